What follows belongs to an exercise in optimizing a design on an open flow for small area, a short achievable clock period and few clock cycles; a production flow would make more cautious choices. In this exercise RTL edits were held to simulation tests only and were not proved equivalent to the original. Runs are listed by start time; runs that overlapped did not see each other's results, and the first one shown may already differ from the original design. The series may have gaps, and a smaller design here may also do less where the tests do not look. No activity file was given, so power comes from the tool's default toggle rates.

[design/flow/design.v]
typedef struct packed {
    logic        valid;
    logic [31:0] pc;
    logic [31:0] pc_plus_four;
} if_id_reg_t;
typedef struct packed {
    logic          valid;
    logic [31:0]   pc_plus_four;
    logic [2:0]    func3;
    logic          ex_ma_intlk;
    logic [31:0] alu_op1;
    logic [31:0] alu_op2;
    logic [10:0] alu_fun;
    logic        dmem_rd_en;
    logic        dmem_wr_en;
    logic [31:0] dmem_data;
    logic        instr_branch;
    logic        instr_jalr;
    logic [31:0] branch_addr;
    logic        rs1_used;
    logic        rs2_used;
    logic [4:0]  rs1_addr;
    logic [4:0]  rs2_addr;
    logic       reg_wr_en;
    logic [1:0] reg_wr_sel;
    logic [4:0] reg_wr_addr;
} id_ex_reg_t;                 
typedef struct packed {
    logic valid;
    logic [31:0] pc_plus_four;
    logic        ex_ma_intlk;
    logic [31:0] alu_result;
    logic        dmem_rd_en;
    logic        dmem_wr_en;
    logic [31:0] dmem_data;
    logic [1:0]  dmem_size;
    logic        dmem_sign;
    logic        reg_wr_en;
    logic [1:0]  reg_wr_sel;
    logic [4:0]  reg_wr_addr;
} ex_ma_reg_t;                 
typedef struct packed {
    logic        valid;
    logic [31:0] pc_plus_four;
    logic [31:0] alu_result;
    logic        reg_wr_en;
    logic [1:0]  reg_wr_sel;
    logic [4:0]  reg_wr_addr;
} ma_wb_reg_t;
module instr_decoder (
        input [6:0] opcode_i,  
        input [2:0] func3_i,   
        input [0:0] func7_i,   
        output logic [10:0] alu_fun_o,        
        output logic [0:0]  alu_op1_sel_o,  
        output logic [1:0]  alu_op2_sel_o,  
        output logic       reg_wr_en_o,   
        output logic [1:0] reg_wr_sel_o,  
        output logic dmem_rd_en_o,       
        output logic dmem_wr_en_o,       
        output logic instr_jalr_o,
        output logic instr_jal_o,
        output logic instr_branch_o,
        output logic rs1_used_o,
        output logic rs2_used_o
    );
    always_comb begin : decode_instr
        alu_fun_o      = '0;
        alu_op1_sel_o  = '0;
        alu_op2_sel_o  = '0;
        reg_wr_en_o    = 1'b0;
        reg_wr_sel_o   = '0;
        dmem_rd_en_o   = 1'b0;
        dmem_wr_en_o   = 1'b0;
        instr_jalr_o   = 1'b0;
        instr_jal_o    = 1'b0;
        instr_branch_o = 1'b0;
        rs1_used_o     = 1'b0;
        rs2_used_o     = 1'b0;
        unique case (opcode_i)
            7'b0110111: begin                
                reg_wr_en_o   = 1'b1;
                reg_wr_sel_o  = 2'b00;
                alu_fun_o     = 11'b10000000000;
                alu_op1_sel_o = 1'b1;   
                alu_op2_sel_o = 2'b00;  
            end
            7'b0010111: begin                
                reg_wr_en_o   = 1'b1;
                reg_wr_sel_o  = 2'b00;
                alu_fun_o     = 11'b00000000001;
                alu_op1_sel_o = 1'b1;   
                alu_op2_sel_o = 2'b11;  
            end
            7'b1101111: begin
                instr_jal_o  = 1'b1;                
                reg_wr_en_o  = 1'b1;
                reg_wr_sel_o = 2'b10;  
            end
            7'b1100111: begin
                instr_jalr_o  = 1'b1;                
                reg_wr_en_o   = 1'b1;
                reg_wr_sel_o  = 2'b10;  
                alu_op1_sel_o = 1'b0;   
                alu_op2_sel_o = 2'b01;  
                alu_fun_o     = 11'b10000000000;  
                rs1_used_o    = 1'b1;
            end
            7'b1100011: begin
                instr_branch_o = 1'b1;
                alu_op1_sel_o  = 1'b0;
                alu_op2_sel_o  = 2'b00;
                rs1_used_o     = 1'b1;
                rs2_used_o     = 1'b1;
            end
            7'b0000011: begin                
                dmem_rd_en_o = 1'b1;  
                reg_wr_en_o  = 1'b1;
                reg_wr_sel_o = 2'b01;  
                alu_fun_o     = 11'b00000000001;
                alu_op1_sel_o = 1'b0;  
                alu_op2_sel_o = 2'b01;  
                rs1_used_o    = 1'b1;      
            end
            7'b0100011:  begin                
                dmem_wr_en_o = 1'b1;
                reg_wr_en_o  = 1'b0;
                alu_fun_o     = 11'b00000000001;
                alu_op1_sel_o = 1'b0;   
                alu_op2_sel_o = 2'b10;  
                rs1_used_o    = 1'b1;
                rs2_used_o    = 1'b1;
            end
            7'b0010011: begin
                reg_wr_en_o   =  1'b1;
                reg_wr_sel_o  = 2'b00;  
                alu_op1_sel_o = 1'b0;   
                alu_op2_sel_o = 2'b01;  
                rs1_used_o    = 1'b1;
                unique case (func3_i)
                    3'b000:  alu_fun_o = 11'b00000000001;  
                    3'b001:  alu_fun_o = 11'b00000000010;  
                    3'b010:  alu_fun_o = 11'b00000000100;  
                    3'b011: alu_fun_o = 11'b00000001000;  
                    3'b100:  alu_fun_o = 11'b00000010000;  
                    3'b110:   alu_fun_o = 11'b00001000000;  
                    3'b111:  alu_fun_o = 11'b00010000000;  
                    3'b101: begin  
                        if (func7_i) alu_fun_o = 11'b01000000000;  
                        else         alu_fun_o = 11'b00000100000;  
                    end 
                    default:
                        alu_fun_o = '0;
                endcase
            end
            7'b0110011: begin                
                reg_wr_en_o   =  1'b1;
                reg_wr_sel_o  = 2'b00;  
                alu_op1_sel_o = 1'b0;   
                alu_op2_sel_o = 2'b00;  
                rs1_used_o    = 1'b1;
                rs2_used_o    = 1'b1;
                unique case (func3_i)
                    3'b001:  alu_fun_o = 11'b00000000010;  
                    3'b010:  alu_fun_o = 11'b00000000100;  
                    3'b011: alu_fun_o = 11'b00000001000;  
                    3'b100:  alu_fun_o = 11'b00000010000;  
                    3'b110:   alu_fun_o = 11'b00001000000;  
                    3'b111:  alu_fun_o = 11'b00010000000;  
                    3'b000: begin  
                        if (func7_i) alu_fun_o = 11'b00100000000;  
                        else         alu_fun_o = 11'b00000000001;  
                    end
                    3'b101: begin  
                        if (func7_i) alu_fun_o = 11'b01000000000;  
                        else         alu_fun_o = 11'b00000100000;  
                    end 
                    default: alu_fun_o = '0;
                endcase
            end
            7'b1110011: begin
            end
            default: begin
            end
        endcase      
    end
endmodule
module alu_onehot (
        input [31:0] op1_i,
        input [31:0] op2_i,
        input [10:0] alu_fun_i,
        output logic [31:0] result_o
    );
    always @(*) begin
        case (alu_fun_i)
            11'b00000000001  : result_o = op1_i + op2_i;  
            11'b00100000000  : result_o = op1_i - op2_i;  
            11'b00001000000   : result_o = op1_i | op2_i;  
            11'b00010000000  : result_o = op1_i & op2_i;  
            11'b00000010000  : result_o = op1_i ^ op2_i;  
            11'b00000100000  : result_o = op1_i >> op2_i[4:0];  
            11'b00000000010  : result_o = op1_i << op2_i[4:0];  
            11'b01000000000  : result_o = $signed(op1_i) >>> op2_i[4:0];  
            11'b00000000100  : result_o = {31'b0, $signed(op1_i) < $signed(op2_i)};  
            11'b00000001000 : result_o = {31'b0, op1_i < op2_i};  
            11'b10000000000  : result_o = op1_i;  
            default  : result_o = 32'hdead_beef;
        endcase
    end
endmodule
module branch_cond_gen (
    input logic [31:0] data_rs1_i,
    input logic [31:0] data_rs2_i,
    input logic [2:0]  func3_i,
    input logic        instr_branch_i,
    output logic       branch_taken_o
    );
    logic br_eq;
    logic br_lt;
    logic br_ltu;
    logic branch_cond_true;
    assign br_eq  = (data_rs1_i == data_rs2_i);
    assign br_lt  = ($signed(data_rs1_i) < $signed(data_rs2_i));
    assign br_ltu = (data_rs1_i < data_rs2_i);
    always_comb begin
        case (func3_i)   
            3'b000:  branch_cond_true = br_eq;
            3'b001:  branch_cond_true = ~br_eq;
            3'b100:  branch_cond_true = br_lt;
            3'b101:  branch_cond_true = ~br_lt;
            3'b110: branch_cond_true = br_ltu;
            3'b111: branch_cond_true = ~br_ltu;
            default: branch_cond_true = 1'b0;  
        endcase
        branch_taken_o = (instr_branch_i && branch_cond_true) ? 1'b1 : 1'b0;
    end
endmodule
module reg_file (
        input               clk,
        input [4:0]         rd_addr1_i,
        input [4:0]         rd_addr2_i,
        input [4:0]         wr_addr_i,
        input [31:0]        wr_data_i,
        input               wr_en_i,
        output logic [31:0] rd_rs1_o,
        output logic [31:0] rd_rs2_o
    );
    logic [31:0] regs [31:0];
    always_ff @(negedge clk) begin
        if (wr_en_i && wr_addr_i != '0) begin
            regs[wr_addr_i] <= wr_data_i;
        end
    end
    assign rd_rs1_o = (rd_addr1_i == '0) ? 32'b0 : regs[rd_addr1_i];
    assign rd_rs2_o = (rd_addr2_i == '0) ? 32'b0 : regs[rd_addr2_i];
endmodule
`timescale 1ns / 1ps
module stage_fetch(
    input clk,
    input rst_i,
    input stall_i,
    input squash_i,
    input instr_jal_i,
    input instr_jalr_i,
    input branch_taken_i,
    input [31:0] jal_addr_i,
    input [31:0] branch_addr_i,
    input [31:0] jalr_addr_i,
    output logic [31:0] imem_addr_o,
    output logic        imem_rd_en_o,    
    output if_id_reg_t  if_id_reg_o  
    );
    if_id_reg_t if_id_r;  
    if_id_reg_t if_id_n;  
    logic [31:0] pc_r;  
    logic [31:0] pc_n;  
    logic [31:0] pc_plus_four;
    assign pc_plus_four = pc_r + 4;
    always_comb begin : next_pc_mux 
        if (instr_jalr_i)        pc_n = jalr_addr_i;
        else if (branch_taken_i) pc_n = branch_addr_i;
        else if (instr_jal_i)    pc_n = jal_addr_i;
        else                     pc_n = pc_plus_four;
    end
    always_ff @(posedge clk) begin : pc_reg
        if (rst_i) 
            pc_r <= '0;  
        else if (!stall_i) 
            pc_r <= pc_n;  
    end
    assign imem_addr_o = pc_r;
    assign imem_rd_en_o = !stall_i;  
    always_comb begin
        if_id_n.valid = (squash_i) ? 1'b0 : 1'b1;
        if_id_n.pc = pc_r;
        if_id_n.pc_plus_four = pc_plus_four;
    end
    always_ff @(posedge clk) begin
        if (rst_i) if_id_r.valid <= 1'b0;  
        else if (!stall_i) begin
            if_id_r <= if_id_n;
        end
    end
    assign if_id_reg_o = if_id_r; 
endmodule
`timescale 1ns / 1ps
module stage_decode (
        input             clk,
        input             rst_i,
        input             stall_i,
        input             squash_i, 
        input [31:0]      instr_i,
        input if_id_reg_t if_id_i,
        input [31:0]      data_rs1_i,
        input [31:0]      data_rs2_i,
        input id_ex_reg_t id_ex_fwd_i,
        output id_ex_reg_t  id_ex_reg_o,
        output logic        instr_jal_o,  
        output logic [31:0] jal_addr_o
    );
    id_ex_reg_t id_ex_r;  
    id_ex_reg_t id_ex_n;  
    logic [10:0] alu_fun;
    logic        alu_op1_sel;
    logic [1:0]  alu_op2_sel; 
    logic        dmem_rd_en;
    logic        dmem_wr_en;
    logic        reg_wr_en;
    logic [1:0]  reg_wr_sel;
    logic        rs1_used;
    logic        rs2_used;
    logic [31:0] u_type_imm;
    logic [31:0] i_type_imm;
    logic [31:0] s_type_imm;
    logic [31:0] j_type_imm;
    logic [31:0] b_type_imm;
    logic        instr_branch;
    logic        instr_jalr;
    logic        instr_jal;
    logic [31:0] branch_addr;
    instr_decoder riscv_decoder (
        .opcode_i       (instr_i[6:0]),
        .func3_i        (instr_i[14:12]),
        .func7_i        (instr_i[30]), 
        .alu_fun_o      (alu_fun),  
        .alu_op1_sel_o  (alu_op1_sel),
        .alu_op2_sel_o  (alu_op2_sel),
        .reg_wr_en_o    (reg_wr_en),
        .reg_wr_sel_o   (reg_wr_sel),
        .dmem_rd_en_o   (dmem_rd_en),
        .dmem_wr_en_o   (dmem_wr_en),
        .instr_jalr_o   (instr_jalr),
        .instr_jal_o    (instr_jal),
        .instr_branch_o (instr_branch),
        .rs1_used_o     (rs1_used),
        .rs2_used_o     (rs2_used)
    );
    assign u_type_imm = {instr_i[31:12], 12'b0};
    assign i_type_imm = {{21{instr_i[31]}}, instr_i[30:25], instr_i[24:20]};
    assign s_type_imm = {{21{instr_i[31]}}, instr_i[30:25], instr_i[11:7]};
    assign j_type_imm = {{12{instr_i[31]}}, instr_i[19:12], instr_i[20], instr_i[30:21], 1'b0};
    assign b_type_imm = {{20{instr_i[31]}}, instr_i[7], instr_i[30:25], instr_i[11:8], 1'b0};
    assign branch_addr   = if_id_i.pc + b_type_imm;
    assign jal_addr_o    = if_id_i.pc + j_type_imm;
    always_comb begin
        unique case (alu_op1_sel)
            1'b0: id_ex_n.alu_op1 = data_rs1_i;  
            1'b1: id_ex_n.alu_op1 = u_type_imm;  
        endcase
    end
    always_comb begin
        unique case (alu_op2_sel)
            2'b00: id_ex_n.alu_op2 = data_rs2_i;  
            2'b01: id_ex_n.alu_op2 = i_type_imm;  
            2'b10: id_ex_n.alu_op2 = s_type_imm;  
            2'b11: id_ex_n.alu_op2 = if_id_i.pc;  
        endcase
    end
    always_comb begin
        if (squash_i) begin
            id_ex_n.valid = 1'b0;
            id_ex_n.dmem_wr_en  = 1'b0;
        end
        else begin
            id_ex_n.valid = if_id_i.valid;
            id_ex_n.dmem_wr_en  = dmem_wr_en;
        end
        id_ex_n.pc_plus_four = if_id_i.pc_plus_four;
        id_ex_n.func3        = instr_i[14:12];  
        id_ex_n.ex_ma_intlk  = (instr_jal_o || dmem_rd_en);
        id_ex_n.alu_fun      = alu_fun;
        id_ex_n.dmem_data    = data_rs2_i;
        id_ex_n.dmem_rd_en   = dmem_rd_en;
        id_ex_n.instr_branch = instr_branch;
        id_ex_n.instr_jalr   = instr_jalr;
        id_ex_n.branch_addr  = branch_addr;
        id_ex_n.rs1_used     = rs1_used;
        id_ex_n.rs2_used     = rs2_used;
        id_ex_n.rs1_addr     = instr_i[19:15];
        id_ex_n.rs2_addr     = instr_i[24:20];
        id_ex_n.reg_wr_en    = (instr_i[11:7] == '0) ? '0 :reg_wr_en;
        id_ex_n.reg_wr_sel   = reg_wr_sel;
        id_ex_n.reg_wr_addr  = instr_i[11:7];    
    end
    always_ff @(posedge clk) begin
        if (rst_i) id_ex_r.valid <= '0;  
        else if (!stall_i) begin
            id_ex_r <= id_ex_n;
        end
        else begin
            id_ex_r.alu_op1   <= id_ex_fwd_i.alu_op1;
            id_ex_r.alu_op2   <= id_ex_fwd_i.alu_op2;
            id_ex_r.dmem_data <= id_ex_fwd_i.dmem_data;
        end
    end 
    assign instr_jal_o = (instr_jal && if_id_i.valid && !squash_i);
    assign id_ex_reg_o = id_ex_r;
endmodule
module stage_ex (
    input clk,
    input rst_i,
    input squash_i,
    input stall_i,
    input id_ex_reg_t id_ex_i,
    output ex_ma_reg_t  ex_ma_reg_o,
    output logic        instr_jalr_o,
    output logic        branch_taken_o,
    output logic [31:0] jalr_addr_o,
    output logic [31:0] branch_addr_o
    );
    ex_ma_reg_t ex_ma_r, ex_ma_n;
    logic [31:0] alu_result;
    logic [31:0] rs1_i_imm_sum;  
    logic        branch_taken;
    alu_onehot ALU (
        .op1_i        (id_ex_i.alu_op1),
        .op2_i        (id_ex_i.alu_op2),
        .alu_fun_i    (id_ex_i.alu_fun),
        .result_o (alu_result)
    );
    branch_cond_gen bcg (
        .data_rs1_i     (id_ex_i.alu_op1),
        .data_rs2_i     (id_ex_i.alu_op2),
        .func3_i        (id_ex_i.func3),
        .instr_branch_i (id_ex_i.instr_branch),
        .branch_taken_o (branch_taken)
    );
    assign branch_addr_o  = id_ex_i.branch_addr;
    assign rs1_i_imm_sum  = id_ex_i.alu_op1 + id_ex_i.alu_op2;
    assign jalr_addr_o    = {rs1_i_imm_sum[31:1], 1'b0};
    assign instr_jalr_o   = (id_ex_i.instr_jalr && id_ex_i.valid && !squash_i);
    assign branch_taken_o = (branch_taken && id_ex_i.valid && !squash_i);
    always_comb begin
        if (squash_i) begin
            ex_ma_n.valid = 1'b0;
            ex_ma_n.dmem_wr_en  = 1'b0;
        end
        else begin
            ex_ma_n.valid = id_ex_i.valid;
            ex_ma_n.dmem_wr_en  = (id_ex_i.dmem_wr_en && id_ex_i.valid);
        end
        ex_ma_n.pc_plus_four = id_ex_i.pc_plus_four;
        ex_ma_n.alu_result   = alu_result;
        ex_ma_n.ex_ma_intlk  = id_ex_i.ex_ma_intlk;
        ex_ma_n.dmem_data  = id_ex_i.dmem_data;
        ex_ma_n.dmem_rd_en = (id_ex_i.dmem_rd_en && id_ex_i.valid);
        ex_ma_n.dmem_size  = id_ex_i.func3[1:0];
        ex_ma_n.dmem_sign  = id_ex_i.func3[2];
        ex_ma_n.reg_wr_en   = id_ex_i.reg_wr_en;
        ex_ma_n.reg_wr_sel  = id_ex_i.reg_wr_sel;
        ex_ma_n.reg_wr_addr = id_ex_i.reg_wr_addr;
    end
    always_ff @(posedge clk) begin
        if (rst_i) begin
            ex_ma_r.valid      <= 1'b0;
            ex_ma_r.dmem_rd_en <= 1'b0;
            ex_ma_r.dmem_wr_en <= 1'b0;
        end
        else if (!stall_i) begin
            ex_ma_r <= ex_ma_n;
        end
    end
    assign ex_ma_reg_o = ex_ma_r;
    wire _unused = &{1'b0, rs1_i_imm_sum[0], id_ex_i.rs1_used, id_ex_i.rs2_used,
        id_ex_i.rs1_addr, id_ex_i.rs2_addr, id_ex_i.ex_ma_intlk};
endmodule
module stage_ma (
    input logic        clk,
    input logic        rst_i,
    input logic        stall_i,
    input logic        squash_i,
    input ex_ma_reg_t  ex_ma_i,  
    output ma_wb_reg_t ma_wb_reg_o
);
    ma_wb_reg_t ma_wb_r;  
    ma_wb_reg_t ma_wb_n;  
    always_comb begin
        if (squash_i) ma_wb_n.valid = 1'b0;
        else          ma_wb_n.valid = ex_ma_i.valid;
        ma_wb_n.pc_plus_four = ex_ma_i.pc_plus_four;
        ma_wb_n.alu_result   = ex_ma_i.alu_result;
        ma_wb_n.reg_wr_en    = ex_ma_i.reg_wr_en;
        ma_wb_n.reg_wr_sel   = ex_ma_i.reg_wr_sel;
        ma_wb_n.reg_wr_addr  = ex_ma_i.reg_wr_addr;
    end
    always_ff @(posedge clk) begin
        if (rst_i) ma_wb_r.valid <= 1'b0;
        else if (!stall_i) begin
            ma_wb_r <= ma_wb_n;
        end
    end
    assign ma_wb_reg_o = ma_wb_r;
    wire _unused = &{
        1'b0, 
        ex_ma_i.dmem_data, 
        ex_ma_i.dmem_rd_en,
        ex_ma_i.dmem_wr_en,
        ex_ma_i.dmem_size,
        ex_ma_i.dmem_sign,
        ex_ma_i.ex_ma_intlk};
endmodule
module core_riscv (
    input logic         clk,
    input logic         rst_i,
    input  logic [31:0] imem_data_i,
    output logic [31:0] imem_addr_o,
    output logic        imem_rd_en_o,
    input  logic [31:0] dmem_data_i,
    output logic [31:0] dmem_data_o,
    output logic [31:0] dmem_addr_o,
    output logic        dmem_rd_en_o,
    output logic        dmem_wr_en_o,
    output logic [1:0]  dmem_size_o,
    output logic        dmem_sign_o
);
    logic instr_jal;
    logic instr_jalr;
    logic branch_taken;
    logic [31:0] jal_addr;
    logic [31:0] jalr_addr;
    logic [31:0] branch_addr;
    if_id_reg_t if_id_reg;
    id_ex_reg_t id_ex_reg, id_ex_forwarded;
    ex_ma_reg_t ex_ma_reg;
    ma_wb_reg_t ma_wb_reg;
    logic        wb_reg_wr_en;
    logic [31:0] wb_data;
    logic [4:0]  wb_reg_wr_addr;
    logic [31:0] data_rs1;
    logic [31:0] data_rs2;
    logic forward_ex_ma_valid;
    logic forward_ma_wb_valid;
    logic squash_if;
    logic squash_id;
    logic squash_ex;
    logic squash_ma;
    logic squash_wb;
    logic stall_if;
    logic stall_id;
    logic stall_ex;
    logic stall_ma;
    stage_fetch fetch (
        .clk            (clk),
        .rst_i          (rst_i),
        .stall_i        (stall_if),
        .squash_i       (squash_if),
        .instr_jal_i    (instr_jal),
        .instr_jalr_i   (instr_jalr),
        .branch_taken_i (branch_taken),
        .jal_addr_i     (jal_addr),
        .jalr_addr_i    (jalr_addr),
        .branch_addr_i  (branch_addr),
        .imem_addr_o    (imem_addr_o),   
        .imem_rd_en_o   (imem_rd_en_o),  
        .if_id_reg_o    (if_id_reg)     
    );
    stage_decode decode (
        .clk            (clk),
        .rst_i          (rst_i),
        .stall_i        (stall_id),
        .squash_i       (squash_id),
        .instr_i        (imem_data_i),  
        .if_id_i        (if_id_reg),    
        .data_rs1_i     (data_rs1),
        .data_rs2_i     (data_rs2),
        .id_ex_fwd_i    (id_ex_forwarded),
        .id_ex_reg_o    (id_ex_reg),   
        .instr_jal_o    (instr_jal),
        .jal_addr_o     (jal_addr)
    );
    stage_ex ex (
        .clk            (clk),
        .rst_i          (rst_i),
        .stall_i        (stall_ex),
        .squash_i       (squash_ex),
        .id_ex_i        (id_ex_forwarded),  
        .ex_ma_reg_o    (ex_ma_reg),   
        .instr_jalr_o   (instr_jalr),
        .branch_taken_o (branch_taken),
        .jalr_addr_o    (jalr_addr),
        .branch_addr_o  (branch_addr)
    );
    stage_ma ma (
        .clk         (clk),
        .rst_i       (rst_i),
        .stall_i     (stall_ma),
        .squash_i    (squash_ma),
        .ex_ma_i     (ex_ma_reg),  
        .ma_wb_reg_o (ma_wb_reg)  
    );
    assign dmem_rd_en_o = ex_ma_reg.dmem_rd_en;  
    assign dmem_wr_en_o = ex_ma_reg.dmem_wr_en;  
    assign dmem_addr_o  = ex_ma_reg.alu_result;  
    assign dmem_data_o  = ex_ma_reg.dmem_data;   
    assign dmem_size_o  = ex_ma_reg.dmem_size;   
    assign dmem_sign_o  = ex_ma_reg.dmem_sign;   
    assign wb_reg_wr_en = (ma_wb_reg.valid && ma_wb_reg.reg_wr_en && !squash_wb) ? 1'b1 : 1'b0;
    assign wb_reg_wr_addr = ma_wb_reg.reg_wr_addr;  
    always_comb begin
        unique case (ma_wb_reg.reg_wr_sel)
        2'b00: wb_data = ma_wb_reg.alu_result;  
        2'b01: wb_data = dmem_data_i;           
        2'b10: wb_data = ma_wb_reg.pc_plus_four;  
        2'b11: wb_data = '0;  
        default: wb_data = '0;  
        endcase
    end
    reg_file core_reg_file (
        .clk        (clk),
        .rd_addr1_i (imem_data_i[19:15]),  
        .rd_addr2_i (imem_data_i[24:20]),  
        .wr_addr_i  (wb_reg_wr_addr),  
        .wr_data_i  (wb_data),
        .wr_en_i    (wb_reg_wr_en),
        .rd_rs1_o   (data_rs1),
        .rd_rs2_o   (data_rs2)
    );
    always_comb begin
        squash_if = 1'b0;
        squash_id = 1'b0;
        squash_ex = 1'b0;
        squash_ma = 1'b0;
        squash_wb = 1'b0;
        stall_if = 1'b0;
        stall_id = 1'b0;
        stall_ex = 1'b0;
        stall_ma = 1'b0;
        if (instr_jalr || branch_taken) begin
            squash_if = 1'b1;
            squash_id = 1'b1;
        end
        if (instr_jal) begin
            squash_if = 1'b1;
        end
        if (((id_ex_reg.rs1_used && ex_ma_reg.reg_wr_addr == id_ex_reg.rs1_addr)
            || (id_ex_reg.rs2_used && ex_ma_reg.reg_wr_addr == id_ex_reg.rs2_addr))
            && ex_ma_reg.valid && ex_ma_reg.reg_wr_en
            && ex_ma_reg.dmem_rd_en) begin
            stall_if  = 1'b1;
            stall_id  = 1'b1;
            squash_ex = 1'b1;
        end
    end
    logic [31:0] ex_ma_fwd_data;
    assign ex_ma_fwd_data = (ex_ma_reg.reg_wr_sel == 2'b10) ? ex_ma_reg.pc_plus_four
                                                            : ex_ma_reg.alu_result;
    always_comb begin
        id_ex_forwarded     = id_ex_reg;
        forward_ex_ma_valid = (ex_ma_reg.valid && ex_ma_reg.reg_wr_en);
        forward_ma_wb_valid = (ma_wb_reg.valid && ma_wb_reg.reg_wr_en);
        if (id_ex_reg.rs1_used && forward_ex_ma_valid 
                && (id_ex_reg.rs1_addr == ex_ma_reg.reg_wr_addr)) begin
            id_ex_forwarded.alu_op1 = ex_ma_fwd_data;
        end
        else if (id_ex_reg.rs1_used && forward_ma_wb_valid 
                && (id_ex_reg.rs1_addr == ma_wb_reg.reg_wr_addr)) begin
            id_ex_forwarded.alu_op1 = wb_data;  
        end
        else begin
            id_ex_forwarded.alu_op1 = id_ex_reg.alu_op1;
        end
        if (id_ex_reg.rs2_used && forward_ex_ma_valid
                && (id_ex_reg.rs2_addr == ex_ma_reg.reg_wr_addr)) begin
            if (id_ex_reg.dmem_wr_en) id_ex_forwarded.dmem_data = ex_ma_fwd_data;
            else                      id_ex_forwarded.alu_op2   = ex_ma_fwd_data;
        end
        else if (id_ex_reg.rs2_used && forward_ma_wb_valid 
                && (id_ex_reg.rs2_addr == ma_wb_reg.reg_wr_addr)) begin
            if (id_ex_reg.dmem_wr_en) id_ex_forwarded.dmem_data = wb_data;
            else                      id_ex_forwarded.alu_op2   = wb_data;
        end
        else begin
            id_ex_forwarded.dmem_data = id_ex_reg.dmem_data;
            id_ex_forwarded.alu_op2   = id_ex_reg.alu_op2;
        end
    end
endmodule
[design/flow/run.sh]
#!/bin/bash
# synth_recipe.tcl (not shown) runs the flow's synth.tcl, then flattens the netlist and writes it again
# the make line also repeats each setting of config.mk as NAME=value (left out here)
make -C /OpenROAD-flow-scripts/flow DESIGN_CONFIG=/design/flow/config.mk WORK_HOME=/design/flow/orfs CLKGATE_MAP_FILE= SYNTH_SCRIPT=/design/flow/synth_recipe.tcl finish
[design/flow/config.mk]
export PLATFORM = sky130hd
export DESIGN_NAME = core_riscv
export DESIGN_NICKNAME = core_riscv
export VERILOG_FILES = /design/flow/design.v
export SDC_FILE = /design/flow/constraint.sdc
export NUM_CORES = 4
export LEC_CHECK = 0
export CAP_MARGIN = 20
export CORE_MARGIN = 2
export CORE_UTILIZATION = 40
export PLACE_DENSITY = 0.6
export SLEW_MARGIN = 20
[design/flow/constraint.sdc]
create_clock -name core_clock -period 10.0 [get_ports {clk}]
set_input_delay 2.0000 -clock core_clock [delete_from_list [all_inputs] [get_ports {clk}]]
set_output_delay 2.0000 -clock core_clock [all_outputs]
set_load 0.01 [all_outputs]
==> results.txt, run 1 <==
In this run the power density over the cells is 190.0 mW/mm^2. After detailed routing, the number of vias per cell comes to 6.224. Biggest area consumer among synthesized cells: sky130_fd_sc_hd__edfxtp_1. In this run, placement finished with an instance count of 8312. For this run, the leading register cell type out of synthesis is sky130_fd_sc_hd__edfxtp_1. Remaining design rule violation count: 0. The logs give 0 ns for the setup TNS and 0.09408 mm^2 for the final instance area. Global routing used 29.51% of the available tracks.

The unique cell type count in the Yosys netlist was 101. The tools report the tightest hold margin as 0.4179 ns. The critical path launch point type was an input port. The final core utilization came out at 47.22%. The tools report the post-synth design cell area as 0.07998 mm^2.

Number of gates resized after cts: 0. The mux cell area share after synthesis works out to 19.53%. The count of standard-cell rows was 164.

Data on the critical path is required at its endpoint by 5.44 ns. The path with the worst hold slack has its endpoint at decode.id_ex_r[170]$_DFFE_PP_. Setup repair after global routing left no endpoint under its margin. The maximum number of pins on one net before global-route repair is 140, and the reported leakage power is 36.67 nW. After clock tree synthesis, the flow added hold-fix buffers numbering 0. For the worst setup path, the data arrival time is 3.81 ns. The area taken by flip-flops and latches is 0.04463 mm^2. The number of global-route vias before repair came out at 60188.

The design draws 17.87 mW. In this run the tightest slew margin relative to its limit is 16.63%. Once detail routing completed, the nets flagged for antenna violations numbered 0. STA classifies the critical path endpoint as a register. At the pin with the least slew margin, the transition time is 1.242 ns.

After the first detailed-routing iteration, the DRC count stood at 7953. Clock-pin slew was measured on the worst setup and hold paths at 0.07 ns. For the worst flop-to-flop path, the logic depth is 7. Sorting the synthesized cells by area gives the leading types as sky130_fd_sc_hd__edfxtp_1 55%, sky130_fd_sc_hd__mux4_2 13%, sky130_fd_sc_hd__mux2i_1 6.2%, sky130_fd_sc_hd__ha_1 2.2%, sky130_fd_sc_hd__a21oi_1 2.1%. Across all register-to-register paths, the minimum setup slack is 1.74 ns. Total count of hold-check failures in the final report: 0. The total area inside the core boundary comes to 0.1992 mm^2. Summing over every cut layer, the via total after detailed routing is 60069. The total of max-cap violations was 0; the sequential area share after synthesis was 55.81%.

Of the total synthesized cell area, the portion taken by AND, OR, NAND and NOR gates is 6.070%. The run finished with no timing, DRC or antenna violations. The class of the tightest hold or removal check is reg2reg.

In this run the horizontal extent of the chip is 451.2 um. The adder-cell share of the synthesized area came out at 2.306%. The depth of the CTS H-tree was 4. The clock net in this run drives a total of 1499 sinks.

The logs give 3 for the buffer depth of the longest clock path and 168 for the number of ports placed on the die boundary. The layout has 17607 filler cells. For the post-synthesis cell count, the log shows 5795.

The startpoint identified for the worst hold timing path is fetch.if_id_r[3]$_DFFE_PP_. The mean area per synthesized cell works out to 13.80 um^2. Summing the areas of all compound-gate instances in the mapped netlist gives 10.83% of the synthesized area.

The synthesized design contains 1499 register bits. The initial antenna violation count is 13. The most repeated cell in the gate-level netlist after synthesis is sky130_fd_sc_hd__edfxtp_1. For this run, the number of Yosys warnings is 9. TritonCTS built the clock tree.

For the die area, the log shows 0.2035 mm^2. The run gives 197400 um as the sum of net half-perimeters after detailed placement. By area, the combinational part of the netlist is dominated by multiplexers. The post-synthesis xor/xnor area fraction is 1.621%, and the average wire per standard cell is 31.69 um. The commonest cells after synthesis are 1461 x sky130_fd_sc_hd__edfxtp_1, 499 x sky130_fd_sc_hd__mux2i_1, 451 x sky130_fd_sc_hd__mux4_2, 403 x sky130_fd_sc_hd__nor2_1, 343 x sky130_fd_sc_hd__a21oi_1. The number of stages on the worst hold path was 0. The portion of synthesized cell area occupied by the leading cell type was 54.86%; the combined area of the multi-input logic cells was 0.03285 mm^2. The count of buffers added on input and output ports is 167. The first TritonRoute pass finished after 6 iterations.

On the final layout, the worst clock skew is 0.07628 ns. Setup violations remaining at the end of the flow were counted as 0. After global routing the overflow that remains totals 0. The tools report the startpoint of the lowest-slack register-to-register path as core_reg_file.regs[28][17]$_DFFE_NP_. At the end of routability-driven placement, the weighted congestion stood at 1.053.

Of all flip-flops after synthesis, the portion carrying an async set or reset was 0%. The finished layout holds 9651 standard cells, fillers aside. The first global-routing pass estimated 428900 um of wire. The endpoint of the worst-slack reg-to-reg timing path is decode.id_ex_r[116]$_DFFE_PN_. The final layout contains 7062 nets. The maximum fanout along the worst path is 33, and the worst slack after detailed placement is 0.8206 ns. Count of flip-flops with a built-in enable after synthesis: 1461. Cells with a size suffix above 1 make up 15.27% of the layout. The number of clock buffers added by TritonCTS is 166. In this run the vertical extent of the chip is 451.2 um.

The clock network latency to the later pin of the worst-skew pair is 0.84 ns. The relative area change from synthesis to final layout came out at 17.64%. After layout, the worst setup slack is 1.633 ns.

The root buffer cell is sky130_fd_sc_hd__clkbuf_16. The logs give 305800 um for the final routed wirelength across all metal layers and 0 for the number of pins exceeding their max-slew limit in the final report. The tools report the initial standard-cell utilization of the core as 40.14%. The peak ir drop on the vdd network was 166.6 uV. The worst setup path is of the in2reg kind.

The number of setup buffers added after CTS is 0. After detailed placement, the total cell area comes to 0.08445 mm^2.
## worst max-delay path, cell delays in order
cell and delay (ns):
sky130_fd_sc_hd__clkdlybuf4s50_1 0.79, sky130_fd_sc_hd__a21oi_1 0.20, sky130_fd_sc_hd__inv_1 0.78
## sequential cells by signal (all words and copies together) (netlist names)
register,count
fetch.if_id_r,63
ex.ex_ma_r,110
ma.ma_wb_r,73
decode.id_ex_r,197
core_reg_file.regs,1024
fetch.pc_r,32
## cells by family (layout without fill, tap and decap cells)
kind of cell | Yosys count | after routing
muxes | 989 | 989
DFF | 1499 | 1499
and+or+nand+nor | 1065 | 1065
adders and majority gates | 145 | 145
buffers and inverters | 655 | 1817
other | 1 | 39
xor gates and xnor gates | 148 | 148
AOI/OAI and AO/OA | 1293 | 1293
## per-layer routing
| metal | up-vias | global-route usage (%) | wire [um] |
|---|---|---|---|
| met5 | - | 0 | 23 |
| met4 | 4 | 21.11 | 22890 |
| met1 | 30316 | 36.06 | 111800 |
| met3 | 771 | 7.118 | 29210 |
| li1 | 25171 | - | - |
| met2 | 3807 | 45.86 | 142000 |
## layout by cell type, fill, tap and decap left out, drive strengths merged, types with 141 or more instances in the layout
master,count
mux2i,499
o221ai,149
inv,1207
clkbuf,180
mux4,453
ha,141
a21oi,350
o21ai,269
edfxtp,1461
nor2,407
nand2,299
clkdlybuf4s50,157
buf,197
## power breakdown
part	switching (mW)	internal [mW]	leakage, nW
sequential	0.146	7.20	13.9
clock	3.75	4.23	8.29
combinational	1.70	0.858	14.5
## area by class of cell
cell class / instances / share of cell area [%]
inverter: 134 / 0.5479
antenna: 7 / 0.01862
sequential: 1499 / 47.44
clock buffer: 180 / 4.536
clock inverter: 1149 / 5.559
multi-input combinational: 3672 / 34.91
tap: 2656 / 3.532
timing repair buffer: 354 / 3.452
## worst max path at each step
stage,startpoint,slack (ns),cells past startpoint,endpoint
final,dmem_data_i[26],1.63,3,core_reg_file.regs[4][26]$_DFFE_NP_
after global routing,dmem_data_i[26],1.42,3,core_reg_file.regs[4][26]$_DFFE_NP_
after CTS,dmem_data_i[25],1.65,3,core_reg_file.regs[0][25]$_DFFE_NP_
after detailed placement,dmem_data_i[25],0.82,3,core_reg_file.regs[0][25]$_DFFE_NP_
after global placement,dmem_data_i[25],0.91,3,core_reg_file.regs[1][25]$_DFFE_NP_
after floorplan,rst_i,1.44,3,fetch.pc_r[8]$_SDFFE_PP0N_
Testbench counts, summed over its fixed seeds: cycles 58,968.
==> inputs of run 2 (changes only) <==
==> design/flow/design.v (replaced) <==
module core_riscv (
    input  logic        clk,
    input  logic        rst_i,
    input  logic [31:0] imem_data_i,
    output logic [31:0] imem_addr_o,
    output logic        imem_rd_en_o,
    input  logic [31:0] dmem_data_i,
    output logic [31:0] dmem_data_o,
    output logic [31:0] dmem_addr_o,
    output logic        dmem_rd_en_o,
    output logic        dmem_wr_en_o,
    output logic [1:0]  dmem_size_o,
    output logic        dmem_sign_o
);
    logic [31:0] pc_f;       
    logic [31:0] pc_i;       
    logic        i_valid;
    logic        stall_r;    
    logic [31:0] ir;
    logic [31:0] pc_r;
    logic        r_valid;
    logic [31:0] e_op1, e_op2, e_x;    
    logic [4:0]  e_rd;
    logic [2:0]  e_f3;
    logic        e_sub, e_s_add, e_s_slt, e_s_sltu, e_s_xor, e_s_or, e_s_and, e_s_sh, e_s_link;
    logic        e_shl, e_sra;
    logic        e_br, e_pred, e_jalr, e_ld, e_st, e_wr;
    logic        e_fwd1, e_fwd2, e_fwds;
    logic [31:0] m_res, m_sd;
    logic [4:0]  m_rd;
    logic [1:0]  m_size;
    logic        m_sign, m_ld, m_st, m_wr;
    logic [31:0] w_res;
    logic [4:0]  w_rd;
    logic        w_ld, w_wr;
    logic [31:0] rf [1:31];
    logic [31:0] wb_data;
    assign wb_data = w_ld ? dmem_data_i : w_res;
    genvar gi;
    generate
        for (gi = 1; gi < 32; gi++) begin : g_rf
            always_ff @(posedge clk) begin
                if (w_wr && w_rd == gi) rf[gi] <= wb_data;
            end
        end
    endgenerate
    logic [4:0] rs1, rs2, rd;
    assign rs1 = ir[19:15];
    assign rs2 = ir[24:20];
    assign rd  = ir[11:7];
    logic [31:0] rf1, rf2;
    always_comb begin
        rf1 = '0;
        rf2 = '0;
        for (int i = 1; i < 32; i++) begin
            rf1 = rf1 | (rf[i] & {32{rs1 == 5'(i)}});
            rf2 = rf2 | (rf[i] & {32{rs2 == 5'(i)}});
        end
    end
    logic [4:0] opc;
    assign opc = ir[6:2];
    logic is_lui, is_auipc, is_jal, is_jalr, is_br, is_ld, is_st, is_opi, is_op;
    assign is_lui   = (opc == 5'b01101);
    assign is_auipc = (opc == 5'b00101);
    assign is_jal   = (opc == 5'b11011);
    assign is_jalr  = (opc == 5'b11001);
    assign is_br    = (opc == 5'b11000);
    assign is_ld    = (opc == 5'b00000);
    assign is_st    = (opc == 5'b01000);
    assign is_opi   = (opc == 5'b00100);
    assign is_op    = (opc == 5'b01100);
    logic [2:0] f3;
    assign f3 = ir[14:12];
    logic r_wr, use1, use2, r_ldw;
    assign r_wr  = (is_lui | is_auipc | is_jal | is_jalr | is_ld | is_opi | is_op) && (rd != 5'd0);
    assign use1  = is_jalr | is_br | is_ld | is_st | is_opi | is_op;    
    assign use2  = is_br | is_op;                                       
    assign r_ldw = r_valid & is_ld & (rd != 5'd0);
    logic [31:0] imm_i, imm_s, imm_b, imm_u, imm_j;
    assign imm_i = {{21{ir[31]}}, ir[30:20]};
    assign imm_s = {{21{ir[31]}}, ir[30:25], ir[11:7]};
    assign imm_b = {{20{ir[31]}}, ir[7], ir[30:25], ir[11:8], 1'b0};
    assign imm_u = {ir[31:12], 12'b0};
    assign imm_j = {{12{ir[31]}}, ir[19:12], ir[20], ir[30:21], 1'b0};
    logic [31:0] r_tgt, r_pc4;
    assign r_tgt = pc_r + (is_jal ? imm_j : imm_b);
    assign r_pc4 = pc_r + 32'd4;
    logic r_pred;    
    assign r_pred = is_br & ir[31];
    logic r_redir;
    assign r_redir = r_valid & ~stall_r & (is_jal | r_pred);
    logic hm1, hm2, hw1, hw2, lw1, lw2;
    assign hm1 = m_wr && (m_rd == rs1);
    assign hm2 = m_wr && (m_rd == rs2);
    assign hw1 = w_wr && (w_rd == rs1);
    assign hw2 = w_wr && (w_rd == rs2);
    assign lw1 = hw1 & w_ld & ~hm1;    
    assign lw2 = hw2 & w_ld & ~hm2;
    logic [31:0] v1, v2;    
    assign v1 = hm1 ? m_res : (hw1 ? w_res : rf1);
    assign v2 = hm2 ? m_res : (hw2 ? w_res : rf2);
    logic [31:0] op1_n, op2_n, x_n;
    always_comb begin
        if (use1 & lw1)      op1_n = dmem_data_i;
        else if (is_lui)     op1_n = '0;
        else if (is_auipc)   op1_n = pc_r;
        else                 op1_n = v1;
        if (use2 & lw2)      op2_n = dmem_data_i;
        else if (use2)       op2_n = v2;
        else if (is_st)      op2_n = imm_s;
        else if (is_lui | is_auipc) op2_n = imm_u;
        else                 op2_n = imm_i;
        if (is_st & lw2)     x_n = dmem_data_i;
        else if (is_st)      x_n = v2;
        else if (is_br & ~r_pred) x_n = r_tgt;
        else                 x_n = r_pc4;
    end
    logic a_sub, a_add, a_slt, a_sltu, a_xor, a_or, a_and, a_sh, a_shl, a_sra;
    logic alu_rr;    
    assign alu_rr = is_op | is_opi;
    always_comb begin
        a_add  = is_lui | is_auipc | is_ld | is_st | (alu_rr & f3 == 3'b000);
        a_sub  = (is_op & f3 == 3'b000 & ir[30]) | (alu_rr & f3[2:1] == 2'b01) | is_br;
        a_slt  = alu_rr & f3 == 3'b010;
        a_sltu = alu_rr & f3 == 3'b011;
        a_xor  = alu_rr & f3 == 3'b100;
        a_or   = alu_rr & f3 == 3'b110;
        a_and  = alu_rr & f3 == 3'b111;
        a_sh   = alu_rr & f3[1:0] == 2'b01;
        a_shl  = ~f3[2];
        a_sra  = ir[30];
    end
    logic [4:0] q_op;
    logic q_use1, q_use2;
    assign q_op   = imem_data_i[6:2];
    assign q_use1 = ~(q_op[0] & (q_op[2] | q_op[1]));    
    assign q_use2 = q_op[3] & ~q_op[0];                   
    logic q_hit_r, q_hit_e, h_hit_e;
    assign q_hit_r = r_ldw & ((q_use1 & imem_data_i[19:15] == rd) |
                              (q_use2 & imem_data_i[24:20] == rd));
    assign q_hit_e = e_ld & e_wr & ((q_use1 & imem_data_i[19:15] == e_rd) |
                                    (q_use2 & imem_data_i[24:20] == e_rd));
    assign h_hit_e = e_ld & e_wr & ((use1 & rs1 == e_rd) |
                                    ((use2 | is_st) & rs2 == e_rd));
    logic [31:0] a, b, sd;
    assign a  = e_fwd1 ? m_res : e_op1;
    assign b  = e_fwd2 ? m_res : e_op2;
    assign sd = e_fwds ? m_res : e_x;
    logic [31:0] b_in, sum;
    logic        cout;
    assign b_in = b ^ {32{e_sub}};
    assign {cout, sum} = {1'b0, a} + {1'b0, b_in} + {32'd0, e_sub};
    logic ltu, lt, eq;
    assign ltu = ~cout;
    assign lt  = (a[31] ^ b[31]) ? a[31] : sum[31];
    assign eq  = (a == b);
    logic [31:0] sh_in, sh_r, sh_out;
    logic [32:0] sh_w;
    always_comb begin
        for (int i = 0; i < 32; i++) sh_in[i] = e_shl ? a[31-i] : a[i];
    end
    assign sh_w = $signed({e_sra & a[31], sh_in}) >>> b[4:0];
    assign sh_r = sh_w[31:0];
    always_comb begin
        for (int i = 0; i < 32; i++) sh_out[i] = e_shl ? sh_r[31-i] : sh_r[i];
    end
    logic [31:0] res;
    assign res = ({32{e_s_add}}  & sum)
               | ({32{e_s_slt}}  & {31'd0, lt})
               | ({32{e_s_sltu}} & {31'd0, ltu})
               | ({32{e_s_xor}}  & (a ^ b))
               | ({32{e_s_or}}   & (a | b))
               | ({32{e_s_and}}  & (a & b))
               | ({32{e_s_sh}}   & sh_out)
               | ({32{e_s_link}} & e_x);
    logic taken, redir_e;
    logic [31:0] e_tgt;
    assign taken   = (e_f3[2] ? (e_f3[1] ? ltu : lt) : eq) ^ e_f3[0];
    assign redir_e = e_jalr | (e_br & (taken ^ e_pred));
    assign e_tgt   = e_jalr ? {sum[31:1], 1'b0} : e_x;
    logic e_go;
    assign e_go = r_valid & ~stall_r & ~redir_e;
    always_ff @(posedge clk) begin
        if (rst_i)            pc_f <= '0;
        else if (redir_e)     pc_f <= e_tgt;
        else if (stall_r)     pc_f <= pc_f;
        else if (r_redir)     pc_f <= r_tgt;
        else                  pc_f <= pc_f + 32'd4;
        if (!stall_r) pc_i <= pc_f;
        if (rst_i || redir_e || r_redir) i_valid <= 1'b0;
        else if (!stall_r)               i_valid <= 1'b1;
        if (rst_i || redir_e || r_redir) stall_r <= 1'b0;
        else if (stall_r)                stall_r <= r_valid & h_hit_e;
        else                             stall_r <= i_valid & (q_hit_r | q_hit_e);
        if (!stall_r) begin
            ir   <= imem_data_i;
            pc_r <= pc_i;
        end
        if (rst_i || redir_e)  r_valid <= 1'b0;
        else if (!stall_r)     r_valid <= i_valid & ~r_redir;
        e_op1 <= op1_n;
        e_op2 <= op2_n;
        e_x   <= x_n;
        e_rd  <= rd;
        e_f3  <= f3;
        e_sub <= a_sub;
        e_s_add  <= a_add;
        e_s_slt  <= a_slt;
        e_s_sltu <= a_sltu;
        e_s_xor  <= a_xor;
        e_s_or   <= a_or;
        e_s_and  <= a_and;
        e_s_sh   <= a_sh;
        e_s_link <= is_jal | is_jalr;
        e_shl    <= a_shl;
        e_sra    <= a_sra;
        e_pred   <= r_pred;
        e_fwd1   <= use1 & e_wr & (e_rd == rs1);
        e_fwd2   <= use2 & e_wr & (e_rd == rs2);
        e_fwds   <= is_st & e_wr & (e_rd == rs2);
        if (rst_i || !e_go) begin
            e_br   <= 1'b0;
            e_jalr <= 1'b0;
            e_ld   <= 1'b0;
            e_st   <= 1'b0;
            e_wr   <= 1'b0;
        end else begin
            e_br   <= is_br;
            e_jalr <= is_jalr;
            e_ld   <= is_ld;
            e_st   <= is_st;
            e_wr   <= r_wr;
        end
        m_res  <= res;
        m_sd   <= sd;
        m_rd   <= e_rd;
        m_size <= e_f3[1:0];
        m_sign <= e_f3[2];
        if (rst_i) begin
            m_ld <= 1'b0;
            m_st <= 1'b0;
            m_wr <= 1'b0;
        end else begin
            m_ld <= e_ld;
            m_st <= e_st;
            m_wr <= e_wr;
        end
        w_res <= m_res;
        w_rd  <= m_rd;
        w_ld  <= m_ld;
        if (rst_i) w_wr <= 1'b0;
        else       w_wr <= m_wr;
    end
    assign imem_addr_o  = pc_f;
    assign imem_rd_en_o = ~stall_r;
    assign dmem_addr_o  = m_res;
    assign dmem_data_o  = m_sd;
    assign dmem_rd_en_o = m_ld;
    assign dmem_wr_en_o = m_st;
    assign dmem_size_o  = m_size;
    assign dmem_sign_o  = m_sign;
endmodule
==> results.txt, run 2 <==
Yosys attributes the largest share of cell area to sky130_fd_sc_hd__edfxtp_1 48%, sky130_fd_sc_hd__dfxtp_1 8.1%, sky130_fd_sc_hd__a22oi_1 7.8%, sky130_fd_sc_hd__and3_1 3.0%, sky130_fd_sc_hd__nand2_1 2.4%. The most repeated cell in the gate-level netlist after synthesis was sky130_fd_sc_hd__edfxtp_1. After the last flow step, the layout net total stands at 6133. For the number of ports placed on the die boundary, the log shows 168.

The kind of end point of the critical path was a register. The root buffer cell is sky130_fd_sc_hd__clkbuf_16. The H-tree was split into 4 levels.

At the end of routability-driven placement, the weighted congestion stood at 1.021. In this run the worst setup path begins at e_fwd1$_DFF_P_. The hold buffer count at cts is 0, and the count of fill cells added during filler insertion is 15102. The worst register-to-register path ends at pc_f[6]$_SDFFE_PP0P_. The count of nets left with antenna violations once routing finished came out at 0. The tools report the peak ir drop on the vdd network as 237.5 uV. The worst pin sits at a relative slew slack of 15.83%. The Yosys step of the flow raised 2 warnings. The number of I/O port buffers was 165. The relative area change from synthesis to final layout came out at 14.34%.

Sequential cells were found to cover 56.40% of the synthesized design area. Of the available clock period, the critical path in the final layout requires 56.27%. The total routing usage reported by global routing came out at 39.43%.

The logs give 0.02781 mm^2 for the combined area of the multi-input logic cells and 61206 for the number of vias after detailed routing. The post-synthesis register bit count was 1359; the final setup skew was 0.07045 ns. The tools report the first-pass GRT wire length as 470200 um. The clock period minus final worst setup slack is 5.627 ns. The commonest cells after synthesis are 1086 x sky130_fd_sc_hd__edfxtp_1, 705 x sky130_fd_sc_hd__a22oi_1, 437 x sky130_fd_sc_hd__nand2_1, 353 x sky130_fd_sc_hd__nor2_1, 328 x sky130_fd_sc_hd__and3_1.

The power per unit of standard cell area works out to 184.0 mW/mm^2. The final layout contains routed wiring with a total length of 353600 um. The tools report the maximum number of pins on one net before global-route repair as 70. The path depth of the worst reg2reg path is 14. The logs give 0 ns for the setup TNS and 40.32% for the initial standard-cell utilization of the core.

The initial antenna violation count was 29. The region available for standard cell placement spans 0.1674 mm^2. The startpoint of the lowest-slack register-to-register path was e_fwd1$_DFF_P_. The tools report the post-synthesis cell count as 5868.

At the worst endpoint, the required time is 10.69 ns. The total of max-cap violations came out at 0. Cells with a size suffix above 1 make up 11.79% of the layout.

The flow ran to the end and the layout has no timing, DRC or antenna violations. Average wire per standard cell: 42.68 um. The setup path with the least slack is of type reg2reg. The floorplan step defined a die boundary enclosing 0.1721 mm^2.

The number of global-route vias before repair was 56293; the number of sinks on the clock net was 1359. Yosys mapped the design onto 95 distinct sky130hd cell types. The portion of synthesized cell area occupied by the leading cell type is 48.31%, and the transition time of the tightest slew-check pin is 1.251 ns. The count of standard-cell rows came out at 150. The sum of overflow across all layers after global routing is 0, and the clock edge transition at the registers on the reported setup and hold paths is 0.06 ns.

TritonCTS built the clock tree. For the number of gates resized after cts, the log shows 0. In this run the worst setup path terminates at pc_f[6]$_SDFFE_PP0P_.

Leaving out fill and tap cells, the most frequent cells in the layout are 1086 x sky130_fd_sc_hd__edfxtp_1, 705 x sky130_fd_sc_hd__a22oi_1, 437 x sky130_fd_sc_hd__nand2_1, 326 x sky130_fd_sc_hd__and3_1, 307 x sky130_fd_sc_hd__nor2_1. The mapped netlist covers 0.06751 mm^2. STA classifies the critical path startpoint as a register.

The number of post-CTS setup repair buffers was 0. The most instantiated flip-flop cell in the synthesis netlist is sky130_fd_sc_hd__edfxtp_1. The class of the tightest hold or removal check is reg2reg. The vertical die dimension is 414.8 um. After detailed routing, the number of remaining DRC violations is 0. Clock network latency to the later pin of the worst-skew pair: 0.85 ns. The number of pins exceeding their max-slew limit in the final report was 0; the minimum setup slack among reg-to-reg paths was 4.37 ns.

Setup repair after global routing left no endpoint under its margin. The count of flip-flops with a built-in enable after synthesis is 1086, and the area taken by flip-flops and latches is 0.03809 mm^2. Excluding fillers, the count of instances in the completed layout stands at 8285. The final setup violation count was 0.

Detailed placement ended at an HPWL of 210200 um. The synthesized design spends more area on one cell type than any other, namely sky130_fd_sc_hd__edfxtp_1. For this design the static power due to leakage is 28.60 nW. No sink is reached through more buffers than the 3 on the longest clock path. The mean area per synthesized cell came out at 11.50 um^2. Based on the critical path, the design can be clocked at up to 0.1777 GHz. In the routed layout, each cell is associated on average with a via count of 7.388. Of all nets on the critical path, the largest fanout is 34. The logs give 6.32 ns for the data arrival time of the worst path and 14782 for the DRC violation total after the first TritonRoute iteration. For this run, asynchronously set or reset flops after synthesis account for 0%. Once placement completed, the tool counted placed cells totaling 7995. Commonest non-fill, non-tap cell in the layout: sky130_fd_sc_hd__edfxtp_1.

The register bank with the most flops was rf. The register with the most flip-flops in the layout has 992 of them. From left edge to right edge, the die measures 414.8 um. The total CTS buffers was 145. The logs give 17 for the detailed-router iteration count before antenna repair and 0 for the total count of hold-check failures in the final report.
run 2: cell types whose count changed after synthesis, moves of 141 or more:
cell and change:
sky130_fd_sc_hd__edfxtp_1 -375, sky130_fd_sc_hd__nand3_1 +158, sky130_fd_sc_hd__mux4_2 -415, sky130_fd_sc_hd__dfxtp_1 +235, sky130_fd_sc_hd__a22oi_1 +691, sky130_fd_sc_hd__and3_1 +299
sky130_fd_sc_hd__o221ai_1 -141, sky130_fd_sc_hd__mux2i_1 -338
run 2: report_power, final:
group,leakage (nW),switching (mW),total [mW],internal (mW)
clock,2.38,2.47,5.64,3.18
combinational,13.7,1.43,2.07,0.643
sequential,12.5,0.192,6.49,6.30
total,28.6,4.09,14.2,10.1
run 2: worst min-delay path by stage:
stage / cells after the start / startpoint / endpoint
2_1_floorplan: 0 / ir[14]$_DFFE_PN_ / e_f3[2]$_DFF_P_
5_1_grt: 0 / m_ld$_SDFF_PP0_ / w_ld$_DFF_P_
4_1_cts: 0 / m_ld$_SDFF_PP0_ / w_ld$_DFF_P_
3_5_place_dp: 0 / m_ld$_SDFF_PP0_ / w_ld$_DFF_P_
3_3_place_gp: 0 / m_ld$_SDFF_PP0_ / w_ld$_DFF_P_
6_report: 0 / m_ld$_SDFF_PP0_ / w_ld$_DFF_P_
run 2: worst max-delay path: stages (launching register included):
cell,delay [ns]
sky130_fd_sc_hd__dfxtp_2,0.76
sky130_fd_sc_hd__buf_4,0.61
sky130_fd_sc_hd__mux2i_1,0.47
sky130_fd_sc_hd__inv_1,0.12
sky130_fd_sc_hd__ha_1,0.35
sky130_fd_sc_hd__o21a_1,0.16
sky130_fd_sc_hd__o31a_1,0.15
sky130_fd_sc_hd__o41ai_2,0.63
sky130_fd_sc_hd__o211a_1,0.33
sky130_fd_sc_hd__o21a_1,0.23
sky130_fd_sc_hd__o311ai_1,0.16
sky130_fd_sc_hd__a211oi_2,0.36
sky130_fd_sc_hd__buf_4,0.41
sky130_fd_sc_hd__o221ai_1,0.33
sky130_fd_sc_hd__a311oi_1,0.34
run 2: kinds of logic (layout without fill, tap and decap cells):
group,count (synthesis),after routing,share of synthesized area [%]
buffers and inverters,543,730,3.275
other,0,26,0
adders and majority gates,129,129,2.413
and+or+nand+nor,1688,1688,12.35
DFF,1359,1359,56.40
xor gates and xnor gates,166,166,2.154
muxes,278,278,5.036
AOI/OAI and AO/OA,1705,1705,18.36
run 2: routing by layer:
layer	vias up	track usage (%)	share of wire, %
met3	1931	18.44	17
met4	22	30.00	9.9
met1	29153	46.49	33
met2	6846	55.39	40
met5	-	1.334	0.18
li1	23254	-	-
run 2: stage by stage:
stage	instance area [um^2]	power, mW	setup WS [ns]	hold slack, ns	util, %
2_1_floorplan	67510	7.586	4.717	0.3462	-
3_3_place_gp	72210	8.528	4.546	0.3892	43.13
3_5_place_dp	72220	8.536	4.519	0.3874	43.14
4_1_cts	77090	14.04	4.466	0.3963	46.05
5_1_grt	77130	14.43	4.196	0.3975	46.07
6_report	77190	14.20	4.374	0.3823	46.11
run 2: cell type report:
cell class,count,share of cell area (%)
antenna,26,0.08429
clock buffer,178,5.119
clock inverter,86,1.200
inverter,95,0.4685
multi-input combinational,3966,36.02
sequential,1359,49.34
tap,2204,3.573
timing repair buffer,371,4.192
Testbench counts for the RTL of run 2, summed over its fixed seeds: cycles 67,539.
==> inputs of run 3 (changes only) <==
--- a/design/flow/design.v
+++ b/design/flow/design.v
@@ -14,4 +14,4 @@
 );
-    logic [31:0] pc_f;       
-    logic [31:0] pc_i;       
+    logic [9:0]  pc_f;       
+    logic [9:0]  pc_i;       
     logic        i_valid;
@@ -19,4 +19,8 @@
     logic [31:0] ir;
-    logic [31:0] pc_r;
+    logic [31:0] pc_r;       
+    logic [31:0] npc;        
+    logic        use_npc;
     logic        r_valid;
+    logic        is_lui, is_auipc, is_jal, is_jalr, is_br, is_ld, is_st, is_opi, is_op;
+    logic        r_wr, use1, use2, r_pred;
     logic [31:0] e_op1, e_op2, e_x;    
@@ -51,29 +55,38 @@
     logic [31:0] rf1, rf2;
-    always_comb begin
-        rf1 = '0;
-        rf2 = '0;
-        for (int i = 1; i < 32; i++) begin
-            rf1 = rf1 | (rf[i] & {32{rs1 == 5'(i)}});
-            rf2 = rf2 | (rf[i] & {32{rs2 == 5'(i)}});
-        end
-    end
-    logic [4:0] opc;
-    assign opc = ir[6:2];
-    logic is_lui, is_auipc, is_jal, is_jalr, is_br, is_ld, is_st, is_opi, is_op;
-    assign is_lui   = (opc == 5'b01101);
-    assign is_auipc = (opc == 5'b00101);
-    assign is_jal   = (opc == 5'b11011);
-    assign is_jalr  = (opc == 5'b11001);
-    assign is_br    = (opc == 5'b11000);
-    assign is_ld    = (opc == 5'b00000);
-    assign is_st    = (opc == 5'b01000);
-    assign is_opi   = (opc == 5'b00100);
-    assign is_op    = (opc == 5'b01100);
+    logic [31:0] rfa [0:31];
+    always_comb begin
+        rfa[0] = '0;
+        for (int i = 1; i < 32; i++) rfa[i] = rf[i];
+    end
+    assign rf1 = rfa[rs1];
+    assign rf2 = rfa[rs2];
+    logic [4:0] q_op;
+    assign q_op = imem_data_i[6:2];
+    logic q_lui, q_auipc, q_jal, q_jalr, q_br, q_ld, q_st, q_opi, q_op_r;
+    assign q_lui   = (q_op == 5'b01101);
+    assign q_auipc = (q_op == 5'b00101);
+    assign q_jal   = (q_op == 5'b11011);
+    assign q_jalr  = (q_op == 5'b11001);
+    assign q_br    = (q_op == 5'b11000);
+    assign q_ld    = (q_op == 5'b00000);
+    assign q_st    = (q_op == 5'b01000);
+    assign q_opi   = (q_op == 5'b00100);
+    assign q_op_r  = (q_op == 5'b01100);
+    logic q_use1, q_use2, q_use2s, q_wr, q_pred;
+    assign q_use1  = q_jalr | q_br | q_ld | q_st | q_opi | q_op_r;    
+    assign q_use2  = q_br | q_op_r;                                   
+    assign q_use2s = q_br | q_op_r | q_st;                            
+    assign q_wr    = (q_lui | q_auipc | q_jal | q_jalr | q_ld | q_opi | q_op_r)
+                     && (imem_data_i[11:7] != 5'd0);
+    assign q_pred  = q_br & imem_data_i[31];
+    logic [9:0] q_off, q_tgt;
+    assign q_off = q_jal ? {imem_data_i[20], imem_data_i[30:22]}
+                         : {imem_data_i[7], imem_data_i[30:25], imem_data_i[11:9]};
+    assign q_tgt = pc_i + q_off;
+    logic i_redir;
+    assign i_redir = i_valid & ~stall_r & (q_jal | q_pred);
     logic [2:0] f3;
     assign f3 = ir[14:12];
-    logic r_wr, use1, use2, r_ldw;
-    assign r_wr  = (is_lui | is_auipc | is_jal | is_jalr | is_ld | is_opi | is_op) && (rd != 5'd0);
-    assign use1  = is_jalr | is_br | is_ld | is_st | is_opi | is_op;    
-    assign use2  = is_br | is_op;                                       
-    assign r_ldw = r_valid & is_ld & (rd != 5'd0);
+    logic r_ldw;
+    assign r_ldw = r_valid & is_ld & r_wr;
     logic [31:0] imm_i, imm_s, imm_b, imm_u, imm_j;
@@ -87,6 +100,4 @@
     assign r_pc4 = pc_r + 32'd4;
-    logic r_pred;    
-    assign r_pred = is_br & ir[31];
-    logic r_redir;
-    assign r_redir = r_valid & ~stall_r & (is_jal | r_pred);
+    logic r_fix;    
+    assign r_fix = r_valid & (is_jal | r_pred);
     logic hm1, hm2, hw1, hw2, lw1, lw2;
@@ -132,12 +143,7 @@
     end
-    logic [4:0] q_op;
-    logic q_use1, q_use2;
-    assign q_op   = imem_data_i[6:2];
-    assign q_use1 = ~(q_op[0] & (q_op[2] | q_op[1]));    
-    assign q_use2 = q_op[3] & ~q_op[0];                   
     logic q_hit_r, q_hit_e, h_hit_e;
     assign q_hit_r = r_ldw & ((q_use1 & imem_data_i[19:15] == rd) |
-                              (q_use2 & imem_data_i[24:20] == rd));
+                              (q_use2s & imem_data_i[24:20] == rd));
     assign q_hit_e = e_ld & e_wr & ((q_use1 & imem_data_i[19:15] == e_rd) |
-                                    (q_use2 & imem_data_i[24:20] == e_rd));
+                                    (q_use2s & imem_data_i[24:20] == e_rd));
     assign h_hit_e = e_ld & e_wr & ((use1 & rs1 == e_rd) |
@@ -180,14 +186,15 @@
     assign e_tgt   = e_jalr ? {sum[31:1], 1'b0} : e_x;
-    logic e_go;
+    logic e_go, r_in;
     assign e_go = r_valid & ~stall_r & ~redir_e;
+    assign r_in = i_valid & ~stall_r & ~redir_e;    
     always_ff @(posedge clk) begin
         if (rst_i)            pc_f <= '0;
-        else if (redir_e)     pc_f <= e_tgt;
+        else if (redir_e)     pc_f <= e_tgt[11:2];
         else if (stall_r)     pc_f <= pc_f;
-        else if (r_redir)     pc_f <= r_tgt;
-        else                  pc_f <= pc_f + 32'd4;
+        else if (i_redir)     pc_f <= q_tgt;
+        else                  pc_f <= pc_f + 10'd1;
         if (!stall_r) pc_i <= pc_f;
-        if (rst_i || redir_e || r_redir) i_valid <= 1'b0;
+        if (rst_i || redir_e || i_redir) i_valid <= 1'b0;
         else if (!stall_r)               i_valid <= 1'b1;
-        if (rst_i || redir_e || r_redir) stall_r <= 1'b0;
+        if (rst_i || redir_e)            stall_r <= 1'b0;
         else if (stall_r)                stall_r <= r_valid & h_hit_e;
@@ -195,7 +202,32 @@
         if (!stall_r) begin
-            ir   <= imem_data_i;
-            pc_r <= pc_i;
+            ir       <= imem_data_i;
+            is_lui   <= q_lui;
+            is_auipc <= q_auipc;
+            is_jal   <= q_jal;
+            is_jalr  <= q_jalr;
+            is_br    <= q_br;
+            is_ld    <= q_ld;
+            is_st    <= q_st;
+            is_opi   <= q_opi;
+            is_op    <= q_op_r;
+            r_wr     <= q_wr;
+            use1     <= q_use1;
+            use2     <= q_use2;
+            r_pred   <= q_pred;
         end
         if (rst_i || redir_e)  r_valid <= 1'b0;
-        else if (!stall_r)     r_valid <= i_valid & ~r_redir;
+        else if (!stall_r)     r_valid <= i_valid;
+        if (r_in) pc_r <= use_npc ? npc : r_pc4;
+        if (rst_i) begin
+            npc     <= '0;
+            use_npc <= 1'b1;
+        end else if (redir_e) begin
+            npc     <= e_tgt;
+            use_npc <= 1'b1;
+        end else if (r_fix) begin
+            npc     <= r_tgt;
+            use_npc <= 1'b1;
+        end else if (r_in) begin
+            use_npc <= 1'b0;
+        end
         e_op1 <= op1_n;
@@ -253,3 +285,3 @@
     end
-    assign imem_addr_o  = pc_f;
+    assign imem_addr_o  = {20'd0, pc_f, 2'b00};
     assign imem_rd_en_o = ~stall_r;
--- a/design/flow/config.mk
+++ b/design/flow/config.mk
@@ -11,2 +11,3 @@
 export PLACE_DENSITY = 0.6
+export SETUP_SLACK_MARGIN = 5
 export SLEW_MARGIN = 20
==> results.txt, run 3 <==
Net switching is 29.34% of the power. The most common cell in the synthesized netlist is sky130_fd_sc_hd__edfxtp_1. Commonest non-fill, non-tap cell in the layout: sky130_fd_sc_hd__edfxtp_1. The tools report the worst-case headroom to the max-slew limit as 17.41%. The setup TNS was 0 ns; the transition time of the tightest slew-check pin was 1.229 ns. After clock tree synthesis, the clock-pin slew on the worst setup and hold paths is 0.06 ns. Buffers inserted during clock tree synthesis total 145. The remaining design rule violation count is 0, and the clock period minus final worst setup slack is 5.185 ns.

The finished cells cover 0.07697 mm^2. Count of flip-flops with a built-in enable after synthesis: 1072. Max-cap violations in this run came to 0. The mean area per synthesized cell is 11.39 um^2. The share of synthesized flip-flops with an asynchronous set or reset was 0%; the initial standard-cell utilization of the core was 40.26%.

The die is 414.0 um tall. The number of cells on the worst reg-to-reg path is 13. Sorting the synthesized cells by how often they occur yields 1072 x sky130_fd_sc_hd__edfxtp_1, 735 x sky130_fd_sc_hd__a22oi_1, 594 x sky130_fd_sc_hd__nand2_1, 400 x sky130_fd_sc_hd__clkbuf_1, 284 x sky130_fd_sc_hd__dfxtp_1.

Counting the fill cells in the layout gives 15035. The highest achievable clock rate was 0.1929 GHz. The final critical path takes up 51.85% of the cycle.

The tools report the total routing usage reported by global routing as 37.09%. In the post-synthesis netlist, the biggest area contributors are sky130_fd_sc_hd__edfxtp_1 48%, sky130_fd_sc_hd__dfxtp_1 8.5%, sky130_fd_sc_hd__a22oi_1 8.2%, sky130_fd_sc_hd__nand2_1 3.3%, sky130_fd_sc_hd__and3_1 2.5%. The run gives 54651 as the number of global-route vias before repair.

The worst-case IR drop observed on VDD is 167.9 uV. The register with the most flip-flops in the layout has 992 of them. The relative area change from synthesis to final layout is 14.46%. The clock network is responsible for 39.3% of the overall power. On the final layout, the worst clock skew is 0.06796 ns. The worst setup path is launched from a register. The portion of synthesized cell area occupied by the leading cell type is 47.87%. Entering global routing, the biggest net connects 66 pins. The tools report the worst slack after detailed placement as 3.964 ns.

The tools report the die area as 0.1714 mm^2. Number of nets with antenna violations after detailed routing: 0. The kind of end point of the critical path was a register.

The reported leakage power is 28.00 nW, and the post-synthesis register bit count is 1356. After floorplanning, the core was divided into 150 placement rows. Final routed wirelength across all metal layers: 332500 um.

The net count of the finished layout is 6147. The routed layout has 59373 vias. The detailed-route vias per instance is 7.170, and the DRC violation total after the first TritonRoute iteration is 13180. The relative contribution of combinational cells to total power was 15.0%; the number of stages on the worst hold path was 0. Total count of hold-check failures in the final report: 0. The logs give 85 for the unique cell type count in the Yosys netlist and 0.06725 mm^2 for the post-synth design cell area.

The run gives 5.91 ns as the data arrival time of the worst path. In this run the tool buffered the top-level ports with 143 buffer cells. Counting every instance in the synthesized netlist gives 5905.

The register bank with the most flops was rf. The tree is rooted in a sky130_fd_sc_hd__clkbuf_16. The width of the die was 414.0 um; the hold buffer count at cts was 0.

The design draws 14.37 mW. The worst setup margin is 4.815 ns, and the initial antenna violation count is 24. The power per unit of standard cell area works out to 186.6 mW/mm^2.

Global routing finished with a remaining overflow of 0. The net switching power came out at 4.215 mW. TritonCTS built the clock tree. The logs give 3 for the warning count from the yosys run and 15 for the detailed-router iteration count before antenna repair. The longest clock path from root to sink contains 3 buffers. At the end of routability-driven placement, the weighted congestion stood at 0.9903.

The flow ran to the end and the layout has no timing, DRC or antenna violations. Cells with a size suffix above 1 make up 12.10% of the layout. Number of sinks on the clock net: 1356. The most used flip-flop cell after synthesis is sky130_fd_sc_hd__edfxtp_1. Summed over all nets, the half-perimeter wirelength after detailed placement is 192200 um.

Of all nets on the critical path, the largest fanout is 34. Placeable core region: 0.1670 mm^2. In the layout the commonest cells are 1072 x sky130_fd_sc_hd__edfxtp_1, 735 x sky130_fd_sc_hd__a22oi_1, 594 x sky130_fd_sc_hd__nand2_1, 269 x sky130_fd_sc_hd__dfxtp_1, 267 x sky130_fd_sc_hd__and3_1.

Setup repair after global routing left no endpoint under its margin. After detailed routing, the average wire length per cell comes to 40.15 um. The share of total power dissipated in sequential elements is 45.7%. The class of the tightest hold or removal check is reg2reg. For the worst setup path, the data required time is 10.73 ns.

Biggest area consumer among synthesized cells: sky130_fd_sc_hd__edfxtp_1. The depth of the CTS H-tree is 4. The placed instances occupy a cell area of 0.07171 mm^2. The number of ports placed on the die boundary is 168. The later pin in the worst-skew pair is clocked with a latency of 0.83 ns. The run gives 0 as the number of pins exceeding their max-slew limit in the final report. Summing the sequential cell areas from Yosys gives 56.33% of the chip area.

The path type of the worst setup path was reg2reg. The first-pass GRT wire length is 446000 um. Setup violations remaining at the end of the flow were counted as 0. The internal portion of the total power is 10.15 mW.
==> run 3: cell types whose count changed after synthesis, sizes merged, moves of 57 or more <==
| cell | delta |
|---|---|
| nor2 | -73 |
| buf | -69 |
| clkbuf | +86 |
| o21ai | +57 |
| a31oi | -62 |
| nand2 | +157 |
==> run 3: per-stage QoR <==
| stage | util, % | hold WS [ns] | instances |
|---|---|---|---|
| after detailed placement | 42.93 | 0.3805 | 7987 |
| final | 46.08 | 0.3981 | 8281 |
| after global placement | 42.92 | 0.3864 | 7985 |
| after floorplan | - | 0.3290 | 5926 |
| after global routing | 46.06 | 0.4063 | 8265 |
| after CTS | 45.97 | 0.3991 | 8260 |
==> run 3: metal layers <==
layer  up-vias  global-route usage (%)  wire length [um]
li1      23135                       -                 -
met1     28649                   44.35            111600
met2      5881                   53.75            137800
met3      1694                   15.31             52660
met4        14                   26.78             30270
met5         -                       0               148
==> run 3: worst paths after layout <==
check	from	endpoint	slack, ns
worst max-delay path	ir[20]$_DFFE_PN_	e_x[12]$_DFF_P_	4.82
worst min-delay path	m_rd[4]$_DFF_P_	w_rd[4]$_DFF_P_	0.40
worst max register to register	ir[20]$_DFFE_PN_	e_x[12]$_DFF_P_	4.82
worst min register to register	m_rd[4]$_DFF_P_	w_rd[4]$_DFF_P_	0.40
==> run 3: logic make-up after synthesis <==
family | share of synthesized area (%)
DFF | 56.33
adders and majority gates | 2.620
xor gates and xnor gates | 2.357
and+or+nand+nor | 11.98
other | 0.005577
AOI/OAI and AO/OA | 18.04
muxes | 5.308
buffers and inverters | 3.358
==> run 3: worst max-delay path, stage by stage (launching register included) <==
cell and delay [ns]:
sky130_fd_sc_hd__edfxtp_1 0.32, sky130_fd_sc_hd__buf_4 0.35, sky130_fd_sc_hd__nor2b_4 0.71, sky130_fd_sc_hd__buf_4 0.61
sky130_fd_sc_hd__and2_2 0.80, sky130_fd_sc_hd__buf_4 0.55, sky130_fd_sc_hd__a222oi_1 0.20, sky130_fd_sc_hd__nand3_1 0.13
sky130_fd_sc_hd__nor4_1 0.09, sky130_fd_sc_hd__o211ai_1 0.16, sky130_fd_sc_hd__o21ai_0 0.09, sky130_fd_sc_hd__o21ai_0 0.75
sky130_fd_sc_hd__nor2_1 0.08, sky130_fd_sc_hd__a31oi_1 0.16
==> run 3: power groups by stage <==
stage / logic, mW / clock network [mW] / registers [mW]
3_3_place_gp: 2.01 / 0 / 6.67
2_1_floorplan: 1.19 / 0 / 6.53
4_1_cts: 2.05 / 5.63 / 6.55
5_1_grt: 2.23 / 5.84 / 6.56
3_5_place_dp: 2.03 / 0 / 6.67
6_report: 2.16 / 5.64 / 6.56
==> run 3: timing repair <==
| action | 4_1_cts | 5_1_grt |
|---|---|---|
| gates cloned | 1 | 0 |
| endpoints found under the setup margin | 93 | 76 |
| setup buffers | 7 | 4 |
| resized for setup | 27 | 23 |
| pin swaps | 0 | 1 |
| endpoints found under the hold margin | 0 | 0 |
==> run 3: layout make-up <==
type,count,area (um^2),share of cell area (%)
Clock inverter,83,974.7,1.266
Inverter,104,390.4,0.5072
Multi-Input combinational cell,4002,28060,36.45
Timing Repair Buffer,333,2925,3.801
Antenna cell,17,42.54,0.05527
Sequential cell,1356,37900,49.24
Clock buffer,182,3923,5.096
Tap cell,2204,2758,3.583
Testbench counts for the RTL of run 3, summed over its fixed seeds: cycles 63,663.
==> inputs of run 4 (changes only) <==
--- a/design/flow/design.v
+++ b/design/flow/design.v
@@ -24,3 +24,3 @@
     logic        is_lui, is_auipc, is_jal, is_jalr, is_br, is_ld, is_st, is_opi, is_op;
-    logic        r_wr, use1, use2, r_pred;
+    logic        r_wr, use1, use2, r_pred, r_redi;
     logic [31:0] e_op1, e_op2, e_x;    
@@ -30,3 +30,3 @@
     logic        e_shl, e_sra;
-    logic        e_br, e_pred, e_jalr, e_ld, e_st, e_wr;
+    logic        e_br, e_pred, e_jalr, e_ld, e_st, e_wr, e_k2, e_k3;
     logic        e_fwd1, e_fwd2, e_fwds;
@@ -81,2 +81,5 @@
     assign q_pred  = q_br & imem_data_i[31];
+    logic q_jal4, q_redi;
+    assign q_jal4 = q_jal & (imem_data_i[31:12] == 20'h00400);
+    assign q_redi = (q_jal & ~q_jal4) | q_pred;
     logic [9:0] q_off, q_tgt;
@@ -86,3 +89,3 @@
     logic i_redir;
-    assign i_redir = i_valid & ~stall_r & (q_jal | q_pred);
+    assign i_redir = i_valid & ~stall_r & q_redi;
     logic [2:0] f3;
@@ -101,3 +104,7 @@
     logic r_fix;    
-    assign r_fix = r_valid & (is_jal | r_pred);
+    assign r_fix = r_valid & r_redi;
+    logic r_k1, r_k2, r_k3;
+    assign r_k1 = (imm_b == 32'd4);
+    assign r_k2 = (imm_b == 32'd8);
+    assign r_k3 = (imm_b == 32'd12);
     logic hm1, hm2, hw1, hw2, lw1, lw2;
@@ -184,6 +191,11 @@
     assign taken   = (e_f3[2] ? (e_f3[1] ? ltu : lt) : eq) ^ e_f3[0];
-    assign redir_e = e_jalr | (e_br & (taken ^ e_pred));
+    logic ok2, ok3, skip2, skip3;
+    assign ok2     = e_k2 & r_valid & ~r_fix & ~stall_r & i_valid;
+    assign ok3     = e_k3 & r_valid & ~r_fix & ~stall_r & i_valid & ~i_redir;
+    assign skip2   = e_br & taken & ok2;
+    assign skip3   = e_br & taken & ok3;
+    assign redir_e = e_jalr | (e_br & (taken ^ e_pred) & ~(ok2 | ok3));
     assign e_tgt   = e_jalr ? {sum[31:1], 1'b0} : e_x;
     logic e_go, r_in;
-    assign e_go = r_valid & ~stall_r & ~redir_e;
+    assign e_go = r_valid & ~stall_r & ~redir_e & ~skip2 & ~skip3;
     assign r_in = i_valid & ~stall_r & ~redir_e;    
@@ -216,5 +228,6 @@
             r_pred   <= q_pred;
+            r_redi   <= q_redi;
         end
         if (rst_i || redir_e)  r_valid <= 1'b0;
-        else if (!stall_r)     r_valid <= i_valid;
+        else if (!stall_r)     r_valid <= i_valid & ~skip3;
         if (r_in) pc_r <= use_npc ? npc : r_pc4;
@@ -249,2 +262,4 @@
         e_pred   <= r_pred;
+        e_k2     <= r_k2;
+        e_k3     <= r_k3;
         e_fwd1   <= use1 & e_wr & (e_rd == rs1);
@@ -259,3 +274,3 @@
         end else begin
-            e_br   <= is_br;
+            e_br   <= is_br & ~r_k1;
             e_jalr <= is_jalr;
--- a/design/flow/config.mk
+++ b/design/flow/config.mk
@@ -10,2 +10,5 @@
 export CORE_UTILIZATION = 40
+export CTS_BUF_LIST = sky130_fd_sc_hd__clkbuf_16
+export CTS_CLUSTER_DIAMETER = 80
+export CTS_CLUSTER_SIZE = 24
 export PLACE_DENSITY = 0.6
==> results.txt, run 4 <==
Counting flops with a built-in enable in the synthesized netlist gives 1073. The largest single stage delay on the critical path is 0.52 ns. Measured on the finished design, the core utilization comes to 44.83%. Net switching is 30.83% of the power. The path type of the worst setup path was reg2reg.

The worst-case headroom to the max-slew limit is 17.46%, and the transition time of the tightest slew-check pin is 1.227 ns. In the routed layout, each cell is associated on average with a via count of 7.276. The remaining design rule violation count came out at 0.

Counting flops and latches in the post-synthesis netlist gives 1359. The tools report the maximum number of pins on one net before global-route repair as 69. In the final timing run, aggregate negative setup slack is 0 ns.

Wire segments on met2 add up to 134000 um in the final route. Data arrives at the worst endpoint at 5.58 ns. After routing the design area is 0.07371 mm^2. By instance count, the leading cell after synthesis is sky130_fd_sc_hd__edfxtp_1. The relative area change from synthesis to final layout was 11.71%; the clock network latency to the later pin of the worst-skew pair was 0.76 ns. The logs give 52350 for the number of global-route vias before repair and 149 for the count of standard-cell rows. The register bank with the most flops is rf. The H-tree was split into 3 levels. For the post-synthesis cell count, the log shows 5540.

The combinational family with the most area after synthesis was compound AO/OA/AOI/OAI gates. The first global-routing pass estimated 429200 um of wire. The number of sinks on the clock net was 1359. The register with the most flip-flops in the layout has 992 of them. After Yosys synthesis, and, or, nand and nor cells account for 8.717% of the synthesized area. Summed over all layers, the routed wires come to 320200 um. The slowest cell on the critical path is sky130_fd_sc_hd__a2111oi_2. In this run, the number of DRC markers left after iteration 0 of detailed routing was 12141.

The critical path required time was 10.62 ns. The share of total power dissipated in the clock network is 30.3%. The longest clock path from root to sink contains 3 buffers.

The initial antenna violation count was 19; the vertical die dimension was 410.2 um. Measured against the total synthesized area, the mux share comes to 4.549%. Timing would allow up to 0.2017 GHz. The detail route stage leaves a number of antenna-violating nets equal to 0. Per report_power, the sequential group accounts for 52.3% of the total. For the post-synth design cell area, the log shows 0.06598 mm^2. Peak ir drop on the vdd network: 142.4 uV. Of the post-synthesis cell area, the dominant cell type holds 48.83%. Once the floorplan was initialized, standard cells occupied 40.13% of the core. The synthesized netlist devotes 20.86% of its cell area to compound gates. After layout, the minimum clock period comes to 4.959 ns. The mean area per synthesized cell was 11.91 um^2.

Setup repair after global routing left no endpoint under its margin. Placeable core region: 0.1644 mm^2. The filler cells instantiated in the layout total 15013.

The post-synthesis xor/xnor area fraction came out at 2.414%. Before antenna repair, the detailed router went through 11 iterations. The power per unit of standard cell area is 170.2 mW/mm^2, and the total of max-cap violations is 0. Number of ports placed on the die boundary: 168. The tree is rooted in a sky130_fd_sc_hd__clkbuf_16.

The internal power of the cells totals 8.675 mW. Clock-pin slew was measured on the worst setup and hold paths at 0.09 ns. The tools report the critical path launch point type as a register. The run gives 0.04200 ns as the final setup skew. After legalization and detailed placement, the total HPWL measured 189800 um.

Walking the worst path, the cells encountered are buf_12 -> buf_4 -> mux2i_1 -> xnor2_1 -> ha_1 -> nand3_1 -> a21oi_1 -> a2111oi_2 -> o311ai_2 -> or3_1 -> a31o_1 -> o22a_2 -> xor3_2 -> and2_4 -> o21ai_1 -> a221o_1. The tools report the reported leakage power as 25.08 nW. The share of synthesized flip-flops with an asynchronous set or reset is 0%.

The detailed router placed 56704 vias in this run. Leaving out fill and tap cells, the most frequent cell in the layout is sky130_fd_sc_hd__edfxtp_1. The tools report the number of pins exceeding their max-slew limit in the final report as 0. Sorting the synthesized cells by area gives the leading types as sky130_fd_sc_hd__edfxtp_1 49%, sky130_fd_sc_hd__dfxtp_1 8.7%, sky130_fd_sc_hd__a22oi_1 4.6%, sky130_fd_sc_hd__a221oi_1 3.9%, sky130_fd_sc_hd__a22o_1 3.8%.

The top cell types in the final layout, fill and taps aside, are 1073 x sky130_fd_sc_hd__edfxtp_1, 412 x sky130_fd_sc_hd__nand2_1, 403 x sky130_fd_sc_hd__a22oi_1, 293 x sky130_fd_sc_hd__a221oi_1, 285 x sky130_fd_sc_hd__a22o_1. For the unique cell type count in the Yosys netlist, the log shows 87. Of all cell types, the one taking the most synthesized area is sky130_fd_sc_hd__edfxtp_1. The number of I/O port buffers was 143. After detailed routing, the met3 layer carries 48430 um of wire.

The run gives 108000 um as the detailed-routing wirelength on met1. The run gives 17.4% as the relative contribution of combinational cells to total power. Total CTS buffers: 80. Setup violations remaining at the end of the flow were counted as 0. The width of the die works out to 410.2 um. The total routing usage reported by global routing is 36.49%.

In the final layout, the share of cells above drive strength 1 is 11.26%. Layout net count: 5743. The run gives 3.867 mW as the net switching power.

Of the total synthesized cell area, the portion taken by full adders, half adders and majority gates is 2.670%. The average wire per standard cell came out at 41.09 um. The run finished with no timing, DRC or antenna violations.

The run gives 0 as the total count of hold-check failures in the final report. The kind of end point of the critical path is a register. Sorting the synthesized cells by how often they occur yields 1073 x sky130_fd_sc_hd__edfxtp_1, 414 x sky130_fd_sc_hd__nand2_1, 403 x sky130_fd_sc_hd__a22oi_1, 364 x sky130_fd_sc_hd__clkbuf_1, 294 x sky130_fd_sc_hd__a221oi_1.

The highest layer touched by signal routing is met5. Among all flip-flop cells after synthesis, the most frequent one is sky130_fd_sc_hd__edfxtp_1. The placed instances occupy a cell area of 0.07042 mm^2. Summing the sequential cell areas from Yosys gives 57.51% of the chip area. Die area: 0.1682 mm^2.

The warning count from the yosys run is 3. Maximum fanout along the worst path: 12. In this run the worst hold path is classified as reg2reg. TritonCTS built the clock tree. The total overflow left after global routing is 0. The share of the cycle needed by the critical path after routing was 49.59%. The congestion estimate from routability-driven global placement came to 1.016.
## run 4: cell types whose count changed in the layout (fill, tap and decap cells not counted), sizes merged, moves of 61 or more
cell,delta
a2111oi,-77
nand2,-180
a22oi,-332
nand4,+61
a22o,+272
clkbuf,-98
a221oi,+275
and3,-235
## run 4: cells by family after synthesis
kind of cell | Yosys count
AOI/OAI and AO/OA | 1848
DFF | 1359
and+or+nand+nor | 1219
buffers and inverters | 543
muxes | 251
xor gates and xnor gates | 180
adders and majority gates | 139
other | 1
## run 4: power by group through the flow
| stage | logic [mW] | registers, mW | clock network (mW) |
|---|---|---|---|
| final | 2.19 | 6.56 | 3.80 |
| after detailed placement | 2.03 | 6.67 | 0 |
| after floorplan | 1.18 | 6.55 | 0 |
| after CTS | 2.05 | 6.54 | 3.78 |
| after global placement | 2.02 | 6.67 | 0 |
| after global routing | 2.25 | 6.56 | 3.97 |
## run 4: path summary, 6_finish.rpt
path / from / end / slack (ns) / cells after the start
hold reg to reg: m_ld$_SDFF_PP0_ / w_ld$_DFF_P_ / 0.35 / 0
setup / recovery: e_fwd2$_DFF_P_ / npc[30]$_SDFFE_PP0P_ / 5.04 / 16
setup reg to reg: e_fwd2$_DFF_P_ / npc[30]$_SDFFE_PP0P_ / 5.04 / 16
hold / removal: m_ld$_SDFF_PP0_ / w_ld$_DFF_P_ / 0.35 / 0
## run 4: area by class of cell
class	instances	area [um^2]	area share [%]
clock buffers	80	2002	2.716
inverters	101	379.1	0.5143
well taps	2189	2739	3.716
diodes	19	47.55	0.06450
flip-flops and latches	1359	37970	51.51
clock inverters	49	643.1	0.8725
repair buffers	336	3042	4.126
multi-input cells	3660	26890	36.48
## run 4: repair_timing
| item | CTS | global route |
|---|---|---|
| hold buffers | 0 | 0 |
| pin swaps | 4 | 3 |
| endpoints found under the setup margin | 88 | 82 |
| setup buffers | 13 | 10 |
| gates resized for setup | 27 | 35 |
| cloned | 1 | 4 |
## run 4: metal layers
metal	vias to the layer above	track usage (%)
met4	20	26.26
met5	-	0
li1	21998	-
met2	5571	53.84
met3	1536	13.21
met1	27579	43.99
## run 4: through the flow
stage | instances | power (mW) | hold slack (ns) | setup WS, ns
2_1_floorplan | 5561 | 7.722 | 0.3290 | 4.956
3_3_place_gp | 7613 | 8.687 | 0.3450 | 3.405
3_5_place_dp | 7614 | 8.698 | 0.3400 | 3.444
4_1_cts | 7757 | 12.37 | 0.3489 | 5.003
5_1_grt | 7783 | 12.78 | 0.3667 | 4.972
6_report | 7793 | 12.54 | 0.3480 | 5.041
## run 4: worst max-delay path, delay by kind of cell, from the launching register on
kind,cells,cell delay [ns]
AO/OA/AOI/OAI,7,1.97
AND/OR/NAND/NOR,3,0.89
XOR/XNOR,2,0.44
flip-flops,1,0.42
adder cells (fa/ha/maj),1,0.39
multiplexers,1,0.38
buffers and inverters,2,0.31
Testbench counts for the RTL of run 4, summed over its fixed seeds: cycles 59,197.
==> inputs of run 5 (changes only) <==
==> design/flow/flow/run.sh (new file) <==
#!/bin/bash
set -euo pipefail
echo 'export SETUP_SLACK_MARGIN = 6.5' >> config.mk
bash standard.sh > standard.log 2>&1
==> design/flow/standard.sh (new file) <==
#!/bin/bash
# synth_recipe.tcl (not shown) runs the flow's synth.tcl, then flattens the netlist and writes it again
# the make line also repeats each setting of config.mk as NAME=value (left out here)
make -C /OpenROAD-flow-scripts/flow DESIGN_CONFIG=/design/flow/config.mk WORK_HOME=/design/flow/orfs CLKGATE_MAP_FILE= SYNTH_SCRIPT=/design/flow/synth_recipe.tcl "${@:-finish}"
--- a/design/flow/config.mk
+++ b/design/flow/config.mk
@@ -14,3 +14,3 @@
 export PLACE_DENSITY = 0.6
-export SETUP_SLACK_MARGIN = 5
 export SLEW_MARGIN = 20
+export SETUP_SLACK_MARGIN = 6.5
removed: design/flow/run.sh
==> results.txt, run 5 <==
The flow ran to the end and the layout has no timing, DRC or antenna violations. During I/O placement, the number of pins put on the boundary was 168. TritonCTS built the clock tree. Counting flops and latches in the post-synthesis netlist gives 1359.

Clock-pin slew was measured on the worst setup and hold paths at 0.10 ns. The run gives 53513 as the number of global-route vias before repair. Yosys printed 3 warnings. CTS built an H-tree with a depth of 3. The worst setup path is of the reg2reg kind. Ranked by flip-flop count, first place goes to rf.

Total routing usage reported by global routing: 37.52%. The total count of hold-check failures in the final report was 0; the data arrival time of the worst path was 5.07 ns. The vertical die dimension came out at 410.2 um. The logs give 0.08050 mm^2 for the final instance area and 1359 for the number of sinks on the clock net. Using the TritonRoute via totals, the vias-per-cell ratio works out to 7.262. The width of the die was 410.2 um; the critical path required time was 10.45 ns. The tools report the DRC violation total after the first TritonRoute iteration as 12634.

The proportion of layout cells with a drive suffix above 1 is 23.72%. The setup TNS came out at 0 ns. Leaving out fill and tap cells, the most frequent cells in the layout are 1073 x sky130_fd_sc_hd__edfxtp_1, 387 x sky130_fd_sc_hd__nand2_1, 384 x sky130_fd_sc_hd__a22oi_1, 353 x sky130_fd_sc_hd__buf_4, 286 x sky130_fd_sc_hd__a22o_1. The worst path needs 4.618 ns of the cycle, external delays included.

The post-synth design cell area is 0.06598 mm^2, and the detailed-router iteration count before antenna repair is 10. Combinational logic burns 21.0% of the power. The worst setup path is captured at a register. The simple-gate portion of the synthesized area is 8.717%. sky130_fd_sc_hd__edfxtp_1 takes more of the synthesized area than any other cell. In this run the tightest slew margin relative to its limit is 17.07%. The first global-routing pass estimated 440200 um of wire. Based on the critical path, the design can be clocked at up to 0.2166 GHz. After synthesis, the cell types taking the most area are sky130_fd_sc_hd__edfxtp_1 49%, sky130_fd_sc_hd__dfxtp_1 8.7%, sky130_fd_sc_hd__a22oi_1 4.6%, sky130_fd_sc_hd__a221oi_1 3.9%, sky130_fd_sc_hd__a22o_1 3.8%.

For the worst-skew pair, the clock arrives at the later sink with an insertion delay of 0.77 ns. The logs give 0 for the number of pins exceeding their max-slew limit in the final report and 0 for the remaining design rule violation count. The total area inside the core boundary comes to 0.1644 mm^2. The most repeated cell in the gate-level netlist after synthesis is sky130_fd_sc_hd__edfxtp_1. The count of flip-flops with a built-in enable after synthesis was 1073; the met2 wirelength from detailed routing was 137000 um. The power per unit of standard cell area was 161.2 mW/mm^2; the adder-cell share of the synthesized area was 2.670%. The share of the synthesized area in compound gates (AO/OA/AOI/OAI) was 20.86%; the power share of the clock group was 28.7%. The min-delay analysis places its worst path in the category reg2reg. The final routed wirelength across all metal layers came out at 335100 um. The clock passes through at most 3 buffers. In this run the core area contains 149 standard-cell rows. Counting instances in the post-synthesis netlist gives the leading cell types as 1073 x sky130_fd_sc_hd__edfxtp_1, 414 x sky130_fd_sc_hd__nand2_1, 403 x sky130_fd_sc_hd__a22oi_1, 364 x sky130_fd_sc_hd__clkbuf_1, 294 x sky130_fd_sc_hd__a221oi_1.

The average wire per standard cell came out at 41.27 um. Entering global routing, the biggest net connects 67 pins. The detailed route wirelength on metal3 is 55190 um, and the number of nets with antenna violations after detailed routing is 0.

The detailed router used layers up to and including met5. The worst setup path is launched from a register. Setup violations remaining at the end of the flow were counted as 0. Setup repair after global routing could not meet its margin everywhere. Sequential elements use 57.51% of the synthesized area. Counting the buffers created by CTS gives 80. Sequential cells burn 50.3% of the power. The post-synthesis cell count is 5540. The portion of synthesized cell area occupied by the leading cell type is 48.83%. After synthesis, the largest family of logic cells by area is compound AO/OA/AOI/OAI gates.

Along the worst path, the maximum fanout reaches 8. Post-synthesis xor/xnor area fraction: 2.414%. Share of synthesized flip-flops with an asynchronous set or reset: 0%.

The relative area change from synthesis to final layout works out to 22.01%. The mean area per synthesized cell is 11.91 um^2. The commonest non-fill, non-tap cell in the layout was sky130_fd_sc_hd__edfxtp_1. After detailed placement, the total cell area comes to 0.07052 mm^2. The internal power of the cells totals 8.951 mW. The netlist uses 87 different library cells. After legalization and detailed placement, the total HPWL measured 191900 um. The net switching power was 4.029 mW; the transition time of the tightest slew-check pin was 1.239 ns. The layout net count came out at 6076.

The die covers 0.1682 mm^2. In the synthesized netlist the dominant register cell turns out to be sky130_fd_sc_hd__edfxtp_1. Global routing finished with a remaining overflow of 0. The number of I/O port buffers was 143. The total of max-cap violations is 0, and the final setup skew is 0.05892 ns.

The register with the most flip-flops in the layout has 992 of them. In this run switching power makes up 31.04% of total power. The run gives 162.0 uV as the peak ir drop on the vdd network. Once the floorplan was initialized, standard cells occupied 40.13% of the core. The share of the cycle needed by the critical path after routing is 46.18%. In this run the clock root is driven by a sky130_fd_sc_hd__clkbuf_16.

Summed over all cells, the static leakage comes to 27.97 nW. The detailed-routing wirelength on met1 was 110500 um; the initial antenna violation count was 13. The number of vias after detailed routing is 58955, and the last weighted congestion value of the routability-driven placer is 1.061. The mux cell area share after synthesis came out at 4.549%.
-- run 5: worst paths after layout --
kind	startpoint	to	slack [ns]	depth (start not counted)
min reg2reg	m_ld$_SDFF_PP0_	w_ld$_DFF_P_	0.36	0
max reg2reg	e_fwd2$_DFF_P_	pc_r[3]$_DFFE_PP_	5.38	18
min	m_ld$_SDFF_PP0_	w_ld$_DFF_P_	0.36	0
max	e_fwd2$_DFF_P_	pc_r[3]$_DFFE_PP_	5.38	18
-- run 5: cell families after synthesis --
logic type / after synthesis
compound gates: 1848
flops: 1359
simple gates: 1219
buf+inv: 543
mux: 251
xor+xnor: 180
fa+ha+maj: 139
other cells: 1
-- run 5: repair_timing --
item | CTS | global route
setup endpoints to repair | 293 | 221
hold buffers | 0 | 0
pin swaps | 106 | 131
gates cloned | 16 | 12
setup buffers | 209 | 132
gates resized for setup | 636 | 447
-- run 5: cell type report --
| type | count | area, um^2 |
|---|---|---|
| clock buffer | 80 | 2002 |
| antenna | 10 | 25.02 |
| clock inverter | 50 | 556.8 |
| tap | 2189 | 2739 |
| timing repair buffer | 664 | 7005 |
| inverter | 101 | 384.1 |
| sequential | 1359 | 38110 |
| multi-input combinational | 3665 | 29690 |
| fill | 14425 | 83930 |
-- run 5: worst max-delay path, stage by stage, from the launching register on --
cell,delay (ns)
sky130_fd_sc_hd__dfxtp_4,0.44
sky130_fd_sc_hd__buf_6,0.13
sky130_fd_sc_hd__buf_16,0.16
sky130_fd_sc_hd__mux2i_4,0.27
sky130_fd_sc_hd__xnor2_1,0.15
sky130_fd_sc_hd__ha_2,0.35
sky130_fd_sc_hd__buf_4,0.16
sky130_fd_sc_hd__a21oi_2,0.37
sky130_fd_sc_hd__o211ai_1,0.15
sky130_fd_sc_hd__nand3_1,0.16
sky130_fd_sc_hd__o311ai_2,0.12
sky130_fd_sc_hd__or3_1,0.34
sky130_fd_sc_hd__a31o_1,0.19
sky130_fd_sc_hd__o22a_4,0.27
sky130_fd_sc_hd__xor3_2,0.30
sky130_fd_sc_hd__and2_4,0.19
sky130_fd_sc_hd__nor3_4,0.16
sky130_fd_sc_hd__buf_12,0.18
sky130_fd_sc_hd__clkbuf_16,0.20
-- run 5: stage by stage --
stage               power (mW)  utilization [%]  hold WS [ns]  cells  worst slack [ns]
finish                   12.98            48.96        0.3631   8118             5.382
global route             13.23            48.95        0.3786   8110             5.338
detailed placement       8.677            42.89        0.3956   7608             3.797
floorplan                7.735                -        0.3290   5561             4.961
global placement         8.666            42.88        0.3898   7607             3.883
CTS                      12.52            46.90        0.3839   7963             5.565
-- run 5: power groups by stage --
| stage | combinational (mW) | clock [mW] | sequential (mW) |
|---|---|---|---|
| floorplan | 1.19 | 0 | 6.55 |
| global placement | 1.99 | 0 | 6.67 |
| detailed placement | 2.00 | 0 | 6.67 |
| CTS | 2.30 | 3.70 | 6.52 |
| global route | 2.79 | 3.90 | 6.54 |
| finish | 2.73 | 3.72 | 6.53 |
-- run 5: metal layers --
metal | global-route usage, % | up-vias
met5 | 0.2299 | -
met4 | 25.26 | 28
met3 | 15.50 | 1656
met2 | 54.45 | 6062
met1 | 45.44 | 28488
li1 | - | 22721
==> inputs of run 6 (changes only) <==
--- a/design/flow/design.v
+++ b/design/flow/design.v
@@ -22,2 +22,4 @@
     logic        use_npc;
+    logic [31:0] et_r;       
+    logic        use_et;     
     logic        r_valid;
@@ -30,4 +32,9 @@
     logic        e_shl, e_sra;
-    logic        e_br, e_pred, e_jalr, e_ld, e_st, e_wr, e_k2, e_k3;
-    logic        e_fwd1, e_fwd2, e_fwds;
+    logic        e_brq, e_jalrq, e_ldq, e_stq, e_wrq, e_kill;    
+    logic        e_br, e_jalr, e_ld, e_st, e_wr, e_pred, e_k2, e_k3;
+    assign e_br   = e_brq   & ~e_kill;
+    assign e_jalr = e_jalrq & ~e_kill;
+    assign e_ld   = e_ldq   & ~e_kill;
+    assign e_st   = e_stq   & ~e_kill;
+    assign e_wr   = e_wrq   & ~e_kill;
     logic [31:0] m_res, m_sd;
@@ -84,6 +91,8 @@
     assign q_redi = (q_jal & ~q_jal4) | q_pred;
-    logic [9:0] q_off, q_tgt;
-    assign q_off = q_jal ? {imem_data_i[20], imem_data_i[30:22]}
-                         : {imem_data_i[7], imem_data_i[30:25], imem_data_i[11:9]};
-    assign q_tgt = pc_i + q_off;
+    logic [9:0] q_tgt_j, q_tgt_b, q_tgt;
+    pfx_add #(.W(10)) u_qj (.a(pc_i), .b({imem_data_i[20], imem_data_i[30:22]}),
+                            .ci(1'b0), .s(q_tgt_j), .co());
+    pfx_add #(.W(10)) u_qb (.a(pc_i), .b({imem_data_i[7], imem_data_i[30:25], imem_data_i[11:9]}),
+                            .ci(1'b0), .s(q_tgt_b), .co());
+    assign q_tgt = q_jal ? q_tgt_j : q_tgt_b;
     logic i_redir;
@@ -101,3 +110,3 @@
     logic [31:0] r_tgt, r_pc4;
-    assign r_tgt = pc_r + (is_jal ? imm_j : imm_b);
+    pfx_add #(.W(32)) u_rt (.a(pc_r), .b(is_jal ? imm_j : imm_b), .ci(1'b0), .s(r_tgt), .co());
     assign r_pc4 = pc_r + 32'd4;
@@ -119,17 +128,25 @@
     assign v2 = hm2 ? m_res : (hw2 ? w_res : rf2);
-    logic [31:0] op1_n, op2_n, x_n;
+    logic fe1, fe2, fes;
+    assign fe1 = use1  & e_wr & (e_rd == rs1);
+    assign fe2 = use2  & e_wr & (e_rd == rs2);
+    assign fes = is_st & e_wr & (e_rd == rs2);
+    logic [31:0] res;
+    logic [31:0] op1_p, op2_p, x_p, op1_n, op2_n, x_n;
+    assign op1_n = fe1 ? res : op1_p;
+    assign op2_n = fe2 ? res : op2_p;
+    assign x_n   = fes ? res : x_p;
     always_comb begin
-        if (use1 & lw1)      op1_n = dmem_data_i;
-        else if (is_lui)     op1_n = '0;
-        else if (is_auipc)   op1_n = pc_r;
-        else                 op1_n = v1;
-        if (use2 & lw2)      op2_n = dmem_data_i;
-        else if (use2)       op2_n = v2;
-        else if (is_st)      op2_n = imm_s;
-        else if (is_lui | is_auipc) op2_n = imm_u;
-        else                 op2_n = imm_i;
-        if (is_st & lw2)     x_n = dmem_data_i;
-        else if (is_st)      x_n = v2;
-        else if (is_br & ~r_pred) x_n = r_tgt;
-        else                 x_n = r_pc4;
+        if (use1 & lw1)      op1_p = dmem_data_i;
+        else if (is_lui)     op1_p = '0;
+        else if (is_auipc)   op1_p = pc_r;
+        else                 op1_p = v1;
+        if (use2 & lw2)      op2_p = dmem_data_i;
+        else if (use2)       op2_p = v2;
+        else if (is_st)      op2_p = imm_s;
+        else if (is_lui | is_auipc) op2_p = imm_u;
+        else                 op2_p = imm_i;
+        if (is_st & lw2)     x_p = dmem_data_i;
+        else if (is_st)      x_p = v2;
+        else if (is_br & ~r_pred) x_p = r_tgt;
+        else                 x_p = r_pc4;
     end
@@ -158,5 +175,5 @@
     logic [31:0] a, b, sd;
-    assign a  = e_fwd1 ? m_res : e_op1;
-    assign b  = e_fwd2 ? m_res : e_op2;
-    assign sd = e_fwds ? m_res : e_x;
+    assign a  = e_op1;
+    assign b  = e_op2;
+    assign sd = e_x;
     logic [31:0] b_in, sum;
@@ -164,3 +181,3 @@
     assign b_in = b ^ {32{e_sub}};
-    assign {cout, sum} = {1'b0, a} + {1'b0, b_in} + {32'd0, e_sub};
+    pfx_add #(.W(32)) u_alu (.a(a), .b(b_in), .ci(e_sub), .s(sum), .co(cout));
     logic ltu, lt, eq;
@@ -179,3 +196,2 @@
     end
-    logic [31:0] res;
     assign res = ({32{e_s_add}}  & sum)
@@ -199,4 +215,4 @@
     logic e_go, r_in;
-    assign e_go = r_valid & ~stall_r & ~redir_e & ~skip2 & ~skip3;
-    assign r_in = i_valid & ~stall_r & ~redir_e;    
+    assign e_go = r_valid & ~stall_r;
+    assign r_in = i_valid & ~stall_r;    
     always_ff @(posedge clk) begin
@@ -232,14 +248,16 @@
         else if (!stall_r)     r_valid <= i_valid & ~skip3;
-        if (r_in) pc_r <= use_npc ? npc : r_pc4;
+        if (r_in) pc_r <= use_et ? et_r : (use_npc ? npc : r_pc4);
+        if (e_br | e_jalr) et_r <= e_tgt;
+        if (rst_i)      npc <= '0;
+        else if (r_fix) npc <= r_tgt;
         if (rst_i) begin
-            npc     <= '0;
+            use_et  <= 1'b0;
             use_npc <= 1'b1;
         end else if (redir_e) begin
-            npc     <= e_tgt;
-            use_npc <= 1'b1;
-        end else if (r_fix) begin
-            npc     <= r_tgt;
-            use_npc <= 1'b1;
+            use_et  <= 1'b1;
         end else if (r_in) begin
+            use_et  <= 1'b0;
             use_npc <= 1'b0;
+        end else if (r_fix) begin
+            use_npc <= 1'b1;
         end
@@ -264,18 +282,16 @@
         e_k3     <= r_k3;
-        e_fwd1   <= use1 & e_wr & (e_rd == rs1);
-        e_fwd2   <= use2 & e_wr & (e_rd == rs2);
-        e_fwds   <= is_st & e_wr & (e_rd == rs2);
         if (rst_i || !e_go) begin
-            e_br   <= 1'b0;
-            e_jalr <= 1'b0;
-            e_ld   <= 1'b0;
-            e_st   <= 1'b0;
-            e_wr   <= 1'b0;
+            e_brq   <= 1'b0;
+            e_jalrq <= 1'b0;
+            e_ldq   <= 1'b0;
+            e_stq   <= 1'b0;
+            e_wrq   <= 1'b0;
         end else begin
-            e_br   <= is_br & ~r_k1;
-            e_jalr <= is_jalr;
-            e_ld   <= is_ld;
-            e_st   <= is_st;
-            e_wr   <= r_wr;
+            e_brq   <= is_br & ~r_k1;
+            e_jalrq <= is_jalr;
+            e_ldq   <= is_ld;
+            e_stq   <= is_st;
+            e_wrq   <= r_wr;
         end
+        e_kill <= redir_e | skip2 | skip3;
         m_res  <= res;
@@ -309 +325,39 @@
 endmodule
+module pfx_add #(
+    parameter int W = 32
+) (
+    input  logic [W-1:0] a,
+    input  logic [W-1:0] b,
+    input  logic         ci,
+    output logic [W-1:0] s,
+    output logic         co
+);
+    localparam int L = (W > 32) ? 6 : (W > 16) ? 5 : (W > 8) ? 4 : (W > 4) ? 3 : (W > 2) ? 2 : 1;
+    logic [(L+1)*W-1:0] gg, pp;
+    assign gg[W-1:0] = a & b;
+    assign pp[W-1:0] = a ^ b;
+    genvar l, i;
+    generate
+        for (l = 0; l < L; l++) begin : g_lv
+            for (i = 0; i < W; i++) begin : g_bt
+                if (((i >> l) & 1) == 1) begin : g_cmb
+                    localparam int J = ((i >> l) << l) - 1;
+                    assign gg[(l+1)*W + i] = gg[l*W + i] | (pp[l*W + i] & gg[l*W + J]);
+                    assign pp[(l+1)*W + i] = pp[l*W + i] & pp[l*W + J];
+                end else begin : g_pass
+                    assign gg[(l+1)*W + i] = gg[l*W + i];
+                    assign pp[(l+1)*W + i] = pp[l*W + i];
+                end
+            end
+        end
+    endgenerate
+    logic [W:0] c;
+    assign c[0] = ci;
+    generate
+        for (i = 0; i < W; i++) begin : g_c
+            assign c[i+1] = gg[L*W + i] | (pp[L*W + i] & ci);
+        end
+    endgenerate
+    assign s  = pp[W-1:0] ^ c[W-1:0];
+    assign co = c[W];
+endmodule
==> design/flow/run.sh (new file) <==
#!/bin/bash
# synth_recipe.tcl (not shown) runs the flow's synth.tcl, then flattens the netlist and writes it again
# the make line also repeats each setting of config.mk as NAME=value (left out here)
make -C /OpenROAD-flow-scripts/flow DESIGN_CONFIG=/design/flow/config.mk WORK_HOME=/design/flow/orfs CLKGATE_MAP_FILE= SYNTH_SCRIPT=/design/flow/synth_recipe.tcl finish
--- a/design/flow/config.mk
+++ b/design/flow/config.mk
@@ -9,3 +9,3 @@
 export CORE_MARGIN = 2
-export CORE_UTILIZATION = 40
+export CORE_UTILIZATION = 60
 export CTS_BUF_LIST = sky130_fd_sc_hd__clkbuf_16
@@ -13,4 +13,4 @@
 export CTS_CLUSTER_SIZE = 24
-export PLACE_DENSITY = 0.6
+export PLACE_DENSITY = 0.75
+export SETUP_SLACK_MARGIN = 5
 export SLEW_MARGIN = 20
-export SETUP_SLACK_MARGIN = 6.5
removed: design/flow/flow/run.sh
removed: design/flow/standard.sh
==> results.txt, run 6 <==
The tools report the startpoint of the lowest-slack register-to-register path as ir[23]$_DFFE_PN_. In this run the worst path has a maximum fanout of 23. The floorplan step set the die height to 338.5 um. Across the whole layout, storage elements account for 0.03890 mm^2. The run gives 0 as the total count of hold-check failures in the final report. Yosys instantiated no cell more often than sky130_fd_sc_hd__edfxtp_1. The average wire per standard cell works out to 42.65 um.

The tools report the peak ir drop on the vdd network as 204.2 uV. Measured against its own limit, the worst slew margin works out to 16.16%. The unique cell type count in the Yosys netlist came out at 87.

Setup violations remaining at the end of the flow were counted as 0. The worst setup path is of the reg2reg kind. For this run, the detailed router's first-pass iteration total came to 14. For this design the ratio of total power to cell area is 168.0 mW/mm^2. The detail route stage leaves a number of antenna-violating nets equal to 0. Measured in cells, the most critical reg-to-reg path has a length of 12. The library cells used most frequently in the layout, excluding fill and tap cells, are 1105 x sky130_fd_sc_hd__edfxtp_1, 752 x sky130_fd_sc_hd__a22oi_1, 451 x sky130_fd_sc_hd__nand2_1, 278 x sky130_fd_sc_hd__dfxtp_1, 212 x sky130_fd_sc_hd__a21oi_1.

The final route contains 58636 vias. The area growth from synthesis to layout is 8.406%. At the end of routability-driven placement, the weighted congestion stood at 1.064. In this run the cell area measured after placement is 0.07039 mm^2. After routing the design area is 0.07277 mm^2. After floorplanning, the core was divided into 122 placement rows. The total CTS buffers was 74; the layout net count was 5836. The first-pass GRT wire length is 414300 um, and the clock period minus final worst setup slack is 5.202 ns.

sky130_fd_sc_hd__edfxtp_1 takes more of the synthesized area than any other cell. STA classifies the critical path endpoint as a register. In this run the deepest clock path goes through 3 buffers. The commonest non-fill, non-tap cell in the layout was sky130_fd_sc_hd__edfxtp_1.

From left edge to right edge, the die measures 338.5 um. Once layout is complete, the cells apart from fillers number 7157. The detailed-route vias per instance came out at 8.193.

The power after layout was 12.23 mW. Setup repair after global routing could not meet its margin everywhere. Reported leakage power: 25.68 nW. The register bank with the most flops was rf. For the pin with the worst max-slew slack, the measured transition is 1.250 ns.

The run finished with no timing, DRC or antenna violations. For the combined area of the multi-input logic cells, the log shows 0.02647 mm^2. For the data arrival time of the worst path, the log shows 5.86 ns. The logs give 53455 for the number of global-route vias before repair and 0.1146 mm^2 for the die area.

Once routing completed, OpenROAD measured the worst setup slack at 4.798 ns. Timing would allow up to 0.1923 GHz. The commonest cells after synthesis are 1105 x sky130_fd_sc_hd__edfxtp_1, 752 x sky130_fd_sc_hd__a22oi_1, 454 x sky130_fd_sc_hd__nand2_1, 301 x sky130_fd_sc_hd__clkbuf_1, 285 x sky130_fd_sc_hd__dfxtp_1. The worst setup path is launched from a register.

Max-cap violations in this run came to 0. The initial antenna violation count was 19. For the number of sinks on the clock net, the log shows 1390. Of the available clock period, the critical path in the final layout requires 52.02%.

After clock tree synthesis, the clock-pin slew on the worst setup and hold paths is 0.09 ns. The total area inside the core boundary comes to 0.1108 mm^2. The mean area per synthesized cell was 11.88 um^2. The initial utilization of the core area, before any placement, comes to 60.57%.

The setup check on the worst reg-to-reg path leaves a slack of 4.80 ns. The synthesized design contains 1105 enable-type register cells. The worst slack after detailed placement is 4.695 ns, and the number of pins exceeding their max-slew limit in the final report is 0. The sum of overflow across all layers after global routing came out at 0. For this run, the total global-route usage over all layers was measured as 51.69%. The number of stages on the worst hold path works out to 0. The sequential area share after synthesis came out at 57.93%.

The worst hold path terminates at w_ld$_DFF_P_. The logs give 0 ns for the setup TNS and 7030 for the count of placed standard cells including taps. The tools report the launch point of the worst hold path as m_ld$_SDFF_PP0_. For this block, the initial DRC count from the detailed router was 14334.

The proportion of layout cells with a drive suffix above 1 came out at 9.648%. The worst register-to-register path ends at e_x[3]$_DFF_P_. The share of synthesized flip-flops with an asynchronous set or reset is 0%, and the maximum number of pins on one net before global-route repair is 67. Between clock sinks in the finished design, the worst skew comes to 0.05313 ns.

At the worst endpoint, the required time is 10.65 ns. The portion of synthesized cell area occupied by the leading cell type is 49.43%, and the count of fill cells added during filler insertion is 8426. Class of the tightest hold or removal check: reg2reg.

The clock network latency to the later pin of the worst-skew pair was 0.76 ns. In this run, synthesis produced a sequential element count of 1390. The number of ports placed on the die boundary was 168.

The number of I/O port buffers was 143. The run gives 3 as the warning count from the yosys run. The post-synthesis cell count is 5652. Number of flip-flops under the largest register name: 992.

Sorting the synthesized cells by area gives the leading types as sky130_fd_sc_hd__edfxtp_1 49%, sky130_fd_sc_hd__dfxtp_1 8.5%, sky130_fd_sc_hd__a22oi_1 8.4%, sky130_fd_sc_hd__ha_1 2.6%, sky130_fd_sc_hd__nand2_1 2.5%. TritonCTS built the clock tree. The most instantiated flip-flop cell in the synthesis netlist is sky130_fd_sc_hd__edfxtp_1.

CTS built an H-tree with a depth of 3. For this run, design rule violations remaining after detail routing come to 0. The logs give 305200 um for the final routed wirelength across all metal layers and 0.06713 mm^2 for the post-synth design cell area. The sum of net half-perimeters after detailed placement was 180200 um. In this run the clock root is driven by a sky130_fd_sc_hd__clkbuf_16.
[run 6: where the power goes]
| group | switching (mW) | internal (mW) | leakage, nW | total, mW |
|---|---|---|---|---|
| clock | 2.03 | 1.43 | 1.11 | 3.46 |
| sequential | 0.253 | 6.47 | 12.7 | 6.72 |
| combinational | 1.35 | 0.695 | 11.9 | 2.04 |
| total | 3.63 | 8.60 | 25.7 | 12.2 |
[run 6: worst max path at each step]
stage	from	to	slack, ns	depth (start not counted)
detailed placement	imem_data_i[30]	pc_f[7]$_SDFFE_PP0P_	4.69	12
global placement	imem_data_i[30]	pc_f[9]$_SDFFE_PP0P_	4.69	12
finish	ir[23]$_DFFE_PN_	e_x[3]$_DFF_P_	4.80	12
global route	is_jal$_DFFE_PN_	e_x[21]$_DFF_P_	4.90	13
CTS	stall_r$_SDFF_PP0_	imem_rd_en_o	5.23	3
floorplan	imem_data_i[6]	pc_f[8]$_SDFFE_PP0P_	5.81	13
[run 6: layer usage]
layer,wire [um],global-route usage [%],share of wire [%],vias up
li1,-,-,-,22102
met1,95230,61.17,31,27539
met2,120300,70.39,39,6800
met3,55150,25.70,18,2167
met4,34040,42.28,11,28
met5,506,1.542,0.17,-
[run 6: cell type report]
type / instances / share of cell area, %
timing repair buffer: 308 / 3.679
antenna: 20 / 0.06877
clock inverter: 28 / 0.4780
inverter: 150 / 0.7737
multi-input combinational: 3697 / 36.38
tap: 1488 / 2.558
clock buffer: 76 / 2.613
sequential: 1390 / 53.45
[run 6: what timing repair did]
action                     4_1_cts  5_1_grt
resized for setup                0        5
pin swaps                        1        0
hold buffers                     0        0
setup endpoints to repair        3       10
buffers inserted                 2        0
[run 6: logic make-up (layout without fill, tap and decap cells)]
| family | Yosys count | count (layout) | share of synthesized area (%) |
|---|---|---|---|
| AOI/OAI and AO/OA | 1811 | 1811 | 19.43 |
| xor gates and xnor gates | 169 | 169 | 2.205 |
| adders and majority gates | 149 | 149 | 2.911 |
| buffers and inverters | 586 | 562 | 3.504 |
| DFF | 1390 | 1390 | 57.93 |
| muxes | 231 | 231 | 4.546 |
| other | 1 | 42 | 0.005586 |
| and+or+nand+nor | 1315 | 1315 | 9.465 |
[run 6: critical path, stage by stage (launching register included)]
cell	delay [ns]
sky130_fd_sc_hd__edfxtp_1	0.33
sky130_fd_sc_hd__buf_4	0.38
sky130_fd_sc_hd__nor3b_2	0.75
sky130_fd_sc_hd__buf_4	0.32
sky130_fd_sc_hd__and2_2	0.61
sky130_fd_sc_hd__buf_4	0.61
sky130_fd_sc_hd__a22o_1	0.23
sky130_fd_sc_hd__nor3_1	0.05
sky130_fd_sc_hd__a31oi_1	0.88
sky130_fd_sc_hd__o22ai_1	0.23
sky130_fd_sc_hd__o211ai_1	0.23
sky130_fd_sc_hd__o21a_1	0.24
sky130_fd_sc_hd__mux2_2	0.17
[run 6: through the flow]
step	hold slack (ns)	utilization (%)
after floorplan	0.3290	-
after global placement	0.3649	63.52
after detailed placement	0.3778	63.52
after CTS	0.3947	65.56
after global routing	0.4002	65.63
final	0.3994	65.67
Testbench counts for the RTL of run 6, summed over its fixed seeds: cycles 59,197.
==> inputs of run 7 (changes only) <==
--- a/design/flow/design.v
+++ b/design/flow/design.v
@@ -16,2 +16,3 @@
     logic [9:0]  pc_i;       
+    logic        pc_f1, pc_i1;   
     logic        i_valid;
@@ -93,5 +94,7 @@
     pfx_add #(.W(10)) u_qj (.a(pc_i), .b({imem_data_i[20], imem_data_i[30:22]}),
-                            .ci(1'b0), .s(q_tgt_j), .co());
+                            .ci(pc_i1 & imem_data_i[21]), .s(q_tgt_j), .co());
     pfx_add #(.W(10)) u_qb (.a(pc_i), .b({imem_data_i[7], imem_data_i[30:25], imem_data_i[11:9]}),
-                            .ci(1'b0), .s(q_tgt_b), .co());
+                            .ci(pc_i1 & imem_data_i[8]), .s(q_tgt_b), .co());
+    logic q_tgt1;
+    assign q_tgt1 = pc_i1 ^ (q_jal ? imem_data_i[21] : imem_data_i[8]);
     assign q_tgt = q_jal ? q_tgt_j : q_tgt_b;
@@ -223,3 +226,9 @@
         else                  pc_f <= pc_f + 10'd1;
-        if (!stall_r) pc_i <= pc_f;
+        if (rst_i)            pc_f1 <= 1'b0;
+        else if (redir_e)     pc_f1 <= e_tgt[1];
+        else if (i_redir)     pc_f1 <= q_tgt1;
+        if (!stall_r) begin
+            pc_i  <= pc_f;
+            pc_i1 <= pc_f1;
+        end
         if (rst_i || redir_e || i_redir) i_valid <= 1'b0;
==> design/flow/flow/run.sh (new file) <==
#!/bin/bash
set -euo pipefail
echo 'export SETUP_SLACK_MARGIN = 6' >> config.mk
bash standard.sh > standard.log 2>&1
==> design/flow/standard.sh (new file) <==
#!/bin/bash
# synth_recipe.tcl (not shown) runs the flow's synth.tcl, then flattens the netlist and writes it again
# the make line also repeats each setting of config.mk as NAME=value (left out here)
make -C /OpenROAD-flow-scripts/flow DESIGN_CONFIG=/design/flow/config.mk WORK_HOME=/design/flow/orfs CLKGATE_MAP_FILE= SYNTH_SCRIPT=/design/flow/synth_recipe.tcl "${@:-finish}"
--- a/design/flow/config.mk
+++ b/design/flow/config.mk
@@ -14,3 +14,3 @@
 export PLACE_DENSITY = 0.75
-export SETUP_SLACK_MARGIN = 5
 export SLEW_MARGIN = 20
+export SETUP_SLACK_MARGIN = 6
removed: design/flow/run.sh
==> results.txt, run 7 <==
The number of global-route vias before repair is 54102. The sequential area share after synthesis was 57.45%. Global routing consumed, over all layers together, 51.93% of the routing resources. The count of cells in the finished layout, fillers not included, comes to 7349. Measured along the y axis, the die boundary spans 340.1 um. The logs give 0 for the remaining design rule violation count and 0 for the final setup violation count. For this run, the top clock speed supported by timing is 0.2309 GHz. The post-synth design cell area came out at 0.06778 mm^2. The maximum number of pins on one net before global-route repair is 75, and the sum of overflow across all layers after global routing is 0. In this run the cell area measured after placement is 0.07099 mm^2. At the worst endpoint, the required time is 10.58 ns. In the routed layout, each cell is associated on average with a via count of 8.148.

For the worst flop-to-flop path, the logic depth is 13. The power after layout is 12.29 mW. After clock tree synthesis, the clock-pin slew on the worst setup and hold paths is 0.10 ns. The register with the most flip-flops in the layout has 992 of them. At the end of routability-driven placement, the weighted congestion stood at 1.034. The proportion of layout cells with a drive suffix above 1 works out to 11.59%. After routing, the total negative slack on setup checks comes to 0 ns. Traced cell by cell, the critical path runs through buf_4 -> nor3b_4 -> buf_4 -> and2_4 -> buf_8 -> a22oi_1 -> nand4_1 -> nor4_1 -> a21oi_2 -> o22ai_1 -> o211ai_1 -> o21ai_0 -> a21oi_1. The library cells used most frequently in the layout, excluding fill and tap cells, are 1106 x sky130_fd_sc_hd__edfxtp_1, 743 x sky130_fd_sc_hd__a22oi_1, 469 x sky130_fd_sc_hd__nand2_1, 275 x sky130_fd_sc_hd__dfxtp_1, 236 x sky130_fd_sc_hd__o21ai_0.

Following the worst setup path forward leads to its endpoint at e_op2[30]$_DFF_P_. Kind of end point of the critical path: a register. The run finished with no timing, DRC or antenna violations. The minimum setup slack among reg-to-reg paths was 5.67 ns. Between clock sinks in the finished design, the worst skew comes to 0.05260 ns. Counting along the longest clock path gives a buffer depth of 3. Detailed-router iteration count before antenna repair: 14. The reported leakage power is 26.86 nW, and the peak per-stage delay on the critical path is 0.45 ns. The power per unit of standard cell area came out at 164.5 mW/mm^2. The share of synthesized flip-flops with an asynchronous set or reset is 0%, and the number of ports placed on the die boundary is 168. Summing all multi-input logic gate instances after layout gives 0.02750 mm^2. The average wire per standard cell is 42.22 um, and the number of pins exceeding their max-slew limit in the final report is 0. The critical path runs through a total of 13 cells.

Port buffering added 143 buffers. The startpoint of the lowest-slack register-to-register path is ir[21]$_DFFE_PN_. The logs give 0.07471 mm^2 for the final instance area and 4.91 ns for the data arrival time of the worst path.

The tools report the total CTS buffers as 74. The biggest area consumer among synthesized cells is sky130_fd_sc_hd__edfxtp_1. Buffering stage count on the worst path with inverters included: 3.

Counting the fill cells in the layout gives 8294. The endpoint of the worst-slack reg-to-reg timing path was e_op2[30]$_DFF_P_. The tightest hold path in the finished design has a slack of 0.3762 ns. The tools report the initial antenna violation count as 14.

The die is 340.1 um wide. For the DRC violation total after the first TritonRoute iteration, the log shows 14053. Of the available clock period, the critical path in the final layout requires 43.32%. The worst slack after detailed placement was 4.370 ns; the post-synthesis register bit count was 1392. The run gives 177200 um as the sum of net half-perimeters after detailed placement. The first global-routing pass estimated 418700 um of wire.

Ranked by flip-flop count, first place goes to rf. For this configuration, the core starts out at a cell density of 60.41%. The startpoint identified for the worst hold timing path is e_x[24]$_DFF_P_.

The placeable core region is 0.1122 mm^2. The H-tree was split into 3 levels. Total of max-cap violations: 0. Of all nets on the critical path, the largest fanout is 21. In this run the worst hold path is classified as reg2reg. STA classifies the critical path startpoint as a register. The clock period could shrink to 4.332 ns. In this run, synthesis inferred 1106 flip-flops with an integrated enable. The run gives 208.1 uV as the peak ir drop on the vdd network. The worst setup margin came out at 5.668 ns. Slowest cell on the critical path: sky130_fd_sc_hd__o211ai_1. By instance count, the leading cell after synthesis is sky130_fd_sc_hd__edfxtp_1. In this design, the largest share of critical-path delay is due to compound AO/OA/AOI/OAI gates. Synthesis instantiated 91 different standard cells from the library. The number of vias after detailed routing was 59879. Yosys printed 3 warnings.

The count of standard-cell rows was 123; the final routed wirelength across all metal layers was 310300 um. The tools report the root buffer cell as sky130_fd_sc_hd__clkbuf_16. The commonest cells after synthesis are 1106 x sky130_fd_sc_hd__edfxtp_1, 743 x sky130_fd_sc_hd__a22oi_1, 473 x sky130_fd_sc_hd__nand2_1, 363 x sky130_fd_sc_hd__clkbuf_1, 286 x sky130_fd_sc_hd__dfxtp_1.

The most critical setup path has its startpoint at ir[21]$_DFFE_PN_. Commonest non-fill, non-tap cell in the layout: sky130_fd_sc_hd__edfxtp_1. TritonCTS built the clock tree.

The portion of synthesized cell area occupied by the leading cell type was 49.00%; the die area was 0.1157 mm^2. The relative area change from synthesis to final layout is 10.23%. Path type of the worst setup path: reg2reg. The count of nets left with antenna violations once routing finished came out at 0. Among all flip-flop cells after synthesis, the most frequent one is sky130_fd_sc_hd__edfxtp_1.

CTS saw 1392 sinks. The tools report the final core utilization as 66.59%. The total count of hold-check failures in the final report is 0. By area the synthesized netlist is led by sky130_fd_sc_hd__edfxtp_1 49%, sky130_fd_sc_hd__dfxtp_1 8.4%, sky130_fd_sc_hd__a22oi_1 8.2%, sky130_fd_sc_hd__nand2_1 2.6%, sky130_fd_sc_hd__ha_1 2.6%.

The dominant cell type by count on the critical path is sky130_fd_sc_hd__buf_4. The later pin in the worst-skew pair is clocked with a latency of 0.74 ns. The worst-case headroom to the max-slew limit is 19.89%. Across the whole layout, storage elements account for 0.03896 mm^2. A synthesized cell averages 11.69 um^2. The run gives 7168 as the count of placed standard cells including taps. Synthesis produced a netlist whose cell count is 5800. The transition time of the tightest slew-check pin was 1.194 ns. Setup repair after global routing could not meet its margin everywhere. After the last flow step, the layout net total stands at 6027.
run 7: area by class of cell:
type                    count  area share (%)
flip-flops and latches   1392           52.14
well taps                1500           2.512
multi-input cells        3819           36.81
repair buffers            380           4.800
clock buffers              78           2.613
diodes                      7         0.02345
inverters                 148          0.7486
clock inverters            25          0.3500
run 7: worst reg2reg max path: stages (launching register included):
cell and delay, ns:
sky130_fd_sc_hd__edfxtp_1 0.42, sky130_fd_sc_hd__buf_4 0.29, sky130_fd_sc_hd__nor3b_4 0.36, sky130_fd_sc_hd__buf_4 0.34, sky130_fd_sc_hd__and2_4 0.39, sky130_fd_sc_hd__buf_8 0.41
sky130_fd_sc_hd__a22oi_1 0.18, sky130_fd_sc_hd__nand4_1 0.14, sky130_fd_sc_hd__nor4_1 0.07, sky130_fd_sc_hd__a21oi_2 0.35, sky130_fd_sc_hd__o22ai_1 0.15, sky130_fd_sc_hd__o211ai_1 0.45
sky130_fd_sc_hd__o21ai_0 0.23, sky130_fd_sc_hd__a21oi_1 0.41
run 7: kinds of logic after synthesis:
group,share of synthesized area [%]
AO/OA/AOI/OAI,19.13
XOR/XNOR,2.145
adder cells (fa/ha/maj),2.762
buffers and inverters,3.639
flip-flops,57.45
multiplexers,4.512
other,0.005533
AND/OR/NAND/NOR,10.35
run 7: report_power, final:
part | switching, mW | total [mW] | leakage, nW | internal, mW
clock network | 1.99 | 3.44 | 1.09 | 1.45
logic | 1.40 | 2.14 | 13.1 | 0.732
registers | 0.238 | 6.72 | 12.7 | 6.48
total | 3.63 | 12.3 | 26.9 | 8.66
run 7: per-layer routing:
layer  routed length, um  GRT usage, %  up-vias  share of wire [%]
li1                    -             -    22655                  -
met1               94870         62.12    27944                 31
met2              121000         70.94     6961                 39
met5                 737         2.369        -               0.24
met4               35660         40.39       38                 11
met3               58080         25.77     2281                 19
run 7: timing repair:
item,4_1_cts,5_1_grt
gates cloned,3,2
pin swaps,10,24
hold buffers,0,0
gates resized for setup,113,99
setup endpoints to repair,111,99
buffers inserted,28,37
run 7: worst min-delay path by stage:
stage / cells after the start / end
floorplan: 0 / m_sd[0]$_DFF_P_
global placement: 0 / m_sd[24]$_DFF_P_
detailed placement: 0 / m_sd[24]$_DFF_P_
CTS: 0 / m_sd[24]$_DFF_P_
global route: 0 / m_sd[24]$_DFF_P_
finish: 0 / m_sd[24]$_DFF_P_
Testbench counts for the RTL of run 7, summed over its fixed seeds: cycles 59,197.
==> inputs of run 8 (changes only) <==
--- a/design/flow/config.mk
+++ b/design/flow/config.mk
@@ -9,3 +9,3 @@
 export CORE_MARGIN = 2
-export CORE_UTILIZATION = 60
+export CORE_UTILIZATION = 40
 export CTS_BUF_LIST = sky130_fd_sc_hd__clkbuf_16
@@ -13,3 +13,3 @@
 export CTS_CLUSTER_SIZE = 24
-export PLACE_DENSITY = 0.75
+export PLACE_DENSITY = 0.6
 export SLEW_MARGIN = 20
==> results.txt, run 8 <==
Initial antenna violation count: 17. Critical path launch point type: a register. The post-synthesis xor/xnor area fraction is 2.145%.

For the pin with the worst max-slew slack, the measured transition is 1.271 ns. sky130_fd_sc_hd__edfxtp_1 is the most common cell in the netlist. The sum of net half-perimeters after detailed placement was 196500 um. The remaining design rule violation count was 0; the post-synthesis cell count was 5800.

The register with the most flip-flops in the layout has 992 of them. The die covers 0.1727 mm^2. Measured against its own limit, the worst slew margin works out to 15.25%. The share of synthesized flip-flops with an asynchronous set or reset is 0%, and the clock edge transition at the registers on the reported setup and hold paths is 0.09 ns. The tools report the detailed-router iteration count before antenna repair as 10. The clock period minus final worst setup slack works out to 4.173 ns.

Summing every instance area after synthesis gives 0.06778 mm^2. For this design, the sink count on the clock tree is 1392. In the final routed layout, each cell accounts on average for 40.84 um. The path type of the worst setup path is reg2reg.

In the final layout, the multi-input gates occupy 0.02763 mm^2. Detailed routing inserted a total of 58737 vias. TritonCTS built the clock tree. The post-route non-filler standard cell count is 8114. By area the synthesized netlist is led by sky130_fd_sc_hd__edfxtp_1 49%, sky130_fd_sc_hd__dfxtp_1 8.4%, sky130_fd_sc_hd__a22oi_1 8.2%, sky130_fd_sc_hd__nand2_1 2.6%, sky130_fd_sc_hd__ha_1 2.6%. The number of nets with antenna violations after detailed routing is 0. sky130_fd_sc_hd__edfxtp_1 takes more of the synthesized area than any other cell. Summed over all failing endpoints, the final setup total negative slack is 0 ns. The count of fill cells added during filler insertion was 15364. In the routed layout, each cell is associated on average with a via count of 7.239.

The peak ir drop on the vdd network is 146.2 uV, and the sum of overflow across all layers after global routing is 0. The clock tree synthesis step divided the H-tree into 3 levels. The sequential cells in the finished layout cover a total of 0.03896 mm^2. In this run, synthesis inferred 1106 flip-flops with an integrated enable.

The final setup skew is 0.06419 ns, and the data arrival time of the worst path is 4.83 ns. The mux cell area share after synthesis came out at 4.512%. Number of global-route vias before repair: 53656. The die is 415.6 um tall.

The width of the die is 415.6 um. In this run the worst hold path is classified as reg2reg. The number of pins exceeding their max-slew limit in the final report was 0; the sequential area share after synthesis was 57.45%.

The tools report the critical path startpoint as ir[22]$_DFFE_PN_. The detailed router finished its first iteration with 13138 violations. The adder-cell share of the synthesized area was 2.762%; the last weighted congestion value of the routability-driven placer was 0.9927. The run gives 331400 um as the final routed wirelength across all metal layers.

The flow ran to the end and the layout has no timing, DRC or antenna violations. The reported leakage power was 27.09 nW. In this run, synthesis produced a sequential element count of 1392. Setup violations remaining at the end of the flow were counted as 0.

The tools report the unique cell type count in the Yosys netlist as 91. The mean area per synthesized cell is 11.69 um^2, and the tightest hold margin is 0.3854 ns. The tools report the kind of end point of the critical path as a register. 168 I/O pins were placed. The commonest cells after synthesis are 1106 x sky130_fd_sc_hd__edfxtp_1, 743 x sky130_fd_sc_hd__a22oi_1, 473 x sky130_fd_sc_hd__nand2_1, 363 x sky130_fd_sc_hd__clkbuf_1, 286 x sky130_fd_sc_hd__dfxtp_1. Ranked by flip-flop count, first place goes to rf.

After the last flow step, the layout net total stands at 6046. The launch point of the worst hold path was e_x[25]$_DFF_P_. The run gives 0.1689 mm^2 as the placeable core region. The first global-routing pass estimated 443300 um of wire. Max-cap violations in this run came to 0.

Summing the areas of all and, or, nand and nor instances in the mapped netlist gives 10.35% of the synthesized area. Leaving out fill and tap cells, the most frequent cell in the layout is sky130_fd_sc_hd__edfxtp_1. The power per unit of standard cell area came out at 166.2 mW/mm^2. The instance area after placement came out at 0.07201 mm^2. The top cell types in the final layout, fill and taps aside, are 1106 x sky130_fd_sc_hd__edfxtp_1, 743 x sky130_fd_sc_hd__a22oi_1, 471 x sky130_fd_sc_hd__nand2_1, 273 x sky130_fd_sc_hd__dfxtp_1, 232 x sky130_fd_sc_hd__o21ai_0. In this run the worst path has a maximum fanout of 21.

The maximum number of pins on one net before global-route repair is 75, and the share of the cycle needed by the critical path after routing is 41.73%. The highest achievable clock rate came out at 0.2396 GHz. Critical path required time: 10.65 ns. The longest clock path from root to sink contains 3 buffers. The total count of hold-check failures in the final report was 0. The relative area change from synthesis to final layout is 12.44%, and the count of standard-cell rows is 151. In this run the critical register-to-register path is launched from ir[22]$_DFFE_PN_.

Global routing used 36.82% of the available tracks across all layers. After routing the design area is 0.07620 mm^2. The root buffer cell is sky130_fd_sc_hd__clkbuf_16. The share of synthesized area in the top cell type comes to 49.00%.

Yosys printed 3 warnings. The total CTS buffers came out at 79. The combinational family with the most area after synthesis is compound AO/OA/AOI/OAI gates. Share of the synthesized area in compound gates (AO/OA/AOI/OAI): 19.13%. Including well taps, the total number of placed cells is 7898. In this run, post-CTS hold repair placed 0 buffers. In the final layout, the share of cells above drive strength 1 is 12.52%. The number of I/O port buffers is 143. In the synthesized netlist the dominant register cell turns out to be sky130_fd_sc_hd__edfxtp_1. The logs give 0.80 ns for the clock network latency to the later pin of the worst-skew pair and 40.13% for the initial standard-cell utilization of the core.

Setup repair after global routing could not meet its margin everywhere.
## run 8: cell count changes in the layout (fill, tap and decap cells not counted), sizes merged
cell	delta
clkinv	+11
inv	+16
dlymetal6s2s	-6
dlygate4sd2	+3
buf	+14
diode	+3
nor2b	+1
clkbuf	+1
bufinv	+1
clkdlybuf4s50	+3
## run 8: final timing paths
path,cells after the start,end,slack (ns)
worst max-delay path,14,e_op2[28]$_DFF_P_,5.83
worst min-delay path,0,m_sd[25]$_DFF_P_,0.39
worst max register to register,14,e_op2[28]$_DFF_P_,5.83
worst min register to register,0,m_sd[25]$_DFF_P_,0.39
## run 8: per-layer routing
metal | wire (um) | up-vias | global-route usage (%) | share of wire (%)
met5 | 264 | - | 0.8891 | 0.080
met2 | 138000 | 5909 | 54.05 | 42
li1 | - | 22720 | - | -
met1 | 109300 | 28414 | 43.99 | 33
met3 | 51610 | 1676 | 13.95 | 16
met4 | 32220 | 18 | 27.00 | 9.7
## run 8: kinds of logic (layout without fill, tap and decap cells)
| family | Yosys count | in the layout |
|---|---|---|
| and+or+nand+nor | 1442 | 1444 |
| DFF | 1392 | 1392 |
| other | 1 | 32 |
| muxes | 224 | 224 |
| xor gates and xnor gates | 166 | 166 |
| adders and majority gates | 146 | 146 |
| buffers and inverters | 611 | 674 |
| AOI/OAI and AO/OA | 1818 | 1818 |
## run 8: cell type report
type | count | area share [%]
multi-input combinational | 3820 | 36.26
clock inverter | 53 | 0.7389
timing repair buffer | 393 | 4.837
tap | 2218 | 3.642
sequential | 1392 | 51.12
antenna | 10 | 0.03284
clock buffer | 80 | 2.627
inverter | 148 | 0.7405
## run 8: report_power, final
part	internal (mW)	switching [mW]
sequential	6.48	0.233
combinational	0.744	1.44
clock	1.57	2.19
total	8.79	3.87
## run 8: metrics by stage
step           total power [mW]  setup WS [ns]  utilization (%)
6_report                  12.66          5.827            45.12
5_1_grt                   12.89          5.920            45.11
4_1_cts                   12.44          5.910            44.72
3_5_place_dp              8.802          4.334            42.63
3_3_place_gp              8.788          4.252            42.61
2_1_floorplan             7.878          5.918                -
## run 8: repair_timing
item / in CTS / in global routing
gates cloned: 4 / 2
buffers inserted: 40 / 27
endpoints found under the hold margin: 0 / 0
endpoints found under the setup margin: 130 / 95
pin swaps: 9 / 19
gates resized for setup: 137 / 97
## run 8: critical path: stages (launching register included)
cell and delay [ns]:
sky130_fd_sc_hd__edfxtp_1 0.37, sky130_fd_sc_hd__buf_6 0.32, sky130_fd_sc_hd__nor3b_2 0.22, sky130_fd_sc_hd__buf_4 0.39, sky130_fd_sc_hd__and2_4 0.50, sky130_fd_sc_hd__buf_6 0.41
sky130_fd_sc_hd__a22oi_1 0.16, sky130_fd_sc_hd__nand2_1 0.13, sky130_fd_sc_hd__nor4_1 0.07, sky130_fd_sc_hd__a21oi_1 0.36, sky130_fd_sc_hd__o22ai_1 0.18, sky130_fd_sc_hd__o211ai_1 0.19
sky130_fd_sc_hd__o21ai_0 0.11, sky130_fd_sc_hd__buf_4 0.21, sky130_fd_sc_hd__a21oi_1 0.33
==> inputs of run 9 (changes only) <==
==> design/flow/flow/run.sh (replaced) <==
#!/bin/bash
set -euo pipefail
echo 'export SETUP_SLACK_MARGIN = 6.5' >> config.mk
bash standard.sh > standard.log 2>&1
--- a/design/flow/config.mk
+++ b/design/flow/config.mk
@@ -15,2 +15,2 @@
 export SLEW_MARGIN = 20
-export SETUP_SLACK_MARGIN = 6
+export SETUP_SLACK_MARGIN = 6.5
==> results.txt, run 9 <==
Leaving out fill and tap cells, the most frequent cell in the layout is sky130_fd_sc_hd__edfxtp_1. The total CTS buffers was 78. Power spread over the standard cell area amounts to 159.8 mW/mm^2.

In the layout the commonest cells are 1106 x sky130_fd_sc_hd__edfxtp_1, 734 x sky130_fd_sc_hd__a22oi_1, 463 x sky130_fd_sc_hd__nand2_1, 327 x sky130_fd_sc_hd__buf_4, 238 x sky130_fd_sc_hd__dfxtp_1. The endpoint of the worst-slack reg-to-reg timing path was pc_f[3]$_SDFFE_PP0P_. Width of the die: 415.6 um. The final routed wirelength across all metal layers was 343500 um; the number of I/O port buffers was 143.

The worst-case IR drop observed on VDD is 121.1 uV. The routed layout has 60482 vias. For the post-synth design cell area, the log shows 0.06778 mm^2. In the routed design, unresolved DRC markers number 0. Startpoint of the lowest-slack register-to-register path: e_sub$_DFF_P_. The number of stages on the worst hold path was 0; the clock edge transition at the registers on the reported setup and hold paths was 0.10 ns. For this design, the slowest cell found on the critical path is sky130_fd_sc_hd__dfxtp_4. The warning count from the yosys run is 3.

The total stage count of the critical path was 15. The critical path's top delay family is compound AO/OA/AOI/OAI gates. The total overflow left after global routing is 0. Setup repair after global routing could not meet its margin everywhere. The logs give 54985 for the number of global-route vias before repair and 57.45% for the sequential area share after synthesis. The run gives 4.51 ns as the data arrival time of the worst path. The floorplan has 151 rows.

In this run, synthesis inferred 1106 flip-flops with an integrated enable. Multiplexer cells account for 4.512% of the synthesized area. Averaged over all synthesized cells, the footprint is 11.69 um^2. Clock skew on the completed layout was measured at 0.04834 ns. The DRC violation total after the first TritonRoute iteration was 12922; the unique cell type count in the Yosys netlist was 91. Summing the areas of all and, or, nand and nor instances in the mapped netlist gives 10.35% of the synthesized area. The buffering stage count on the worst path with inverters included is 3, and the total count of hold-check failures in the final report is 0. Kind of end point of the critical path: a register. The maximum fanout along the worst path works out to 9.

The flow ran to the end and the layout has no timing, DRC or antenna violations. After synthesis, the largest family of logic cells by area is compound AO/OA/AOI/OAI gates. The relative area change from synthesis to final layout was 19.80%. Setup slack closes at 6.091 ns. The run gives 0 as the number of nets with antenna violations after detailed routing.

The critical path goes through buf_12 -> xor2_1 -> ha_1 -> o21a_1 -> a221o_1 -> a31oi_4 -> nor3b_4 -> a311o_1 -> o221ai_4 -> buf_12 -> o2111a_2 -> nor3_4 -> buf_12 -> mux2i_1 -> nor2_1. The vertical die dimension works out to 415.6 um. The register with the most flip-flops in the layout has 992 of them. The post-synthesis cell count is 5800. The critical path required time was 10.60 ns. For the setup TNS, the log shows 0 ns. The synthesized netlist devotes 2.762% of its cell area to adder and majority cells. The initial antenna violation count was 23. Of the available clock period, the critical path in the final layout requires 39.09%.

The post-synthesis xor/xnor area fraction came out at 2.145%. In the synthesized netlist, the cells that appear most often are 1106 x sky130_fd_sc_hd__edfxtp_1, 743 x sky130_fd_sc_hd__a22oi_1, 473 x sky130_fd_sc_hd__nand2_1, 363 x sky130_fd_sc_hd__clkbuf_1, 286 x sky130_fd_sc_hd__dfxtp_1. The tools report the layout net count as 6308. The register with the most flip-flops in the final layout is rf. Met2 track utilization from global routing: 54.76%. STA classifies the critical path startpoint as a register. Across the run, the number of max-cap violations was 0. met2 is the most crowded layer. The first detailed-routing pass ran for 11 iterations.

Counting flops with an async set or reset pin after synthesis yields a share of 0%. The sum of net half-perimeters after detailed placement is 199300 um, and the maximum number of pins on one net before global-route repair is 68. The root buffer cell was sky130_fd_sc_hd__clkbuf_16. The worst-case headroom to the max-slew limit was 11.81%. The logs give 0.1689 mm^2 for the placeable core region and 29.35 nW for the reported leakage power. The depth of the CTS H-tree is 3, and the buffer depth of the longest clock path is 3. Biggest area consumer among synthesized cells: sky130_fd_sc_hd__edfxtp_1. The tools report the endpoint with the worst hold slack as w_ld$_DFF_P_.

Setup violations remaining at the end of the flow were counted as 0. The layout has 15026 filler cells. The run gives 453400 um as the first-pass GRT wire length. The largest single stage delay on the critical path is 0.42 ns. TritonCTS built the clock tree. Initial standard-cell utilization of the core: 40.13%. The share of the synthesized area in compound gates (AO/OA/AOI/OAI) is 19.13%, and the area taken by flip-flops and latches is 0.03906 mm^2. The tools report the met3 demand-to-capacity share in global routing as 15.28%. In this run, synthesis produced a sequential element count of 1392.

The most repeated cell in the gate-level netlist after synthesis is sky130_fd_sc_hd__edfxtp_1. The worst register-to-register path has a setup slack of 6.09 ns. The transition time of the tightest slew-check pin works out to 1.320 ns. Among all flip-flop cells after synthesis, the most frequent one is sky130_fd_sc_hd__edfxtp_1. The path type of the worst setup path is reg2reg. The total routing usage reported by global routing was 37.69%; the hold buffer count at cts was 0. Sorting the synthesized cells by area gives the leading types as sky130_fd_sc_hd__edfxtp_1 49%, sky130_fd_sc_hd__dfxtp_1 8.4%, sky130_fd_sc_hd__a22oi_1 8.2%, sky130_fd_sc_hd__nand2_1 2.6%, sky130_fd_sc_hd__ha_1 2.6%.

The tightest min-delay check is of the reg2reg type. The path depth of the worst reg2reg path is 15, and the combined area of the multi-input logic cells is 0.02918 mm^2. The logs give 0.1727 mm^2 for the die area and 168 for the number of ports placed on the die boundary.

Clock tree synthesis found a total of 1392 sinks. Clock latency on the worst-skew pair, taken at its later pin, is 0.76 ns. The number of pins exceeding their max-slew limit in the final report was 0; the portion of synthesized cell area occupied by the leading cell type was 49.00%. The clock period minus final worst setup slack is 3.909 ns, and the average wire per standard cell is 40.95 um.

The logs give 4.506 ns for the worst slack after detailed placement and 44.66% for the met1 track utilization from global routing. The tools report the launch point of the worst hold path as m_ld$_SDFF_PP0_. Power comes to 12.97 mW.

In this design, the critical path's most frequently occurring cell is sky130_fd_sc_hd__buf_12. After detailed routing, the number of vias per cell comes to 7.211. Cells with a size suffix above 1 make up 20.65% of the layout.

Timing would allow up to 0.2558 GHz. The last weighted congestion value of the routability-driven placer was 0.9630.
run 9: cell counts after synthesis:
Identical to the previous run, type by type.
run 9: what timing repair did:
action                                  4_1_cts  5_1_grt
pin swaps                                   102      154
endpoints found under the setup margin      248      146
buffers inserted                            155      144
resized for setup                           684      301
gates cloned                                 14       13
run 9: logic make-up (layout without fill, tap and decap cells):
group / Yosys count / in the layout
AO/OA/AOI/OAI: 1818 / 1818
multiplexers: 224 / 224
flip-flops: 1392 / 1392
adder cells (fa/ha/maj): 146 / 146
other: 1 / 48
AND/OR/NAND/NOR: 1442 / 1443
buffers and inverters: 611 / 933
XOR/XNOR: 166 / 166
run 9: routing by layer:
layer	up-vias	part of all wire [%]
met4	14	10
met3	1746	16
met5	-	0.094
met1	29455	33
li1	23272	-
met2	5995	41
run 9: area by class of cell:
class / count / area share [%]
Tap cell: 2218 / 3.418
Multi-Input combinational cell: 3819 / 35.94
Antenna cell: 26 / 0.08013
Inverter: 148 / 0.7027
Clock inverter: 50 / 0.6888
Timing Repair Buffer: 657 / 8.668
Sequential cell: 1392 / 48.10
Clock buffer: 78 / 2.404
run 9: power breakdown:
part	switching, mW	total [mW]	internal [mW]
Combinational	1.59	2.54	0.950
Clock	2.16	3.70	1.54
Sequential	0.243	6.73	6.48
Total	3.99	13.0	8.98
run 9: worst register-to-register path, stage by stage (launching register included):
cell                       delay (ns)
sky130_fd_sc_hd__dfxtp_4         0.42
sky130_fd_sc_hd__buf_12          0.17
sky130_fd_sc_hd__xor2_1          0.17
sky130_fd_sc_hd__ha_1            0.38
sky130_fd_sc_hd__o21a_1          0.23
sky130_fd_sc_hd__a221o_1         0.35
sky130_fd_sc_hd__a31oi_4         0.27
sky130_fd_sc_hd__nor3b_4         0.30
sky130_fd_sc_hd__a311o_1         0.25
sky130_fd_sc_hd__o221ai_4        0.14
sky130_fd_sc_hd__buf_12          0.20
sky130_fd_sc_hd__o2111a_2        0.19
sky130_fd_sc_hd__nor3_4          0.25
sky130_fd_sc_hd__buf_12          0.17
sky130_fd_sc_hd__mux2i_1         0.20
sky130_fd_sc_hd__nor2_1          0.06
run 9: worst max-delay path by stage:
stage	startpoint	to
final	e_sub$_DFF_P_	pc_f[3]$_SDFFE_PP0P_
after global routing	e_sub$_DFF_P_	pc_f[7]$_SDFFE_PP0P_
after CTS	e_sub$_DFF_P_	pc_f[3]$_SDFFE_PP0P_
after detailed placement	imem_data_i[15]	pc_f[3]$_SDFFE_PP0P_
after global placement	imem_data_i[15]	pc_f[3]$_SDFFE_PP0P_
after floorplan	imem_data_i[21]	pc_f[3]$_SDFFE_PP0P_
run 9: per-stage QoR:
stage	utilization (%)	cell area [um^2]	cells	hold WS [ns]
2_1_floorplan	-	68070	5821	0.3442
3_3_place_gp	42.73	72170	7905	0.3389
3_5_place_dp	42.73	72170	7905	0.3401
4_1_cts	46.39	78360	8202	0.3519
5_1_grt	48.04	81140	8367	0.3629
6_report	48.07	81190	8388	0.3516
==> inputs of run 10 (changes only) <==
==> design/flow/flow/run.sh (replaced) <==
#!/bin/bash
set -euo pipefail
echo 'export SETUP_SLACK_MARGIN = 6.2' >> config.mk
bash standard.sh > standard.log 2>&1
--- a/design/flow/config.mk
+++ b/design/flow/config.mk
@@ -15,2 +15,2 @@
 export SLEW_MARGIN = 20
-export SETUP_SLACK_MARGIN = 6.5
+export SETUP_SLACK_MARGIN = 6.2
==> results.txt, run 10 <==
The count of buffers added on input and output ports is 143. In the routed design, unresolved DRC markers number 0. The logs give 0 for the sum of overflow across all layers after global routing and 3 for the depth of the CTS H-tree. Startpoint of the lowest-slack register-to-register path: ir[22]$_DFFE_PN_. The clock passes through at most 3 buffers. The critical path in this run is classified as reg2reg. For the warning count from the yosys run, the log shows 3. Yosys attributes the largest share of cell area to sky130_fd_sc_hd__edfxtp_1 49%, sky130_fd_sc_hd__dfxtp_1 8.4%, sky130_fd_sc_hd__a22oi_1 8.2%, sky130_fd_sc_hd__nand2_1 2.6%, sky130_fd_sc_hd__ha_1 2.6%.

TritonCTS built the clock tree. Initial standard-cell utilization of the core: 40.13%. Max-cap violations in this run came to 0.

The count of flip-flops with a built-in enable after synthesis is 1106, and the power per unit of standard cell area is 166.9 mW/mm^2. Critical path launch point type: a register. For the reported leakage power, the log shows 27.83 nW. Commonest non-fill, non-tap cell in the layout: sky130_fd_sc_hd__edfxtp_1. The final setup violation count was 0; the data arrival time of the worst path was 4.64 ns.

The final layout contains 6121 nets. Pin placement for this block handled 168 I/O pins. The transition time of the tightest slew-check pin was 1.208 ns.

Hold repair after CTS inserted 0 buffers. Measured along the y axis, the die boundary spans 415.6 um. The first-pass GRT wire length was 447900 um. The last weighted congestion value of the routability-driven placer was 0.9848.

The flow ran to the end and the layout has no timing, DRC or antenna violations. Setup slack on the worst reg-to-reg path comes out at 6.01 ns. Sequential cells were found to cover 57.45% of the synthesized design area.

Of all nets on the critical path, the largest fanout is 22. The detailed-route vias per instance is 7.251, and the initial antenna violation count is 22. The logs give 0.1689 mm^2 for the placeable core region and 0 for the total count of hold-check failures in the final report. The worst pin sits at a relative slew slack of 19.50%. The logs give 5800 for the post-synthesis cell count and 0.1727 mm^2 for the die area. Measured in cells, the most critical reg-to-reg path has a length of 14. Ranked by instance count, the synthesized netlist is headed by 1106 x sky130_fd_sc_hd__edfxtp_1, 743 x sky130_fd_sc_hd__a22oi_1, 473 x sky130_fd_sc_hd__nand2_1, 363 x sky130_fd_sc_hd__clkbuf_1, 286 x sky130_fd_sc_hd__dfxtp_1. Measured along the x axis, the die boundary spans 415.6 um. The total CTS buffers was 82. The register bank with the most flops was rf. The count of fill cells added during filler insertion was 15248. The synthesized design contains 1392 register bits. Of the available clock period, the critical path in the final layout requires 39.86%. The proportion of layout cells with a drive suffix above 1 came out at 15.43%.

Among all cell types in the netlist, the one instantiated most often is sky130_fd_sc_hd__edfxtp_1. Setup TNS: 0 ns. For this block, the via count after detailed routing is 59507. The tools report the launch point of the worst hold path as m_ld$_SDFF_PP0_. The DRC violation total after the first TritonRoute iteration came out at 12873. The number of stages on the worst hold path was 0.

The most instantiated flip-flop cell in the synthesis netlist is sky130_fd_sc_hd__edfxtp_1. The biggest area consumer among synthesized cells is sky130_fd_sc_hd__edfxtp_1. The number of flip-flops under the largest register name was 992. Across the whole layout, storage elements account for 0.03902 mm^2. The final setup skew was 0.07742 ns. The relative area change from synthesis to final layout works out to 14.99%. The min-delay analysis places its worst path in the category reg2reg.

In the layout the commonest cells are 1106 x sky130_fd_sc_hd__edfxtp_1, 740 x sky130_fd_sc_hd__a22oi_1, 469 x sky130_fd_sc_hd__nand2_1, 247 x sky130_fd_sc_hd__dfxtp_1, 236 x sky130_fd_sc_hd__buf_4. Across all hold checks on the routed design, the worst slack comes to 0.3521 ns. For the critical path required time, the log shows 10.66 ns. The kind of end point of the critical path is a register.

The detailed-router iteration count before antenna repair was 11; the highest achievable clock rate was 0.2509 GHz. Clock-pin slew was measured on the worst setup and hold paths at 0.10 ns. The clock period minus final worst setup slack works out to 3.986 ns. For this run, asynchronously set or reset flops after synthesis account for 0%. The path with the worst hold slack has its endpoint at w_ld$_DFF_P_.

The final layout contains routed wiring with a total length of 335400 um. The number of global-route vias before repair is 54066, and the average wire per standard cell is 40.86 um. At the later pin of the worst-skew pair, clock insertion delay measures 0.79 ns. CTS saw 1392 sinks.

The combined area of the multi-input logic cells is 0.02818 mm^2. The number of nets with antenna violations after detailed routing was 0; the sum of net half-perimeters after detailed placement was 200900 um. Across the VDD grid, the largest voltage drop is 121.5 uV. The worst register-to-register path ends at e_op2[24]$_DFF_P_. The run gives 0.06778 mm^2 as the post-synth design cell area. After synthesis, the largest area contributor takes up 49.00% of total cell area. The maximum number of pins on one net before global-route repair is 65. After floorplanning, the core was divided into 151 placement rows. Clock tree synthesis selected as its root buffer the cell sky130_fd_sc_hd__clkbuf_16.

Setup repair after global routing could not meet its margin everywhere. The mean area per synthesized cell was 11.69 um^2. Global routing used 37.20% of the available tracks across all layers. The unique cell type count in the Yosys netlist was 91. For the number of pins exceeding their max-slew limit in the final report, the log shows 0.
run 10: cell counts after synthesis:
Identical to the previous run, type by type.
run 10: per-stage QoR:
step                setup WS (ns)  util, %  std cells  cell area (um^2)  power (mW)
detailed placement          4.474    42.72       7904             72160       8.816
floorplan                   6.080        -       5821             68020       7.883
global route                5.970    46.12       8190             77890       13.25
global placement            4.514    42.72       7904             72160       8.800
finish                      6.015    46.14       8207             77940       13.01
CTS                         6.125    45.30       8116             76520       12.73
run 10: critical path, stage by stage (launching register included):
cell	delay, ns
sky130_fd_sc_hd__edfxtp_1	0.45
sky130_fd_sc_hd__buf_12	0.19
sky130_fd_sc_hd__buf_4	0.15
sky130_fd_sc_hd__nor3b_2	0.18
sky130_fd_sc_hd__buf_6	0.32
sky130_fd_sc_hd__and2_4	0.39
sky130_fd_sc_hd__buf_8	0.39
sky130_fd_sc_hd__a22oi_1	0.17
sky130_fd_sc_hd__nand2_1	0.10
sky130_fd_sc_hd__nor4_1	0.06
sky130_fd_sc_hd__a21oi_1	0.39
sky130_fd_sc_hd__o22ai_1	0.17
sky130_fd_sc_hd__o211ai_1	0.32
sky130_fd_sc_hd__o21ai_4	0.19
sky130_fd_sc_hd__a21oi_1	0.34
run 10: routing by layer:
layer  up-vias  track usage [%]  part of all wire [%]
li1      22890                -                     -
met1     28879            44.25                    33
met2      6009            54.04                    42
met3      1723            15.29                    16
met4         6            27.22                   9.3
met5         -                0                 0.012
run 10: final cells by class:
cell class | instances | area share (%)
Clock buffer | 84 | 2.697
Timing Repair Buffer | 465 | 5.812
Sequential cell | 1392 | 50.06
Multi-Input combinational cell | 3820 | 36.16
Clock inverter | 58 | 0.9135
Inverter | 148 | 0.7240
Antenna cell | 22 | 0.07064
Tap cell | 2218 | 3.561
run 10: kinds of logic after synthesis:
| group | synth area share [%] |
|---|---|
| and+or+nand+nor | 10.35 |
| muxes | 4.512 |
| other | 0.005533 |
| DFF | 57.45 |
| xor gates and xnor gates | 2.145 |
| AOI/OAI and AO/OA | 19.13 |
| adders and majority gates | 2.762 |
| buffers and inverters | 3.639 |
run 10: report_power, final:
group          internal, mW  switching, mW
sequential             6.48          0.232
clock                  1.73           2.22
combinational         0.826           1.51
total                  9.04           3.97
run 10: worst max path at each step:
| stage | to | depth (start not counted) | from |
|---|---|---|---|
| floorplan | pc_f[3]$_SDFFE_PP0P_ | 12 | imem_data_i[21] |
| global placement | pc_f[1]$_SDFFE_PP0P_ | 11 | imem_data_i[21] |
| detailed placement | pc_f[1]$_SDFFE_PP0P_ | 11 | imem_data_i[22] |
| CTS | use_npc$_SDFFE_PP1P_ | 17 | e_sub$_DFF_P_ |
| global route | pc_f[1]$_SDFFE_PP0P_ | 15 | e_sub$_DFF_P_ |
| finish | e_op2[24]$_DFF_P_ | 14 | ir[22]$_DFFE_PN_ |
run 10: timing repair:
| item | in CTS | in global routing |
|---|---|---|
| pin swaps | 41 | 70 |
| setup buffers | 63 | 60 |
| resized for setup | 268 | 190 |
| endpoints found under the setup margin | 190 | 109 |
| cloned | 7 | 7 |
| endpoints found under the hold margin | 0 | 0 |
==> inputs of run 11 (changes only) <==
==> design/flow/flow/run.sh (replaced) <==
#!/bin/bash
set -euo pipefail
echo 'export SETUP_SLACK_MARGIN = 6.8' >> config.mk
bash standard.sh > standard.log 2>&1
--- a/design/flow/config.mk
+++ b/design/flow/config.mk
@@ -15,2 +15,2 @@
 export SLEW_MARGIN = 20
-export SETUP_SLACK_MARGIN = 6.2
+export SETUP_SLACK_MARGIN = 6.8
==> results.txt, run 11 <==
The run gives 0.1689 mm^2 as the placeable core region. The run finished with no timing, DRC or antenna violations. After synthesis, flip-flops and latches occupy 57.45% of the total area. The share of total power dissipated in sequential elements is 50.9%. The DRC violation total after the first TritonRoute iteration came out at 14501.

The pre-antenna-repair detailed-routing pass consisted of 13 iterations. At the end of routability-driven placement, the weighted congestion stood at 1.031. The run gives 0.80 ns as the clock network latency to the later pin of the worst-skew pair. Averaged over all synthesized cells, the footprint is 11.69 um^2. Number of sinks on the clock net: 1392. Row generation in the floorplan step produced 151 rows. The first-pass GRT wire length is 468100 um. The tree is rooted in a sky130_fd_sc_hd__clkbuf_16. In this run, CTS created clock tree buffers numbering 76. The synthesized netlist contains 91 unique library cells.

The count of nets left with antenna violations once routing finished came out at 0. For the sum of net half-perimeters after detailed placement, the log shows 192800 um. The power per unit of standard cell area is 155.1 mW/mm^2. Traced cell by cell, the critical path runs through buf_12 -> buf_16 -> xor2_2 -> ha_1 -> nand4_1 -> a2111o_1 -> a31o_4 -> a311o_1 -> o221ai_4 -> buf_12 -> a211oi_4 -> nor3_4 -> buf_6 -> buf_16 -> nor2_4 -> a211oi_2. Max-cap violations in this run came to 0.

Wires add up to 356400 um. Counting flops per register, the top entry is rf. The share of total power dissipated in combinational logic is 21.8%. TritonCTS built the clock tree. The die is 415.6 um tall. The tools report the total count of hold-check failures in the final report as 0.

The proportion of layout cells with a drive suffix above 1 is 27.52%. Compared with the post-synthesis result, the final layout area differs by 25.80%. Derived from the worst setup path, the maximum achievable clock frequency is 0.2656 GHz. The cell-internal power is 9.142 mW, and the width of the die is 415.6 um. The biggest area consumer among synthesized cells is sky130_fd_sc_hd__edfxtp_1. During placement, the flow inserted port buffers numbering 143.

The share of the cycle needed by the critical path after routing works out to 37.65%. The class of the tightest hold or removal check was reg2reg. The fraction of power spent switching nets is 30.88%.

During I/O placement, the number of pins put on the boundary was 168. In the detailed route, the total length drawn on met3 is 58890 um. The kind of end point of the critical path is a register.

Headroom to the max-slew limit came out at 11.88%. Setup total negative slack on the finished layout was measured at 0 ns. Most instantiated flip-flop cell in the synthesis netlist: sky130_fd_sc_hd__edfxtp_1.

Data on the critical path is required at its endpoint by 10.68 ns. The mux cell area share after synthesis was 4.512%; the maximum fanout along the worst path was 8. The tools report the instance area after placement as 0.07226 mm^2. The detailed-route vias per instance is 7.363, and the post-synthesis register bit count is 1392. The combinational family with the most area after synthesis is compound AO/OA/AOI/OAI gates. For this design, the CTS-stage hold fixing added 0 buffers. The critical path starts at e_sub$_DFF_P_.

Count of flip-flops with a built-in enable after synthesis: 1106. In the routed design, unresolved DRC markers number 0. The library cells used most frequently in the layout, excluding fill and tap cells, are 1106 x sky130_fd_sc_hd__edfxtp_1, 721 x sky130_fd_sc_hd__a22oi_1, 456 x sky130_fd_sc_hd__nand2_1, 435 x sky130_fd_sc_hd__buf_4, 209 x sky130_fd_sc_hd__dfxtp_1. The share of total power dissipated in the clock network is 27.3%.

VDD sags by at most 148.9 uV. After layout, the design draws a total of 13.23 mW. The Yosys step of the flow raised 3 warnings. Signal routing reaches up to met5.

Summing the areas of all fa, ha and maj instances in the mapped netlist gives 2.762% of the synthesized area. The logs give 0 for the number of pins exceeding their max-slew limit in the final report and 4.084 mW for the net switching power. At the pin with the least slew margin, the transition time is 1.313 ns. The logs give 41 for the initial antenna violation count and 5800 for the post-synthesis cell count.

For the final setup skew, the log shows 0.07641 ns. The peak per-stage delay on the critical path was 0.47 ns; the average wire per standard cell was 41.45 um. Setup repair after global routing could not meet its margin everywhere.

For this run, asynchronously set or reset flops after synthesis account for 0%. The startpoint of the lowest-slack register-to-register path was e_sub$_DFF_P_. Global routing used 38.97% of the available tracks across all layers. For this configuration, the core starts out at a cell density of 40.13%. The final setup violation count is 0, and the portion of synthesized cell area occupied by the leading cell type is 49.00%. The detailed router placed 63303 vias in this run. On the final layout, the worst hold slack is 0.3651 ns. The tools report the layout net count as 6499.

The critical path in this run is classified as reg2reg. Sorting the synthesized cells by area gives the leading types as sky130_fd_sc_hd__edfxtp_1 49%, sky130_fd_sc_hd__dfxtp_1 8.4%, sky130_fd_sc_hd__a22oi_1 8.2%, sky130_fd_sc_hd__nand2_1 2.6%, sky130_fd_sc_hd__ha_1 2.6%. Among all stages on the critical path, the largest delay is contributed by sky130_fd_sc_hd__a2111o_1.

The simple-gate portion of the synthesized area is 10.35%. The library cell used most frequently in the layout, excluding fill and tap cells, is sky130_fd_sc_hd__edfxtp_1. STA classifies the critical path startpoint as a register. The longest clock path from root to sink contains 3 buffers. The number of global-route vias before repair is 57366, and the post-synth design cell area is 0.06778 mm^2. The post-synthesis xor/xnor area fraction is 2.145%.

Share of the synthesized area in compound gates (AO/OA/AOI/OAI): 19.13%. The most repeated cell in the gate-level netlist after synthesis was sky130_fd_sc_hd__edfxtp_1. The tools report the die area as 0.1727 mm^2.

The clock edge transition at the registers on the reported setup and hold paths works out to 0.09 ns. The worst hold path begins at e_x[27]$_DFF_P_. The reported leakage power was 30.99 nW. Summing all non-filler instances in the final layout gives an area of 0.08526 mm^2. The commonest cells after synthesis are 1106 x sky130_fd_sc_hd__edfxtp_1, 743 x sky130_fd_sc_hd__a22oi_1, 473 x sky130_fd_sc_hd__nand2_1, 363 x sky130_fd_sc_hd__clkbuf_1, 286 x sky130_fd_sc_hd__dfxtp_1.

STA puts the critical path data arrival time at 4.44 ns. Final core utilization: 50.48%. The routed design uses 142600 um of met2 wire. For the detailed-routing wirelength on met1, the log shows 112000 um. The depth of the CTS H-tree is 3, and the sum of overflow across all layers after global routing is 0. Entering global routing, the biggest net connects 68 pins. The clock period minus final worst setup slack works out to 3.765 ns. The register with the most flip-flops in the layout has 992 of them.
## run 11: cell counts after synthesis
Identical to the previous run, type by type.
## run 11: area by class of cell
class	count	area, um^2
Fill cell	14408	83640
Sequential cell	1392	39150
Multi-Input combinational cell	3825	30810
Timing Repair Buffer	843	9434
Tap cell	2218	2775
Clock buffer	77	1927
Inverter	148	584.3
Clock inverter	47	456.7
Antenna cell	47	117.6
Timing Repair inverter	1	3.754
## run 11: worst paths after layout
check,to,slack [ns],cells after the start
setup / recovery,pc_f[0]$_SDFFE_PP0P_,6.24,16
hold / removal,m_sd[27]$_DFF_P_,0.37,0
setup reg to reg,pc_f[0]$_SDFFE_PP0P_,6.24,16
hold reg to reg,m_sd[27]$_DFF_P_,0.37,0
## run 11: critical path, delay by kind of cell, from the launching register on
kind / cells / cell delay (ns)
flops: 1 / 0.37
xor+xnor: 1 / 0.14
buf+inv: 5 / 0.72
compound gates: 6 / 1.58
fa+ha+maj: 1 / 0.35
simple gates: 3 / 0.48
## run 11: cells by family after synthesis
logic type	Yosys count
AO/OA/AOI/OAI	1818
XOR/XNOR	166
adder cells (fa/ha/maj)	146
buffers and inverters	611
flip-flops	1392
multiplexers	224
other	1
AND/OR/NAND/NOR	1442
## run 11: what timing repair did
action / CTS / global route
setup endpoints to repair: 273 / 243
gates cloned: 35 / 14
gates resized for setup: 1336 / 399
pin swaps: 213 / 235
buffers inserted: 319 / 162
## run 11: power groups by stage
| stage | registers (mW) | logic, mW | clock network [mW] |
|---|---|---|---|
| floorplan | 6.72 | 1.20 | 0 |
| global route | 6.73 | 2.95 | 3.77 |
| finish | 6.73 | 2.89 | 3.61 |
| global placement | 6.85 | 1.94 | 0 |
| detailed placement | 6.85 | 1.96 | 0 |
| CTS | 6.71 | 2.47 | 3.56 |
## run 11: stage by stage
step | instances | setup slack (ns)
after floorplan | 5821 | 6.113
after global placement | 7892 | 4.574
after detailed placement | 7894 | 4.513
after CTS | 8372 | 6.316
after global routing | 8568 | 6.160
final | 8598 | 6.235
## run 11: layer usage
| layer | vias up | global-route usage, % |
|---|---|---|
| li1 | 23696 | - |
| met1 | 30426 | 44.31 |
| met2 | 6894 | 54.21 |
| met3 | 2249 | 18.01 |
| met4 | 38 | 34.96 |
| met5 | - | 3.195 |
==> inputs of run 12 (changes only) <==
--- a/design/flow/design.v
+++ b/design/flow/design.v
@@ -128,5 +128,2 @@
     assign lw2 = hw2 & w_ld & ~hm2;
-    logic [31:0] v1, v2;    
-    assign v1 = hm1 ? m_res : (hw1 ? w_res : rf1);
-    assign v2 = hm2 ? m_res : (hw2 ? w_res : rf2);
     logic fe1, fe2, fes;
@@ -135,22 +132,35 @@
     assign fes = is_st & e_wr & (e_rd == rs2);
+    logic s1_e, s1_ld, s1_pc, s1_m, s1_w, s1_rf;
+    assign s1_e  = fe1;
+    assign s1_ld = ~fe1 & use1 & lw1;
+    assign s1_pc = ~fe1 & ~(use1 & lw1) & ~is_lui & is_auipc;
+    assign s1_m  = ~fe1 & ~(use1 & lw1) & ~is_lui & ~is_auipc & hm1;
+    assign s1_w  = ~fe1 & ~(use1 & lw1) & ~is_lui & ~is_auipc & ~hm1 & hw1;
+    assign s1_rf = ~fe1 & ~(use1 & lw1) & ~is_lui & ~is_auipc & ~hm1 & ~hw1;
+    logic [31:0] imm2;
+    assign imm2 = is_st ? imm_s : ((is_lui | is_auipc) ? imm_u : imm_i);
+    logic s2_e, s2_ld, s2_m, s2_w, s2_rf, s2_im;
+    assign s2_e  = fe2;
+    assign s2_ld = ~fe2 & use2 & lw2;
+    assign s2_m  = ~fe2 & use2 & ~lw2 & hm2;
+    assign s2_w  = ~fe2 & use2 & ~lw2 & ~hm2 & hw2;
+    assign s2_rf = ~fe2 & use2 & ~lw2 & ~hm2 & ~hw2;
+    assign s2_im = ~fe2 & ~use2;
+    logic sx_e, sx_ld, sx_m, sx_w, sx_rf, sx_t, sx_p;
+    assign sx_e  = fes;
+    assign sx_ld = ~fes & is_st & lw2;
+    assign sx_m  = ~fes & is_st & ~lw2 & hm2;
+    assign sx_w  = ~fes & is_st & ~lw2 & ~hm2 & hw2;
+    assign sx_rf = ~fes & is_st & ~lw2 & ~hm2 & ~hw2;
+    assign sx_t  = ~fes & ~is_st & is_br & ~r_pred;
+    assign sx_p  = ~fes & ~is_st & ~(is_br & ~r_pred);
     logic [31:0] res;
-    logic [31:0] op1_p, op2_p, x_p, op1_n, op2_n, x_n;
-    assign op1_n = fe1 ? res : op1_p;
-    assign op2_n = fe2 ? res : op2_p;
-    assign x_n   = fes ? res : x_p;
-    always_comb begin
-        if (use1 & lw1)      op1_p = dmem_data_i;
-        else if (is_lui)     op1_p = '0;
-        else if (is_auipc)   op1_p = pc_r;
-        else                 op1_p = v1;
-        if (use2 & lw2)      op2_p = dmem_data_i;
-        else if (use2)       op2_p = v2;
-        else if (is_st)      op2_p = imm_s;
-        else if (is_lui | is_auipc) op2_p = imm_u;
-        else                 op2_p = imm_i;
-        if (is_st & lw2)     x_p = dmem_data_i;
-        else if (is_st)      x_p = v2;
-        else if (is_br & ~r_pred) x_p = r_tgt;
-        else                 x_p = r_pc4;
-    end
+    logic [31:0] op1_n, op2_n, x_n;
+    assign op1_n = ({32{s1_e}}  & res)  | ({32{s1_ld}} & dmem_data_i) | ({32{s1_pc}} & pc_r)
+                 | ({32{s1_m}}  & m_res) | ({32{s1_w}}  & w_res)       | ({32{s1_rf}} & rf1);
+    assign op2_n = ({32{s2_e}}  & res)  | ({32{s2_ld}} & dmem_data_i) | ({32{s2_m}}  & m_res)
+                 | ({32{s2_w}}  & w_res) | ({32{s2_rf}} & rf2)         | ({32{s2_im}} & imm2);
+    assign x_n   = ({32{sx_e}}  & res)  | ({32{sx_ld}} & dmem_data_i) | ({32{sx_m}}  & m_res)
+                 | ({32{sx_w}}  & w_res) | ({32{sx_rf}} & rf2)         | ({32{sx_t}}  & r_tgt)
+                 | ({32{sx_p}}  & r_pc4);
     logic a_sub, a_add, a_slt, a_sltu, a_xor, a_or, a_and, a_sh, a_shl, a_sra;
==> design/flow/flow/run.sh (replaced) <==
#!/bin/bash
set -euo pipefail
echo 'export SETUP_SLACK_MARGIN = 6.2' >> config.mk
bash standard.sh > standard.log 2>&1
--- a/design/flow/config.mk
+++ b/design/flow/config.mk
@@ -15,2 +15,2 @@
 export SLEW_MARGIN = 20
-export SETUP_SLACK_MARGIN = 6.8
+export SETUP_SLACK_MARGIN = 6.2
==> results.txt, run 12 <==
The most common cell in the synthesized netlist is sky130_fd_sc_hd__edfxtp_1. Compared with the post-synthesis result, the final layout area differs by 14.97%. Setup repair after global routing could not meet its margin everywhere. After Yosys synthesis, XOR and XNOR cells account for 2.312% of the synthesized area. The first-pass GRT wire length was 432200 um; the clock period minus final worst setup slack was 3.942 ns.

The share of synthesized flip-flops with an asynchronous set or reset is 0%, and the data arrival time of the worst path is 4.56 ns. The number of I/O port buffers was 143; the unique cell type count in the Yosys netlist was 90. For the tightest hold margin, the log shows 0.3899 ns.

By area the synthesized netlist is led by sky130_fd_sc_hd__edfxtp_1 50%, sky130_fd_sc_hd__dfxtp_1 8.7%, sky130_fd_sc_hd__a22oi_1 7.0%, sky130_fd_sc_hd__a221oi_1 3.2%, sky130_fd_sc_hd__nand2_1 2.9%. The die is 409.8 um tall. After synthesis, the largest family of logic cells by area is compound AO/OA/AOI/OAI gates.

After Yosys synthesis, full adders, half adders and majority gates account for 2.842% of the synthesized area. In the routed design, unresolved DRC markers number 0. In the routed layout, each cell is associated on average with a via count of 7.370. The simple-gate portion of the synthesized area came out at 9.085%. The tools report the sequential power share as 51.8%.

The hold buffer count at cts came out at 0. In the synthesized netlist, mux cells make up 3.744% of the area. By count the netlist is led by 1106 x sky130_fd_sc_hd__edfxtp_1, 615 x sky130_fd_sc_hd__a22oi_1, 505 x sky130_fd_sc_hd__nand2_1, 292 x sky130_fd_sc_hd__clkbuf_1, 286 x sky130_fd_sc_hd__dfxtp_1. The sum of overflow across all layers after global routing was 0; the maximum fanout along the worst path was 8. Clock skew on the completed layout was measured at 0.05594 ns. The run gives 3 as the depth of the CTS H-tree.

The total count of hold-check failures in the final report was 0; the sequential area share after synthesis was 59.12%. Yosys mapped a number of flops with a built-in enable equal to 1106. The tools report the last weighted congestion value of the routability-driven placer as 0.9927. The worst setup path is captured at a register. After floorplanning, the core was divided into 148 placement rows.

The analysis attributes to cell leakage a power of 26.29 nW. Entering global routing, the biggest net connects 72 pins. The internal portion of the total power is 9.001 mW. Clock latency on the worst-skew pair, taken at its later pin, is 0.77 ns. Counting every instance in the synthesized netlist gives 5393. After detailed routing, the average wire length per cell comes to 41.49 um.

The number of vias after detailed routing is 57266. Class of the tightest hold or removal check: reg2reg. The initial antenna violation count was 20; the number of nets with antenna violations after detailed routing was 0. The flow ran to the end and the layout has no timing, DRC or antenna violations. Per report_power, the clock group accounts for 31.3% of the total. The die covers 0.1679 mm^2. For the worst setup path, the data required time is 10.62 ns. At the pin with the least slew margin, the transition time is 1.155 ns.

For the power after layout, the log shows 12.93 mW. For this block, the initial DRC count from the detailed router was 12427. Across the VDD grid, the largest voltage drop is 144.9 uV. The power per unit of standard cell area was 170.7 mW/mm^2. The register bank with the most flops is rf. 168 I/O pins were placed.

CTS placed an instance of sky130_fd_sc_hd__clkbuf_16 at the clock tree root. At the end of the flow, the number of nets in the layout was 5736. The worst pin sits at a relative slew slack of 23.03%. The share of synthesized area in the top cell type comes to 50.43%.

Commonest non-fill, non-tap cell in the layout: sky130_fd_sc_hd__edfxtp_1. In this run switching power makes up 30.36% of total power. The number of global-route vias before repair was 52174; the width of the die was 409.8 um.

STA classifies the critical path startpoint as a register. The clock drives 1392 sinks. The logs give 3 for the buffer depth of the longest clock path and 0.1631 mm^2 for the placeable core region.

Setup TNS: 0 ns. The share of the cycle needed by the critical path after routing is 39.42%. The worst setup margin was 6.058 ns. The net switching power was 3.925 mW; the share of the synthesized area in compound gates (AO/OA/AOI/OAI) was 19.64%. The most used flip-flop cell after synthesis is sky130_fd_sc_hd__edfxtp_1. The mean area per synthesized cell is 12.21 um^2. The proportion of layout cells with a drive suffix above 1 came out at 15.14%. Summing every instance area after synthesis gives 0.06586 mm^2. The critical path is of the reg2reg type.

The highest achievable clock rate is 0.2537 GHz, and the count of fill cells added during filler insertion is 14537. TritonCTS built the clock tree. The number of flip-flops under the largest register name works out to 992. The warning count from the yosys run came out at 3. The worst slack after detailed placement was 4.923 ns. Once layout is complete, the utilization of the core stands at 46.41%.

Synthesis inferred 1392 register bits. After clock tree synthesis, the clock-pin slew on the worst setup and hold paths is 0.09 ns. The logs give 187500 um for the sum of net half-perimeters after detailed placement and 16.8% for the relative contribution of combinational cells to total power. Setup violations remaining at the end of the flow were counted as 0. The top cell types in the final layout, fill and taps aside, are 1106 x sky130_fd_sc_hd__edfxtp_1, 614 x sky130_fd_sc_hd__a22oi_1, 499 x sky130_fd_sc_hd__nand2_1, 255 x sky130_fd_sc_hd__dfxtp_1, 239 x sky130_fd_sc_hd__buf_4. Summed over all layers, the routed wires come to 322400 um. The tools report the number of pins exceeding their max-slew limit in the final report as 0. Across every metal layer, demand over resource in global routing totals 36.83%. The biggest area consumer among synthesized cells is sky130_fd_sc_hd__edfxtp_1. The total CTS buffers was 84; the total of max-cap violations was 0. The first TritonRoute pass finished after 11 iterations.

For this configuration, the core starts out at a cell density of 40.37%.
-- run 12: changes by cell type after synthesis, moves of 32 or more --
cell | previous run | this run
sky130_fd_sc_hd__a221oi_1 | 54 | 244
sky130_fd_sc_hd__a22o_1 | 74 | 171
sky130_fd_sc_hd__a2111oi_0 | 43 | 1
sky130_fd_sc_hd__clkbuf_1 | 363 | 292
sky130_fd_sc_hd__nand2_1 | 473 | 505
sky130_fd_sc_hd__and3_1 | 191 | 27
sky130_fd_sc_hd__a21oi_1 | 228 | 121
sky130_fd_sc_hd__o21ai_0 | 252 | 144
sky130_fd_sc_hd__a222oi_1 | 43 | 86
sky130_fd_sc_hd__nor4_1 | 80 | 32
sky130_fd_sc_hd__a22oi_1 | 743 | 615
sky130_fd_sc_hd__and2_1 | 50 | 11
sky130_fd_sc_hd__nand4_1 | 74 | 110
-- run 12: logic make-up after synthesis --
kind of cell	count (synthesis)
flops	1392
mux	190
simple gates	1293
buf+inv	529
fa+ha+maj	146
compound gates	1669
xor+xnor	173
other cells	1
-- run 12: critical path, stage by stage (launching register included) --
cell and delay [ns]:
sky130_fd_sc_hd__dfxtp_4 0.41, sky130_fd_sc_hd__buf_4 0.17, sky130_fd_sc_hd__buf_16 0.15, sky130_fd_sc_hd__xor2_1 0.16, sky130_fd_sc_hd__ha_1 0.36, sky130_fd_sc_hd__and4_1 0.19, sky130_fd_sc_hd__a221o_1 0.39, sky130_fd_sc_hd__a221o_1 0.46
sky130_fd_sc_hd__buf_6 0.16, sky130_fd_sc_hd__a221oi_4 0.33, sky130_fd_sc_hd__xnor2_2 0.11, sky130_fd_sc_hd__a221o_2 0.48, sky130_fd_sc_hd__a221oi_2 0.31, sky130_fd_sc_hd__o21ai_2 0.11
-- run 12: final timing paths --
path	startpoint	endpoint	slack, ns	cells past startpoint
hold reg to reg	m_ld$_SDFF_PP0_	w_ld$_DFF_P_	0.39	0
hold / removal	m_ld$_SDFF_PP0_	w_ld$_DFF_P_	0.39	0
setup / recovery	e_sub$_DFF_P_	e_x[29]$_DFF_P_	6.06	13
setup reg to reg	e_sub$_DFF_P_	e_x[29]$_DFF_P_	6.06	13
-- run 12: layer usage --
layer	routed length (um)	global-route usage, %	up-vias	share of wire (%)
met3	53820	15.37	1716	17
met4	30280	26.04	24	9.4
li1	-	-	21796	-
met2	130400	52.33	6070	40
met1	107500	44.95	27660	33
met5	344	0.5747	-	0.11
-- run 12: final cells by class --
cell class	instances	area (um^2)	area share, %
Inverter	131	491.7	0.6494
Multi-Input combinational cell	3494	26750	35.33
Antenna cell	14	35.03	0.04627
Clock buffer	85	2127	2.809
Sequential cell	1392	38990	51.49
Timing Repair Buffer	421	3799	5.017
Clock inverter	58	807.0	1.066
Tap cell	2175	2721	3.594
-- run 12: timing repair --
item                                    CTS  global route
endpoints found under the setup margin  202           102
resized for setup                       170           129
endpoints found under the hold margin     0             0
cloned                                    4             1
setup buffers                            51            48
pin swaps                                41            54
-- run 12: through the flow --
| step | std cells | area, um^2 |
|---|---|---|
| 2_1_floorplan | 5414 | 66060 |
| 3_3_place_gp | 7508 | 70630 |
| 3_5_place_dp | 7508 | 70630 |
| 4_1_cts | 7706 | 74700 |
| 5_1_grt | 7756 | 75690 |
| 6_report | 7770 | 75720 |
-- run 12: power groups by stage --
| stage | combinational (mW) | clock (mW) | sequential, mW |
|---|---|---|---|
| after floorplan | 1.10 | 0 | 6.72 |
| after global placement | 1.86 | 0 | 6.82 |
| after detailed placement | 1.88 | 0 | 6.82 |
| after CTS | 1.97 | 4.04 | 6.69 |
| after global routing | 2.24 | 4.23 | 6.71 |
| final | 2.17 | 4.05 | 6.70 |
Testbench counts for the RTL of run 12, summed over its fixed seeds: cycles 59,197.
==> inputs of run 13 (changes only) <==
==> design/flow/flow/run.sh (replaced) <==
#!/bin/bash
set -euo pipefail
echo 'export SETUP_SLACK_MARGIN = 6.4' >> config.mk
bash standard.sh > standard.log 2>&1
--- a/design/flow/config.mk
+++ b/design/flow/config.mk
@@ -15,2 +15,2 @@
 export SLEW_MARGIN = 20
-export SETUP_SLACK_MARGIN = 6.2
+export SETUP_SLACK_MARGIN = 6.4
==> results.txt, run 13 <==
Wires add up to 323500 um. In this run the horizontal extent of the chip is 409.8 um. The run gives 44.89% as the met1 track utilization from global routing. In this run the critical register-to-register path is launched from e_sub$_DFF_P_. The share of synthesized flip-flops with an asynchronous set or reset was 0%.

The total count of hold-check failures in the final report was 0; the placeable core region was 0.1631 mm^2. More flip-flops sit in one register than any other, and that register is rf. Yosys printed 3 warnings.

At the end of the flow, the number of nets in the layout was 5798. The number of flip-flops under the largest register name was 992; the highest achievable clock rate was 0.2602 GHz. In this run the number of H-tree levels came out at 3.

The run gives 26.94 nW as the reported leakage power. STA classifies the critical path endpoint as a register. In this run the worst setup path begins at e_sub$_DFF_P_. Total stage count of the critical path: 14. Final setup skew: 0.06055 ns. The run gives 0 as the number of pins exceeding their max-slew limit in the final report. Global routing used 16.14% of the available met3 tracks. Most repeated cell in the gate-level netlist after synthesis: sky130_fd_sc_hd__edfxtp_1. The peak ir drop on the vdd network is 128.1 uV, and the power after layout is 13.02 mW. The tree is rooted in a sky130_fd_sc_hd__clkbuf_16. At the pin with the least slew margin, the transition time is 1.239 ns.

The detailed-route vias per instance is 7.340. In this run the cell area of the synthesized design comes to 0.06586 mm^2. The cell that appears most often on the critical path is sky130_fd_sc_hd__a221o_1. The run finished with no timing, DRC or antenna violations. The sum of overflow across all layers after global routing was 0. After global routing, the most crowded layer is met2.

Measured along the y axis, the die boundary spans 409.8 um. Counting both buffers and inverters, the worst setup path holds a total of 2. The buffer depth of the longest clock path came out at 3. In the layout the commonest cells are 1106 x sky130_fd_sc_hd__edfxtp_1, 613 x sky130_fd_sc_hd__a22oi_1, 498 x sky130_fd_sc_hd__nand2_1, 248 x sky130_fd_sc_hd__buf_4, 237 x sky130_fd_sc_hd__dfxtp_1. Cells with a size suffix above 1 make up 17.81% of the layout. The logs give 0 for the remaining design rule violation count and 40.37% for the initial standard-cell utilization of the core.

Total of max-cap violations: 0. The critical path's top delay family was compound AO/OA/AOI/OAI gates. The post-synthesis cell count was 5393; the mean area per synthesized cell was 12.21 um^2. For this design the ratio of total power to cell area is 169.1 mW/mm^2. Summing over every cut layer, the via total after detailed routing is 57454. Entering global routing, the biggest net connects 78 pins.

Summed over all failing endpoints, the final setup total negative slack is 0 ns. The total routing usage reported by global routing was 37.01%. Ranked by instance count, the synthesized netlist is headed by 1106 x sky130_fd_sc_hd__edfxtp_1, 615 x sky130_fd_sc_hd__a22oi_1, 505 x sky130_fd_sc_hd__nand2_1, 292 x sky130_fd_sc_hd__clkbuf_1, 286 x sky130_fd_sc_hd__dfxtp_1.

The detailed router finished its first iteration with 12332 violations. Count of standard-cell rows: 148. The largest individual stage delay along the critical path comes from the cell sky130_fd_sc_hd__dfxtp_4. STA puts the critical path data arrival time at 4.47 ns. The number of cells on the worst reg-to-reg path is 14. The endpoint of the worst-slack reg-to-reg timing path was e_op2[0]$_DFF_P_. On the worst path, the slowest cell contributes a delay of 0.47 ns. Following the worst setup path forward leads to its endpoint at e_op2[0]$_DFF_P_. Counting every sink on the clock net gives 1392. The floorplan step defined a die boundary enclosing 0.1679 mm^2. The tools report the final setup violation count as 0. The signal on the critical path passes through buf_12 -> xor2_1 -> ha_1 -> a21oi_2 -> o21ai_4 -> a221o_1 -> a221o_1 -> a211oi_2 -> buf_4 -> xnor2_4 -> mux2_4 -> a22oi_2 -> o311a_4 -> o211ai_1.

The later pin in the worst-skew pair is clocked with a latency of 0.81 ns. The class of the tightest hold or removal check was reg2reg. The number of global-route vias before repair is 53238. Hold is met by 0.4010 ns. TritonCTS built the clock tree. Sequential cells were found to cover 59.12% of the synthesized design area.

Summed over all nets, the half-perimeter wirelength after detailed placement is 188000 um. Measured against its own limit, the worst slew margin works out to 17.22%. The met2 track utilization from global routing is 52.46%. The area growth from synthesis to layout is 16.89%.

STA puts the critical path data required time at 10.63 ns. Input and output buffers added on the ports amount to 143. The launch point of the worst hold path is m_ld$_SDFF_PP0_.

Of the available clock period, the critical path in the final layout requires 38.43%. Setup repair after global routing could not meet its margin everywhere. The minimum setup slack among reg-to-reg paths was 6.16 ns. The worst setup path is launched from a register.

Clock-pin slew was measured on the worst setup and hold paths at 0.10 ns. The library cell used most frequently in the layout, excluding fill and tap cells, is sky130_fd_sc_hd__edfxtp_1. Once detail routing completed, the nets flagged for antenna violations numbered 0. The tools report the last weighted congestion value of the routability-driven placer as 0.9819.

After synthesis, the largest area contributor takes up 50.43% of total cell area. The largest total area in the synthesized netlist belongs to sky130_fd_sc_hd__edfxtp_1. In the final routed layout, each cell accounts on average for 41.33 um.

Yosys attributes the largest share of cell area to sky130_fd_sc_hd__edfxtp_1 50%, sky130_fd_sc_hd__dfxtp_1 8.7%, sky130_fd_sc_hd__a22oi_1 7.0%, sky130_fd_sc_hd__a221oi_1 3.2%, sky130_fd_sc_hd__nand2_1 2.9%. The first detailed-routing pass ran for 11 iterations. The number of ports placed on the die boundary is 168, and the post-synthesis register bit count is 1392. Of all nets on the critical path, the largest fanout is 5.

Counting distinct cell types in the post-synthesis netlist gives 90. Path type of the worst setup path: reg2reg. The count of flip-flops with a built-in enable after synthesis was 1106; the first-pass GRT wire length was 433900 um.

The tools report the total CTS buffers as 85. The clock period could shrink to 3.843 ns. The most instantiated flip-flop cell in the synthesis netlist was sky130_fd_sc_hd__edfxtp_1. The initial antenna violation count came out at 17.
## run 13: layout make-up
class                      instances  area, um^2
multi-input combinational       3494       27370
sequential                      1392       39040
clock inverter                    59       765.7
clock buffer                      85        2127
tap                             2175        2721
antenna                            9       22.52
inverter                         131       493.0
fill                           14422       86150
timing repair buffer             482        4454
## run 13: how the worst min path moves through the flow
stage / slack, ns / cells past startpoint / to
after global placement: 0.38 / 0 / m_sd[7]$_DFF_P_
after global routing: 0.40 / 0 / m_sd[19]$_DFF_P_
after detailed placement: 0.38 / 0 / m_sd[7]$_DFF_P_
after floorplan: 0.33 / 0 / m_rd[2]$_DFF_P_
final: 0.40 / 0 / w_ld$_DFF_P_
after CTS: 0.38 / 0 / w_res[9]$_DFF_P_
## run 13: repair_timing
item | CTS | global route
hold buffers | 0 | 0
gates cloned | 4 | 0
setup buffers | 104 | 65
gates resized for setup | 411 | 194
pin swaps | 92 | 77
setup endpoints to repair | 263 | 141
## run 13: layer usage
layer / vias up / routed length, um
li1: 21908 / -
met1: 27756 / 106200
met2: 6040 / 130000
met3: 1728 / 56230
met4: 22 / 30810
met5: - / 210
## run 13: where the power goes
part           total [mW]  switching [mW]  internal [mW]
clock                4.02            2.27           1.75
combinational        2.29            1.48          0.815
sequential           6.70           0.221           6.48
total                13.0            3.97           9.05
## run 13: worst register-to-register path: stages (launching register included)
cell and delay, ns:
sky130_fd_sc_hd__dfxtp_4 0.47, sky130_fd_sc_hd__buf_12 0.19, sky130_fd_sc_hd__xor2_1 0.17, sky130_fd_sc_hd__ha_1 0.29
sky130_fd_sc_hd__a21oi_2 0.19, sky130_fd_sc_hd__o21ai_4 0.11, sky130_fd_sc_hd__a221o_1 0.40, sky130_fd_sc_hd__a221o_1 0.45
sky130_fd_sc_hd__a211oi_2 0.26, sky130_fd_sc_hd__buf_4 0.19, sky130_fd_sc_hd__xnor2_4 0.08, sky130_fd_sc_hd__mux2_4 0.27
sky130_fd_sc_hd__a22oi_2 0.17, sky130_fd_sc_hd__o311a_4 0.31, sky130_fd_sc_hd__o211ai_1 0.16
## run 13: logic make-up (layout without fill, tap and decap cells)
| family | count (synthesis) | after routing | share of synthesized area [%] |
|---|---|---|---|
| AOI/OAI and AO/OA | 1669 | 1670 | 19.64 |
| DFF | 1392 | 1392 | 59.12 |
| other | 1 | 31 | 0.005694 |
| buffers and inverters | 529 | 757 | 3.256 |
| and+or+nand+nor | 1293 | 1293 | 9.085 |
| muxes | 190 | 190 | 3.744 |
| adders and majority gates | 146 | 146 | 2.842 |
| xor gates and xnor gates | 173 | 173 | 2.312 |
## run 13: through the flow
| step | worst slack [ns] | std cells | instance area (um^2) | utilization (%) |
|---|---|---|---|---|
| floorplan | 5.973 | 5414 | 66080 | - |
| CTS | 6.227 | 7753 | 75640 | 46.37 |
| global placement | 4.840 | 7501 | 70590 | 43.27 |
| global route | 6.110 | 7820 | 76970 | 47.18 |
| detailed placement | 4.792 | 7501 | 70590 | 43.27 |
| finish | 6.157 | 7827 | 76990 | 47.19 |

static timing again, ports no longer ideal:
No port has a modelled driver above. Below, the same layouts with a new extraction and two added sets of constraints. Step 1 assumes that a clkbuf_16 drives the clock port and a buf_2 every other input. Step 2 times the ports against the registers' clock, not the clock port: input delays grow and output delays shrink by t, the midpoint of the rising clock arrivals with the driver on. Slacks: ideal ports / drivers / drivers and shift; pairs: ideal ports / drivers.
run	shift t [ns]	slack for setup (ns)	worst hold slack (ns)	clock arrival spread, ns	slew at the worst register clock pin (ns)
run 2	0.899	4.373 / 4.373 / 4.373	0.382 / 0.382 / 0.382	0.075 / 0.074	0.07 / 0.07
run 3	0.883	4.815 / 4.815 / 4.462	0.398 / 0.398 / 0.398	0.071 / 0.071	0.07 / 0.07
run 4	0.820	5.041 / 5.041 / 4.512	0.348 / 0.348 / 0.348	0.047 / 0.048	0.11 / 0.11
run 5	0.824	5.382 / 5.382 / 4.761	0.363 / 0.363 / 0.363	0.067 / 0.067	0.11 / 0.11
run 6	0.810	4.798 / 4.798 / 4.653	0.399 / 0.399 / 0.399	0.053 / 0.053	0.10 / 0.10
run 7	0.793	5.668 / 5.668 / 5.341	0.376 / 0.376 / 0.376	0.060 / 0.060	0.11 / 0.11
run 8	0.843	5.827 / 5.827 / 5.285	0.385 / 0.385 / 0.385	0.069 / 0.068	0.11 / 0.11
run 9	0.825	6.091 / 6.091 / 5.450	0.352 / 0.352 / 0.352	0.049 / 0.049	0.11 / 0.11
run 10	0.834	6.015 / 6.015 / 5.360	0.352 / 0.352 / 0.352	0.083 / 0.082	0.10 / 0.10
run 11	0.854	6.235 / 6.235 / 5.517	0.365 / 0.365 / 0.365	0.084 / 0.084	0.11 / 0.11
run 12	0.839	6.058 / 6.058 / 5.418	0.390 / 0.390 / 0.390	0.074 / 0.074	0.11 / 0.11
run 13	0.865	6.157 / 6.157 / 5.464	0.401 / 0.401 / 0.401	0.070 / 0.071	0.11 / 0.11
After both steps every run listed still meets setup and hold. The setup slack of run 11, which loses most, moves by 0.000 ns with the drivers and by -0.718 ns with both steps.
